What follows belongs to an exercise in optimizing a design on an open flow for small area, a short achievable clock period and few clock cycles per item; a production flow would make more cautious choices. RTL that was checked went through simulation tests only; none was proved equivalent to the original. Runs are listed by start time; runs that overlapped did not see each other's results, and the first one shown may already differ from the original design. The series may have gaps, and a smaller design here may also do less where the tests do not look. For run 2, only the layout was checked, not whether the RTL still works. Power figures rest on the tool's default switching activity, not on a simulated workload.

### constraint.sdc
create_clock -name core_clock -period 12.5 [get_ports {clk}]
set_input_delay 2.5000 -clock core_clock [delete_from_list [all_inputs] [get_ports {clk}]]
set_output_delay 2.5000 -clock core_clock [all_outputs]
set_load 0.01 [all_outputs]
### layer_2_weights.hex
12222f21f10f1000f0fff000e0000ff0
101100010210f011010000010e000000
102cfd51f2ef2d02043ff2ee2e2d01f1
10f101001d002fee0f0003122311e00f
1f01101001000f00f0101f1111f1e110
121133f2f1e1200000d110e2f0e1200f
ec0ff2e0100f01f40e30f02c3013f114
000000f010101f0f0100ff0f00100000
32f123f00f012efe01c00ff203df111f
11f30f11101eff2d11001ff1f0eef210
0f0f00001010000f00000ff0f000f001
00f100ef1020f120100f1f000f102022
f101000210f000f01f1f10f001102f12
100e21fe0123122ff0e011fff0013f0f
00f10f0f1012f12ef201121ff2101f1f
11011010001f0000ff1f11111110f110
1f00011f0110101fff1001101001f0f1
010111022efe0fe10f0f1e0101011102
1f1e0200f1211011f01fef000e11f100
121e1f301021210e02f01201d20f1dee
10011111010ff000001000011100e110
0fff1f10f120112ff10f11f1f0012ff0
121120011ff121f000000f0010001011
2ee020fff2fe0ef1f02f110032021201
f1012012010f0001ff1f01100f110f01
e0fefd001012123202101f1c1e2e3f00
020f2f21000221ff11f00100f1010e0e
01021101010100f0010ff00101f0f000
f1211001f11001100000ff10ff010001
1110220002f11f00f1f0010100f10010
ff0ff2fff1210110fe10ff011103c2e2
e3020e141e1f012e12112102d02dfdef
1110f021f2000010010f001010ff1100
0f000f10f200ff110000ff00ff01f100
1ff01f2ff31f1000f01f0001f101f0d0
111ff220f00ff000f000e0100201c2f1
f21200110001f1f011d0100101f0001f
211f111ff101100101f0f10012f1e100
120101010101f00002ffff1001ff1200
2f0102df1f31f12e1f0ffffe10310113
e3110f241dfc2fc0fe10032f030ffef1
01111100010f0000f01f01101111f101
00011f11100f01000010101f111001f1
1f001f20010e1ff1f010011001f0f110
0f0eee1f00110121012fff1e1e3001f2
010ff0002e3112200000020f02202eff
0f01f0f01f10f000001010000f1000f2
11000101f1f00000000010ff0110f010
f22db3de2c141502020ff31d405f2010
20ff110f01010f00f110100111001110
21f0f1001020f13d010f0fe0ef1f0000
e21110233dff11e00f212212101ffd00
22200021f1002ff101e0e01ff1fff11f
00111100011f10010000101001001100
11f110f01100ff11110f0f0f10011211
e113f0f22e0f01f10f00f12e11001021
12d220f02000ff0d02e02102e1eff02f
0f1f1f2ff2001f010010f00ff00110f0
110fe20ffe30111f0f1fe1000130f1f1
0ffdd3cd3e321432101020f11f521011
ff01ef002f0f00010110122f20011100
100f001f02f00ef001ff011011e0011f
1001de2f003df12d0ff0eee0d020e0c1
d14d0f32ffe232e30010020e1f314ee1
2ee013ee01f110e10e00f00021e23322
d111ff021e12020f00f1112f1f2f1e20
32ef42f01df250dfff0122d7e1210eff
1f001f11f10f1f100f0f10001f01f0f1
c02f0d32e3e000030110013e2e2f2f00
0e10fe00010dfe020f2ffe1e1f02f103
d13df211fcb15fd20f41f42f30401ff2
1003e0ef1e51c3300ee0ed1fff110123
f0110d3310fc0fe0ff2f1110001fe0f1
d03eff41f1d020e3f12ff24c312001ff
22202011e2100fff02ef0000e0e0f010
2fbf02ed2f21002d002011f30221f00f
42ee101f03100f1f13f11fe3e0fe010e
f0010f010f01f101f00f1f010f010001
f00000f00000000f00f1f00101000ff0
0101201211f010f100101f0100111f00
0011ff11f010e11101000f01ff001f00
0cfe04dd12120003ff201f103e032001
e2000f121f01120100f0111f00001f1f
1dbdf4dd311333110f1030f122234eee
010200f110000111f00f101101000011
120310001f01f0fff0e0ff100201f120
0f0f0001f00000110f000f00000f0100
0f10000ff001000f000001010ff1ff10
11011101000f0f00001f1000101ff101
f1011f11110101110010111f10010000
00f0ff111001f11000100100f0000000
f002f1f22ef010e00f11001011111111
1001f11011000f0f000f0f00110ff211
1f000011010f0001ff0fff0f0100e1f1
00022001100f11010f00101101010f01
f1010f010100e111f1f1ff010e1f0011
02f4f00f3e21e00d0ff1002003f0f10f
00fffd1f02f0f010f12f21001f0f20ff
f0ff001100001000000010f000000000
001ef11ff10f1f01f110022022ff0200
e102000111010110000f001010000f10
fef0f1ef012212120f1fff1c2f212012
011ff0f0f00000f0010111010ff010f0
f11120010000f110000f1f01f0110e11
2000e0ff0120f03e1210f0eef01f11f2
1110111002f00f1002f0f0110f1ff121
0101f10f011ff110001ff000f1f0f101
01ff0000f0100020f110011d00102111
1f03f1e00132e23000e0ed10eef20020
22ee23e02d0242fd00e021e301111e1f
21f212f0f111e11f11df1d01e0fff12f
1101011f011ff011001001001101e011
d12fed4210fe20f1f120f24f001ee0f0
10ff002fef2f101eff1021f2f120f0d1
101cf01ff1332330f200f0fff0202eef
f102ef001d0f01e0f000000f22102011
10111011f2f100f001fff00101f1e110
00b0e1be6d32c33ef11032112110f01f
320fe20e0f31f22d0001e0d0e02ff200
222f2110e1f12ff100f001f01100111f
0f10001000ff11010f10000f0f001f00
0100ff0110f0f000f01f1f1010001110
1f111001f11f0f000f101f021f00e1f1
021100110f0010000010010f22000101
301f030fe00022ee0ef001d4e405ffb0
100f230f10f120e0101022f132001000
1f00ff2f0100f0000ff0f1100101e1ff
000ff0110010100100f00000f0f00000
### config.mk
export PLATFORM = sky130hd
export DESIGN_NAME = mnist_head
export DESIGN_NICKNAME = mnist_head
export VERILOG_FILES = /design/flow/design.v
export SDC_FILE = /design/flow/constraint.sdc
export NUM_CORES = 4
export LEC_CHECK = 0
export CAP_MARGIN = 35
export CORE_MARGIN = 2
export CORE_UTILIZATION = 40
export SLEW_MARGIN = 20
export SYNTH_MEMORY_MAX_BITS = 32768
### run.sh
#!/bin/bash
# synth_recipe.tcl (not shown) runs the flow's synth.tcl, then flattens the netlist and writes it again
# the make line also repeats each setting of config.mk as NAME=value (left out here)
make -C /OpenROAD-flow-scripts/flow DESIGN_CONFIG=/design/flow/config.mk WORK_HOME=/design/flow/orfs CLKGATE_MAP_FILE= SYNTH_SCRIPT=/design/flow/synth_recipe.tcl finish
### layer_3_weights.hex
220122e1fe
f22ebdee1f
e1d2eee01e
c0702de1fc
d1dd11d302
1c2233cf0f
f0dfff223d
d2f111fc3c
9e4c0f23ff
02ce011c11
efef303e39
d03d013eef
0ff0e2e0fe
efe111fdcc
0013fb2e12
1220f10ff1
020030cdf2
1d23d2f0e3
0b2c12c022
dc0f4d1131
ef3d0dd042
1d01d3f102
e1d2fef0c3
0f2dd32e2b
311c2f1ece
2fc12d3fe1
cf2e0fd34a
d21f1c23d1
330cc111de
31ee3be0e0
3f2afd2f0e
ee02dcf30f
### design.v
`timescale 1ns / 1ps
module neuron #(
    parameter IN_WIDTH = 4,       
    parameter NUM_INPUTS = 784,
    parameter SHIFT = 6           
)(
    input clk,
    input rst,
    input [IN_WIDTH-1:0] data_in,    
    input [IN_WIDTH-1:0] weight_in,  
    input input_valid,
    output reg [3:0] data_out,       
    output reg out_valid
);
    reg signed [19:0] accumulator;
    reg [31:0] count;
    wire signed [19:0] product = $signed({1'b0, data_in}) * $signed(weight_in);
    wire signed [19:0] normalized_sum = (accumulator + product) >>> SHIFT;
    always @(posedge clk) begin
        if (rst) begin
            accumulator <= 0;
            count <= 0;
            out_valid <= 0;
            data_out <= 0;
        end else if (input_valid) begin
            if (count < NUM_INPUTS - 1) begin
                accumulator <= accumulator + product;
                count <= count + 1;
                out_valid <= 0;
            end else begin
                if (normalized_sum < 0) 
                    data_out <= 4'd0;        
                else if (normalized_sum > 15) 
                    data_out <= 4'd15;       
                else 
                    data_out <= normalized_sum[3:0];
                out_valid <= 1;
                count <= 0;
                accumulator <= 0;
            end
        end else begin
            out_valid <= 0;
        end
    end
endmodule
`timescale 1ns / 1ps
module nn_layer #(
    parameter NUM_INPUTS = 784,
    parameter NUM_NEURONS = 128,
    parameter SHIFT = 6
)(
    input clk,
    input rst,
    input [3:0] data_in,
    input input_valid,
    input [NUM_NEURONS*4-1:0] weights_in,  
    output [NUM_NEURONS-1:0] out_valids,
    output [NUM_NEURONS*4-1:0] layer_out  
);
    genvar i;
    generate
        for (i = 0; i < NUM_NEURONS; i = i + 1) begin : neuron_block
            neuron #(
                .IN_WIDTH(4), 
                .NUM_INPUTS(NUM_INPUTS), 
                .SHIFT(SHIFT)
            ) n_inst (
                .clk(clk), 
                .rst(rst), 
                .data_in(data_in), 
                .weight_in(weights_in[i*4 +: 4]), 
                .input_valid(input_valid), 
                .data_out(layer_out[i*4 +: 4]), 
                .out_valid(out_valids[i])
            );
        end
    endgenerate
endmodule
`timescale 1ns / 1ps
module weight_rom_l2 (
    input clk,
    input [6:0] addr,
    output reg [32*4-1:0] q
);
    reg [32*4-1:0] mem [0:127];
    initial begin
        $readmemh("layer_2_weights.hex", mem);
    end
    always @(posedge clk) begin
        q <= mem[addr];
    end
endmodule
`timescale 1ns / 1ps
module weight_rom_l3 (
    input clk,
    input [4:0] addr,
    output reg [10*4-1:0] q
);
    reg [10*4-1:0] mem [0:31];
    initial begin
        $readmemh("layer_3_weights.hex", mem);
    end
    always @(posedge clk) begin
        q <= mem[addr];
    end
endmodule
`timescale 1ns / 1ps
module argmax_unit (
    input clk,
    input rst,
    input in_valid,
    input [10*4-1:0] neuron_outputs,
    output reg [3:0] prediction,
    output reg out_valid
);
    reg [3:0] max_val;
    reg [3:0] best;
    integer i;
    always @(*) begin
        max_val = 4'd0;
        best = 4'd0;
        for (i = 0; i < 10; i = i + 1) begin
            if (neuron_outputs[i*4 +: 4] > max_val) begin
                max_val = neuron_outputs[i*4 +: 4];
                best = i[3:0];
            end
        end
    end
    always @(posedge clk) begin
        if (rst) begin
            prediction <= 0;
            out_valid <= 0;
        end else if (in_valid) begin
            prediction <= best;
            out_valid <= 1;
        end else begin
            out_valid <= 0;
        end
    end
endmodule
`timescale 1ns / 1ps
module global_controller (
    input clk,
    input rst,
    input start_network,
    input l2_done,
    input l3_done,
    output reg [6:0] current_addr,
    output reg l2_run,
    output reg l3_run
);
    localparam IDLE   = 3'b000;
    localparam LAYER2 = 3'b001;
    localparam WAIT2  = 3'b010;
    localparam LAYER3 = 3'b011;
    localparam WAIT3  = 3'b100;
    reg [2:0] state;
    always @(posedge clk) begin
        if (rst) begin
            state <= IDLE; current_addr <= 0;
            l2_run <= 0; l3_run <= 0;
        end else begin
            l2_run <= (state == LAYER2);
            l3_run <= (state == LAYER3);
            case (state)
                IDLE: begin
                    if (start_network) begin
                        state <= LAYER2;
                        current_addr <= 0;
                    end
                end
                LAYER2: begin
                    current_addr <= current_addr + 1;
                    if (current_addr == 127) state <= WAIT2;
                end
                WAIT2: begin
                    if (l2_done) begin
                        state <= LAYER3; current_addr <= 0;
                    end
                end
                LAYER3: begin
                    current_addr <= current_addr + 1;
                    if (current_addr == 31) state <= WAIT3;
                end
                WAIT3: begin
                    if (l3_done) state <= IDLE;
                end
                default: state <= IDLE;
            endcase
        end
    end
endmodule
`timescale 1ns / 1ps
module mnist_head (
    input clk,
    input rst,
    input start,
    output [6:0] act_addr,
    input [3:0] act_data,
    output [3:0] predicted_class,
    output [39:0] logits,
    output [127:0] hidden,
    output done
);
    wire [6:0] internal_addr;
    wire l2_run, l3_run;
    wire [31:0] l2_valids; wire [9:0] l3_valids;
    wire [32*4-1:0] l2_bus; wire [10*4-1:0] l3_bus;
    wire [32*4-1:0] l2_w; wire [10*4-1:0] l3_w;
    reg [3:0] l3_data;
    wire am_done;
    global_controller ctrl (
        .clk(clk), .rst(rst), .start_network(start),
        .l2_done(l2_valids[0]), .l3_done(l3_valids[0]),
        .current_addr(internal_addr), .l2_run(l2_run), .l3_run(l3_run)
    );
    assign act_addr = internal_addr;
    weight_rom_l2 w2 (.clk(clk), .addr(internal_addr), .q(l2_w));
    weight_rom_l3 w3 (.clk(clk), .addr(internal_addr[4:0]), .q(l3_w));
    always @(posedge clk) l3_data <= l2_bus[internal_addr[4:0]*4 +: 4];
    nn_layer #(.NUM_INPUTS(128), .NUM_NEURONS(32), .SHIFT(6)) L2 (
        .clk(clk), .rst(rst), .data_in(act_data), .input_valid(l2_run),
        .weights_in(l2_w), .out_valids(l2_valids), .layer_out(l2_bus)
    );
    nn_layer #(.NUM_INPUTS(32), .NUM_NEURONS(10), .SHIFT(6)) L3 (
        .clk(clk), .rst(rst), .data_in(l3_data), .input_valid(l3_run),
        .weights_in(l3_w), .out_valids(l3_valids), .layer_out(l3_bus)
    );
    argmax_unit am (
        .clk(clk), .rst(rst), .in_valid(l3_valids[0]),
        .neuron_outputs(l3_bus), .prediction(predicted_class), .out_valid(am_done)
    );
    assign done = am_done;
    assign logits = l3_bus;
    assign hidden = l2_bus;
endmodule
==> results of run 1 <==
[state kept, by name (all words and copies together) (netlist names), 7 cells and up]
signal	cells
ctrl.current_addr	7
L2.neuron_block.n_inst.data_out	128
L2.neuron_block.n_inst.accumulator	640
L3.neuron_block.n_inst.count	320
L3.neuron_block.n_inst.accumulator	200
L3.neuron_block.n_inst.data_out	40
w2.q	119
w3.q	38
L2.neuron_block.n_inst.count	1024
[critical path, delay by kind of cell, from the launching register on]
kind,cells,cell delay [ps]
mux,8,2230
buf+inv,9,1110
flops,1,320
simple gates,13,1610
compound gates,25,4250
fa+ha+maj,9,2260
[area by class of cell]
type	count	share of cell area, %
Tap cell	5474	3.657
Multi-Input combinational cell	14820	57.39
Antenna cell	25	0.03340
Clock inverter	109	0.7355
Inverter	1578	3.172
Sequential cell	2532	27.08
Timing Repair Buffer	696	3.235
Clock buffer	443	4.692
[synth_stat cells, types with 413 or more instances]
library cell	n
a21oi_1	1702
a22oi_1	537
ha_1	2236
xnor2_1	740
nor2_1	2673
inv_1	1572
nand3_1	577
fa_1	462
o21bai_1	445
xor2_1	413
clkbuf_1	775
dfxtp_1	2532
a31oi_1	415
nand2_1	1209
[stage by stage]
stage | setup TNS (ps) | instances | setup WS, ps | total power [mW]
2_1_floorplan | 0 | 19790 | 553.4 | 11.89
3_3_place_gp | -68.56 | 24980 | -43.92 | 12.88
3_5_place_dp | 0 | 25060 | 30.41 | 12.96
4_1_cts | 0 | 25610 | 51.89 | 22.20
5_1_grt | -332.4 | 25660 | -110.2 | 23.14
6_report | 0 | 25680 | 591.2 | 21.93
[logic make-up after synthesis]
family / Yosys count / synth area share [%]
mux: 71 / 0.7595
compound gates: 4513 / 17.18
fa+ha+maj: 2701 / 22.37
simple gates: 6385 / 17.71
flops: 2532 / 30.43
buf+inv: 2434 / 5.492
xor+xnor: 1153 / 6.063
[power by group through the flow]
stage | sequential, mW | clock (mW) | combinational, mW
finish | 8.40 | 9.08 | 4.45
CTS | 8.41 | 9.37 | 4.42
global placement | 8.58 | 0 | 4.30
floorplan | 8.53 | 0 | 3.36
detailed placement | 8.59 | 0 | 4.37
global route | 8.43 | 9.69 | 5.02
[layer usage]
layer	track usage, %	part of all wire (%)
met1	35.12	44
met2	41.35	42
met3	7.127	7.6
met4	12.80	5.6
met5	0.04527	0.023
[layout by cell type, fill, tap and decap left out, drive strengths merged, types with 131 or more instances in the layout]
cell type,count
o21ai,410
nor3,281
and2,349
a41oi,131
o22ai,180
a22oi,537
nor2,2673
xor2,413
a21oi,1703
clkbuf,449
and3,346
nor4,266
buf,508
clkdlybuf4s50,181
nand2,1209
ha,2236
nand4,186
o21bai,445
a21o,191
a31oi,416
fa,462
dfxtp,2532
xnor2,740
inv,1592
nand3,577
nand2b,181
[how the worst max path moves through the flow]
stage	start	to	slack [ps]
2_1_floorplan	L3.neuron_block[0].n_inst.data_out[1]	am.prediction[1]	550
3_3_place_gp	L3.neuron_block[0].n_inst.data_out[3]	am.prediction[0]	-40
3_5_place_dp	L3.neuron_block[0].n_inst.data_out[3]	am.prediction[1]	30
4_1_cts	L3.neuron_block[0].n_inst.data_out[3]	am.prediction[1]	50
5_1_grt	L3.neuron_block[0].n_inst.data_out[1]	am.prediction[1]	-110
6_report	L3.neuron_block[0].n_inst.data_out[1]	am.prediction[0]	590
[what timing repair did]
action / 4_1_cts / 5_1_grt
endpoints found under the setup margin: 1 / 4
resized for setup: 1 / 40
setup buffers: 0 / 4
pin swaps: 0 / 18
==> results.sh, run 1 <==
export IMPL_outcome="timing/DRC/antenna clean"
export IMPL_cts_root_buffer="clkbuf_16"
export IMPL_setup_viol=0
export IMPL_yosysTopAreaCellShare_pct=30.43
export IMPL_grt_max_degree=141
export IMPL_drt_total_wl_um=585700
export IMPL_drc=0
export IMPL_fin_crit_ps=11910
export IMPL_start_kind="register"
export IMPL_criticalPathCategory="register to register"
export IMPL_synth_edf_count=0
export IMPL_cts_tree="yes"
export IMPL_fin_util_pct=45.24
export IMPL_slowest_delay_ps=560
export IMPL_maxCapViolCount=0
export IMPL_area_delta_synth_final_pct=12.45
export IMPL_ant_nets=0
export IMPL_crit_arrival_ps=12740
export IMPL_routabilityCongestion=1.119
export IMPL_drt_iter0_drc=10860
export IMPL_regToRegStartpoint="L3.neuron_block[0].n_inst.data_out[1]"
export IMPL_max_freq_mhz=83.97
export IMPL_power_density_mw_per_mm2=117.1
export IMPL_holdPathStages=2
export IMPL_p_comb_share_pct=20.3
export IMPL_path_common_cell="ha_1"
export IMPL_n_fill_cell=40940
export IMPL_power_switching_mw=6.556
export IMPL_leakagePower_nw=84.16
export IMPL_grt_usage_pct=26.95
export IMPL_cp_data_required_time_ps=13330
export IMPL_syn_avg_cell_area_um2=8.417
export IMPL_hold_end="L2.neuron_block[29].n_inst.accumulator[6]"
export IMPL_yosys_top_cells_area="dfxtp_1, ha_1, nor2_1"
export IMPL_cts_max_path_buffers=4
export IMPL_finalMaxSlewViolations=0
export IMPL_synthFlopType="dfxtp_1"
export IMPL_grt_pass1_wl_um=879600
export IMPL_crit_fanout=5
export IMPL_cts_sinks=2532
export IMPL_intPower_mw=15.37
export IMPL_power_share_switching_pct=29.90
export IMPL_viasPerCell=5.616
export IMPL_wl_per_cell_um=22.81
export IMPL_cpMaxStageDelayCell="a2111oi_0"
export IMPL_relSlewSlack_pct=19.53
export IMPL_die_w_um=649.3
export IMPL_cts_made_buffers=308
export IMPL_vias=144200
export IMPL_hpwl_um=425200
export IMPL_first_pass_iters=8
export IMPL_hold_start="L2.neuron_block[29].n_inst.accumulator[6]"
export IMPL_vdd_drop_max_mv=0.1065
export IMPL_hold_viol=0
export IMPL_power_frac_seq_pct=38.3
export IMPL_syn_inst=19790
export IMPL_drive_gt1_share_pct=6.204
export IMPL_grt_overflow_total=0
export IMPL_core_region_area_mm2=0.4140
export IMPL_yosys_warnings=7
export IMPL_synth_top_area_cell="dfxtp_1"
export IMPL_postCtsHoldBufs=0
export IMPL_power_frac_clock_pct=41.4
export IMPL_final_period_utilization_pct=95.27
export IMPL_r2r_end="am.prediction[0]"
export IMPL_placed_area_mm2=0.1764
export IMPL_die_h_um=649.3
export IMPL_synth_seq_cells=2532
export IMPL_multiInputGateArea_mm2=0.1075
export IMPL_end_kind="register"
export IMPL_r2r_slack_ps=590
export IMPL_reg2regPathDepth=64
export IMPL_io_buffers=186
export IMPL_synth_distinct_cells=92
export IMPL_worst_pin_slew_ps=1207
export IMPL_ys_async_sr_fraction_pct=0
export IMPL_final_area_mm2=0.1873
export IMPL_num_io_pins=187
export IMPL_fp_row_count=236
export IMPL_fin_skew_ps=46.19
export IMPL_clk_latency_ps=970
export IMPL_synth_seq_area_share_pct=30.43
export IMPL_nets=22640
export IMPL_path_clk_slew_ps=60
export IMPL_die_area_mm2=0.4216
export IMPL_antenna_found_initial=52
export IMPL_grt_pass1_vias=139600
export IMPL_hold_class="register to register"
export IMPL_htree_num_levels=5
export IMPL_initial_core_util_pct=40.23
export IMPL_fin_hold_ws_ps=460.3
export IMPL_regArea_mm2=0.05072
export IMPL_syn_area_mm2=0.1666
Testbench counts, summed over its fixed seeds: cycles 52,808, inferences 320.
==> inputs of run 2 (changes only) <==
==> design.v (replaced) <==
`timescale 1ns / 1ps
module neuron (
    input clk,
    input [3:0] a,           
    input [3:0] w,           
    input first,             
    input run,
    input fin,
    output [3:0] h,          
    output [3:0] q           
);
    reg signed [11:0] acc;
    wire signed [8:0] prod = $signed({1'b0, a}) * $signed(w);
    wire signed [11:0] base = first ? 12'sd0 : acc;
    wire signed [11:0] sum = base + prod;
    assign q = acc[9:6];
    assign h = acc[11] ? 4'd0 : (acc[10] ? 4'd15 : acc[9:6]);
    always @(posedge clk) begin
        if (run) acc <= sum;
        else if (fin) acc[9:6] <= h;
    end
endmodule
`timescale 1ns / 1ps
module nn_layer (
    input clk,
    input [3:0] x0, x1,      
    input [3:0] w0, w1,      
    input first,
    input run,
    input fin,
    output [3:0] o,
    output [3:0] q
);
    reg signed [10:0] acc;
    wire signed [8:0] p0 = $signed({1'b0, x0}) * $signed(w0);
    wire signed [8:0] p1 = $signed({1'b0, x1}) * $signed(w1);
    wire signed [10:0] base = first ? 11'sd0 : acc;
    wire signed [10:0] sum = base + p0 + p1;
    assign q = acc[9:6];
    assign o = acc[10] ? 4'd0 : acc[9:6];
    always @(posedge clk) begin
        if (run) acc <= sum;
        else if (fin) acc[9:6] <= o;
    end
endmodule
`timescale 1ns / 1ps
module weight_rom_l2 (
    input clk,
    input [6:0] addr,
    output reg [32*4-1:0] q
);
    reg [32*4-1:0] mem [0:127];
    initial begin
        $readmemh("layer_2_weights.hex", mem);
    end
    wire [6:0] ra = addr - 7'd1;
    always @(posedge clk) begin
        q <= mem[ra];
    end
endmodule
`timescale 1ns / 1ps
module weight_rom_l3 (
    input [4:0] addr,
    output [10*4-1:0] q
);
    reg [10*4-1:0] mem [0:31];
    initial begin
        $readmemh("layer_3_weights.hex", mem);
    end
    assign q = mem[addr];
endmodule
`timescale 1ns / 1ps
module argmax_unit (
    input [10*4-1:0] v,
    output [3:0] idx
);
    function [7:0] pick;   
        input [7:0] a;     
        input [7:0] b;     
        pick = (b[7:4] > a[7:4]) ? b : a;
    endfunction
    wire [7:0] l0 [0:9];
    genvar i;
    generate
        for (i = 0; i < 10; i = i + 1) begin : g
            assign l0[i] = {v[i*4 +: 4], i[3:0]};
        end
    endgenerate
    wire [7:0] a01 = pick(l0[0], l0[1]);
    wire [7:0] a23 = pick(l0[2], l0[3]);
    wire [7:0] a45 = pick(l0[4], l0[5]);
    wire [7:0] a67 = pick(l0[6], l0[7]);
    wire [7:0] a89 = pick(l0[8], l0[9]);
    wire [7:0] a03 = pick(a01, a23);
    wire [7:0] a47 = pick(a45, a67);
    wire [7:0] a07 = pick(a03, a47);
    wire [7:0] a09 = pick(a07, a89);
    assign idx = a09[3:0];
endmodule
`timescale 1ns / 1ps
module global_controller (
    input clk,
    input rst,
    input start,
    output reg [6:0] addr,
    output reg l2_first,
    output reg l2_run,
    output reg l2_fin,
    output reg [3:0] grp,      
    output reg l3_first,
    output reg l3_run,
    output reg l3_fin,
    output reg done
);
    reg rd1;       
    reg f1;        
    reg sel;       
    always @(posedge clk) begin
        if (rst) begin
            addr <= 7'd0;
            rd1 <= 1'b0; f1 <= 1'b0;
            l2_first <= 1'b0; l2_run <= 1'b0; l2_fin <= 1'b0;
            sel <= 1'b0; grp <= 4'd0;
            l3_first <= 1'b0; l3_run <= 1'b0; l3_fin <= 1'b0;
            done <= 1'b0;
        end else begin
            if (start || addr != 7'd0) addr <= addr + 7'd1;
            rd1 <= start || addr != 7'd0;
            f1 <= start;
            l2_run <= rd1;
            l2_first <= f1;
            l2_fin <= l2_run && !rd1;
            if (l2_run && !rd1) begin
                sel <= 1'b1;
                grp <= 4'd0;
            end else if (sel) begin
                grp <= grp + 4'd1;
                if (grp == 4'd15) sel <= 1'b0;
            end
            l3_run <= sel;
            l3_first <= sel && grp == 4'd0;
            l3_fin <= l3_run && !sel;
            done <= l3_fin;
        end
    end
endmodule
`timescale 1ns / 1ps
module mnist_head (
    input clk,
    input rst,
    input start,
    output [6:0] act_addr,
    input [3:0] act_data,
    output [3:0] predicted_class,
    output [39:0] logits,
    output [127:0] hidden,
    output done
);
    wire l2_first, l2_run, l2_fin, l3_first, l3_run, l3_fin;
    wire [3:0] grp;
    global_controller ctrl (
        .clk(clk), .rst(rst), .start(start), .addr(act_addr),
        .l2_first(l2_first), .l2_run(l2_run), .l2_fin(l2_fin),
        .grp(grp), .l3_first(l3_first), .l3_run(l3_run), .l3_fin(l3_fin),
        .done(done)
    );
    reg [3:0] a_q;
    always @(posedge clk) a_q <= act_data;
    wire [32*4-1:0] w2;
    weight_rom_l2 w2rom (.clk(clk), .addr(act_addr), .q(w2));
    wire [32*4-1:0] h2;
    genvar n;
    generate
        for (n = 0; n < 32; n = n + 1) begin : l2
            neuron u (
                .clk(clk), .a(a_q), .w(w2[n*4 +: 4]),
                .first(l2_first), .run(l2_run), .fin(l2_fin),
                .h(h2[n*4 +: 4]), .q(hidden[n*4 +: 4])
            );
        end
    endgenerate
    reg [3:0] x0_q, x1_q;
    reg [3:0] k_q;
    always @(posedge clk) begin
        x0_q <= h2[{grp, 1'b0}*4 +: 4];
        x1_q <= h2[{grp, 1'b1}*4 +: 4];
        k_q <= grp;
    end
    wire [10*4-1:0] w3a, w3b;
    weight_rom_l3 w3r0 (.addr({k_q, 1'b0}), .q(w3a));
    weight_rom_l3 w3r1 (.addr({k_q, 1'b1}), .q(w3b));
    wire [10*4-1:0] o3;
    genvar m;
    generate
        for (m = 0; m < 10; m = m + 1) begin : l3
            nn_layer u (
                .clk(clk), .x0(x0_q), .x1(x1_q),
                .w0(w3a[m*4 +: 4]), .w1(w3b[m*4 +: 4]),
                .first(l3_first), .run(l3_run), .fin(l3_fin),
                .o(o3[m*4 +: 4]), .q(logits[m*4 +: 4])
            );
        end
    endgenerate
    wire [3:0] best;
    argmax_unit am (.v(o3), .idx(best));
    reg [3:0] cls;
    always @(posedge clk) if (l3_fin) cls <= best;
    assign predicted_class = cls;
endmodule
==> run 2 against run 1 <==
Against the previous run:
- via count shrank 47%
- worst setup slack gained 5300 ps
- clock-buffer cell count decreased by 302
- register-to-register slack improved by 5300 ps
- highest routed layer unchanged
- fmax rose by 79%
- hold slack improved by 24 ps
- sequential share of layout area fell by 7.2 points
- sequential cell count down 1811
- critical path type unchanged
- cell count is 49% lower
==> results.sh, run 2 <==
export IMPL_grt_max_degree=138
export IMPL_num_io_pins=187
export IMPL_cts_tree="yes"
export IMPL_fp_row_count=173
export IMPL_largest_register_ffs=384
export IMPL_routabilityCongestion=1.103
export IMPL_nets=11970
export IMPL_cts_root_buffer="clkbuf_16"
export IMPL_met2_length_um=170600
export IMPL_wl_met1_um=168100
export IMPL_htree_num_levels=3
export IMPL_maxCapViolCount=0
export IMPL_antenna_found_initial=59
export IMPL_cts_resized=0
export IMPL_drc=0
export IMPL_cts_sinks=721
export IMPL_viasPerCell=5.852
export IMPL_setup_viol=0
export IMPL_layout_commonest_cell="ha_1"
export IMPL_synth_seq_cells=721
export IMPL_cts_made_buffers=102
export IMPL_hold_class="register to register"
export IMPL_crit_arrival_ps=7160
export IMPL_synth_edf_count=498
export IMPL_tns_ps=0
export IMPL_yosys_top_cells_area="ha_1, edfxtp_1, fa_1"
export IMPL_synthTopCellsByCount="ha_1, inv_1, nand2_1"
export IMPL_yosys_warnings=7
export IMPL_die_area_mm2=0.2282
export IMPL_grt_usage_pct=34.86
export IMPL_yosysMostFrequentCell="ha_1"
export IMPL_regMostFlops="l2.u.acc"
export IMPL_drive_gt1_share_pct=6.249
export IMPL_slowest_delay_ps=500
export IMPL_grt_overflow_total=0
export IMPL_start_kind="register"
export IMPL_syn_avg_cell_area_um2=8.880
export IMPL_postCtsHoldBufs=0
export IMPL_die_w_um=477.7
export IMPL_synthFlopType="edfxtp_1"
export IMPL_grt_pass1_wl_um=571800
export IMPL_grt_pass1_vias=76740
export IMPL_hold_viol=0
export IMPL_vias=76430
export IMPL_final_period_utilization_pct=53.20
export IMPL_first_pass_iters=6
export IMPL_relSlewSlack_pct=16.91
export IMPL_crit_fanout=10
export IMPL_core_region_area_mm2=0.2227
export IMPL_finalMaxSlewViolations=0
export IMPL_max_freq_mhz=150.4
export IMPL_hpwl_um=302800
export IMPL_cts_setup_buffers=0
export IMPL_syn_inst=10110
export IMPL_yosysTopAreaCellShare_pct=18.81
export IMPL_path_clk_slew_ps=60
export IMPL_worst_pin_slew_ps=1246
export IMPL_reg_largest_list="l2.u.acc x384, w2rom.q x119, l3.u.acc x110"
export IMPL_wl_per_cell_um=30.86
export IMPL_drt_total_wl_um=403000
export IMPL_cts_max_path_buffers=3
export IMPL_cp_data_required_time_ps=13010
export IMPL_path_common_cell="a21oi_1"
export IMPL_rsz0062_at_grt="no"
export IMPL_synth_distinct_cells=87
export IMPL_outcome="timing/DRC/antenna clean"
export IMPL_fin_skew_ps=53.07
export IMPL_cpMaxStageDelayCell="a31oi_1"
export IMPL_wl_met3_um=34210
export IMPL_end_kind="register"
export IMPL_criticalPathCategory="register to register"
export IMPL_fin_crit_ps=6650
export IMPL_die_h_um=477.7
export IMPL_ys_async_sr_fraction_pct=0
export IMPL_ant_nets=0
export IMPL_final_cell_mix="ha_1, inv_1, nand2_1"
export IMPL_highest_layer="met5"
export IMPL_synth_seq_area_share_pct=21.64
export IMPL_synth_top_area_cell="ha_1"
export IMPL_drt_iter0_drc=7564
export IMPL_area_delta_synth_final_pct=9.316
export IMPL_syn_area_mm2=0.08975
export IMPL_io_buffers=186
export IMPL_initial_core_util_pct=40.30
export IMPL_clk_latency_ps=790
[run 2: cell types whose count changed after synthesis, moves of 503 or more]
cell	before	now
nor2_1	2673	668
a21oi_1	1702	676
dfxtp_1	2532	223
ha_1	2236	1349
nand2_1	1209	706
a22oi_1	537	13
[run 2: path summary, 6_finish.rpt]
| kind | start | to | slack, ps | cells after the start |
|---|---|---|---|---|
| max | l3[4].u.acc[10] | cls[0] | 5850 | 33 |
| min | ctrl.rd1 | ctrl.l2_run | 480 | 1 |
| max reg2reg | l3[4].u.acc[10] | cls[0] | 5850 | 33 |
| min reg2reg | ctrl.rd1 | ctrl.l2_run | 480 | 1 |
[run 2: layout make-up]
type | instances | area (µm²)
Tap cell | 2975 | 3722
Antenna cell | 20 | 50.05
Inverter | 1162 | 4362
Multi-Input combinational cell | 7542 | 63090
Clock buffer | 141 | 2833
Clock inverter | 49 | 483.0
Fill cell | 21730 | 124600
Timing Repair Buffer | 450 | 4113
Sequential cell | 721 | 19470
[run 2: critical path: cells and delay by family, from the launching register on]
family                     cells  cell delay [ps]
muxes                          1              380
adders and majority gates      4             1100
AOI/OAI and AO/OA             16             3060
and+or+nand+nor               11             1360
buffers and inverters          1               60
DFF                            1              430
[run 2: cells by family after synthesis]
| logic type | after synthesis | synth area share, % |
|---|---|---|
| AOI/OAI and AO/OA | 2083 | 14.47 |
| xor gates and xnor gates | 516 | 5.044 |
| adders and majority gates | 1987 | 33.02 |
| buffers and inverters | 1845 | 8.513 |
| DFF | 721 | 21.64 |
| muxes | 113 | 1.507 |
| and+or+nand+nor | 2843 | 15.81 |
[run 2: through the flow]
step / setup slack, ps / utilization (%) / instances / cell area [µm²] / hold slack [ps]
floorplan: 3593 / - / 10110 / 89750 / 413.8
global placement: 5608 / 42.26 / 12790 / 94120 / 443.0
detailed placement: 5937 / 42.48 / 12840 / 94620 / 448.0
CTS: 5928 / 43.97 / 13030 / 97940 / 474.0
global route: 5297 / 44.03 / 13040 / 98070 / 483.8
finish: 5850 / 44.05 / 13060 / 98120 / 484.5
[run 2: per-layer routing]
metal	GRT usage (%)	vias up
li1	-	33760
met1	45.20	38230
met2	52.18	3348
met3	8.736	1046
met4	20.93	42
met5	0	-
Power of run 2 is left out: the tool's default activity adds up to more than one toggle a clock period on the data nets, which glitch-free logic cannot reach.
==> inputs of run 3 (changes only) <==
==> design.v (replaced) <==
`timescale 1ns / 1ps
module neuron #(
    parameter W = 12,
    parameter MB = 3,        
    parameter HAS_COMB = 0
)(
    input clk,
    input [3:0] a,
    input [MB-1:0] m,
    input s,
    input first,
    input comb,
    input [W-1:0] other,
    input wb,                
    input [3:0] wbv,
    output reg [W-1:0] acc
);
    wire [MB+3:0] p = a * m;
    wire [W-1:0] px = {{(W-MB-4){1'b0}}, p} ^ {W{s}};
    wire [W-1:0] opb = (HAS_COMB && comb) ? other : px;
    wire [W-1:0] base = first ? {W{1'b0}} : acc;
    wire [W-1:0] sum = base + opb + {{(W-1){1'b0}}, s};
    always @(posedge clk) begin
        acc <= sum;
        if (wb) acc[9:6] <= wbv;
    end
endmodule
`timescale 1ns / 1ps
`timescale 1ns / 1ps
module weight_rom_l2 (
    input clk,
    input rd,
    input [6:0] addr,
    input sel,
    input [3:0] k,
    output reg [2:0] m0,
    output reg s0,
    output reg [2:0] m1,
    output reg s1,
    output reg [2:0] m2,
    output reg s2,
    output reg [2:0] m3,
    output reg s3,
    output reg [2:0] m4,
    output reg s4,
    output reg [2:0] m5,
    output reg s5,
    output reg [2:0] m6,
    output reg s6,
    output reg [2:0] m7,
    output reg s7,
    output reg [2:0] m8,
    output reg s8,
    output reg [2:0] m9,
    output reg s9,
    output reg [2:0] m10,
    output reg s10,
    output reg [2:0] m11,
    output reg s11,
    output reg [0:0] m12,
    output reg s12,
    output reg [2:0] m13,
    output reg s13,
    output reg [2:0] m14,
    output reg s14,
    output reg [0:0] m15,
    output reg s15,
    output reg [2:0] m16,
    output reg s16,
    output reg [2:0] m17,
    output reg s17,
    output reg [2:0] m18,
    output reg s18,
    output reg [2:0] m19,
    output reg s19,
    output reg [2:0] m20,
    output reg s20,
    output reg [2:0] m21,
    output reg s21,
    output reg [2:0] m22,
    output reg s22,
    output reg [2:0] m23,
    output reg s23,
    output reg [2:0] m24,
    output reg s24,
    output reg [2:0] m25,
    output reg s25,
    output reg [2:0] m26,
    output reg s26,
    output reg [2:0] m27,
    output reg s27,
    output reg [2:0] m28,
    output reg s28,
    output reg [2:0] m29,
    output reg s29,
    output reg [2:0] m30,
    output reg s30,
    output reg [2:0] m31,
    output reg s31
);
    wire [7:0] ah = rd ? (8'd1 << addr[6:4]) : 8'd0;
    wire [15:0] al = 16'd1 << addr[3:0];
    wire [127:0] d2;    
    wire [15:0] d3 = sel ? (16'd1 << k) : 16'd0;
    genvar i;
    generate
        for (i = 0; i < 128; i = i + 1) begin : dec
            assign d2[i] = ah[i >> 4] & al[i & 15];
        end
    endgenerate
    wire m0_0 = d2[3] | d2[4] | d2[6] | d2[9] | d2[11] | d2[14] | d2[15] | d2[17] | d2[23] | d2[24] | d2[25] | d2[29] | d2[32] | d2[36] | d2[37] | d2[40] | d2[41] | d2[42] | d2[43] | d2[46] | d2[53] | d2[55] | d2[56] | d2[57] | d2[59] | d2[60] | d2[62] | d2[63] | d2[64] | d2[67] | d2[68] | d2[70] | d2[72] | d2[73] | d2[74] | d2[76] | d2[78] | d2[82] | d2[83] | d2[85] | d2[89] | d2[92] | d2[93] | d2[94] | d2[95] | d2[96] | d2[97] | d2[98] | d2[104] | d2[106] | d2[107] | d2[108] | d2[110] | d2[111] | d2[112] | d2[114] | d2[115] | d2[116] | d2[118] | d2[120] | d2[123] | d2[124] | d2[127] | d3[2] | d3[3] | d3[5] | d3[7] | d3[8] | d3[9] | d3[11] | d3[15];
    wire m0_1 = d2[12] | d2[13] | d2[18] | d2[20] | d2[27] | d2[31] | d2[40] | d2[45] | d2[47] | d2[65] | d2[70] | d2[71] | d2[72] | d2[77] | d2[84] | d2[102] | d2[105] | d3[0] | d3[1] | d3[5] | d3[6] | d3[8] | d3[12];
    wire m0_2 = d2[7] | d3[14];
    wire s0_d = d2[4] | d2[6] | d2[9] | d2[14] | d2[15] | d2[20] | d2[27] | d2[32] | d2[37] | d2[46] | d2[53] | d2[57] | d2[62] | d2[67] | d2[74] | d2[76] | d2[77] | d2[83] | d2[84] | d2[97] | d2[98] | d2[110] | d2[111] | d2[115] | d2[118] | d2[120] | d2[127] | d3[1] | d3[3] | d3[6] | d3[7] | d3[11] | d3[14] | d3[15];
    wire m1_0 = d2[1] | d2[3] | d2[5] | d2[7] | d2[9] | d2[10] | d2[13] | d2[15] | d2[16] | d2[17] | d2[21] | d2[22] | d2[23] | d2[30] | d2[35] | d2[36] | d2[37] | d2[40] | d2[41] | d2[43] | d2[44] | d2[45] | d2[46] | d2[47] | d2[48] | d2[49] | d2[50] | d2[53] | d2[55] | d2[58] | d2[59] | d2[60] | d2[62] | d2[67] | d2[68] | d2[71] | d2[73] | d2[74] | d2[75] | d2[79] | d2[83] | d2[85] | d2[88] | d2[92] | d2[93] | d2[94] | d2[96] | d2[98] | d2[101] | d2[102] | d2[103] | d2[104] | d2[105] | d2[108] | d2[110] | d2[112] | d2[113] | d2[114] | d2[116] | d2[117] | d2[118] | d2[120] | d2[122] | d2[123] | d2[125] | d2[127] | d3[0] | d3[2] | d3[3] | d3[5] | d3[7] | d3[10];
    wire m1_1 = d2[12] | d2[20] | d2[31] | d2[32] | d2[35] | d2[56] | d2[57] | d2[64] | d2[65] | d2[66] | d2[72] | d2[84] | d2[86] | d2[106] | d2[109] | d2[111] | d2[114] | d2[115] | d3[1] | d3[2] | d3[7] | d3[10] | d3[11] | d3[13] | d3[15];
    wire m1_2 = d2[63] | d2[125] | d3[4] | d3[9] | d3[12] | d3[14] | d3[15];
    wire s1_d = d2[1] | d2[3] | d2[17] | d2[20] | d2[22] | d2[31] | d2[32] | d2[35] | d2[36] | d2[41] | d2[43] | d2[45] | d2[46] | d2[47] | d2[58] | d2[59] | d2[63] | d2[64] | d2[67] | d2[68] | d2[71] | d2[73] | d2[74] | d2[79] | d2[84] | d2[94] | d2[98] | d2[103] | d2[105] | d2[113] | d2[114] | d2[115] | d2[123] | d2[125] | d2[127] | d3[2] | d3[3] | d3[4] | d3[5] | d3[9] | d3[10] | d3[12] | d3[13] | d3[14] | d3[15];
    wire m2_0 = d2[1] | d2[3] | d2[5] | d2[7] | d2[9] | d2[13] | d2[14] | d2[15] | d2[16] | d2[18] | d2[19] | d2[20] | d2[21] | d2[22] | d2[25] | d2[26] | d2[32] | d2[33] | d2[34] | d2[38] | d2[40] | d2[42] | d2[43] | d2[44] | d2[45] | d2[50] | d2[52] | d2[53] | d2[54] | d2[59] | d2[61] | d2[62] | d2[65] | d2[69] | d2[70] | d2[71] | d2[72] | d2[74] | d2[77] | d2[79] | d2[80] | d2[81] | d2[83] | d2[86] | d2[87] | d2[88] | d2[89] | d2[92] | d2[94] | d2[95] | d2[97] | d2[101] | d2[105] | d2[106] | d2[107] | d2[108] | d2[111] | d2[117] | d2[120] | d2[121] | d2[122] | d2[123] | d2[124] | d2[125] | d2[127] | d3[1] | d3[2] | d3[3] | d3[6] | d3[7] | d3[10] | d3[11] | d3[12];
    wire m2_1 = d2[10] | d2[20] | d2[24] | d2[27] | d2[31] | d2[32] | d2[36] | d2[39] | d2[41] | d2[46] | d2[52] | d2[55] | d2[64] | d2[65] | d2[66] | d2[67] | d2[84] | d2[93] | d2[100] | d2[104] | d2[110] | d2[115] | d2[119] | d3[1] | d3[2] | d3[3] | d3[5] | d3[9] | d3[10] | d3[11] | d3[13] | d3[15];
    wire m2_2 = d3[4];
    wire s2_d = d2[1] | d2[13] | d2[14] | d2[15] | d2[20] | d2[22] | d2[25] | d2[26] | d2[27] | d2[32] | d2[41] | d2[46] | d2[52] | d2[64] | d2[66] | d2[67] | d2[69] | d2[71] | d2[79] | d2[80] | d2[81] | d2[83] | d2[84] | d2[88] | d2[95] | d2[101] | d2[104] | d2[110] | d2[115] | d2[121] | d2[125] | d3[1] | d3[2] | d3[3] | d3[5] | d3[6] | d3[11];
    wire m3_0 = d2[7] | d2[9] | d2[10] | d2[11] | d2[14] | d2[15] | d2[16] | d2[17] | d2[18] | d2[19] | d2[20] | d2[23] | d2[24] | d2[26] | d2[28] | d2[32] | d2[33] | d2[34] | d2[35] | d2[39] | d2[41] | d2[42] | d2[44] | d2[48] | d2[50] | d2[52] | d2[53] | d2[54] | d2[55] | d2[56] | d2[57] | d2[58] | d2[59] | d2[60] | d2[61] | d2[65] | d2[66] | d2[68] | d2[70] | d2[71] | d2[75] | d2[76] | d2[80] | d2[81] | d2[83] | d2[86] | d2[88] | d2[89] | d2[92] | d2[93] | d2[97] | d2[103] | d2[105] | d2[106] | d2[107] | d2[110] | d2[111] | d2[114] | d2[118] | d2[119] | d2[120] | d2[121] | d2[122] | d2[125] | d2[126] | d3[3] | d3[4] | d3[5] | d3[11];
    wire m3_1 = d2[4] | d2[5] | d2[6] | d2[12] | d2[13] | d2[14] | d2[21] | d2[22] | d2[26] | d2[38] | d2[46] | d2[49] | d2[63] | d2[65] | d2[69] | d2[73] | d2[82] | d2[94] | d2[98] | d2[102] | d2[108] | d2[112] | d2[113] | d2[115] | d2[116] | d2[117] | d2[123] | d2[127] | d3[0] | d3[1] | d3[2] | d3[3] | d3[5] | d3[6] | d3[7] | d3[8] | d3[9] | d3[10] | d3[11] | d3[12] | d3[13] | d3[14] | d3[15];
    wire m3_2 = d2[31] | d2[36] | d2[64] | d2[84] | d3[5] | d3[13];
    wire s3_d = d2[4] | d2[5] | d2[7] | d2[10] | d2[11] | d2[16] | d2[17] | d2[19] | d2[21] | d2[28] | d2[31] | d2[32] | d2[34] | d2[35] | d2[36] | d2[38] | d2[41] | d2[42] | d2[44] | d2[48] | d2[52] | d2[53] | d2[57] | d2[59] | d2[63] | d2[68] | d2[70] | d2[73] | d2[75] | d2[76] | d2[86] | d2[88] | d2[89] | d2[93] | d2[94] | d2[97] | d2[106] | d2[107] | d2[111] | d2[112] | d2[113] | d2[114] | d2[117] | d2[118] | d2[119] | d2[123] | d2[125] | d2[127] | d3[0] | d3[1] | d3[3] | d3[4] | d3[5] | d3[6] | d3[12] | d3[13] | d3[14] | d3[15];
    wire m4_0 = d2[3] | d2[4] | d2[5] | d2[6] | d2[7] | d2[9] | d2[14] | d2[17] | d2[18] | d2[19] | d2[20] | d2[22] | d2[25] | d2[27] | d2[29] | d2[30] | d2[31] | d2[32] | d2[33] | d2[34] | d2[35] | d2[36] | d2[38] | d2[39] | d2[40] | d2[41] | d2[42] | d2[49] | d2[51] | d2[52] | d2[53] | d2[55] | d2[57] | d2[58] | d2[61] | d2[64] | d2[66] | d2[67] | d2[68] | d2[69] | d2[72] | d2[73] | d2[76] | d2[78] | d2[80] | d2[82] | d2[84] | d2[86] | d2[87] | d2[88] | d2[89] | d2[90] | d2[92] | d2[93] | d2[95] | d2[96] | d2[98] | d2[100] | d2[102] | d2[104] | d2[105] | d2[106] | d2[110] | d2[111] | d2[112] | d2[117] | d2[119] | d2[125] | d2[127] | d3[1] | d3[2] | d3[5] | d3[6] | d3[9] | d3[10] | d3[11] | d3[12] | d3[13] | d3[14] | d3[15];
    wire m4_1 = d2[3] | d2[7] | d2[10] | d2[24] | d2[26] | d2[31] | d2[32] | d2[60] | d2[65] | d2[70] | d2[77] | d2[82] | d2[84] | d2[109] | d2[113] | d3[0] | d3[4] | d3[8] | d3[14];
    wire m4_2 = d2[125] | d3[9];
    wire s4_d = d2[3] | d2[9] | d2[10] | d2[20] | d2[26] | d2[32] | d2[33] | d2[39] | d2[41] | d2[49] | d2[51] | d2[52] | d2[53] | d2[57] | d2[66] | d2[69] | d2[73] | d2[77] | d2[87] | d2[89] | d2[93] | d2[96] | d2[98] | d2[100] | d2[105] | d2[106] | d2[111] | d2[113] | d2[119] | d3[4] | d3[5] | d3[6] | d3[9] | d3[10] | d3[13] | d3[15];
    wire m5_0 = d2[0] | d2[4] | d2[5] | d2[7] | d2[8] | d2[9] | d2[12] | d2[13] | d2[15] | d2[16] | d2[19] | d2[25] | d2[28] | d2[30] | d2[33] | d2[37] | d2[38] | d2[39] | d2[40] | d2[42] | d2[43] | d2[44] | d2[45] | d2[47] | d2[48] | d2[49] | d2[51] | d2[52] | d2[53] | d2[59] | d2[60] | d2[64] | d2[72] | d2[73] | d2[77] | d2[80] | d2[88] | d2[89] | d2[92] | d2[96] | d2[97] | d2[100] | d2[103] | d2[104] | d2[105] | d2[106] | d2[107] | d2[108] | d2[109] | d2[110] | d2[111] | d2[113] | d2[116] | d2[117] | d2[118] | d3[2] | d3[3] | d3[4] | d3[12] | d3[14] | d3[15];
    wire m5_1 = d2[3] | d2[6] | d2[9] | d2[10] | d2[26] | d2[32] | d2[40] | d2[45] | d2[46] | d2[57] | d2[59] | d2[62] | d2[63] | d2[64] | d2[65] | d2[66] | d2[67] | d2[69] | d2[74] | d2[75] | d2[76] | d2[84] | d2[102] | d2[114] | d2[115] | d2[119] | d3[0] | d3[1] | d3[2] | d3[4] | d3[5] | d3[10] | d3[11] | d3[12] | d3[14] | d3[15];
    wire m5_2 = d2[49] | d2[60] | d2[71] | d3[4] | d3[13];
    wire s5_d = d2[0] | d2[5] | d2[6] | d2[9] | d2[10] | d2[28] | d2[30] | d2[33] | d2[37] | d2[38] | d2[39] | d2[44] | d2[53] | d2[57] | d2[62] | d2[65] | d2[75] | d2[77] | d2[88] | d2[97] | d2[100] | d2[103] | d2[107] | d2[109] | d2[111] | d2[117] | d3[1] | d3[2] | d3[3] | d3[4] | d3[5] | d3[10] | d3[11] | d3[13];
    wire m6_0 = d2[4] | d2[5] | d2[9] | d2[12] | d2[13] | d2[16] | d2[18] | d2[21] | d2[25] | d2[27] | d2[28] | d2[29] | d2[31] | d2[34] | d2[35] | d2[37] | d2[39] | d2[41] | d2[42] | d2[43] | d2[44] | d2[47] | d2[48] | d2[50] | d2[51] | d2[53] | d2[54] | d2[56] | d2[57] | d2[59] | d2[60] | d2[62] | d2[64] | d2[65] | d2[66] | d2[67] | d2[68] | d2[70] | d2[72] | d2[74] | d2[78] | d2[79] | d2[81] | d2[85] | d2[88] | d2[92] | d2[93] | d2[94] | d2[95] | d2[97] | d2[98] | d2[102] | d2[103] | d2[106] | d2[107] | d2[110] | d2[112] | d2[114] | d2[117] | d2[118] | d2[120] | d2[121] | d2[123] | d2[127] | d3[0] | d3[2] | d3[4] | d3[5] | d3[7] | d3[8] | d3[9] | d3[11] | d3[12] | d3[13] | d3[15];
    wire m6_1 = d2[2] | d2[3] | d2[4] | d2[9] | d2[15] | d2[19] | d2[20] | d2[24] | d2[26] | d2[36] | d2[38] | d2[41] | d2[45] | d2[46] | d2[69] | d2[76] | d2[82] | d2[84] | d2[86] | d2[96] | d2[97] | d2[100] | d2[109] | d2[116] | d2[124] | d2[126] | d3[8] | d3[10];
    wire m6_2 = d2[125] | d3[1] | d3[3] | d3[6] | d3[11];
    wire s6_d = d2[2] | d2[3] | d2[12] | d2[19] | d2[25] | d2[26] | d2[29] | d2[34] | d2[45] | d2[47] | d2[51] | d2[60] | d2[64] | d2[66] | d2[68] | d2[69] | d2[70] | d2[72] | d2[78] | d2[81] | d2[82] | d2[88] | d2[96] | d2[98] | d2[102] | d2[103] | d2[106] | d2[109] | d2[121] | d2[123] | d3[0] | d3[1] | d3[2] | d3[3] | d3[5] | d3[6] | d3[11] | d3[15];
    wire m7_0 = d2[0] | d2[5] | d2[6] | d2[7] | d2[10] | d2[11] | d2[14] | d2[15] | d2[16] | d2[17] | d2[20] | d2[21] | d2[22] | d2[23] | d2[24] | d2[26] | d2[27] | d2[29] | d2[31] | d2[32] | d2[33] | d2[34] | d2[35] | d2[38] | d2[40] | d2[42] | d2[43] | d2[45] | d2[50] | d2[52] | d2[53] | d2[55] | d2[56] | d2[58] | d2[60] | d2[62] | d2[63] | d2[64] | d2[66] | d2[68] | d2[70] | d2[71] | d2[72] | d2[74] | d2[81] | d2[82] | d2[89] | d2[90] | d2[91] | d2[92] | d2[93] | d2[98] | d2[101] | d2[104] | d2[105] | d2[107] | d2[112] | d2[114] | d2[115] | d2[120] | d2[122] | d2[123] | d2[126] | d3[0] | d3[1] | d3[3] | d3[4] | d3[7] | d3[9] | d3[13];
    wire m7_1 = d2[1] | d2[3] | d2[4] | d2[7] | d2[20] | d2[24] | d2[32] | d2[51] | d2[57] | d2[61] | d2[63] | d2[65] | d2[67] | d2[69] | d2[71] | d2[74] | d2[75] | d2[77] | d2[82] | d2[84] | d2[100] | d2[102] | d2[109] | d2[111] | d2[116] | d2[118] | d2[119] | d2[124] | d2[125] | d2[126] | d3[3] | d3[5] | d3[8] | d3[9] | d3[11] | d3[12] | d3[13] | d3[14];
    wire m7_2 = d2[49] | d3[6];
    wire s7_d = d2[0] | d2[1] | d2[6] | d2[10] | d2[11] | d2[14] | d2[15] | d2[20] | d2[22] | d2[27] | d2[29] | d2[32] | d2[34] | d2[35] | d2[51] | d2[53] | d2[57] | d2[58] | d2[63] | d2[67] | d2[72] | d2[75] | d2[77] | d2[81] | d2[91] | d2[104] | d2[105] | d2[107] | d2[109] | d2[111] | d2[114] | d2[115] | d2[119] | d2[125] | d3[1] | d3[5] | d3[6] | d3[7] | d3[8] | d3[12] | d3[13] | d3[14];
    wire m8_0 = d2[2] | d2[5] | d2[8] | d2[10] | d2[14] | d2[15] | d2[16] | d2[18] | d2[20] | d2[21] | d2[22] | d2[28] | d2[30] | d2[31] | d2[35] | d2[37] | d2[41] | d2[43] | d2[46] | d2[48] | d2[49] | d2[50] | d2[53] | d2[55] | d2[58] | d2[60] | d2[61] | d2[66] | d2[67] | d2[71] | d2[72] | d2[76] | d2[77] | d2[78] | d2[79] | d2[80] | d2[81] | d2[83] | d2[84] | d2[85] | d2[88] | d2[90] | d2[94] | d2[95] | d2[96] | d2[103] | d2[104] | d2[106] | d2[108] | d2[110] | d2[111] | d2[113] | d2[115] | d2[116] | d2[117] | d2[118] | d2[121] | d2[124] | d2[126] | d3[1] | d3[2] | d3[6] | d3[7] | d3[9] | d3[10] | d3[12] | d3[13] | d3[15];
    wire m8_1 = d2[3] | d2[4] | d2[6] | d2[9] | d2[32] | d2[40] | d2[45] | d2[49] | d2[52] | d2[56] | d2[57] | d2[64] | d2[67] | d2[69] | d2[70] | d2[76] | d2[77] | d2[105] | d2[108] | d2[110] | d2[114] | d2[123] | d3[0] | d3[5] | d3[6] | d3[11] | d3[13] | d3[15];
    wire m8_2 = d2[7] | d2[26] | d2[67] | d2[74] | d2[102] | d2[125] | d3[3] | d3[4];
    wire s8_d = d2[3] | d2[7] | d2[8] | d2[14] | d2[15] | d2[26] | d2[40] | d2[41] | d2[43] | d2[45] | d2[46] | d2[48] | d2[49] | d2[53] | d2[55] | d2[56] | d2[58] | d2[61] | d2[64] | d2[66] | d2[69] | d2[70] | d2[71] | d2[72] | d2[74] | d2[83] | d2[90] | d2[94] | d2[102] | d2[105] | d2[108] | d2[113] | d2[115] | d2[116] | d2[121] | d2[124] | d3[0] | d3[2] | d3[3] | d3[4] | d3[5] | d3[6] | d3[7] | d3[11] | d3[12];
    wire m9_0 = d2[4] | d2[5] | d2[9] | d2[10] | d2[11] | d2[13] | d2[14] | d2[15] | d2[16] | d2[17] | d2[22] | d2[25] | d2[26] | d2[29] | d2[33] | d2[36] | d2[39] | d2[40] | d2[42] | d2[43] | d2[44] | d2[45] | d2[48] | d2[49] | d2[52] | d2[53] | d2[54] | d2[60] | d2[62] | d2[67] | d2[69] | d2[70] | d2[72] | d2[73] | d2[76] | d2[82] | d2[83] | d2[84] | d2[85] | d2[86] | d2[90] | d2[92] | d2[95] | d2[99] | d2[101] | d2[102] | d2[106] | d2[108] | d2[109] | d2[114] | d2[115] | d2[118] | d2[119] | d2[120] | d2[122] | d2[125] | d2[126] | d2[127] | d3[3] | d3[4] | d3[5] | d3[6] | d3[8] | d3[9] | d3[10] | d3[12] | d3[15];
    wire m9_1 = d2[3] | d2[6] | d2[7] | d2[41] | d2[51] | d2[56] | d2[61] | d2[63] | d2[66] | d2[67] | d2[69] | d2[71] | d2[77] | d2[97] | d2[100] | d2[105] | d2[110] | d2[119] | d2[125] | d3[0] | d3[1] | d3[5] | d3[11] | d3[12] | d3[13] | d3[14];
    wire m9_2 = d2[74] | d2[113] | d3[2];
    wire s9_d = d2[3] | d2[6] | d2[9] | d2[10] | d2[11] | d2[13] | d2[14] | d2[22] | d2[40] | d2[48] | d2[51] | d2[60] | d2[63] | d2[67] | d2[76] | d2[77] | d2[84] | d2[99] | d2[105] | d2[110] | d2[114] | d2[115] | d2[119] | d2[120] | d2[125] | d2[126] | d3[0] | d3[1] | d3[2] | d3[3] | d3[6] | d3[8] | d3[10] | d3[14] | d3[15];
    wire m10_0 = d2[4] | d2[5] | d2[8] | d2[9] | d2[10] | d2[11] | d2[12] | d2[14] | d2[16] | d2[17] | d2[19] | d2[22] | d2[23] | d2[24] | d2[25] | d2[26] | d2[27] | d2[29] | d2[30] | d2[31] | d2[32] | d2[34] | d2[38] | d2[39] | d2[40] | d2[41] | d2[42] | d2[44] | d2[45] | d2[49] | d2[51] | d2[55] | d2[56] | d2[57] | d2[59] | d2[62] | d2[66] | d2[69] | d2[72] | d2[73] | d2[76] | d2[77] | d2[78] | d2[80] | d2[81] | d2[82] | d2[83] | d2[86] | d2[87] | d2[88] | d2[90] | d2[91] | d2[93] | d2[94] | d2[96] | d2[98] | d2[102] | d2[103] | d2[104] | d2[108] | d2[109] | d2[110] | d2[111] | d2[112] | d2[114] | d2[120] | d2[122] | d2[123] | d2[124] | d2[125] | d2[127] | d3[0] | d3[1] | d3[2] | d3[3] | d3[4] | d3[5] | d3[6] | d3[7] | d3[9] | d3[10] | d3[11] | d3[12] | d3[14];
    wire m10_1 = d2[3] | d2[4] | d2[15] | d2[18] | d2[20] | d2[41] | d2[46] | d2[49] | d2[52] | d2[61] | d2[63] | d2[64] | d2[67] | d2[70] | d2[72] | d2[74] | d2[100] | d2[109] | d2[111] | d2[113] | d2[118] | d2[126] | d3[0] | d3[1] | d3[2] | d3[8] | d3[9] | d3[10] | d3[11] | d3[12];
    wire m10_2 = d2[71] | d3[13] | d3[14] | d3[15];
    wire s10_d = d2[5] | d2[8] | d2[9] | d2[10] | d2[11] | d2[12] | d2[18] | d2[19] | d2[23] | d2[26] | d2[29] | d2[31] | d2[34] | d2[39] | d2[40] | d2[45] | d2[51] | d2[55] | d2[63] | d2[70] | d2[72] | d2[77] | d2[78] | d2[80] | d2[81] | d2[82] | d2[86] | d2[87] | d2[93] | d2[94] | d2[96] | d2[102] | d2[104] | d2[109] | d2[111] | d2[122] | d2[123] | d3[0] | d3[1] | d3[9] | d3[12] | d3[13] | d3[14] | d3[15];
    wire m11_0 = d2[1] | d2[3] | d2[5] | d2[6] | d2[7] | d2[8] | d2[10] | d2[12] | d2[13] | d2[14] | d2[15] | d2[16] | d2[18] | d2[20] | d2[22] | d2[24] | d2[26] | d2[28] | d2[29] | d2[31] | d2[34] | d2[37] | d2[38] | d2[39] | d2[40] | d2[43] | d2[45] | d2[47] | d2[48] | d2[49] | d2[50] | d2[54] | d2[56] | d2[58] | d2[61] | d2[65] | d2[66] | d2[68] | d2[70] | d2[71] | d2[73] | d2[74] | d2[76] | d2[77] | d2[78] | d2[79] | d2[80] | d2[82] | d2[83] | d2[84] | d2[85] | d2[86] | d2[89] | d2[90] | d2[94] | d2[95] | d2[96] | d2[99] | d2[102] | d2[103] | d2[104] | d2[105] | d2[106] | d2[107] | d2[111] | d2[113] | d2[115] | d2[117] | d2[118] | d2[122] | d2[123] | d2[127] | d3[0] | d3[2] | d3[3] | d3[6] | d3[7] | d3[8] | d3[10] | d3[11] | d3[13] | d3[14] | d3[15];
    wire m11_1 = d2[19] | d2[32] | d2[36] | d2[52] | d2[53] | d2[57] | d2[59] | d2[60] | d2[63] | d2[67] | d2[72] | d2[84] | d2[98] | d2[109] | d2[110] | d2[114] | d2[118] | d2[119] | d2[126] | d3[1] | d3[2] | d3[8] | d3[10] | d3[11] | d3[12] | d3[14] | d3[15];
    wire m11_2 = d3[0] | d3[9];
    wire s11_d = d2[1] | d2[3] | d2[7] | d2[8] | d2[19] | d2[28] | d2[29] | d2[31] | d2[34] | d2[36] | d2[38] | d2[39] | d2[40] | d2[45] | d2[49] | d2[53] | d2[56] | d2[58] | d2[59] | d2[63] | d2[65] | d2[70] | d2[71] | d2[72] | d2[74] | d2[79] | d2[86] | d2[94] | d2[96] | d2[102] | d2[105] | d2[106] | d2[107] | d2[109] | d2[113] | d2[115] | d2[117] | d2[119] | d2[127] | d3[0] | d3[7] | d3[8] | d3[10] | d3[11] | d3[15];
    wire m12_0 = d2[1] | d2[3] | d2[6] | d2[12] | d2[13] | d2[15] | d2[16] | d2[18] | d2[19] | d2[22] | d2[24] | d2[25] | d2[28] | d2[32] | d2[33] | d2[35] | d2[39] | d2[40] | d2[42] | d2[45] | d2[49] | d2[51] | d2[52] | d2[55] | d2[59] | d2[62] | d2[66] | d2[67] | d2[68] | d2[70] | d2[71] | d2[73] | d2[74] | d2[75] | d2[77] | d2[78] | d2[79] | d2[85] | d2[89] | d2[92] | d2[93] | d2[94] | d2[96] | d2[97] | d2[98] | d2[101] | d2[102] | d2[103] | d2[104] | d2[107] | d2[111] | d2[117] | d2[119] | d2[122];
    wire s12_d = d2[1] | d2[3] | d2[12] | d2[13] | d2[16] | d2[18] | d2[19] | d2[22] | d2[24] | d2[25] | d2[28] | d2[33] | d2[35] | d2[39] | d2[40] | d2[42] | d2[45] | d2[49] | d2[51] | d2[55] | d2[59] | d2[62] | d2[68] | d2[70] | d2[73] | d2[74] | d2[75] | d2[78] | d2[85] | d2[89] | d2[93] | d2[94] | d2[98] | d2[101] | d2[102] | d2[104] | d2[107] | d2[111] | d2[117] | d2[122];
    wire m13_0 = d2[0] | d2[1] | d2[3] | d2[5] | d2[6] | d2[7] | d2[13] | d2[16] | d2[17] | d2[19] | d2[20] | d2[21] | d2[25] | d2[26] | d2[27] | d2[30] | d2[31] | d2[32] | d2[35] | d2[37] | d2[38] | d2[39] | d2[41] | d2[42] | d2[43] | d2[44] | d2[47] | d2[50] | d2[58] | d2[59] | d2[60] | d2[61] | d2[62] | d2[63] | d2[64] | d2[66] | d2[69] | d2[77] | d2[79] | d2[80] | d2[83] | d2[84] | d2[89] | d2[90] | d2[91] | d2[92] | d2[96] | d2[97] | d2[100] | d2[102] | d2[105] | d2[106] | d2[107] | d2[108] | d2[111] | d2[112] | d2[114] | d2[117] | d2[118] | d2[120] | d2[121] | d2[122] | d2[123] | d2[124] | d2[125] | d2[126] | d2[127] | d3[3] | d3[5] | d3[6] | d3[8] | d3[9] | d3[10] | d3[11] | d3[12] | d3[13];
    wire m13_1 = d2[3] | d2[6] | d2[7] | d2[14] | d2[24] | d2[37] | d2[45] | d2[52] | d2[53] | d2[57] | d2[70] | d2[72] | d2[73] | d2[74] | d2[75] | d2[76] | d2[82] | d2[86] | d2[98] | d2[109] | d2[110] | d2[111] | d2[113] | d3[0] | d3[2] | d3[4] | d3[5] | d3[8] | d3[11] | d3[14] | d3[15];
    wire m13_2 = d2[9] | d2[71];
    wire s13_d = d2[0] | d2[1] | d2[6] | d2[9] | d2[14] | d2[20] | d2[27] | d2[30] | d2[37] | d2[38] | d2[39] | d2[53] | d2[57] | d2[62] | d2[63] | d2[66] | d2[72] | d2[75] | d2[77] | d2[79] | d2[83] | d2[86] | d2[96] | d2[97] | d2[106] | d2[109] | d2[110] | d2[111] | d2[117] | d2[120] | d2[125] | d2[127] | d3[0] | d3[4] | d3[5] | d3[9] | d3[11] | d3[13] | d3[14];
    wire m14_0 = d2[2] | d2[4] | d2[8] | d2[9] | d2[10] | d2[13] | d2[16] | d2[17] | d2[18] | d2[22] | d2[25] | d2[27] | d2[28] | d2[30] | d2[33] | d2[37] | d2[38] | d2[40] | d2[45] | d2[50] | d2[51] | d2[52] | d2[53] | d2[55] | d2[56] | d2[59] | d2[61] | d2[62] | d2[63] | d2[67] | d2[68] | d2[69] | d2[70] | d2[71] | d2[73] | d2[74] | d2[77] | d2[81] | d2[82] | d2[84] | d2[87] | d2[92] | d2[94] | d2[95] | d2[96] | d2[97] | d2[98] | d2[100] | d2[102] | d2[103] | d2[108] | d2[111] | d2[113] | d2[114] | d2[117] | d2[118] | d2[121] | d2[123] | d2[127] | d3[1] | d3[3] | d3[5] | d3[13];
    wire m14_1 = d2[7] | d2[15] | d2[20] | d2[26] | d2[31] | d2[32] | d2[39] | d2[41] | d2[49] | d2[57] | d2[65] | d2[72] | d2[75] | d2[77] | d2[105] | d2[106] | d2[115] | d2[125] | d3[0] | d3[1] | d3[2] | d3[5] | d3[6] | d3[7] | d3[8] | d3[11] | d3[14];
    wire m14_2 = d2[3] | d3[1] | d3[4] | d3[12];
    wire s14_d = d2[4] | d2[7] | d2[13] | d2[16] | d2[17] | d2[18] | d2[25] | d2[31] | d2[40] | d2[41] | d2[52] | d2[56] | d2[59] | d2[63] | d2[65] | d2[67] | d2[68] | d2[70] | d2[71] | d2[72] | d2[73] | d2[82] | d2[84] | d2[87] | d2[92] | d2[94] | d2[95] | d2[97] | d2[102] | d2[114] | d2[121] | d2[123] | d2[125] | d2[127] | d3[3] | d3[4] | d3[6] | d3[12] | d3[14];
    wire m15_0 = d2[1] | d2[5] | d2[10] | d2[12] | d2[13] | d2[14] | d2[15] | d2[16] | d2[17] | d2[19] | d2[22] | d2[24] | d2[25] | d2[27] | d2[30] | d2[31] | d2[32] | d2[35] | d2[36] | d2[37] | d2[40] | d2[41] | d2[42] | d2[44] | d2[50] | d2[55] | d2[60] | d2[67] | d2[73] | d2[74] | d2[77] | d2[78] | d2[82] | d2[85] | d2[86] | d2[94] | d2[96] | d2[98] | d2[100] | d2[105] | d2[108] | d2[111] | d2[113] | d2[114] | d2[115] | d2[116] | d2[118] | d2[122] | d2[126];
    wire s15_d = d2[1] | d2[5] | d2[14] | d2[15] | d2[16] | d2[17] | d2[19] | d2[22] | d2[24] | d2[25] | d2[30] | d2[31] | d2[35] | d2[36] | d2[41] | d2[42] | d2[44] | d2[50] | d2[67] | d2[73] | d2[74] | d2[78] | d2[82] | d2[85] | d2[86] | d2[94] | d2[96] | d2[98] | d2[100] | d2[108] | d2[113] | d2[114] | d2[115] | d2[116] | d2[118] | d2[122];
    wire m16_0 = d2[0] | d2[2] | d2[8] | d2[10] | d2[11] | d2[14] | d2[17] | d2[18] | d2[19] | d2[22] | d2[24] | d2[25] | d2[27] | d2[34] | d2[38] | d2[44] | d2[45] | d2[51] | d2[53] | d2[54] | d2[55] | d2[56] | d2[57] | d2[58] | d2[59] | d2[61] | d2[63] | d2[64] | d2[65] | d2[66] | d2[67] | d2[69] | d2[74] | d2[75] | d2[76] | d2[77] | d2[78] | d2[79] | d2[80] | d2[81] | d2[82] | d2[83] | d2[84] | d2[85] | d2[86] | d2[87] | d2[88] | d2[90] | d2[93] | d2[94] | d2[95] | d2[96] | d2[97] | d2[100] | d2[110] | d2[111] | d2[112] | d2[113] | d2[119] | d2[120] | d2[121] | d3[6] | d3[8] | d3[10] | d3[11] | d3[12] | d3[14];
    wire m16_1 = d2[3] | d2[4] | d2[9] | d2[10] | d2[15] | d2[20] | d2[26] | d2[32] | d2[40] | d2[49] | d2[51] | d2[57] | d2[60] | d2[63] | d2[64] | d2[69] | d2[70] | d2[71] | d2[74] | d2[76] | d2[82] | d2[97] | d2[102] | d2[105] | d2[110] | d2[114] | d2[118] | d2[119] | d2[125] | d3[0] | d3[3] | d3[4] | d3[7] | d3[8] | d3[10] | d3[13] | d3[15];
    wire m16_2 = d2[7] | d3[2] | d3[9];
    wire s16_d = d2[4] | d2[8] | d2[9] | d2[10] | d2[11] | d2[14] | d2[15] | d2[17] | d2[20] | d2[22] | d2[27] | d2[32] | d2[40] | d2[51] | d2[57] | d2[59] | d2[63] | d2[66] | d2[67] | d2[75] | d2[76] | d2[77] | d2[79] | d2[86] | d2[88] | d2[93] | d2[97] | d2[105] | d2[110] | d2[111] | d2[114] | d2[118] | d2[119] | d2[125] | d3[2] | d3[6] | d3[8] | d3[9] | d3[10] | d3[11] | d3[12] | d3[15];
    wire m17_0 = d2[2] | d2[7] | d2[9] | d2[13] | d2[17] | d2[19] | d2[23] | d2[24] | d2[26] | d2[27] | d2[28] | d2[29] | d2[31] | d2[33] | d2[34] | d2[37] | d2[44] | d2[51] | d2[53] | d2[55] | d2[56] | d2[59] | d2[60] | d2[62] | d2[67] | d2[68] | d2[71] | d2[72] | d2[75] | d2[77] | d2[80] | d2[81] | d2[84] | d2[85] | d2[86] | d2[87] | d2[90] | d2[91] | d2[96] | d2[98] | d2[101] | d2[102] | d2[103] | d2[104] | d2[105] | d2[106] | d2[107] | d2[109] | d2[110] | d2[111] | d2[112] | d2[113] | d2[114] | d2[115] | d2[117] | d2[118] | d2[120] | d3[0] | d3[2] | d3[3] | d3[5] | d3[7] | d3[8] | d3[9] | d3[10] | d3[13] | d3[14];
    wire m17_1 = d2[4] | d2[10] | d2[12] | d2[14] | d2[15] | d2[18] | d2[22] | d2[26] | d2[32] | d2[40] | d2[45] | d2[46] | d2[51] | d2[52] | d2[60] | d2[63] | d2[64] | d2[65] | d2[67] | d2[71] | d2[72] | d2[73] | d2[74] | d2[76] | d2[92] | d2[105] | d2[108] | d2[109] | d2[115] | d2[116] | d2[118] | d2[119] | d2[125] | d2[126] | d3[3] | d3[5] | d3[6] | d3[9] | d3[12] | d3[13] | d3[14] | d3[15];
    wire m17_2 = d2[41] | d3[1];
    wire s17_d = d2[4] | d2[7] | d2[9] | d2[13] | d2[18] | d2[23] | d2[24] | d2[27] | d2[28] | d2[37] | d2[41] | d2[44] | d2[52] | d2[53] | d2[56] | d2[62] | d2[64] | d2[65] | d2[67] | d2[71] | d2[73] | d2[74] | d2[75] | d2[80] | d2[86] | d2[92] | d2[103] | d2[110] | d2[113] | d2[116] | d2[117] | d2[120] | d2[125] | d2[126] | d3[0] | d3[1] | d3[3] | d3[5] | d3[6] | d3[9] | d3[13] | d3[15];
    wire m18_0 = d2[3] | d2[4] | d2[5] | d2[7] | d2[8] | d2[10] | d2[12] | d2[15] | d2[18] | d2[20] | d2[22] | d2[23] | d2[27] | d2[29] | d2[30] | d2[31] | d2[32] | d2[34] | d2[37] | d2[40] | d2[41] | d2[43] | d2[44] | d2[45] | d2[49] | d2[50] | d2[51] | d2[52] | d2[53] | d2[55] | d2[56] | d2[57] | d2[58] | d2[59] | d2[63] | d2[68] | d2[71] | d2[72] | d2[73] | d2[75] | d2[77] | d2[78] | d2[81] | d2[84] | d2[85] | d2[89] | d2[90] | d2[91] | d2[93] | d2[95] | d2[96] | d2[100] | d2[101] | d2[104] | d2[106] | d2[107] | d2[111] | d2[115] | d2[116] | d2[118] | d2[120] | d2[121] | d2[123];
    wire m18_1 = d2[3] | d2[9] | d2[14] | d2[24] | d2[26] | d2[46] | d2[62] | d2[64] | d2[66] | d2[70] | d2[72] | d2[83] | d2[84] | d2[102] | d2[109] | d2[110] | d2[115] | d2[118] | d2[119] | d2[125];
    wire m18_2 = d2[49] | d2[60];
    wire s18_d = d2[3] | d2[4] | d2[5] | d2[8] | d2[9] | d2[10] | d2[18] | d2[24] | d2[30] | d2[34] | d2[41] | d2[44] | d2[50] | d2[53] | d2[55] | d2[57] | d2[58] | d2[62] | d2[68] | d2[70] | d2[71] | d2[73] | d2[75] | d2[77] | d2[89] | d2[93] | d2[100] | d2[106] | d2[120] | d2[123];
    wire m19_0 = d2[0] | d2[1] | d2[2] | d2[8] | d2[10] | d2[12] | d2[14] | d2[15] | d2[17] | d2[19] | d2[21] | d2[22] | d2[26] | d2[30] | d2[34] | d2[35] | d2[36] | d2[37] | d2[38] | d2[39] | d2[40] | d2[44] | d2[46] | d2[47] | d2[49] | d2[51] | d2[52] | d2[54] | d2[55] | d2[57] | d2[58] | d2[59] | d2[60] | d2[63] | d2[64] | d2[65] | d2[67] | d2[68] | d2[70] | d2[71] | d2[78] | d2[80] | d2[83] | d2[84] | d2[86] | d2[91] | d2[92] | d2[95] | d2[98] | d2[99] | d2[100] | d2[102] | d2[104] | d2[105] | d2[107] | d2[112] | d2[114] | d2[119] | d2[121] | d2[122] | d2[124] | d2[127];
    wire m19_1 = d2[3] | d2[4] | d2[6] | d2[9] | d2[20] | d2[23] | d2[27] | d2[41] | d2[53] | d2[64] | d2[74] | d2[81] | d2[84] | d2[96] | d2[97] | d2[109] | d2[111] | d2[113] | d2[115] | d2[120] | d2[125] | d2[126];
    wire m19_2 = d2[67] | d2[71] | d2[72] | d2[110] | d2[118];
    wire s19_d = d2[2] | d2[10] | d2[12] | d2[15] | d2[21] | d2[34] | d2[36] | d2[37] | d2[39] | d2[40] | d2[47] | d2[51] | d2[55] | d2[57] | d2[63] | d2[70] | d2[72] | d2[78] | d2[81] | d2[86] | d2[91] | d2[96] | d2[97] | d2[98] | d2[104] | d2[105] | d2[107] | d2[109] | d2[111] | d2[112] | d2[118] | d2[119] | d2[122] | d2[127];
    wire m20_0 = d2[1] | d2[3] | d2[6] | d2[7] | d2[9] | d2[14] | d2[16] | d2[19] | d2[20] | d2[21] | d2[23] | d2[25] | d2[28] | d2[30] | d2[31] | d2[32] | d2[35] | d2[36] | d2[37] | d2[38] | d2[39] | d2[40] | d2[42] | d2[43] | d2[45] | d2[46] | d2[50] | d2[52] | d2[54] | d2[56] | d2[61] | d2[63] | d2[65] | d2[68] | d2[70] | d2[71] | d2[72] | d2[76] | d2[78] | d2[83] | d2[84] | d2[86] | d2[88] | d2[89] | d2[90] | d2[91] | d2[94] | d2[95] | d2[97] | d2[100] | d2[101] | d2[107] | d2[111] | d2[112] | d2[114] | d2[115] | d2[116] | d2[117] | d2[119] | d2[120] | d2[121] | d2[123] | d2[126];
    wire m20_1 = d2[10] | d2[14] | d2[15] | d2[18] | d2[24] | d2[26] | d2[27] | d2[44] | d2[60] | d2[63] | d2[64] | d2[66] | d2[67] | d2[70] | d2[82] | d2[84] | d2[102] | d2[109] | d2[110] | d2[113] | d2[115] | d2[118];
    wire m20_2 = d2[41] | d2[49] | d2[73];
    wire s20_d = d2[1] | d2[3] | d2[7] | d2[10] | d2[16] | d2[18] | d2[21] | d2[24] | d2[25] | d2[32] | d2[35] | d2[36] | d2[41] | d2[42] | d2[43] | d2[44] | d2[52] | d2[54] | d2[56] | d2[61] | d2[63] | d2[68] | d2[70] | d2[73] | d2[89] | d2[94] | d2[95] | d2[100] | d2[107] | d2[112] | d2[113] | d2[114] | d2[116] | d2[121] | d2[123];
    wire m21_0 = d2[0] | d2[2] | d2[8] | d2[10] | d2[11] | d2[13] | d2[15] | d2[16] | d2[17] | d2[18] | d2[23] | d2[24] | d2[26] | d2[29] | d2[30] | d2[32] | d2[35] | d2[40] | d2[41] | d2[45] | d2[46] | d2[47] | d2[48] | d2[49] | d2[52] | d2[54] | d2[59] | d2[60] | d2[62] | d2[63] | d2[65] | d2[66] | d2[67] | d2[71] | d2[72] | d2[73] | d2[74] | d2[75] | d2[77] | d2[80] | d2[81] | d2[82] | d2[84] | d2[92] | d2[98] | d2[106] | d2[107] | d2[108] | d2[109] | d2[111] | d2[112] | d2[113] | d2[115] | d2[117] | d2[118] | d2[119] | d2[120] | d2[121] | d2[122] | d2[123] | d2[126];
    wire m21_1 = d2[3] | d2[6] | d2[12] | d2[14] | d2[19] | d2[20] | d2[22] | d2[31] | d2[40] | d2[46] | d2[51] | d2[59] | d2[60] | d2[63] | d2[64] | d2[69] | d2[74] | d2[76] | d2[97] | d2[102] | d2[105] | d2[109] | d2[114] | d2[115] | d2[118] | d2[119];
    wire m21_2 = d2[71] | d2[72];
    wire s21_d = d2[3] | d2[6] | d2[13] | d2[18] | d2[23] | d2[24] | d2[30] | d2[41] | d2[48] | d2[52] | d2[62] | d2[64] | d2[65] | d2[67] | d2[69] | d2[71] | d2[73] | d2[74] | d2[80] | d2[92] | d2[98] | d2[106] | d2[113] | d2[117] | d2[120] | d2[121] | d2[122] | d2[126];
    wire m22_0 = d2[1] | d2[4] | d2[5] | d2[6] | d2[9] | d2[14] | d2[17] | d2[19] | d2[21] | d2[22] | d2[23] | d2[25] | d2[28] | d2[29] | d2[31] | d2[35] | d2[38] | d2[39] | d2[40] | d2[41] | d2[42] | d2[44] | d2[47] | d2[48] | d2[50] | d2[52] | d2[53] | d2[54] | d2[55] | d2[61] | d2[64] | d2[65] | d2[67] | d2[68] | d2[69] | d2[70] | d2[74] | d2[76] | d2[77] | d2[78] | d2[80] | d2[83] | d2[84] | d2[86] | d2[90] | d2[93] | d2[94] | d2[96] | d2[100] | d2[101] | d2[102] | d2[105] | d2[107] | d2[109] | d2[110] | d2[111] | d2[112] | d2[114] | d2[115] | d2[116] | d2[118] | d2[119] | d2[120] | d2[123] | d2[124] | d2[127] | d3[0] | d3[1] | d3[3] | d3[4] | d3[5] | d3[6] | d3[7] | d3[8] | d3[14];
    wire m22_1 = d2[2] | d2[3] | d2[4] | d2[18] | d2[24] | d2[30] | d2[32] | d2[33] | d2[34] | d2[35] | d2[41] | d2[46] | d2[52] | d2[56] | d2[58] | d2[59] | d2[60] | d2[62] | d2[66] | d2[67] | d2[69] | d2[72] | d2[75] | d2[77] | d2[82] | d2[92] | d2[97] | d2[98] | d2[106] | d2[110] | d2[116] | d2[117] | d2[118] | d3[3] | d3[5] | d3[9] | d3[14];
    wire m22_2 = d2[49] | d2[71] | d3[10] | d3[11] | d3[12] | d3[13];
    wire s22_d = d2[4] | d2[9] | d2[18] | d2[23] | d2[32] | d2[40] | d2[41] | d2[46] | d2[47] | d2[49] | d2[52] | d2[56] | d2[59] | d2[60] | d2[61] | d2[64] | d2[66] | d2[67] | d2[71] | d2[72] | d2[76] | d2[78] | d2[83] | d2[86] | d2[92] | d2[97] | d2[110] | d2[114] | d2[116] | d2[118] | d2[119] | d2[124] | d3[0] | d3[4] | d3[6] | d3[8] | d3[11] | d3[12] | d3[14];
    wire m23_0 = d2[1] | d2[3] | d2[4] | d2[6] | d2[7] | d2[8] | d2[10] | d2[11] | d2[12] | d2[13] | d2[15] | d2[19] | d2[20] | d2[22] | d2[23] | d2[24] | d2[26] | d2[29] | d2[31] | d2[32] | d2[33] | d2[34] | d2[35] | d2[36] | d2[38] | d2[40] | d2[41] | d2[43] | d2[47] | d2[48] | d2[51] | d2[52] | d2[53] | d2[55] | d2[58] | d2[59] | d2[60] | d2[64] | d2[66] | d2[67] | d2[68] | d2[71] | d2[72] | d2[73] | d2[74] | d2[80] | d2[81] | d2[82] | d2[83] | d2[84] | d2[85] | d2[86] | d2[87] | d2[88] | d2[90] | d2[91] | d2[93] | d2[95] | d2[97] | d2[100] | d2[101] | d2[103] | d2[108] | d2[111] | d2[113] | d2[115] | d2[116] | d2[117] | d2[122] | d2[123] | d2[126];
    wire m23_1 = d2[18] | d2[46] | d2[49] | d2[52] | d2[56] | d2[57] | d2[60] | d2[61] | d2[69] | d2[75] | d2[76] | d2[84] | d2[92] | d2[97] | d2[110] | d2[114] | d2[118] | d2[120] | d2[125];
    wire m23_2 = d2[118];
    wire s23_d = d2[1] | d2[3] | d2[6] | d2[19] | d2[22] | d2[24] | d2[29] | d2[31] | d2[33] | d2[34] | d2[35] | d2[36] | d2[38] | d2[48] | d2[53] | d2[58] | d2[59] | d2[64] | d2[68] | d2[69] | d2[71] | d2[74] | d2[75] | d2[81] | d2[87] | d2[88] | d2[100] | d2[103] | d2[108] | d2[111] | d2[114] | d2[115] | d2[117] | d2[120] | d2[123] | d2[125];
    wire m24_0 = d2[0] | d2[1] | d2[2] | d2[3] | d2[10] | d2[12] | d2[15] | d2[17] | d2[21] | d2[23] | d2[24] | d2[27] | d2[28] | d2[29] | d2[31] | d2[33] | d2[35] | d2[37] | d2[38] | d2[39] | d2[40] | d2[43] | d2[45] | d2[48] | d2[50] | d2[52] | d2[53] | d2[58] | d2[59] | d2[60] | d2[62] | d2[63] | d2[68] | d2[71] | d2[72] | d2[73] | d2[74] | d2[75] | d2[76] | d2[77] | d2[78] | d2[81] | d2[82] | d2[84] | d2[85] | d2[87] | d2[88] | d2[89] | d2[90] | d2[91] | d2[94] | d2[95] | d2[96] | d2[97] | d2[98] | d2[99] | d2[100] | d2[101] | d2[102] | d2[104] | d2[105] | d2[107] | d2[112] | d2[114] | d2[115] | d2[117] | d2[122] | d2[123] | d2[124] | d2[125] | d2[126] | d2[127];
    wire m24_1 = d2[6] | d2[13] | d2[14] | d2[18] | d2[25] | d2[49] | d2[52] | d2[56] | d2[60] | d2[64] | d2[65] | d2[66] | d2[69] | d2[73] | d2[76] | d2[80] | d2[82] | d2[83] | d2[84] | d2[92] | d2[113] | d2[118] | d2[119];
    wire m24_2 = d2[32] | d2[41];
    wire s24_d = d2[12] | d2[14] | d2[15] | d2[17] | d2[24] | d2[31] | d2[35] | d2[38] | d2[40] | d2[45] | d2[49] | d2[50] | d2[58] | d2[59] | d2[60] | d2[62] | d2[63] | d2[65] | d2[72] | d2[76] | d2[77] | d2[82] | d2[84] | d2[88] | d2[97] | d2[98] | d2[100] | d2[102] | d2[105] | d2[107] | d2[112] | d2[114] | d2[115] | d2[118] | d2[119] | d2[125] | d2[126] | d2[127];
    wire m25_0 = d2[0] | d2[3] | d2[5] | d2[6] | d2[8] | d2[9] | d2[10] | d2[14] | d2[16] | d2[17] | d2[20] | d2[21] | d2[22] | d2[24] | d2[25] | d2[31] | d2[32] | d2[34] | d2[37] | d2[38] | d2[40] | d2[43] | d2[45] | d2[47] | d2[49] | d2[55] | d2[56] | d2[57] | d2[62] | d2[64] | d2[67] | d2[68] | d2[69] | d2[71] | d2[73] | d2[75] | d2[77] | d2[79] | d2[80] | d2[81] | d2[82] | d2[83] | d2[84] | d2[85] | d2[90] | d2[91] | d2[92] | d2[93] | d2[94] | d2[98] | d2[99] | d2[100] | d2[103] | d2[105] | d2[106] | d2[111] | d2[112] | d2[115] | d2[117] | d2[118] | d2[120] | d2[121] | d2[124] | d3[0] | d3[2] | d3[4] | d3[8] | d3[13] | d3[14] | d3[15];
    wire m25_1 = d2[1] | d2[7] | d2[12] | d2[20] | d2[27] | d2[33] | d2[35] | d2[36] | d2[40] | d2[41] | d2[44] | d2[49] | d2[52] | d2[53] | d2[58] | d2[63] | d2[64] | d2[65] | d2[69] | d2[72] | d2[73] | d2[76] | d2[82] | d2[84] | d2[102] | d2[109] | d2[110] | d2[114] | d2[127] | d3[2] | d3[3] | d3[4] | d3[5] | d3[7] | d3[8] | d3[12] | d3[13];
    wire m25_2 = d2[3] | d2[60] | d2[74] | d2[113] | d2[118];
    wire s25_d = d2[6] | d2[7] | d2[8] | d2[9] | d2[12] | d2[14] | d2[24] | d2[31] | d2[40] | d2[47] | d2[49] | d2[55] | d2[56] | d2[57] | d2[60] | d2[65] | d2[67] | d2[72] | d2[76] | d2[79] | d2[82] | d2[84] | d2[85] | d2[92] | d2[102] | d2[103] | d2[105] | d2[109] | d2[110] | d2[111] | d2[118] | d3[5] | d3[7] | d3[8] | d3[12] | d3[15];
    wire m26_0 = d2[1] | d2[3] | d2[4] | d2[6] | d2[9] | d2[10] | d2[14] | d2[15] | d2[17] | d2[18] | d2[20] | d2[21] | d2[22] | d2[26] | d2[27] | d2[28] | d2[34] | d2[35] | d2[38] | d2[39] | d2[41] | d2[42] | d2[43] | d2[44] | d2[48] | d2[49] | d2[50] | d2[51] | d2[54] | d2[58] | d2[60] | d2[61] | d2[64] | d2[65] | d2[66] | d2[68] | d2[69] | d2[73] | d2[74] | d2[78] | d2[81] | d2[83] | d2[89] | d2[90] | d2[91] | d2[92] | d2[93] | d2[96] | d2[98] | d2[100] | d2[102] | d2[106] | d2[107] | d2[109] | d2[110] | d2[112] | d2[113] | d2[116] | d2[118] | d2[120] | d2[122] | d2[125] | d2[126] | d2[127];
    wire m26_1 = d2[3] | d2[6] | d2[7] | d2[9] | d2[19] | d2[26] | d2[30] | d2[31] | d2[32] | d2[36] | d2[40] | d2[45] | d2[49] | d2[59] | d2[60] | d2[63] | d2[65] | d2[67] | d2[69] | d2[70] | d2[71] | d2[73] | d2[76] | d2[98] | d2[110] | d2[111] | d2[113] | d2[119] | d2[125] | d2[126];
    wire m26_2 = d2[82] | d2[84];
    wire s26_d = d2[1] | d2[3] | d2[10] | d2[15] | d2[20] | d2[22] | d2[26] | d2[27] | d2[32] | d2[34] | d2[35] | d2[41] | d2[43] | d2[44] | d2[45] | d2[58] | d2[61] | d2[63] | d2[64] | d2[66] | d2[68] | d2[69] | d2[70] | d2[73] | d2[74] | d2[78] | d2[81] | d2[83] | d2[90] | d2[91] | d2[96] | d2[98] | d2[113] | d2[116] | d2[122] | d2[127];
    wire m27_0 = d2[0] | d2[3] | d2[5] | d2[6] | d2[7] | d2[16] | d2[18] | d2[20] | d2[21] | d2[22] | d2[26] | d2[28] | d2[29] | d2[31] | d2[33] | d2[35] | d2[36] | d2[38] | d2[42] | d2[43] | d2[44] | d2[46] | d2[47] | d2[49] | d2[50] | d2[51] | d2[52] | d2[54] | d2[55] | d2[56] | d2[58] | d2[60] | d2[63] | d2[65] | d2[66] | d2[68] | d2[70] | d2[71] | d2[74] | d2[77] | d2[81] | d2[84] | d2[86] | d2[89] | d2[90] | d2[91] | d2[92] | d2[93] | d2[97] | d2[98] | d2[100] | d2[102] | d2[103] | d2[106] | d2[107] | d2[109] | d2[111] | d2[115] | d2[117] | d2[122] | d2[123] | d2[127];
    wire m27_1 = d2[1] | d2[6] | d2[9] | d2[14] | d2[23] | d2[24] | d2[25] | d2[27] | d2[30] | d2[45] | d2[57] | d2[59] | d2[60] | d2[61] | d2[63] | d2[72] | d2[75] | d2[80] | d2[95] | d2[104] | d2[105] | d2[110] | d2[113] | d2[116] | d2[118] | d2[119] | d2[120] | d2[126];
    wire m27_2 = d2[49] | d2[67];
    wire s27_d = d2[0] | d2[3] | d2[7] | d2[26] | d2[31] | d2[33] | d2[36] | d2[45] | d2[46] | d2[47] | d2[49] | d2[51] | d2[56] | d2[59] | d2[60] | d2[61] | d2[63] | d2[66] | d2[70] | d2[71] | d2[72] | d2[74] | d2[81] | d2[84] | d2[91] | d2[92] | d2[93] | d2[97] | d2[98] | d2[100] | d2[102] | d2[103] | d2[105] | d2[107] | d2[109] | d2[113] | d2[115] | d2[116] | d2[118] | d2[119] | d2[122] | d2[127];
    wire m28_0 = d2[0] | d2[2] | d2[4] | d2[5] | d2[6] | d2[7] | d2[9] | d2[10] | d2[11] | d2[12] | d2[13] | d2[15] | d2[16] | d2[18] | d2[21] | d2[22] | d2[23] | d2[25] | d2[27] | d2[29] | d2[31] | d2[36] | d2[38] | d2[39] | d2[40] | d2[41] | d2[42] | d2[43] | d2[46] | d2[47] | d2[49] | d2[50] | d2[52] | d2[54] | d2[55] | d2[56] | d2[58] | d2[59] | d2[60] | d2[61] | d2[62] | d2[63] | d2[64] | d2[66] | d2[67] | d2[69] | d2[71] | d2[72] | d2[73] | d2[76] | d2[78] | d2[80] | d2[81] | d2[84] | d2[86] | d2[87] | d2[89] | d2[90] | d2[93] | d2[96] | d2[98] | d2[99] | d2[103] | d2[104] | d2[107] | d2[108] | d2[109] | d2[112] | d2[113] | d2[114] | d2[117] | d2[119] | d2[120] | d2[123] | d2[124] | d2[125] | d2[126] | d3[2] | d3[5] | d3[10] | d3[11] | d3[12] | d3[13] | d3[14];
    wire m28_1 = d2[1] | d2[10] | d2[14] | d2[19] | d2[20] | d2[26] | d2[28] | d2[32] | d2[37] | d2[45] | d2[49] | d2[56] | d2[57] | d2[60] | d2[64] | d2[71] | d2[72] | d2[74] | d2[77] | d2[82] | d2[84] | d2[85] | d2[86] | d2[92] | d2[95] | d2[100] | d2[101] | d2[109] | d2[110] | d2[111] | d2[116] | d3[0] | d3[1] | d3[2] | d3[3] | d3[4] | d3[5] | d3[6] | d3[7] | d3[10] | d3[13] | d3[15];
    wire m28_2 = d2[3] | d2[97] | d2[115] | d3[8] | d3[9];
    wire s28_d = d2[0] | d2[3] | d2[7] | d2[11] | d2[14] | d2[19] | d2[20] | d2[22] | d2[26] | d2[27] | d2[31] | d2[36] | d2[38] | d2[45] | d2[46] | d2[49] | d2[50] | d2[58] | d2[59] | d2[60] | d2[62] | d2[64] | d2[67] | d2[69] | d2[71] | d2[74] | d2[76] | d2[77] | d2[82] | d2[84] | d2[87] | d2[98] | d2[99] | d2[100] | d2[103] | d2[108] | d2[110] | d2[113] | d2[114] | d2[115] | d2[119] | d2[120] | d2[125] | d2[126] | d3[0] | d3[1] | d3[2] | d3[6] | d3[8] | d3[9] | d3[10] | d3[11] | d3[13];
    wire m29_0 = d2[2] | d2[4] | d2[6] | d2[9] | d2[10] | d2[12] | d2[15] | d2[19] | d2[20] | d2[22] | d2[23] | d2[26] | d2[30] | d2[33] | d2[35] | d2[36] | d2[37] | d2[38] | d2[41] | d2[42] | d2[50] | d2[51] | d2[52] | d2[54] | d2[55] | d2[56] | d2[57] | d2[58] | d2[60] | d2[66] | d2[70] | d2[71] | d2[73] | d2[74] | d2[76] | d2[81] | d2[82] | d2[84] | d2[88] | d2[91] | d2[97] | d2[98] | d2[99] | d2[100] | d2[102] | d2[103] | d2[104] | d2[106] | d2[108] | d2[111] | d2[114] | d2[115] | d2[117] | d2[118] | d2[121] | d2[123] | d2[124] | d2[125];
    wire m29_1 = d2[1] | d2[3] | d2[24] | d2[29] | d2[49] | d2[53] | d2[57] | d2[65] | d2[67] | d2[69] | d2[71] | d2[74] | d2[75] | d2[77] | d2[110] | d2[113] | d2[120];
    wire m29_2 = d2[64] | d2[76] | d2[84] | d2[118];
    wire s29_d = d2[4] | d2[9] | d2[10] | d2[12] | d2[15] | d2[22] | d2[24] | d2[26] | d2[35] | d2[50] | d2[51] | d2[55] | d2[57] | d2[60] | d2[65] | d2[67] | d2[76] | d2[77] | d2[82] | d2[84] | d2[91] | d2[97] | d2[98] | d2[99] | d2[102] | d2[108] | d2[110] | d2[111] | d2[114] | d2[118];
    wire m30_0 = d2[5] | d2[10] | d2[11] | d2[13] | d2[16] | d2[17] | d2[18] | d2[19] | d2[22] | d2[25] | d2[28] | d2[29] | d2[30] | d2[31] | d2[32] | d2[33] | d2[34] | d2[35] | d2[36] | d2[38] | d2[40] | d2[41] | d2[42] | d2[44] | d2[45] | d2[46] | d2[47] | d2[48] | d2[51] | d2[55] | d2[56] | d2[58] | d2[59] | d2[60] | d2[61] | d2[64] | d2[66] | d2[68] | d2[71] | d2[76] | d2[80] | d2[84] | d2[85] | d2[87] | d2[88] | d2[89] | d2[90] | d2[94] | d2[96] | d2[101] | d2[103] | d2[104] | d2[106] | d2[107] | d2[108] | d2[109] | d2[111] | d2[112] | d2[113] | d2[116] | d2[121] | d2[122] | d2[123] | d2[127];
    wire m30_1 = d2[1] | d2[6] | d2[9] | d2[20] | d2[23] | d2[24] | d2[27] | d2[32] | d2[37] | d2[39] | d2[41] | d2[49] | d2[52] | d2[53] | d2[57] | d2[65] | d2[67] | d2[70] | d2[75] | d2[77] | d2[83] | d2[84] | d2[86] | d2[97] | d2[102] | d2[110] | d2[119] | d2[120] | d2[124];
    wire m30_2 = d2[7] | d2[82];
    wire s30_d = d2[5] | d2[7] | d2[11] | d2[17] | d2[19] | d2[22] | d2[24] | d2[31] | d2[34] | d2[35] | d2[40] | d2[44] | d2[45] | d2[47] | d2[58] | d2[60] | d2[61] | d2[65] | d2[68] | d2[70] | d2[76] | d2[82] | d2[84] | d2[87] | d2[88] | d2[94] | d2[102] | d2[109] | d2[121] | d2[123] | d2[127];
    wire m31_0 = d2[1] | d2[2] | d2[3] | d2[4] | d2[5] | d2[6] | d2[9] | d2[10] | d2[13] | d2[14] | d2[16] | d2[17] | d2[19] | d2[20] | d2[21] | d2[23] | d2[25] | d2[29] | d2[30] | d2[31] | d2[33] | d2[35] | d2[36] | d2[37] | d2[39] | d2[44] | d2[48] | d2[49] | d2[55] | d2[57] | d2[59] | d2[61] | d2[62] | d2[63] | d2[64] | d2[66] | d2[67] | d2[68] | d2[71] | d2[72] | d2[73] | d2[74] | d2[78] | d2[79] | d2[84] | d2[86] | d2[89] | d2[90] | d2[92] | d2[93] | d2[94] | d2[96] | d2[99] | d2[102] | d2[104] | d2[106] | d2[109] | d2[112] | d2[113] | d2[114] | d2[115] | d2[116] | d2[117] | d2[119] | d2[123] | d2[125] | d2[126] | d2[127] | d3[2] | d3[3] | d3[4] | d3[7] | d3[10] | d3[12] | d3[13] | d3[14] | d3[15];
    wire m31_1 = d2[7] | d2[9] | d2[24] | d2[26] | d2[32] | d2[38] | d2[40] | d2[41] | d2[50] | d2[51] | d2[52] | d2[53] | d2[56] | d2[64] | d2[65] | d2[66] | d2[67] | d2[71] | d2[74] | d2[75] | d2[76] | d2[83] | d2[101] | d2[105] | d2[110] | d2[111] | d2[113] | d2[119] | d2[120] | d2[125] | d3[0] | d3[1] | d3[6] | d3[9] | d3[10] | d3[11] | d3[15];
    wire m31_2 = d2[69] | d2[77] | d3[7];
    wire s31_d = d2[7] | d2[13] | d2[25] | d2[26] | d2[29] | d2[31] | d2[32] | d2[37] | d2[41] | d2[49] | d2[52] | d2[56] | d2[61] | d2[64] | d2[66] | d2[69] | d2[71] | d2[73] | d2[74] | d2[78] | d2[79] | d2[83] | d2[90] | d2[92] | d2[96] | d2[99] | d2[101] | d2[102] | d2[104] | d2[113] | d2[116] | d3[1] | d3[3] | d3[4] | d3[7] | d3[10] | d3[11] | d3[12] | d3[13] | d3[15];
    always @(posedge clk) begin
        m0 <= {m0_2, m0_1, m0_0};
        s0 <= s0_d;
        m1 <= {m1_2, m1_1, m1_0};
        s1 <= s1_d;
        m2 <= {m2_2, m2_1, m2_0};
        s2 <= s2_d;
        m3 <= {m3_2, m3_1, m3_0};
        s3 <= s3_d;
        m4 <= {m4_2, m4_1, m4_0};
        s4 <= s4_d;
        m5 <= {m5_2, m5_1, m5_0};
        s5 <= s5_d;
        m6 <= {m6_2, m6_1, m6_0};
        s6 <= s6_d;
        m7 <= {m7_2, m7_1, m7_0};
        s7 <= s7_d;
        m8 <= {m8_2, m8_1, m8_0};
        s8 <= s8_d;
        m9 <= {m9_2, m9_1, m9_0};
        s9 <= s9_d;
        m10 <= {m10_2, m10_1, m10_0};
        s10 <= s10_d;
        m11 <= {m11_2, m11_1, m11_0};
        s11 <= s11_d;
        m12 <= {m12_0};
        s12 <= s12_d;
        m13 <= {m13_2, m13_1, m13_0};
        s13 <= s13_d;
        m14 <= {m14_2, m14_1, m14_0};
        s14 <= s14_d;
        m15 <= {m15_0};
        s15 <= s15_d;
        m16 <= {m16_2, m16_1, m16_0};
        s16 <= s16_d;
        m17 <= {m17_2, m17_1, m17_0};
        s17 <= s17_d;
        m18 <= {m18_2, m18_1, m18_0};
        s18 <= s18_d;
        m19 <= {m19_2, m19_1, m19_0};
        s19 <= s19_d;
        m20 <= {m20_2, m20_1, m20_0};
        s20 <= s20_d;
        m21 <= {m21_2, m21_1, m21_0};
        s21 <= s21_d;
        m22 <= {m22_2, m22_1, m22_0};
        s22 <= s22_d;
        m23 <= {m23_2, m23_1, m23_0};
        s23 <= s23_d;
        m24 <= {m24_2, m24_1, m24_0};
        s24 <= s24_d;
        m25 <= {m25_2, m25_1, m25_0};
        s25 <= s25_d;
        m26 <= {m26_2, m26_1, m26_0};
        s26 <= s26_d;
        m27 <= {m27_2, m27_1, m27_0};
        s27 <= s27_d;
        m28 <= {m28_2, m28_1, m28_0};
        s28 <= s28_d;
        m29 <= {m29_2, m29_1, m29_0};
        s29 <= s29_d;
        m30 <= {m30_2, m30_1, m30_0};
        s30 <= s30_d;
        m31 <= {m31_2, m31_1, m31_0};
        s31 <= s31_d;
    end
endmodule
`timescale 1ns / 1ps
`timescale 1ns / 1ps
module argmax_unit (
    input [10*4-1:0] v,
    output reg [3:0] idx
);
    reg [9:0] c;
    reg any;
    integer b, i;
    always @(*) begin
        c = 10'h3ff;
        for (b = 3; b >= 0; b = b - 1) begin
            any = 1'b0;
            for (i = 0; i < 10; i = i + 1)
                any = any | (c[i] & v[i*4 + b]);
            for (i = 0; i < 10; i = i + 1)
                c[i] = c[i] & (v[i*4 + b] | ~any);
        end
        idx = 4'd0;
        for (i = 9; i >= 0; i = i - 1)
            if (c[i]) idx = i[3:0];
    end
endmodule
`timescale 1ns / 1ps
module global_controller (
    input clk,
    input rst,
    input start,
    output reg [6:0] addr,
    output reg rd,           
    output reg first,
    output reg l2fin,
    output reg sel,
    output reg [3:0] k,
    output reg comb,
    output reg fin,
    output reg done
);
    reg f1, v2, seld;
    always @(posedge clk) begin
        if (rst) begin
            addr <= 7'd0;
            rd <= 1'b0; f1 <= 1'b0; v2 <= 1'b0; first <= 1'b0; l2fin <= 1'b0;
            sel <= 1'b0; k <= 4'd0; seld <= 1'b0;
            comb <= 1'b0; fin <= 1'b0; done <= 1'b0;
        end else begin
            if (start || addr != 7'd0) addr <= addr + 7'd1;
            rd <= start || addr != 7'd0;
            f1 <= start;
            v2 <= rd;
            l2fin <= v2 && !rd;
            first <= f1 || (sel && k == 4'd0);
            if (v2 && !rd) begin
                sel <= 1'b1;
                k <= 4'd0;
            end else if (sel) begin
                k <= k + 4'd1;
                if (k == 4'd15) sel <= 1'b0;
            end
            seld <= sel;
            comb <= seld && !sel;
            fin <= comb;
            done <= fin;
        end
    end
endmodule
`timescale 1ns / 1ps
module mnist_head (
    input clk,
    input rst,
    input start,
    output [6:0] act_addr,
    input [3:0] act_data,
    output [3:0] predicted_class,
    output [39:0] logits,
    output [127:0] hidden,
    output done
);
    wire rd, first, l2fin, sel, comb, fin;
    wire [3:0] k;
    global_controller ctrl (
        .clk(clk), .rst(rst), .start(start), .addr(act_addr), .rd(rd),
        .first(first), .l2fin(l2fin), .sel(sel), .k(k), .comb(comb),
        .fin(fin), .done(done)
    );
    wire [2:0] m0;
    wire s0;
    wire [2:0] m1;
    wire s1;
    wire [2:0] m2;
    wire s2;
    wire [2:0] m3;
    wire s3;
    wire [2:0] m4;
    wire s4;
    wire [2:0] m5;
    wire s5;
    wire [2:0] m6;
    wire s6;
    wire [2:0] m7;
    wire s7;
    wire [2:0] m8;
    wire s8;
    wire [2:0] m9;
    wire s9;
    wire [2:0] m10;
    wire s10;
    wire [2:0] m11;
    wire s11;
    wire [0:0] m12;
    wire s12;
    wire [2:0] m13;
    wire s13;
    wire [2:0] m14;
    wire s14;
    wire [0:0] m15;
    wire s15;
    wire [2:0] m16;
    wire s16;
    wire [2:0] m17;
    wire s17;
    wire [2:0] m18;
    wire s18;
    wire [2:0] m19;
    wire s19;
    wire [2:0] m20;
    wire s20;
    wire [2:0] m21;
    wire s21;
    wire [2:0] m22;
    wire s22;
    wire [2:0] m23;
    wire s23;
    wire [2:0] m24;
    wire s24;
    wire [2:0] m25;
    wire s25;
    wire [2:0] m26;
    wire s26;
    wire [2:0] m27;
    wire s27;
    wire [2:0] m28;
    wire s28;
    wire [2:0] m29;
    wire s29;
    wire [2:0] m30;
    wire s30;
    wire [2:0] m31;
    wire s31;
    weight_rom_l2 rom (.clk(clk), .rd(rd), .addr(act_addr), .sel(sel), .k(k),
        .m0(m0), .s0(s0), .m1(m1), .s1(s1), .m2(m2), .s2(s2), .m3(m3), .s3(s3), .m4(m4), .s4(s4), .m5(m5), .s5(s5), .m6(m6), .s6(s6), .m7(m7), .s7(s7), .m8(m8), .s8(s8), .m9(m9), .s9(s9), .m10(m10), .s10(s10), .m11(m11), .s11(s11), .m12(m12), .s12(s12), .m13(m13), .s13(s13), .m14(m14), .s14(s14), .m15(m15), .s15(s15), .m16(m16), .s16(s16), .m17(m17), .s17(s17), .m18(m18), .s18(s18), .m19(m19), .s19(s19), .m20(m20), .s20(s20), .m21(m21), .s21(s21), .m22(m22), .s22(s22), .m23(m23), .s23(s23), .m24(m24), .s24(s24), .m25(m25), .s25(s25), .m26(m26), .s26(s26), .m27(m27), .s27(s27), .m28(m28), .s28(s28), .m29(m29), .s29(s29), .m30(m30), .s30(s30), .m31(m31), .s31(s31));
    wire [127:0] hd;
    reg [127:0] hq;
    always @(posedge clk) if (l2fin) hq <= hd;
    assign hidden = hq;
    reg [3:0] a0, a1;
    reg [3:0] x0, x1;
    always @(*) begin
        case (k)
            4'd0: begin x0 = hd[0 +: 4]; x1 = hd[4 +: 4]; end
            4'd1: begin x0 = hq[8 +: 4]; x1 = hq[12 +: 4]; end
            4'd2: begin x0 = hq[16 +: 4]; x1 = hq[20 +: 4]; end
            4'd3: begin x0 = hq[24 +: 4]; x1 = hq[28 +: 4]; end
            4'd4: begin x0 = hq[32 +: 4]; x1 = hq[36 +: 4]; end
            4'd5: begin x0 = hq[40 +: 4]; x1 = hq[44 +: 4]; end
            4'd6: begin x0 = hq[48 +: 4]; x1 = hq[52 +: 4]; end
            4'd7: begin x0 = hq[56 +: 4]; x1 = hq[60 +: 4]; end
            4'd8: begin x0 = hq[64 +: 4]; x1 = hq[68 +: 4]; end
            4'd9: begin x0 = hq[72 +: 4]; x1 = hq[76 +: 4]; end
            4'd10: begin x0 = hq[80 +: 4]; x1 = hq[84 +: 4]; end
            4'd11: begin x0 = hq[88 +: 4]; x1 = hq[92 +: 4]; end
            4'd12: begin x0 = hq[96 +: 4]; x1 = hq[100 +: 4]; end
            4'd13: begin x0 = hq[104 +: 4]; x1 = hq[108 +: 4]; end
            4'd14: begin x0 = hq[112 +: 4]; x1 = hq[116 +: 4]; end
            4'd15: begin x0 = hq[120 +: 4]; x1 = hq[124 +: 4]; end
            default: begin x0 = 4'd0; x1 = 4'd0; end
        endcase
    end
    always @(posedge clk) begin
        a0 <= sel ? x0 : act_data;
        a1 <= sel ? x1 : act_data;
    end
    wire [3:0] o [0:9];    
    wire [10:0] acc0;
    wire [10:0] acc1;
    wire [10:0] acc2;
    wire [11:0] acc3;
    wire [10:0] acc4;
    wire [10:0] acc5;
    wire [10:0] acc6;
    wire [10:0] acc7;
    wire [10:0] acc8;
    wire [10:0] acc9;
    wire [10:0] acc10;
    wire [10:0] acc11;
    wire [9:0] acc12;
    wire [10:0] acc13;
    wire [10:0] acc14;
    wire [9:0] acc15;
    wire [10:0] acc16;
    wire [10:0] acc17;
    wire [10:0] acc18;
    wire [10:0] acc19;
    wire [10:0] acc20;
    wire [10:0] acc21;
    wire [11:0] acc22;
    wire [10:0] acc23;
    wire [10:0] acc24;
    wire [11:0] acc25;
    wire [10:0] acc26;
    wire [10:0] acc27;
    wire [11:0] acc28;
    wire [10:0] acc29;
    wire [10:0] acc30;
    wire [11:0] acc31;
    neuron #(.W(11), .MB(3), .HAS_COMB(1)) u0 (.clk(clk), .a(a0), .m(m0), .s(s0),
        .first(first), .comb(comb), .other(acc11[10:0]), .wb(fin), .wbv(o[5]), .acc(acc0));
    wire [4:0] t0 = acc0[10:6];
    assign hd[0 +: 4] = (t0 >= 5'd24) ? 4'd0 : (t0 >= 5'd16) ? 4'd15 : t0[3:0];
    assign o[5] = acc0[10] ? 4'd0 : acc0[9:6];
    assign logits[20 +: 4] = acc0[9:6];
    neuron #(.W(11), .MB(3), .HAS_COMB(1)) u1 (.clk(clk), .a(a0), .m(m1), .s(s1),
        .first(first), .comb(comb), .other(acc13[10:0]), .wb(fin), .wbv(o[6]), .acc(acc1));
    wire [4:0] t1 = acc1[10:6];
    assign hd[4 +: 4] = (t1 >= 5'd16) ? 4'd0 : t1[3:0];
    assign o[6] = acc1[10] ? 4'd0 : acc1[9:6];
    assign logits[24 +: 4] = acc1[9:6];
    neuron #(.W(11), .MB(3), .HAS_COMB(1)) u2 (.clk(clk), .a(a0), .m(m2), .s(s2),
        .first(first), .comb(comb), .other(acc14[10:0]), .wb(fin), .wbv(o[7]), .acc(acc2));
    wire [4:0] t2 = acc2[10:6];
    assign hd[8 +: 4] = (t2 >= 5'd16) ? 4'd0 : t2[3:0];
    assign o[7] = acc2[10] ? 4'd0 : acc2[9:6];
    assign logits[28 +: 4] = acc2[9:6];
    neuron #(.W(12), .MB(3), .HAS_COMB(1)) u3 (.clk(clk), .a(a0), .m(m3), .s(s3),
        .first(first), .comb(comb), .other({{1{acc6[10]}}, acc6}), .wb(fin), .wbv(o[0]), .acc(acc3));
    wire [5:0] t3 = acc3[11:6];
    assign hd[12 +: 4] = (t3 >= 6'd32) ? 4'd0 : (t3 >= 6'd16) ? 4'd15 : t3[3:0];
    assign o[0] = acc3[11] ? 4'd0 : acc3[9:6];
    assign logits[0 +: 4] = acc3[9:6];
    neuron #(.W(11), .MB(3), .HAS_COMB(1)) u4 (.clk(clk), .a(a0), .m(m4), .s(s4),
        .first(first), .comb(comb), .other(acc16[10:0]), .wb(fin), .wbv(o[8]), .acc(acc4));
    wire [4:0] t4 = acc4[10:6];
    assign hd[16 +: 4] = (t4 >= 5'd16) ? 4'd0 : t4[3:0];
    assign o[8] = acc4[10] ? 4'd0 : acc4[9:6];
    assign logits[32 +: 4] = acc4[9:6];
    neuron #(.W(11), .MB(3), .HAS_COMB(1)) u5 (.clk(clk), .a(a0), .m(m5), .s(s5),
        .first(first), .comb(comb), .other(acc17[10:0]), .wb(fin), .wbv(o[9]), .acc(acc5));
    wire [4:0] t5 = acc5[10:6];
    assign hd[20 +: 4] = (t5 >= 5'd24) ? 4'd0 : (t5 >= 5'd16) ? 4'd15 : t5[3:0];
    assign o[9] = acc5[10] ? 4'd0 : acc5[9:6];
    assign logits[36 +: 4] = acc5[9:6];
    neuron #(.W(11), .MB(3), .HAS_COMB(0)) u6 (.clk(clk), .a(a1), .m(m6), .s(s6),
        .first(first), .comb(1'b0), .other({11{1'b0}}), .wb(1'b0), .wbv(4'd0), .acc(acc6));
    wire [4:0] t6 = acc6[10:6];
    assign hd[24 +: 4] = (t6 >= 5'd20) ? 4'd0 : (t6 >= 5'd16) ? 4'd15 : t6[3:0];
    neuron #(.W(11), .MB(3), .HAS_COMB(0)) u7 (.clk(clk), .a(a1), .m(m7), .s(s7),
        .first(first), .comb(1'b0), .other({11{1'b0}}), .wb(1'b0), .wbv(4'd0), .acc(acc7));
    wire [4:0] t7 = acc7[10:6];
    assign hd[28 +: 4] = (t7 >= 5'd20) ? 4'd0 : (t7 >= 5'd16) ? 4'd15 : t7[3:0];
    neuron #(.W(11), .MB(3), .HAS_COMB(0)) u8 (.clk(clk), .a(a1), .m(m8), .s(s8),
        .first(first), .comb(1'b0), .other({11{1'b0}}), .wb(1'b0), .wbv(4'd0), .acc(acc8));
    wire [4:0] t8 = acc8[10:6];
    assign hd[32 +: 4] = (t8 >= 5'd16) ? 4'd0 : t8[3:0];
    neuron #(.W(11), .MB(3), .HAS_COMB(0)) u9 (.clk(clk), .a(a1), .m(m9), .s(s9),
        .first(first), .comb(1'b0), .other({11{1'b0}}), .wb(1'b0), .wbv(4'd0), .acc(acc9));
    wire [4:0] t9 = acc9[10:6];
    assign hd[36 +: 4] = (t9 >= 5'd16) ? 4'd0 : t9[3:0];
    neuron #(.W(11), .MB(3), .HAS_COMB(0)) u10 (.clk(clk), .a(a1), .m(m10), .s(s10),
        .first(first), .comb(1'b0), .other({11{1'b0}}), .wb(1'b0), .wbv(4'd0), .acc(acc10));
    wire [4:0] t10 = acc10[10:6];
    assign hd[40 +: 4] = (t10 >= 5'd20) ? 4'd0 : (t10 >= 5'd16) ? 4'd15 : t10[3:0];
    neuron #(.W(11), .MB(3), .HAS_COMB(0)) u11 (.clk(clk), .a(a1), .m(m11), .s(s11),
        .first(first), .comb(1'b0), .other({11{1'b0}}), .wb(1'b0), .wbv(4'd0), .acc(acc11));
    wire [4:0] t11 = acc11[10:6];
    assign hd[44 +: 4] = (t11 >= 5'd16) ? 4'd0 : t11[3:0];
    neuron #(.W(10), .MB(1), .HAS_COMB(0)) u12 (.clk(clk), .a(a0), .m(m12), .s(s12),
        .first(first), .comb(1'b0), .other({10{1'b0}}), .wb(1'b0), .wbv(4'd0), .acc(acc12));
    wire [3:0] t12 = acc12[9:6];
    assign hd[48 +: 4] = (t12 >= 4'd4) ? 4'd0 : t12[3:0];
    neuron #(.W(11), .MB(3), .HAS_COMB(0)) u13 (.clk(clk), .a(a1), .m(m13), .s(s13),
        .first(first), .comb(1'b0), .other({11{1'b0}}), .wb(1'b0), .wbv(4'd0), .acc(acc13));
    wire [4:0] t13 = acc13[10:6];
    assign hd[52 +: 4] = (t13 >= 5'd20) ? 4'd0 : (t13 >= 5'd16) ? 4'd15 : t13[3:0];
    neuron #(.W(11), .MB(3), .HAS_COMB(0)) u14 (.clk(clk), .a(a1), .m(m14), .s(s14),
        .first(first), .comb(1'b0), .other({11{1'b0}}), .wb(1'b0), .wbv(4'd0), .acc(acc14));
    wire [4:0] t14 = acc14[10:6];
    assign hd[56 +: 4] = (t14 >= 5'd16) ? 4'd0 : t14[3:0];
    neuron #(.W(10), .MB(1), .HAS_COMB(0)) u15 (.clk(clk), .a(a0), .m(m15), .s(s15),
        .first(first), .comb(1'b0), .other({10{1'b0}}), .wb(1'b0), .wbv(4'd0), .acc(acc15));
    wire [3:0] t15 = acc15[9:6];
    assign hd[60 +: 4] = (t15 >= 4'd4) ? 4'd0 : t15[3:0];
    neuron #(.W(11), .MB(3), .HAS_COMB(0)) u16 (.clk(clk), .a(a1), .m(m16), .s(s16),
        .first(first), .comb(1'b0), .other({11{1'b0}}), .wb(1'b0), .wbv(4'd0), .acc(acc16));
    wire [4:0] t16 = acc16[10:6];
    assign hd[64 +: 4] = (t16 >= 5'd16) ? 4'd0 : t16[3:0];
    neuron #(.W(11), .MB(3), .HAS_COMB(0)) u17 (.clk(clk), .a(a1), .m(m17), .s(s17),
        .first(first), .comb(1'b0), .other({11{1'b0}}), .wb(1'b0), .wbv(4'd0), .acc(acc17));
    wire [4:0] t17 = acc17[10:6];
    assign hd[68 +: 4] = (t17 >= 5'd19) ? 4'd0 : (t17 >= 5'd16) ? 4'd15 : t17[3:0];
    neuron #(.W(11), .MB(3), .HAS_COMB(0)) u18 (.clk(clk), .a(a0), .m(m18), .s(s18),
        .first(first), .comb(1'b0), .other({11{1'b0}}), .wb(1'b0), .wbv(4'd0), .acc(acc18));
    wire [4:0] t18 = acc18[10:6];
    assign hd[72 +: 4] = (t18 >= 5'd20) ? 4'd0 : (t18 >= 5'd16) ? 4'd15 : t18[3:0];
    neuron #(.W(11), .MB(3), .HAS_COMB(0)) u19 (.clk(clk), .a(a0), .m(m19), .s(s19),
        .first(first), .comb(1'b0), .other({11{1'b0}}), .wb(1'b0), .wbv(4'd0), .acc(acc19));
    wire [4:0] t19 = acc19[10:6];
    assign hd[76 +: 4] = (t19 >= 5'd20) ? 4'd0 : (t19 >= 5'd16) ? 4'd15 : t19[3:0];
    neuron #(.W(11), .MB(3), .HAS_COMB(0)) u20 (.clk(clk), .a(a0), .m(m20), .s(s20),
        .first(first), .comb(1'b0), .other({11{1'b0}}), .wb(1'b0), .wbv(4'd0), .acc(acc20));
    wire [4:0] t20 = acc20[10:6];
    assign hd[80 +: 4] = (t20 >= 5'd20) ? 4'd0 : (t20 >= 5'd16) ? 4'd15 : t20[3:0];
    neuron #(.W(11), .MB(3), .HAS_COMB(0)) u21 (.clk(clk), .a(a0), .m(m21), .s(s21),
        .first(first), .comb(1'b0), .other({11{1'b0}}), .wb(1'b0), .wbv(4'd0), .acc(acc21));
    wire [4:0] t21 = acc21[10:6];
    assign hd[84 +: 4] = (t21 >= 5'd20) ? 4'd0 : (t21 >= 5'd16) ? 4'd15 : t21[3:0];
    neuron #(.W(12), .MB(3), .HAS_COMB(1)) u22 (.clk(clk), .a(a0), .m(m22), .s(s22),
        .first(first), .comb(comb), .other({{1{acc7[10]}}, acc7}), .wb(fin), .wbv(o[1]), .acc(acc22));
    wire [5:0] t22 = acc22[11:6];
    assign hd[88 +: 4] = (t22 >= 6'd32) ? 4'd0 : (t22 >= 6'd16) ? 4'd15 : t22[3:0];
    assign o[1] = acc22[11] ? 4'd0 : acc22[9:6];
    assign logits[4 +: 4] = acc22[9:6];
    neuron #(.W(11), .MB(3), .HAS_COMB(0)) u23 (.clk(clk), .a(a0), .m(m23), .s(s23),
        .first(first), .comb(1'b0), .other({11{1'b0}}), .wb(1'b0), .wbv(4'd0), .acc(acc23));
    wire [4:0] t23 = acc23[10:6];
    assign hd[92 +: 4] = (t23 >= 5'd20) ? 4'd0 : (t23 >= 5'd16) ? 4'd15 : t23[3:0];
    neuron #(.W(11), .MB(3), .HAS_COMB(0)) u24 (.clk(clk), .a(a0), .m(m24), .s(s24),
        .first(first), .comb(1'b0), .other({11{1'b0}}), .wb(1'b0), .wbv(4'd0), .acc(acc24));
    wire [4:0] t24 = acc24[10:6];
    assign hd[96 +: 4] = (t24 >= 5'd20) ? 4'd0 : (t24 >= 5'd16) ? 4'd15 : t24[3:0];
    neuron #(.W(12), .MB(3), .HAS_COMB(1)) u25 (.clk(clk), .a(a0), .m(m25), .s(s25),
        .first(first), .comb(comb), .other({{1{acc8[10]}}, acc8}), .wb(fin), .wbv(o[2]), .acc(acc25));
    wire [5:0] t25 = acc25[11:6];
    assign hd[100 +: 4] = (t25 >= 6'd32) ? 4'd0 : (t25 >= 6'd16) ? 4'd15 : t25[3:0];
    assign o[2] = acc25[11] ? 4'd0 : acc25[9:6];
    assign logits[8 +: 4] = acc25[9:6];
    neuron #(.W(11), .MB(3), .HAS_COMB(0)) u26 (.clk(clk), .a(a0), .m(m26), .s(s26),
        .first(first), .comb(1'b0), .other({11{1'b0}}), .wb(1'b0), .wbv(4'd0), .acc(acc26));
    wire [4:0] t26 = acc26[10:6];
    assign hd[104 +: 4] = (t26 >= 5'd19) ? 4'd0 : (t26 >= 5'd16) ? 4'd15 : t26[3:0];
    neuron #(.W(11), .MB(3), .HAS_COMB(0)) u27 (.clk(clk), .a(a0), .m(m27), .s(s27),
        .first(first), .comb(1'b0), .other({11{1'b0}}), .wb(1'b0), .wbv(4'd0), .acc(acc27));
    wire [4:0] t27 = acc27[10:6];
    assign hd[108 +: 4] = (t27 >= 5'd16) ? 4'd0 : t27[3:0];
    neuron #(.W(12), .MB(3), .HAS_COMB(1)) u28 (.clk(clk), .a(a0), .m(m28), .s(s28),
        .first(first), .comb(comb), .other({{1{acc9[10]}}, acc9}), .wb(fin), .wbv(o[3]), .acc(acc28));
    wire [5:0] t28 = acc28[11:6];
    assign hd[112 +: 4] = (t28 >= 6'd32) ? 4'd0 : (t28 >= 6'd16) ? 4'd15 : t28[3:0];
    assign o[3] = acc28[11] ? 4'd0 : acc28[9:6];
    assign logits[12 +: 4] = acc28[9:6];
    neuron #(.W(11), .MB(3), .HAS_COMB(0)) u29 (.clk(clk), .a(a0), .m(m29), .s(s29),
        .first(first), .comb(1'b0), .other({11{1'b0}}), .wb(1'b0), .wbv(4'd0), .acc(acc29));
    wire [4:0] t29 = acc29[10:6];
    assign hd[116 +: 4] = (t29 >= 5'd16) ? 4'd0 : t29[3:0];
    neuron #(.W(11), .MB(3), .HAS_COMB(0)) u30 (.clk(clk), .a(a0), .m(m30), .s(s30),
        .first(first), .comb(1'b0), .other({11{1'b0}}), .wb(1'b0), .wbv(4'd0), .acc(acc30));
    wire [4:0] t30 = acc30[10:6];
    assign hd[120 +: 4] = (t30 >= 5'd21) ? 4'd0 : (t30 >= 5'd16) ? 4'd15 : t30[3:0];
    neuron #(.W(12), .MB(3), .HAS_COMB(1)) u31 (.clk(clk), .a(a0), .m(m31), .s(s31),
        .first(first), .comb(comb), .other({{1{acc10[10]}}, acc10}), .wb(fin), .wbv(o[4]), .acc(acc31));
    wire [5:0] t31 = acc31[11:6];
    assign hd[124 +: 4] = (t31 >= 6'd32) ? 4'd0 : (t31 >= 6'd16) ? 4'd15 : t31[3:0];
    assign o[4] = acc31[11] ? 4'd0 : acc31[9:6];
    assign logits[16 +: 4] = acc31[9:6];
    wire [39:0] ov = {o[9], o[8], o[7], o[6], o[5], o[4], o[3], o[2], o[1], o[0]};
    wire [3:0] best;
    argmax_unit am (.v(ov), .idx(best));
    reg [3:0] cls;
    always @(posedge clk) if (fin) cls <= best;
    assign predicted_class = cls;
endmodule
removed: layer_2_weights.hex
removed: layer_3_weights.hex
==> run 3 against run 2 <==
Against the previous run:
- sequential cell count decreased by 81
- via count decreased by 26%
- synthesized area decreased by 43%
- die area decreased by 43%
- non-clock buffer count increased by 67
- fmax increased by 20%
- clock skew increased by 11 ps
- core utilization increased by 3.4 points
- sequential share of layout area increased by 3.8 points
==> results.sh, run 3 <==
export IMPL_initial_core_util_pct=40.45
export IMPL_grt_overflow_total=0
export IMPL_synth_seq_area_share_pct=27.72
export IMPL_p_comb_share_pct=51.7
export IMPL_fp_row_count=130
export IMPL_intPower_mw=7.003
export IMPL_cts_resized=0
export IMPL_leakagePower_nw=30.16
export IMPL_die_area_mm2=0.1303
export IMPL_htree_num_levels=3
export IMPL_power_density_mw_per_mm2=211.8
export IMPL_num_io_pins=187
export IMPL_die_w_um=361.0
export IMPL_fin_crit_ps=5522
export IMPL_synth_edf_count=132
export IMPL_synthTopCellsByCount="nand2_1, nor2_1, dfxtp_1"
export IMPL_multiInputGateArea_mm2=0.03463
export IMPL_routabilityCongestion=1.308
export IMPL_ant_nets=0
export IMPL_syn_avg_cell_area_um2=8.095
export IMPL_antenna_found_initial=83
export IMPL_synth_distinct_cells=81
export IMPL_power_frac_clock_pct=19.3
export IMPL_worst_pin_slew_ps=1176
export IMPL_cts_made_buffers=79
export IMPL_yosysTopAreaCellShare_pct=19.94
export IMPL_drive_gt1_share_pct=9.065
export IMPL_nets=7243
export IMPL_hold_class="register to register"
export IMPL_area_delta_synth_final_pct=17.21
export IMPL_yosys_warnings=8
export IMPL_cts_root_buffer="clkbuf_16"
export IMPL_wl_per_cell_um=42.71
export IMPL_max_freq_mhz=181.1
export IMPL_yosys_top_cells_area="dfxtp_1, ha_1, edfxtp_1"
export IMPL_tns_ps=0
export IMPL_hpwl_um=271500
export IMPL_regArea_mm2=0.01415
export IMPL_cts_max_path_buffers=3
export IMPL_hold_viol=0
export IMPL_dp_cells=8140
export IMPL_largest_register_ffs=128
export IMPL_clk_latency_ps=740
export IMPL_synth_top_area_cell="dfxtp_1"
export IMPL_cts_setup_buffers=0
export IMPL_regMostFlops="hq"
export IMPL_n_fill_cell=11700
export IMPL_io_buffers=186
export IMPL_maxCapViolCount=0
export IMPL_grt_max_degree=93
export IMPL_synth_seq_cells=640
export IMPL_vdd_drop_max_mv=0.1330
export IMPL_grt_pass1_vias=54220
export IMPL_vias=56660
export IMPL_drt_iter0_drc=8599
export IMPL_final_cell_mix="nand2_1, dfxtp_1, nor2_1"
export IMPL_drc=0
export IMPL_fin_skew_ps=63.62
export IMPL_relSlewSlack_pct=20.85
export IMPL_criticalPathCategory="register to register"
export IMPL_grt_pass1_wl_um=484600
export IMPL_ys_async_sr_fraction_pct=0
export IMPL_first_pass_iters=8
export IMPL_power_switching_mw=5.653
export IMPL_finalMaxSlewViolations=0
export IMPL_synthFlopType="dfxtp_1"
export IMPL_cts_tree="yes"
export IMPL_grt_usage_pct=54.98
export IMPL_postCtsHoldBufs=0
export IMPL_die_h_um=361.0
export IMPL_setup_viol=0
export IMPL_drt_total_wl_um=358300
export IMPL_fin_cells=8389
export IMPL_syn_area_mm2=0.05099
export IMPL_outcome="timing/DRC/antenna clean"
export IMPL_yosysMostFrequentCell="nand2_1"
export IMPL_end_kind="register"
export IMPL_layout_commonest_cell="nand2_1"
export IMPL_crit_fanout=16
export IMPL_cp_data_required_time_ps=13040
export IMPL_syn_inst=6299
export IMPL_start_kind="register"
export IMPL_final_period_utilization_pct=44.18
export IMPL_cts_sinks=640
export IMPL_viasPerCell=6.754
export IMPL_power_frac_seq_pct=29.0
export IMPL_core_region_area_mm2=0.1261
export IMPL_power_share_switching_pct=44.67
export IMPL_crit_arrival_ps=6060
export IMPL_rsz0062_at_grt="no"
export IMPL_path_clk_slew_ps=70
## run 3: cell types whose count changed in the layout (fill, tap and decap cells not counted), moves of 182 or more
cell / previous run / this run
ha_1: 1343 / 482
a21oi_1: 666 / 330
inv_1: 1159 / 379
edfxtp_1: 498 / 132
dfxtp_1: 207 / 498
and2_1: 417 / 185
o21ai_0: 424 / 242
fa_1: 637 / 132
## run 3: path summary, 6_finish.rpt
path	startpoint	endpoint	slack [ps]	depth (start not counted)
max reg2reg	ctrl.addr[2]	rom.m9[0]	6980	9
max	ctrl.addr[2]	rom.m9[0]	6980	9
min reg2reg	ctrl.seld	ctrl.comb	450	1
min	ctrl.seld	ctrl.comb	450	1
## run 3: final cells by class
cell class                 count  area share (%)
multi-input combinational   4999           57.94
sequential                   640           23.68
timing repair buffer         517           7.844
clock buffer                 107           3.636
tap                         1650           3.454
inverter                     381           2.393
clock inverter                41          0.8248
antenna                       54          0.2261
## run 3: layer usage
| layer | GRT usage (%) | share of wire (%) | vias up |
|---|---|---|---|
| met3 | 31.04 | 13 | 1916 |
| met5 | 6.548 | 0.34 | - |
| met4 | 50.99 | 12 | 72 |
| li1 | - | - | 22330 |
| met2 | 75.30 | 40 | 4750 |
| met1 | 58.85 | 35 | 27590 |
## run 3: power by group through the flow
stage | Clock [mW] | Combinational (mW) | Sequential [mW]
2_1_floorplan | 0 | 4.61 | 3.27
3_3_place_gp | 0 | 5.82 | 3.66
3_5_place_dp | 0 | 6.16 | 3.66
4_1_cts | 2.42 | 6.26 | 3.64
5_1_grt | 2.50 | 7.05 | 3.71
6_report | 2.44 | 6.54 | 3.67
## run 3: cell families (layout without fill, tap and decap cells)
kind of cell / count (synthesis) / in the layout / synth area share [%]
mux: 40 / 40 / 0.9374
buf+inv: 663 / 1046 / 5.205
other cells: 1 / 58 / 0.007354
simple gates: 2765 / 2765 / 27.10
compound gates: 978 / 978 / 11.72
xor+xnor: 594 / 594 / 10.20
fa+ha+maj: 618 / 618 / 17.11
flops: 640 / 640 / 27.72
## run 3: critical path, cell delays in order (launching register included)
cell,delay (ps)
dfxtp_1,610
clkinv_1,350
nand2_1,400
nor2_1,310
nand2_1,370
nand2_1,610
nor4_1,820
nand3_1,820
nor4_1,750
nand4_1,260
## run 3: per-stage QoR
step	utilization, %	instance area [µm²]	power, mW	hold slack (ps)	worst slack (ps)
2_1_floorplan	-	51000	7.881	416.1	7821
3_3_place_gp	44.26	55790	9.473	434.0	7382
3_5_place_dp	44.64	56280	9.830	444.1	7474
4_1_cts	46.76	58940	12.32	453.4	7463
5_1_grt	47.33	59660	13.27	467.3	6961
6_report	47.41	59770	12.66	451.8	6978
Testbench counts for the RTL of run 3, summed over its fixed seeds: cycles 47,688, inferences 320.
--- run 4: outline of the changes from run 3 ---
design.v: 671 -> 1164 lines; modules unchanged: 0
  neuron: edited, 26 -> 33 lines
  weight_rom_l2: edited, 272 -> 509 lines, shown in part
  argmax_unit: edited, 21 -> 24 lines
  global_controller: edited, 42 -> 41 lines
  mnist_head: edited, 303 -> 550 lines
==> module neuron as of run 4 <==
module neuron #(
    parameter W = 12,
    parameter HAS_COMB = 0
)(
    input clk,
    input [3:0] m1,
    input [5:0] m3,
    input [6:0] m5,
    input [6:0] m7,
    input [7:1] e,
    input s,
    input clr,
    input comb,
    input [W-1:0] other,
    input wb,                
    input [3:0] wbv,
    output reg [W-1:0] acc
);
    wire [6:0] p = ({7{e[1]}} & {3'd0, m1})
                 | ({7{e[2]}} & {2'd0, m1, 1'b0})
                 | ({7{e[3]}} & {1'd0, m3})
                 | ({7{e[4]}} & {1'd0, m1, 2'b0})
                 | ({7{e[5]}} & m5)
                 | ({7{e[6]}} & {m3, 1'b0})
                 | ({7{e[7]}} & m7);
    wire [W-1:0] px = {{(W-7){s}}, p ^ {7{s}}};
    wire [W-1:0] opb = HAS_COMB ? (px | (other & {W{comb}})) : px;
    wire [W-1:0] sum = acc + opb + {{(W-1){1'b0}}, s};
    always @(posedge clk) begin
        acc <= clr ? {W{1'b0}} : sum;
        if (wb) acc[9:6] <= wbv;
    end
endmodule
==> module weight_rom_l2, changes in run 4, first 80 of 681 lines <==
@@ -4,69 +4,168 @@
     input [6:0] addr,
     input sel,
     input [3:0] k,
-    output reg [2:0] m0,
+    output reg e0_1,
+    output reg e0_2,
+    output reg e0_3,
+    output reg e0_4,
     output reg s0,
-    output reg [2:0] m1,
+    output reg e1_1,
+    output reg e1_2,
+    output reg e1_3,
+    output reg e1_4,
+    output reg e1_5,
     output reg s1,
-    output reg [2:0] m2,
+    output reg e2_1,
+    output reg e2_2,
+    output reg e2_3,
     output reg s2,
-    output reg [2:0] m3,
+    output reg e3_1,
+    output reg e3_2,
+    output reg e3_3,
+    output reg e3_4,
     output reg s3,
-    output reg [2:0] m4,
+    output reg e4_1,
+    output reg e4_2,
+    output reg e4_3,
+    output reg e4_5,
     output reg s4,
-    output reg [2:0] m5,
+    output reg e5_1,
+    output reg e5_2,
+    output reg e5_3,
+    output reg e5_4,
+    output reg e5_5,
     output reg s5,
-    output reg [2:0] m6,
+    output reg e6_1,
+    output reg e6_2,
+    output reg e6_3,
+    output reg e6_4,
     output reg s6,
-    output reg [2:0] m7,
+    output reg e7_1,
+    output reg e7_2,
+    output reg e7_3,
+    output reg e7_4,
     output reg s7,
-    output reg [2:0] m8,
+    output reg e8_1,
+    output reg e8_2,
+    output reg e8_3,
+    output reg e8_4,
+    output reg e8_7,
     output reg s8,
-    output reg [2:0] m9,
+    output reg e9_1,
+    output reg e9_2,
+    output reg e9_3,
+    output reg e9_4,
     output reg s9,
-    output reg [2:0] m10,
+    output reg e10_1,
+    output reg e10_2,
+    output reg e10_3,
+    output reg e10_4,
+    output reg e10_6,
     output reg s10,
-    output reg [2:0] m11,
+    output reg e11_1,
+    output reg e11_2,
+    output reg e11_3,
     output reg s11,
-    output reg [0:0] m12,
+    output reg e12_1,
==> module argmax_unit as of run 4 <==
module argmax_unit #(
    parameter OMAX = 15
)(
    input [10*4-1:0] v,
    output reg [3:0] idx
);
    reg [OMAX:1] t [0:9];
    reg [OMAX:1] mx;
    reg [9:0] c;
    integer i, k;
    always @(*) begin
        mx = {OMAX{1'b0}};
        for (i = 0; i < 10; i = i + 1) begin
            for (k = 1; k <= OMAX; k = k + 1)
                t[i][k] = (v[i*4 +: 4] >= k);
            mx = mx | t[i];
        end
        for (i = 0; i < 10; i = i + 1)
            c[i] = &(t[i] | ~mx);
        idx = 4'd0;
        for (i = 9; i >= 0; i = i - 1)
            if (c[i]) idx = i[3:0];
    end
endmodule
==> module global_controller as of run 4 <==
module global_controller (
    input clk,
    input rst,
    input start,
    output reg [6:0] addr,
    output reg rd,           
    output reg clr,
    output reg l2fin,
    output reg sel,
    output reg [3:0] k,
    output reg comb,
    output reg fin,
    output reg done
);
    reg v2, seld;
    always @(posedge clk) begin
        if (rst) begin
            addr <= 7'd0;
            rd <= 1'b0; v2 <= 1'b0; clr <= 1'b0; l2fin <= 1'b0;
            sel <= 1'b0; k <= 4'd0; seld <= 1'b0;
            comb <= 1'b0; fin <= 1'b0; done <= 1'b0;
        end else begin
            if (start || addr != 7'd0) addr <= addr + 7'd1;
            rd <= start || addr != 7'd0;
            v2 <= rd;
            l2fin <= v2 && !rd;
            clr <= start || (v2 && !rd);
            if (v2 && !rd) begin
                sel <= 1'b1;
                k <= 4'd0;
            end else if (sel) begin
                k <= k + 4'd1;
                if (k == 4'd15) sel <= 1'b0;
            end
            seld <= sel;
            comb <= seld && !sel;
            fin <= comb;
            done <= fin;
        end
    end
endmodule
==> module mnist_head as of run 4 <==
module mnist_head (
    input clk,
    input rst,
    input start,
    output [6:0] act_addr,
    input [3:0] act_data,
    output [3:0] predicted_class,
    output [39:0] logits,
    output [127:0] hidden,
    output done
);
    wire rd, clr, l2fin, sel, comb, fin;
    wire [3:0] k;
    global_controller ctrl (
        .clk(clk), .rst(rst), .start(start), .addr(act_addr), .rd(rd),
        .clr(clr), .l2fin(l2fin), .sel(sel), .k(k), .comb(comb),
        .fin(fin), .done(done)
    );
    wire e0_1;
    wire e0_2;
    wire e0_3;
    wire e0_4;
    wire s0;
    wire e1_1;
    wire e1_2;
    wire e1_3;
    wire e1_4;
    wire e1_5;
    wire s1;
    wire e2_1;
    wire e2_2;
    wire e2_3;
    wire s2;
    wire e3_1;
    wire e3_2;
    wire e3_3;
    wire e3_4;
    wire s3;
    wire e4_1;
    wire e4_2;
    wire e4_3;
    wire e4_5;
    wire s4;
    wire e5_1;
    wire e5_2;
    wire e5_3;
    wire e5_4;
    wire e5_5;
    wire s5;
    wire e6_1;
    wire e6_2;
    wire e6_3;
    wire e6_4;
    wire s6;
    wire e7_1;
    wire e7_2;
    wire e7_3;
    wire e7_4;
    wire s7;
    wire e8_1;
    wire e8_2;
    wire e8_3;
    wire e8_4;
    wire e8_7;
    wire s8;
    wire e9_1;
    wire e9_2;
    wire e9_3;
    wire e9_4;
    wire s9;
    wire e10_1;
    wire e10_2;
    wire e10_3;
    wire e10_4;
    wire e10_6;
    wire s10;
    wire e11_1;
    wire e11_2;
    wire e11_3;
    wire s11;
    wire e12_1;
    wire s12;
    wire e13_1;
    wire e13_2;
    wire e13_3;
    wire e13_4;
    wire s13;
    wire e14_1;
    wire e14_2;
    wire e14_3;
    wire e14_4;
    wire s14;
    wire e15_1;
    wire s15;
    wire e16_1;
    wire e16_2;
    wire e16_3;
    wire e16_4;
    wire e16_7;
    wire s16;
    wire e17_1;
    wire e17_2;
    wire e17_3;
    wire e17_4;
    wire s17;
    wire e18_1;
    wire e18_2;
    wire e18_3;
    wire e18_4;
    wire e18_5;
    wire s18;
    wire e19_1;
    wire e19_2;
    wire e19_3;
    wire e19_4;
    wire e19_5;
    wire s19;
    wire e20_1;
    wire e20_2;
    wire e20_3;
    wire e20_4;
    wire s20;
    wire e21_1;
    wire e21_2;
    wire e21_3;
    wire e21_5;
    wire s21;
    wire e22_1;
    wire e22_2;
    wire e22_3;
    wire e22_4;
    wire s22;
    wire e23_1;
    wire e23_2;
    wire e23_3;
    wire e23_6;
    wire e23_7;
    wire s23;
    wire e24_1;
    wire e24_2;
    wire e24_3;
    wire e24_4;
    wire s24;
    wire e25_1;
    wire e25_2;
    wire e25_3;
    wire e25_4;
    wire e25_5;
    wire s25;
    wire e26_1;
    wire e26_2;
    wire e26_3;
    wire e26_4;
    wire s26;
    wire e27_1;
    wire e27_2;
    wire e27_3;
    wire e27_4;
    wire e27_5;
    wire s27;
    wire e28_1;
    wire e28_2;
    wire e28_3;
    wire e28_4;
    wire s28;
    wire e29_1;
    wire e29_2;
    wire e29_3;
    wire e29_4;
    wire e29_5;
    wire s29;
    wire e30_1;
    wire e30_2;
    wire e30_3;
    wire e30_4;
    wire s30;
    wire e31_1;
    wire e31_2;
    wire e31_3;
    wire e31_4;
    wire s31;
    weight_rom_l2 rom (.clk(clk), .rd(rd), .addr(act_addr), .sel(sel), .k(k),
        .e0_1(e0_1), .e0_2(e0_2), .e0_3(e0_3), .e0_4(e0_4), .s0(s0), .e1_1(e1_1), .e1_2(e1_2), .e1_3(e1_3), .e1_4(e1_4), .e1_5(e1_5), .s1(s1), .e2_1(e2_1), .e2_2(e2_2), .e2_3(e2_3), .s2(s2), .e3_1(e3_1), .e3_2(e3_2), .e3_3(e3_3), .e3_4(e3_4), .s3(s3), .e4_1(e4_1), .e4_2(e4_2), .e4_3(e4_3), .e4_5(e4_5), .s4(s4), .e5_1(e5_1), .e5_2(e5_2), .e5_3(e5_3), .e5_4(e5_4), .e5_5(e5_5), .s5(s5), .e6_1(e6_1), .e6_2(e6_2), .e6_3(e6_3), .e6_4(e6_4), .s6(s6), .e7_1(e7_1), .e7_2(e7_2), .e7_3(e7_3), .e7_4(e7_4), .s7(s7), .e8_1(e8_1), .e8_2(e8_2), .e8_3(e8_3), .e8_4(e8_4), .e8_7(e8_7), .s8(s8), .e9_1(e9_1), .e9_2(e9_2), .e9_3(e9_3), .e9_4(e9_4), .s9(s9), .e10_1(e10_1), .e10_2(e10_2), .e10_3(e10_3), .e10_4(e10_4), .e10_6(e10_6), .s10(s10), .e11_1(e11_1), .e11_2(e11_2), .e11_3(e11_3), .s11(s11), .e12_1(e12_1), .s12(s12), .e13_1(e13_1), .e13_2(e13_2), .e13_3(e13_3), .e13_4(e13_4), .s13(s13), .e14_1(e14_1), .e14_2(e14_2), .e14_3(e14_3), .e14_4(e14_4), .s14(s14), .e15_1(e15_1), .s15(s15), .e16_1(e16_1), .e16_2(e16_2), .e16_3(e16_3), .e16_4(e16_4), .e16_7(e16_7), .s16(s16), .e17_1(e17_1), .e17_2(e17_2), .e17_3(e17_3), .e17_4(e17_4), .s17(s17), .e18_1(e18_1), .e18_2(e18_2), .e18_3(e18_3), .e18_4(e18_4), .e18_5(e18_5), .s18(s18), .e19_1(e19_1), .e19_2(e19_2), .e19_3(e19_3), .e19_4(e19_4), .e19_5(e19_5), .s19(s19), .e20_1(e20_1), .e20_2(e20_2), .e20_3(e20_3), .e20_4(e20_4), .s20(s20), .e21_1(e21_1), .e21_2(e21_2), .e21_3(e21_3), .e21_5(e21_5), .s21(s21), .e22_1(e22_1), .e22_2(e22_2), .e22_3(e22_3), .e22_4(e22_4), .s22(s22), .e23_1(e23_1), .e23_2(e23_2), .e23_3(e23_3), .e23_6(e23_6), .e23_7(e23_7), .s23(s23), .e24_1(e24_1), .e24_2(e24_2), .e24_3(e24_3), .e24_4(e24_4), .s24(s24), .e25_1(e25_1), .e25_2(e25_2), .e25_3(e25_3), .e25_4(e25_4), .e25_5(e25_5), .s25(s25), .e26_1(e26_1), .e26_2(e26_2), .e26_3(e26_3), .e26_4(e26_4), .s26(s26), .e27_1(e27_1), .e27_2(e27_2), .e27_3(e27_3), .e27_4(e27_4), .e27_5(e27_5), .s27(s27), .e28_1(e28_1), .e28_2(e28_2), .e28_3(e28_3), .e28_4(e28_4), .s28(s28), .e29_1(e29_1), .e29_2(e29_2), .e29_3(e29_3), .e29_4(e29_4), .e29_5(e29_5), .s29(s29), .e30_1(e30_1), .e30_2(e30_2), .e30_3(e30_3), .e30_4(e30_4), .s30(s30), .e31_1(e31_1), .e31_2(e31_2), .e31_3(e31_3), .e31_4(e31_4), .s31(s31));
    wire [127:0] hd;
    wire [127:0] hq;
    reg [3:0] x0, x1;
    always @(*) begin
        case (k)
            4'd0: begin x0 = hd[0 +: 4]; x1 = hd[4 +: 4]; end
            4'd1: begin x0 = hq[8 +: 4]; x1 = hq[12 +: 4]; end
            4'd2: begin x0 = hq[16 +: 4]; x1 = hq[20 +: 4]; end
            4'd3: begin x0 = hq[24 +: 4]; x1 = hq[28 +: 4]; end
            4'd4: begin x0 = hq[32 +: 4]; x1 = hq[36 +: 4]; end
            4'd5: begin x0 = hq[40 +: 4]; x1 = hq[44 +: 4]; end
            4'd6: begin x0 = hq[48 +: 4]; x1 = hq[52 +: 4]; end
            4'd7: begin x0 = hq[56 +: 4]; x1 = hq[60 +: 4]; end
            4'd8: begin x0 = hq[64 +: 4]; x1 = hq[68 +: 4]; end
            4'd9: begin x0 = hq[72 +: 4]; x1 = hq[76 +: 4]; end
            4'd10: begin x0 = hq[80 +: 4]; x1 = hq[84 +: 4]; end
            4'd11: begin x0 = hq[88 +: 4]; x1 = hq[92 +: 4]; end
            4'd12: begin x0 = hq[96 +: 4]; x1 = hq[100 +: 4]; end
            4'd13: begin x0 = hq[104 +: 4]; x1 = hq[108 +: 4]; end
            4'd14: begin x0 = hq[112 +: 4]; x1 = hq[116 +: 4]; end
            4'd15: begin x0 = hq[120 +: 4]; x1 = hq[124 +: 4]; end
            default: begin x0 = 4'd0; x1 = 4'd0; end
        endcase
    end
    wire [3:0] v0 = sel ? x0 : act_data;
    wire [3:0] v1 = sel ? x1 : act_data;
    reg [3:0] b0_m1;
    reg [5:0] b0_m3;
    reg [6:0] b0_m5, b0_m7;
    reg [3:0] b1_m1;
    reg [5:0] b1_m3;
    reg [6:0] b1_m5, b1_m7;
    always @(posedge clk) begin
        b0_m1 <= v0;
        b0_m3 <= {2'd0, v0} + {1'd0, v0, 1'b0};
        b0_m5 <= {3'd0, v0} + {1'd0, v0, 2'b0};
        b0_m7 <= {v0, 3'b0} - {3'd0, v0};
        b1_m1 <= v1;
        b1_m3 <= {2'd0, v1} + {1'd0, v1, 1'b0};
        b1_m5 <= {3'd0, v1} + {1'd0, v1, 2'b0};
        b1_m7 <= {v1, 3'b0} - {3'd0, v1};
    end
    wire [3:0] o [0:9];    
    wire [10:0] acc0;
    wire [10:0] acc1;
    wire [10:0] acc2;
    wire [11:0] acc3;
    wire [10:0] acc4;
    wire [10:0] acc5;
    wire [10:0] acc6;
    wire [10:0] acc7;
    wire [10:0] acc8;
    wire [10:0] acc9;
    wire [10:0] acc10;
    wire [10:0] acc11;
    wire [9:0] acc12;
    wire [10:0] acc13;
    wire [10:0] acc14;
    wire [9:0] acc15;
    wire [10:0] acc16;
    wire [10:0] acc17;
    wire [10:0] acc18;
    wire [10:0] acc19;
    wire [10:0] acc20;
    wire [10:0] acc21;
    wire [11:0] acc22;
    wire [10:0] acc23;
    wire [10:0] acc24;
    wire [11:0] acc25;
    wire [10:0] acc26;
    wire [10:0] acc27;
    wire [11:0] acc28;
    wire [10:0] acc29;
    wire [10:0] acc30;
    wire [11:0] acc31;
    neuron #(.W(11), .HAS_COMB(0)) u0 (.clk(clk),
        .m1(b0_m1), .m3(b0_m3), .m5(b0_m5), .m7(b0_m7),
        .e({1'b0, 1'b0, 1'b0, e0_4, e0_3, e0_2, e0_1}), .s(s0), .clr(clr),
        .comb(1'b0), .other({11{1'b0}}), .wb(1'b0), .wbv(4'd0), .acc(acc0));
    reg [3:0] hq0;
    always @(posedge clk) hq0 <= (hd[0 +: 4] & {4{l2fin}}) | (hq0 & {4{~l2fin}});
    assign hq[0 +: 4] = hq0;
    wire [4:0] t0 = acc0[10:6];
    assign hd[0 +: 4] = (t0[3:0] | {4{t0 >= 5'd16}}) & {4{t0 < 5'd24}};
    neuron #(.W(11), .HAS_COMB(0)) u1 (.clk(clk),
        .m1(b1_m1), .m3(b1_m3), .m5(b1_m5), .m7(b1_m7),
        .e({1'b0, 1'b0, e1_5, e1_4, e1_3, e1_2, e1_1}), .s(s1), .clr(clr),
        .comb(1'b0), .other({11{1'b0}}), .wb(1'b0), .wbv(4'd0), .acc(acc1));
    reg [3:0] hq1;
    always @(posedge clk) hq1 <= (hd[4 +: 4] & {4{l2fin}}) | (hq1 & {4{~l2fin}});
    assign hq[4 +: 4] = hq1;
    wire [4:0] t1 = acc1[10:6];
    assign hd[4 +: 4] = t1[3:0] & {4{t1 < 5'd16}};
    neuron #(.W(11), .HAS_COMB(1)) u2 (.clk(clk),
        .m1(b0_m1), .m3(b0_m3), .m5(b0_m5), .m7(b0_m7),
        .e({1'b0, 1'b0, 1'b0, 1'b0, e2_3, e2_2, e2_1}), .s(s2), .clr(clr),
        .comb(comb), .other(acc5), .wb(fin), .wbv(o[2]), .acc(acc2));
    reg [3:0] hq2;
    always @(posedge clk) hq2 <= (hd[8 +: 4] & {4{l2fin}}) | (hq2 & {4{~l2fin}});
    assign hq[8 +: 4] = hq2;
    wire [4:0] t2 = acc2[10:6];
    assign hd[8 +: 4] = t2[3:0] & {4{t2 < 5'd16}};
    assign o[2] = acc2[9:6] & {4{~acc2[10]}};
    assign logits[8 +: 4] = acc2[9:6];
    neuron #(.W(12), .HAS_COMB(1)) u3 (.clk(clk),
        .m1(b1_m1), .m3(b1_m3), .m5(b1_m5), .m7(b1_m7),
        .e({1'b0, 1'b0, 1'b0, e3_4, e3_3, e3_2, e3_1}), .s(s3), .clr(clr),
        .comb(comb), .other({{1{acc0[10]}}, acc0}), .wb(fin), .wbv(o[1]), .acc(acc3));
    reg [3:0] hq3;
    always @(posedge clk) hq3 <= (hd[12 +: 4] & {4{l2fin}}) | (hq3 & {4{~l2fin}});
    assign hq[12 +: 4] = hq3;
    wire [5:0] t3 = acc3[11:6];
    assign hd[12 +: 4] = (t3[3:0] | {4{t3 >= 6'd16}}) & {4{t3 < 6'd32}};
    assign o[1] = acc3[9:6] & {4{~acc3[11]}};
    assign logits[4 +: 4] = acc3[9:6];
    neuron #(.W(11), .HAS_COMB(1)) u4 (.clk(clk),
        .m1(b0_m1), .m3(b0_m3), .m5(b0_m5), .m7(b0_m7),
        .e({1'b0, 1'b0, e4_5, 1'b0, e4_3, e4_2, e4_1}), .s(s4), .clr(clr),
        .comb(comb), .other(acc18), .wb(fin), .wbv(o[4]), .acc(acc4));
    reg [3:0] hq4;
    always @(posedge clk) hq4 <= (hd[16 +: 4] & {4{l2fin}}) | (hq4 & {4{~l2fin}});
    assign hq[16 +: 4] = hq4;
    wire [4:0] t4 = acc4[10:6];
    assign hd[16 +: 4] = t4[3:0] & {4{t4 < 5'd16}};
    assign o[4] = acc4[9:6] & {4{~acc4[10]}};
    assign logits[16 +: 4] = acc4[9:6];
    neuron #(.W(11), .HAS_COMB(0)) u5 (.clk(clk),
        .m1(b1_m1), .m3(b1_m3), .m5(b1_m5), .m7(b1_m7),
        .e({1'b0, 1'b0, e5_5, e5_4, e5_3, e5_2, e5_1}), .s(s5), .clr(clr),
        .comb(1'b0), .other({11{1'b0}}), .wb(1'b0), .wbv(4'd0), .acc(acc5));
    reg [3:0] hq5;
    always @(posedge clk) hq5 <= (hd[20 +: 4] & {4{l2fin}}) | (hq5 & {4{~l2fin}});
    assign hq[20 +: 4] = hq5;
    wire [4:0] t5 = acc5[10:6];
    assign hd[20 +: 4] = (t5[3:0] | {4{t5 >= 5'd16}}) & {4{t5 < 5'd24}};
    neuron #(.W(11), .HAS_COMB(1)) u6 (.clk(clk),
        .m1(b0_m1), .m3(b0_m3), .m5(b0_m5), .m7(b0_m7),
        .e({1'b0, 1'b0, 1'b0, e6_4, e6_3, e6_2, e6_1}), .s(s6), .clr(clr),
        .comb(comb), .other(acc7), .wb(fin), .wbv(o[3]), .acc(acc6));
    reg [3:0] hq6;
    always @(posedge clk) hq6 <= (hd[24 +: 4] & {4{l2fin}}) | (hq6 & {4{~l2fin}});
    assign hq[24 +: 4] = hq6;
    wire [4:0] t6 = acc6[10:6];
    assign hd[24 +: 4] = (t6[3:0] | {4{t6 >= 5'd16}}) & {4{t6 < 5'd20}};
    assign o[3] = acc6[9:6] & {4{~acc6[10]}};
    assign logits[12 +: 4] = acc6[9:6];
    neuron #(.W(11), .HAS_COMB(0)) u7 (.clk(clk),
        .m1(b1_m1), .m3(b1_m3), .m5(b1_m5), .m7(b1_m7),
        .e({1'b0, 1'b0, 1'b0, e7_4, e7_3, e7_2, e7_1}), .s(s7), .clr(clr),
        .comb(1'b0), .other({11{1'b0}}), .wb(1'b0), .wbv(4'd0), .acc(acc7));
    reg [3:0] hq7;
    always @(posedge clk) hq7 <= (hd[28 +: 4] & {4{l2fin}}) | (hq7 & {4{~l2fin}});
    assign hq[28 +: 4] = hq7;
    wire [4:0] t7 = acc7[10:6];
    assign hd[28 +: 4] = (t7[3:0] | {4{t7 >= 5'd16}}) & {4{t7 < 5'd20}};
    neuron #(.W(11), .HAS_COMB(0)) u8 (.clk(clk),
        .m1(b1_m1), .m3(b1_m3), .m5(b1_m5), .m7(b1_m7),
        .e({e8_7, 1'b0, 1'b0, e8_4, e8_3, e8_2, e8_1}), .s(s8), .clr(clr),
        .comb(1'b0), .other({11{1'b0}}), .wb(1'b0), .wbv(4'd0), .acc(acc8));
    reg [3:0] hq8;
    always @(posedge clk) hq8 <= (hd[32 +: 4] & {4{l2fin}}) | (hq8 & {4{~l2fin}});
    assign hq[32 +: 4] = hq8;
    wire [4:0] t8 = acc8[10:6];
    assign hd[32 +: 4] = t8[3:0] & {4{t8 < 5'd16}};
    neuron #(.W(11), .HAS_COMB(1)) u9 (.clk(clk),
        .m1(b0_m1), .m3(b0_m3), .m5(b0_m5), .m7(b0_m7),
        .e({1'b0, 1'b0, 1'b0, e9_4, e9_3, e9_2, e9_1}), .s(s9), .clr(clr),
        .comb(comb), .other(acc19), .wb(fin), .wbv(o[5]), .acc(acc9));
    reg [3:0] hq9;
    always @(posedge clk) hq9 <= (hd[36 +: 4] & {4{l2fin}}) | (hq9 & {4{~l2fin}});
    assign hq[36 +: 4] = hq9;
    wire [4:0] t9 = acc9[10:6];
    assign hd[36 +: 4] = t9[3:0] & {4{t9 < 5'd16}};
    assign o[5] = acc9[9:6] & {4{~acc9[10]}};
    assign logits[20 +: 4] = acc9[9:6];
    neuron #(.W(11), .HAS_COMB(1)) u10 (.clk(clk),
        .m1(b0_m1), .m3(b0_m3), .m5(b0_m5), .m7(b0_m7),
        .e({1'b0, e10_6, 1'b0, e10_4, e10_3, e10_2, e10_1}), .s(s10), .clr(clr),
        .comb(comb), .other(acc11), .wb(fin), .wbv(o[6]), .acc(acc10));
    reg [3:0] hq10;
    always @(posedge clk) hq10 <= (hd[40 +: 4] & {4{l2fin}}) | (hq10 & {4{~l2fin}});
    assign hq[40 +: 4] = hq10;
    wire [4:0] t10 = acc10[10:6];
    assign hd[40 +: 4] = (t10[3:0] | {4{t10 >= 5'd16}}) & {4{t10 < 5'd20}};
    assign o[6] = acc10[9:6] & {4{~acc10[10]}};
    assign logits[24 +: 4] = acc10[9:6];
    neuron #(.W(11), .HAS_COMB(0)) u11 (.clk(clk),
        .m1(b1_m1), .m3(b1_m3), .m5(b1_m5), .m7(b1_m7),
        .e({1'b0, 1'b0, 1'b0, 1'b0, e11_3, e11_2, e11_1}), .s(s11), .clr(clr),
        .comb(1'b0), .other({11{1'b0}}), .wb(1'b0), .wbv(4'd0), .acc(acc11));
    reg [3:0] hq11;
    always @(posedge clk) hq11 <= (hd[44 +: 4] & {4{l2fin}}) | (hq11 & {4{~l2fin}});
    assign hq[44 +: 4] = hq11;
    wire [4:0] t11 = acc11[10:6];
    assign hd[44 +: 4] = t11[3:0] & {4{t11 < 5'd16}};
    neuron #(.W(10), .HAS_COMB(0)) u12 (.clk(clk),
        .m1(b0_m1), .m3(b0_m3), .m5(b0_m5), .m7(b0_m7),
        .e({1'b0, 1'b0, 1'b0, 1'b0, 1'b0, 1'b0, e12_1}), .s(s12), .clr(clr),
        .comb(1'b0), .other({10{1'b0}}), .wb(l2fin), .wbv(hd[48 +: 4]), .acc(acc12));
    assign hq[48 +: 4] = acc12[9:6];
    wire [3:0] t12 = acc12[9:6];
    assign hd[48 +: 4] = t12[3:0] & {4{t12 < 4'd4}};
    neuron #(.W(11), .HAS_COMB(1)) u13 (.clk(clk),
        .m1(b0_m1), .m3(b0_m3), .m5(b0_m5), .m7(b0_m7),
        .e({1'b0, 1'b0, 1'b0, e13_4, e13_3, e13_2, e13_1}), .s(s13), .clr(clr),
        .comb(comb), .other(acc8), .wb(fin), .wbv(o[7]), .acc(acc13));
    reg [3:0] hq13;
    always @(posedge clk) hq13 <= (hd[52 +: 4] & {4{l2fin}}) | (hq13 & {4{~l2fin}});
    assign hq[52 +: 4] = hq13;
    wire [4:0] t13 = acc13[10:6];
    assign hd[52 +: 4] = (t13[3:0] | {4{t13 >= 5'd16}}) & {4{t13 < 5'd20}};
    assign o[7] = acc13[9:6] & {4{~acc13[10]}};
    assign logits[28 +: 4] = acc13[9:6];
    neuron #(.W(11), .HAS_COMB(0)) u14 (.clk(clk),
        .m1(b1_m1), .m3(b1_m3), .m5(b1_m5), .m7(b1_m7),
        .e({1'b0, 1'b0, 1'b0, e14_4, e14_3, e14_2, e14_1}), .s(s14), .clr(clr),
        .comb(1'b0), .other({11{1'b0}}), .wb(1'b0), .wbv(4'd0), .acc(acc14));
    reg [3:0] hq14;
    always @(posedge clk) hq14 <= (hd[56 +: 4] & {4{l2fin}}) | (hq14 & {4{~l2fin}});
    assign hq[56 +: 4] = hq14;
    wire [4:0] t14 = acc14[10:6];
    assign hd[56 +: 4] = t14[3:0] & {4{t14 < 5'd16}};
    neuron #(.W(10), .HAS_COMB(0)) u15 (.clk(clk),
        .m1(b0_m1), .m3(b0_m3), .m5(b0_m5), .m7(b0_m7),
        .e({1'b0, 1'b0, 1'b0, 1'b0, 1'b0, 1'b0, e15_1}), .s(s15), .clr(clr),
        .comb(1'b0), .other({10{1'b0}}), .wb(l2fin), .wbv(hd[60 +: 4]), .acc(acc15));
    assign hq[60 +: 4] = acc15[9:6];
    wire [3:0] t15 = acc15[9:6];
    assign hd[60 +: 4] = t15[3:0] & {4{t15 < 4'd4}};
    neuron #(.W(11), .HAS_COMB(1)) u16 (.clk(clk),
        .m1(b0_m1), .m3(b0_m3), .m5(b0_m5), .m7(b0_m7),
        .e({e16_7, 1'b0, 1'b0, e16_4, e16_3, e16_2, e16_1}), .s(s16), .clr(clr),
        .comb(comb), .other(acc17), .wb(fin), .wbv(o[9]), .acc(acc16));
    reg [3:0] hq16;
    always @(posedge clk) hq16 <= (hd[64 +: 4] & {4{l2fin}}) | (hq16 & {4{~l2fin}});
    assign hq[64 +: 4] = hq16;
    wire [4:0] t16 = acc16[10:6];
    assign hd[64 +: 4] = t16[3:0] & {4{t16 < 5'd16}};
    assign o[9] = acc16[9:6] & {4{~acc16[10]}};
    assign logits[36 +: 4] = acc16[9:6];
    neuron #(.W(11), .HAS_COMB(0)) u17 (.clk(clk),
        .m1(b1_m1), .m3(b1_m3), .m5(b1_m5), .m7(b1_m7),
        .e({1'b0, 1'b0, 1'b0, e17_4, e17_3, e17_2, e17_1}), .s(s17), .clr(clr),
        .comb(1'b0), .other({11{1'b0}}), .wb(1'b0), .wbv(4'd0), .acc(acc17));
    reg [3:0] hq17;
    always @(posedge clk) hq17 <= (hd[68 +: 4] & {4{l2fin}}) | (hq17 & {4{~l2fin}});
    assign hq[68 +: 4] = hq17;
    wire [4:0] t17 = acc17[10:6];
    assign hd[68 +: 4] = (t17[3:0] | {4{t17 >= 5'd16}}) & {4{t17 < 5'd19}};
    neuron #(.W(11), .HAS_COMB(0)) u18 (.clk(clk),
        .m1(b1_m1), .m3(b1_m3), .m5(b1_m5), .m7(b1_m7),
        .e({1'b0, 1'b0, e18_5, e18_4, e18_3, e18_2, e18_1}), .s(s18), .clr(clr),
        .comb(1'b0), .other({11{1'b0}}), .wb(1'b0), .wbv(4'd0), .acc(acc18));
    reg [3:0] hq18;
    always @(posedge clk) hq18 <= (hd[72 +: 4] & {4{l2fin}}) | (hq18 & {4{~l2fin}});
    assign hq[72 +: 4] = hq18;
    wire [4:0] t18 = acc18[10:6];
    assign hd[72 +: 4] = (t18[3:0] | {4{t18 >= 5'd16}}) & {4{t18 < 5'd20}};
    neuron #(.W(11), .HAS_COMB(0)) u19 (.clk(clk),
        .m1(b1_m1), .m3(b1_m3), .m5(b1_m5), .m7(b1_m7),
        .e({1'b0, 1'b0, e19_5, e19_4, e19_3, e19_2, e19_1}), .s(s19), .clr(clr),
        .comb(1'b0), .other({11{1'b0}}), .wb(1'b0), .wbv(4'd0), .acc(acc19));
    reg [3:0] hq19;
    always @(posedge clk) hq19 <= (hd[76 +: 4] & {4{l2fin}}) | (hq19 & {4{~l2fin}});
    assign hq[76 +: 4] = hq19;
    wire [4:0] t19 = acc19[10:6];
    assign hd[76 +: 4] = (t19[3:0] | {4{t19 >= 5'd16}}) & {4{t19 < 5'd20}};
    neuron #(.W(11), .HAS_COMB(0)) u20 (.clk(clk),
        .m1(b0_m1), .m3(b0_m3), .m5(b0_m5), .m7(b0_m7),
        .e({1'b0, 1'b0, 1'b0, e20_4, e20_3, e20_2, e20_1}), .s(s20), .clr(clr),
        .comb(1'b0), .other({11{1'b0}}), .wb(l2fin), .wbv(hd[80 +: 4]), .acc(acc20));
    assign hq[80 +: 4] = acc20[9:6];
    wire [4:0] t20 = acc20[10:6];
    assign hd[80 +: 4] = (t20[3:0] | {4{t20 >= 5'd16}}) & {4{t20 < 5'd20}};
    neuron #(.W(11), .HAS_COMB(1)) u21 (.clk(clk),
        .m1(b0_m1), .m3(b0_m3), .m5(b0_m5), .m7(b0_m7),
        .e({1'b0, 1'b0, e21_5, 1'b0, e21_3, e21_2, e21_1}), .s(s21), .clr(clr),
        .comb(comb), .other(acc14), .wb(fin), .wbv(o[8]), .acc(acc21));
    reg [3:0] hq21;
    always @(posedge clk) hq21 <= (hd[84 +: 4] & {4{l2fin}}) | (hq21 & {4{~l2fin}});
    assign hq[84 +: 4] = hq21;
    wire [4:0] t21 = acc21[10:6];
    assign hd[84 +: 4] = (t21[3:0] | {4{t21 >= 5'd16}}) & {4{t21 < 5'd20}};
    assign o[8] = acc21[9:6] & {4{~acc21[10]}};
    assign logits[32 +: 4] = acc21[9:6];
    neuron #(.W(12), .HAS_COMB(0)) u22 (.clk(clk),
        .m1(b0_m1), .m3(b0_m3), .m5(b0_m5), .m7(b0_m7),
        .e({1'b0, 1'b0, 1'b0, e22_4, e22_3, e22_2, e22_1}), .s(s22), .clr(clr),
        .comb(1'b0), .other({12{1'b0}}), .wb(l2fin), .wbv(hd[88 +: 4]), .acc(acc22));
    assign hq[88 +: 4] = acc22[9:6];
    wire [5:0] t22 = acc22[11:6];
    assign hd[88 +: 4] = (t22[3:0] | {4{t22 >= 6'd16}}) & {4{t22 < 6'd32}};
    neuron #(.W(11), .HAS_COMB(1)) u23 (.clk(clk),
        .m1(b0_m1), .m3(b0_m3), .m5(b0_m5), .m7(b0_m7),
        .e({e23_7, e23_6, 1'b0, 1'b0, e23_3, e23_2, e23_1}), .s(s23), .clr(clr),
        .comb(comb), .other(acc1), .wb(fin), .wbv(o[0]), .acc(acc23));
    reg [3:0] hq23;
    always @(posedge clk) hq23 <= (hd[92 +: 4] & {4{l2fin}}) | (hq23 & {4{~l2fin}});
    assign hq[92 +: 4] = hq23;
    wire [4:0] t23 = acc23[10:6];
    assign hd[92 +: 4] = (t23[3:0] | {4{t23 >= 5'd16}}) & {4{t23 < 5'd20}};
    assign o[0] = acc23[9:6] & {4{~acc23[10]}};
    assign logits[0 +: 4] = acc23[9:6];
    neuron #(.W(11), .HAS_COMB(0)) u24 (.clk(clk),
        .m1(b0_m1), .m3(b0_m3), .m5(b0_m5), .m7(b0_m7),
        .e({1'b0, 1'b0, 1'b0, e24_4, e24_3, e24_2, e24_1}), .s(s24), .clr(clr),
        .comb(1'b0), .other({11{1'b0}}), .wb(l2fin), .wbv(hd[96 +: 4]), .acc(acc24));
    assign hq[96 +: 4] = acc24[9:6];
    wire [4:0] t24 = acc24[10:6];
    assign hd[96 +: 4] = (t24[3:0] | {4{t24 >= 5'd16}}) & {4{t24 < 5'd20}};
    neuron #(.W(12), .HAS_COMB(0)) u25 (.clk(clk),
        .m1(b0_m1), .m3(b0_m3), .m5(b0_m5), .m7(b0_m7),
        .e({1'b0, 1'b0, e25_5, e25_4, e25_3, e25_2, e25_1}), .s(s25), .clr(clr),
        .comb(1'b0), .other({12{1'b0}}), .wb(l2fin), .wbv(hd[100 +: 4]), .acc(acc25));
    assign hq[100 +: 4] = acc25[9:6];
    wire [5:0] t25 = acc25[11:6];
    assign hd[100 +: 4] = (t25[3:0] | {4{t25 >= 6'd16}}) & {4{t25 < 6'd32}};
    neuron #(.W(11), .HAS_COMB(0)) u26 (.clk(clk),
        .m1(b0_m1), .m3(b0_m3), .m5(b0_m5), .m7(b0_m7),
        .e({1'b0, 1'b0, 1'b0, e26_4, e26_3, e26_2, e26_1}), .s(s26), .clr(clr),
        .comb(1'b0), .other({11{1'b0}}), .wb(l2fin), .wbv(hd[104 +: 4]), .acc(acc26));
    assign hq[104 +: 4] = acc26[9:6];
    wire [4:0] t26 = acc26[10:6];
    assign hd[104 +: 4] = (t26[3:0] | {4{t26 >= 5'd16}}) & {4{t26 < 5'd19}};
    neuron #(.W(11), .HAS_COMB(0)) u27 (.clk(clk),
        .m1(b0_m1), .m3(b0_m3), .m5(b0_m5), .m7(b0_m7),
        .e({1'b0, 1'b0, e27_5, e27_4, e27_3, e27_2, e27_1}), .s(s27), .clr(clr),
        .comb(1'b0), .other({11{1'b0}}), .wb(l2fin), .wbv(hd[108 +: 4]), .acc(acc27));
    assign hq[108 +: 4] = acc27[9:6];
    wire [4:0] t27 = acc27[10:6];
    assign hd[108 +: 4] = t27[3:0] & {4{t27 < 5'd16}};
    neuron #(.W(12), .HAS_COMB(0)) u28 (.clk(clk),
        .m1(b0_m1), .m3(b0_m3), .m5(b0_m5), .m7(b0_m7),
        .e({1'b0, 1'b0, 1'b0, e28_4, e28_3, e28_2, e28_1}), .s(s28), .clr(clr),
        .comb(1'b0), .other({12{1'b0}}), .wb(l2fin), .wbv(hd[112 +: 4]), .acc(acc28));
    assign hq[112 +: 4] = acc28[9:6];
    wire [5:0] t28 = acc28[11:6];
    assign hd[112 +: 4] = (t28[3:0] | {4{t28 >= 6'd16}}) & {4{t28 < 6'd32}};
    neuron #(.W(11), .HAS_COMB(0)) u29 (.clk(clk),
        .m1(b0_m1), .m3(b0_m3), .m5(b0_m5), .m7(b0_m7),
        .e({1'b0, 1'b0, e29_5, e29_4, e29_3, e29_2, e29_1}), .s(s29), .clr(clr),
        .comb(1'b0), .other({11{1'b0}}), .wb(l2fin), .wbv(hd[116 +: 4]), .acc(acc29));
    assign hq[116 +: 4] = acc29[9:6];
    wire [4:0] t29 = acc29[10:6];
    assign hd[116 +: 4] = t29[3:0] & {4{t29 < 5'd16}};
    neuron #(.W(11), .HAS_COMB(0)) u30 (.clk(clk),
        .m1(b0_m1), .m3(b0_m3), .m5(b0_m5), .m7(b0_m7),
        .e({1'b0, 1'b0, 1'b0, e30_4, e30_3, e30_2, e30_1}), .s(s30), .clr(clr),
        .comb(1'b0), .other({11{1'b0}}), .wb(l2fin), .wbv(hd[120 +: 4]), .acc(acc30));
    assign hq[120 +: 4] = acc30[9:6];
    wire [4:0] t30 = acc30[10:6];
    assign hd[120 +: 4] = (t30[3:0] | {4{t30 >= 5'd16}}) & {4{t30 < 5'd21}};
    neuron #(.W(12), .HAS_COMB(0)) u31 (.clk(clk),
        .m1(b0_m1), .m3(b0_m3), .m5(b0_m5), .m7(b0_m7),
        .e({1'b0, 1'b0, 1'b0, e31_4, e31_3, e31_2, e31_1}), .s(s31), .clr(clr),
        .comb(1'b0), .other({12{1'b0}}), .wb(l2fin), .wbv(hd[124 +: 4]), .acc(acc31));
    assign hq[124 +: 4] = acc31[9:6];
    wire [5:0] t31 = acc31[11:6];
    assign hd[124 +: 4] = (t31[3:0] | {4{t31 >= 6'd16}}) & {4{t31 < 6'd32}};
    wire [39:0] ov = {o[9], o[8], o[7], o[6], o[5], o[4], o[3], o[2], o[1], o[0]};
    wire [3:0] best;
    argmax_unit #(.OMAX(8)) am (.v(ov), .idx(best));
    assign hidden = hq;
    reg [3:0] cls;           
    always @(posedge clk) cls <= best;
    assign predicted_class = cls;
endmodule
removed: run.sh
==> flow/run.sh (new file) <==
#!/bin/bash
set -euo pipefail
echo "export SETUP_SLACK_MARGIN = 8.9" >> config.mk
bash standard.sh > standard.log 2>&1
==> standard.sh (new file) <==
#!/bin/bash
# synth_recipe.tcl (not shown) runs the flow's synth.tcl, then flattens the netlist and writes it again
# the make line also repeats each setting of config.mk as NAME=value (left out here)
make -C /OpenROAD-flow-scripts/flow DESIGN_CONFIG=/design/flow/config.mk WORK_HOME=/design/flow/orfs CLKGATE_MAP_FILE= SYNTH_SCRIPT=/design/flow/synth_recipe.tcl "${@:-finish}"
--- a/config.mk
+++ b/config.mk
@@ -7,6 +7,7 @@
 export LEC_CHECK = 0
 export CAP_MARGIN = 35
 export CORE_MARGIN = 2
-export CORE_UTILIZATION = 40
+export CORE_UTILIZATION = 55
 export SLEW_MARGIN = 20
 export SYNTH_MEMORY_MAX_BITS = 32768
+export SETUP_SLACK_MARGIN = 8.9
==> run 4 against run 3 <==
Against the previous run:
- the run now fails in global routing (5_1_grt)
- synthesized cell count is 6.3% lower
- synthesized area is 8.3% lower
==> results.sh, run 4 <==
export IMPL_outcome="aborted with a tool error"
export IMPL_stop_stage="global routing (5_1_grt)"
export IMPL_stop_error="[ERROR GRT-0116] Global routing finished with congestion. Check the congestion regions in the DRC Viewer."
export IMPL_synth_distinct_cells=88
export IMPL_cts_sinks=660
export IMPL_num_io_pins=187
export IMPL_cts_root_buffer="clkbuf_16"
export IMPL_htree_num_levels=3
export IMPL_grt_overflow_total=1253
export IMPL_grt_usage_pct=82.70
export IMPL_hpwl_um=212900
export IMPL_synth_top_area_cell="dfxtp_1"
export IMPL_grt_pass1_wl_um=530300
export IMPL_cts_made_buffers=74
export IMPL_die_h_um=295.6
export IMPL_syn_avg_cell_area_um2=7.923
export IMPL_initial_core_util_pct=55.69
export IMPL_yosys_top_cells_area="dfxtp_1, ha_1, nand2_1"
export IMPL_synthFlopType="dfxtp_1"
export IMPL_yosysTopAreaCellShare_pct=24.84
export IMPL_synth_edf_count=80
export IMPL_postCtsHoldBufs=0
export IMPL_cts_max_path_buffers=3
export IMPL_synthTopCellsByCount="nand2_1, nor2_1, dfxtp_1"
export IMPL_grt_max_degree=80
export IMPL_syn_inst=5901
export IMPL_yosys_warnings=10
export IMPL_die_w_um=295.6
export IMPL_grt_pass1_vias=65450
export IMPL_fp_row_count=106
export IMPL_ys_async_sr_fraction_pct=0
export IMPL_synth_seq_area_share_pct=29.97
export IMPL_syn_area_mm2=0.04675
export IMPL_yosysMostFrequentCell="nand2_1"
export IMPL_io_buffers=186
export IMPL_synth_seq_cells=660
export IMPL_routabilityCongestion=1.612
## run 4: timing repair
action	in CTS
setup endpoints to repair	298
setup buffers	163
pin swaps	19
hold endpoints to repair	0
resized for setup	1137
cloned	1
## run 4: how the worst min path moves through the flow
stage	slack [ps]	from	endpoint
global placement	450	ctrl.seld	ctrl.comb
floorplan	440	ctrl.seld	ctrl.comb
CTS	470	ctrl.seld	ctrl.comb
detailed placement	460	ctrl.seld	ctrl.comb
## run 4: kinds of logic after synthesis
logic type	Yosys count	share of synthesized area (%)
simple gates	2540	26.18
compound gates	1247	18.04
fa+ha+maj	369	10.61
flops	660	29.97
mux	42	1.044
xor+xnor	464	8.693
buf+inv	579	5.454
## run 4: through the flow
| step | hold slack (ps) | cells | setup slack, ps | cell area [µm²] |
|---|---|---|---|---|
| 2_1_floorplan | 442.1 | 5901 | 8798 | 46930 |
| 3_5_place_dp | 458.3 | 7039 | 7790 | 49920 |
| 3_3_place_gp | 454.9 | 7007 | 8021 | 49650 |
| 4_1_cts | 473.2 | 7335 | 8622 | 54220 |
## run 4: layer usage
layer	track usage (%)	GRT overflow
met4	78.88	435
met1	83.16	61
met2	95.59	697
met3	73.03	56
met5	40.91	4
Testbench counts for the RTL of run 4, summed over its fixed seeds: cycles 47,688, inferences 320.
==> inputs of run 5 (changes only) <==
==> run.sh (new file) <==
#!/bin/bash
# synth_recipe.tcl (not shown) runs the flow's synth.tcl, then flattens the netlist and writes it again
# the make line also repeats each setting of config.mk as NAME=value (left out here)
make -C /OpenROAD-flow-scripts/flow DESIGN_CONFIG=/design/flow/config.mk WORK_HOME=/design/flow/orfs CLKGATE_MAP_FILE= SYNTH_SCRIPT=/design/flow/synth_recipe.tcl finish
--- a/config.mk
+++ b/config.mk
@@ -8,6 +8,6 @@
 export CAP_MARGIN = 35
 export CORE_MARGIN = 2
 export CORE_UTILIZATION = 55
+export SETUP_SLACK_MARGIN = 5
 export SLEW_MARGIN = 20
 export SYNTH_MEMORY_MAX_BITS = 32768
-export SETUP_SLACK_MARGIN = 8.9
removed: flow/run.sh
removed: standard.sh
==> run 5 against run 4 <==
Against the previous run:
- the run again fails in global routing (5_1_grt)
- synthesized area unchanged
- synthesized cell count unchanged
==> results.sh, run 5 <==
export IMPL_stop_error="[ERROR GRT-0116] Global routing finished with congestion. Check the congestion regions in the DRC Viewer."
export IMPL_grt_pass1_wl_um=444200
export IMPL_cts_setup_buffers=0
export IMPL_dp_cells=7039
export IMPL_synth_top_area_cell="dfxtp_1"
export IMPL_outcome="aborted with a tool error"
export IMPL_grt_overflow_total=80
export IMPL_initial_core_util_pct=55.69
export IMPL_io_buffers=186
export IMPL_yosys_top_cells_area="dfxtp_1, ha_1, nand2_1"
export IMPL_yosys_warnings=10
export IMPL_yosysMostFrequentCell="nand2_1"
export IMPL_cts_resized=0
export IMPL_htree_num_levels=3
export IMPL_postCtsHoldBufs=0
export IMPL_synth_distinct_cells=88
export IMPL_synth_edf_count=80
export IMPL_grt_max_degree=188
export IMPL_die_h_um=295.6
export IMPL_cts_made_buffers=74
export IMPL_grt_usage_pct=71.42
export IMPL_die_w_um=295.6
export IMPL_cts_root_buffer="clkbuf_16"
export IMPL_syn_avg_cell_area_um2=7.923
export IMPL_num_io_pins=187
export IMPL_syn_inst=5901
export IMPL_synth_seq_area_share_pct=29.97
export IMPL_cts_max_path_buffers=3
export IMPL_ys_async_sr_fraction_pct=0
export IMPL_stop_stage="global routing (5_1_grt)"
export IMPL_fp_row_count=106
export IMPL_yosysTopAreaCellShare_pct=24.84
export IMPL_cts_sinks=660
export IMPL_syn_area_mm2=0.04675
export IMPL_routabilityCongestion=1.573
export IMPL_synthTopCellsByCount="nand2_1, nor2_1, dfxtp_1"
export IMPL_synth_seq_cells=660
export IMPL_grt_pass1_vias=56520
export IMPL_hpwl_um=212200
export IMPL_synthFlopType="dfxtp_1"
[run 5: cell counts after synthesis]
Identical to the previous run, type by type.
[run 5: worst max-delay path by stage]
stage | start | slack, ps | end | cells past startpoint
2_1_floorplan | act_data[2] | 8460 | b1_m5[4] | 6
3_5_place_dp | act_data[3] | 7560 | b1_m7[6] | 8
4_1_cts | b0_m5[1] | 7850 | u6.acc[10] | 15
3_3_place_gp | act_data[2] | 7480 | b1_m7[5] | 7
[run 5: cell families after synthesis]
kind of cell	after synthesis	synth area share, %
and+or+nand+nor	2540	26.18
buffers and inverters	579	5.454
adders and majority gates	369	10.61
muxes	42	1.044
xor gates and xnor gates	464	8.693
DFF	660	29.97
AOI/OAI and AO/OA	1247	18.04
[run 5: layer usage]
metal,track usage (%),GRT overflow
met1,74.40,0
met2,87.68,38
met3,56.51,2
met4,63.51,40
met5,24.56,0
[run 5: through the flow]
| stage | hold WS, ps | util, % | area (µm²) | worst slack [ps] |
|---|---|---|---|---|
| after detailed placement | 438.4 | 59.25 | 49750 | 7557 |
| after floorplan | 442.1 | - | 46750 | 8462 |
| after CTS | 448.1 | 62.34 | 52340 | 7852 |
| after global placement | 434.7 | 58.87 | 49420 | 7477 |
==> inputs of run 6 (changes only) <==
--- a/design.v
+++ b/design.v
@@ -11,6 +11,7 @@
     input [7:1] e,
     input s,
     input clr,
+    input [W-1:0] ldv,
     input comb,
     input [W-1:0] other,
     input wb,                
@@ -28,7 +29,7 @@
     wire [W-1:0] opb = HAS_COMB ? (px | (other & {W{comb}})) : px;
     wire [W-1:0] sum = acc + opb + {{(W-1){1'b0}}, s};
     always @(posedge clk) begin
-        acc <= clr ? {W{1'b0}} : sum;
+        acc <= clr ? ldv : sum;
         if (wb) acc[9:6] <= wbv;
     end
 endmodule
@@ -872,288 +873,292 @@
     wire [11:0] acc31;
     neuron #(.W(11), .HAS_COMB(0)) u0 (.clk(clk),
         .m1(b0_m1), .m3(b0_m3), .m5(b0_m5), .m7(b0_m7),
-        .e({1'b0, 1'b0, 1'b0, e0_4, e0_3, e0_2, e0_1}), .s(s0), .clr(clr),
+        .e({1'b0, 1'b0, 1'b0, e0_4, e0_3, e0_2, e0_1}), .s(s0),
+        .clr(clr), .ldv({11{1'b0}}),
         .comb(1'b0), .other({11{1'b0}}), .wb(1'b0), .wbv(4'd0), .acc(acc0));
-    reg [3:0] hq0;
-    always @(posedge clk) hq0 <= (hd[0 +: 4] & {4{l2fin}}) | (hq0 & {4{~l2fin}});
-    assign hq[0 +: 4] = hq0;
     wire [4:0] t0 = acc0[10:6];
     assign hd[0 +: 4] = (t0[3:0] | {4{t0 >= 5'd16}}) & {4{t0 < 5'd24}};
     neuron #(.W(11), .HAS_COMB(0)) u1 (.clk(clk),
         .m1(b1_m1), .m3(b1_m3), .m5(b1_m5), .m7(b1_m7),
-        .e({1'b0, 1'b0, e1_5, e1_4, e1_3, e1_2, e1_1}), .s(s1), .clr(clr),
+        .e({1'b0, 1'b0, e1_5, e1_4, e1_3, e1_2, e1_1}), .s(s1),
+        .clr(clr), .ldv({11{1'b0}}),
         .comb(1'b0), .other({11{1'b0}}), .wb(1'b0), .wbv(4'd0), .acc(acc1));
-    reg [3:0] hq1;
-    always @(posedge clk) hq1 <= (hd[4 +: 4] & {4{l2fin}}) | (hq1 & {4{~l2fin}});
-    assign hq[4 +: 4] = hq1;
     wire [4:0] t1 = acc1[10:6];
     assign hd[4 +: 4] = t1[3:0] & {4{t1 < 5'd16}};
     neuron #(.W(11), .HAS_COMB(1)) u2 (.clk(clk),
         .m1(b0_m1), .m3(b0_m3), .m5(b0_m5), .m7(b0_m7),
-        .e({1'b0, 1'b0, 1'b0, 1'b0, e2_3, e2_2, e2_1}), .s(s2), .clr(clr),
+        .e({1'b0, 1'b0, 1'b0, 1'b0, e2_3, e2_2, e2_1}), .s(s2),
+        .clr(clr), .ldv({11{1'b0}}),
         .comb(comb), .other(acc5), .wb(fin), .wbv(o[2]), .acc(acc2));
-    reg [3:0] hq2;
-    always @(posedge clk) hq2 <= (hd[8 +: 4] & {4{l2fin}}) | (hq2 & {4{~l2fin}});
-    assign hq[8 +: 4] = hq2;
     wire [4:0] t2 = acc2[10:6];
     assign hd[8 +: 4] = t2[3:0] & {4{t2 < 5'd16}};
     assign o[2] = acc2[9:6] & {4{~acc2[10]}};
     assign logits[8 +: 4] = acc2[9:6];
     neuron #(.W(12), .HAS_COMB(1)) u3 (.clk(clk),
         .m1(b1_m1), .m3(b1_m3), .m5(b1_m5), .m7(b1_m7),
-        .e({1'b0, 1'b0, 1'b0, e3_4, e3_3, e3_2, e3_1}), .s(s3), .clr(clr),
+        .e({1'b0, 1'b0, 1'b0, e3_4, e3_3, e3_2, e3_1}), .s(s3),
+        .clr(clr), .ldv({12{1'b0}}),
         .comb(comb), .other({{1{acc0[10]}}, acc0}), .wb(fin), .wbv(o[1]), .acc(acc3));
-    reg [3:0] hq3;
-    always @(posedge clk) hq3 <= (hd[12 +: 4] & {4{l2fin}}) | (hq3 & {4{~l2fin}});
-    assign hq[12 +: 4] = hq3;
     wire [5:0] t3 = acc3[11:6];
     assign hd[12 +: 4] = (t3[3:0] | {4{t3 >= 6'd16}}) & {4{t3 < 6'd32}};
     assign o[1] = acc3[9:6] & {4{~acc3[11]}};
     assign logits[4 +: 4] = acc3[9:6];
     neuron #(.W(11), .HAS_COMB(1)) u4 (.clk(clk),
         .m1(b0_m1), .m3(b0_m3), .m5(b0_m5), .m7(b0_m7),
-        .e({1'b0, 1'b0, e4_5, 1'b0, e4_3, e4_2, e4_1}), .s(s4), .clr(clr),
+        .e({1'b0, 1'b0, e4_5, 1'b0, e4_3, e4_2, e4_1}), .s(s4),
+        .clr(clr), .ldv({11{1'b0}}),
         .comb(comb), .other(acc18), .wb(fin), .wbv(o[4]), .acc(acc4));
-    reg [3:0] hq4;
-    always @(posedge clk) hq4 <= (hd[16 +: 4] & {4{l2fin}}) | (hq4 & {4{~l2fin}});
-    assign hq[16 +: 4] = hq4;
     wire [4:0] t4 = acc4[10:6];
     assign hd[16 +: 4] = t4[3:0] & {4{t4 < 5'd16}};
     assign o[4] = acc4[9:6] & {4{~acc4[10]}};
     assign logits[16 +: 4] = acc4[9:6];
     neuron #(.W(11), .HAS_COMB(0)) u5 (.clk(clk),
         .m1(b1_m1), .m3(b1_m3), .m5(b1_m5), .m7(b1_m7),
-        .e({1'b0, 1'b0, e5_5, e5_4, e5_3, e5_2, e5_1}), .s(s5), .clr(clr),
+        .e({1'b0, 1'b0, e5_5, e5_4, e5_3, e5_2, e5_1}), .s(s5),
+        .clr(clr), .ldv({11{1'b0}}),
         .comb(1'b0), .other({11{1'b0}}), .wb(1'b0), .wbv(4'd0), .acc(acc5));
-    reg [3:0] hq5;
-    always @(posedge clk) hq5 <= (hd[20 +: 4] & {4{l2fin}}) | (hq5 & {4{~l2fin}});
-    assign hq[20 +: 4] = hq5;
     wire [4:0] t5 = acc5[10:6];
     assign hd[20 +: 4] = (t5[3:0] | {4{t5 >= 5'd16}}) & {4{t5 < 5'd24}};
     neuron #(.W(11), .HAS_COMB(1)) u6 (.clk(clk),
         .m1(b0_m1), .m3(b0_m3), .m5(b0_m5), .m7(b0_m7),
-        .e({1'b0, 1'b0, 1'b0, e6_4, e6_3, e6_2, e6_1}), .s(s6), .clr(clr),
+        .e({1'b0, 1'b0, 1'b0, e6_4, e6_3, e6_2, e6_1}), .s(s6),
+        .clr(clr), .ldv({11{1'b0}}),
         .comb(comb), .other(acc7), .wb(fin), .wbv(o[3]), .acc(acc6));
-    reg [3:0] hq6;
-    always @(posedge clk) hq6 <= (hd[24 +: 4] & {4{l2fin}}) | (hq6 & {4{~l2fin}});
-    assign hq[24 +: 4] = hq6;
     wire [4:0] t6 = acc6[10:6];
     assign hd[24 +: 4] = (t6[3:0] | {4{t6 >= 5'd16}}) & {4{t6 < 5'd20}};
     assign o[3] = acc6[9:6] & {4{~acc6[10]}};
     assign logits[12 +: 4] = acc6[9:6];
     neuron #(.W(11), .HAS_COMB(0)) u7 (.clk(clk),
         .m1(b1_m1), .m3(b1_m3), .m5(b1_m5), .m7(b1_m7),
-        .e({1'b0, 1'b0, 1'b0, e7_4, e7_3, e7_2, e7_1}), .s(s7), .clr(clr),
+        .e({1'b0, 1'b0, 1'b0, e7_4, e7_3, e7_2, e7_1}), .s(s7),
+        .clr(clr), .ldv({11{1'b0}}),
         .comb(1'b0), .other({11{1'b0}}), .wb(1'b0), .wbv(4'd0), .acc(acc7));
-    reg [3:0] hq7;
-    always @(posedge clk) hq7 <= (hd[28 +: 4] & {4{l2fin}}) | (hq7 & {4{~l2fin}});
-    assign hq[28 +: 4] = hq7;
     wire [4:0] t7 = acc7[10:6];
     assign hd[28 +: 4] = (t7[3:0] | {4{t7 >= 5'd16}}) & {4{t7 < 5'd20}};
     neuron #(.W(11), .HAS_COMB(0)) u8 (.clk(clk),
         .m1(b1_m1), .m3(b1_m3), .m5(b1_m5), .m7(b1_m7),
-        .e({e8_7, 1'b0, 1'b0, e8_4, e8_3, e8_2, e8_1}), .s(s8), .clr(clr),
+        .e({e8_7, 1'b0, 1'b0, e8_4, e8_3, e8_2, e8_1}), .s(s8),
+        .clr(clr), .ldv({11{1'b0}}),
         .comb(1'b0), .other({11{1'b0}}), .wb(1'b0), .wbv(4'd0), .acc(acc8));
-    reg [3:0] hq8;
-    always @(posedge clk) hq8 <= (hd[32 +: 4] & {4{l2fin}}) | (hq8 & {4{~l2fin}});
-    assign hq[32 +: 4] = hq8;
     wire [4:0] t8 = acc8[10:6];
     assign hd[32 +: 4] = t8[3:0] & {4{t8 < 5'd16}};
     neuron #(.W(11), .HAS_COMB(1)) u9 (.clk(clk),
         .m1(b0_m1), .m3(b0_m3), .m5(b0_m5), .m7(b0_m7),
-        .e({1'b0, 1'b0, 1'b0, e9_4, e9_3, e9_2, e9_1}), .s(s9), .clr(clr),
+        .e({1'b0, 1'b0, 1'b0, e9_4, e9_3, e9_2, e9_1}), .s(s9),
+        .clr(clr), .ldv({11{1'b0}}),
         .comb(comb), .other(acc19), .wb(fin), .wbv(o[5]), .acc(acc9));
-    reg [3:0] hq9;
-    always @(posedge clk) hq9 <= (hd[36 +: 4] & {4{l2fin}}) | (hq9 & {4{~l2fin}});
-    assign hq[36 +: 4] = hq9;
     wire [4:0] t9 = acc9[10:6];
     assign hd[36 +: 4] = t9[3:0] & {4{t9 < 5'd16}};
     assign o[5] = acc9[9:6] & {4{~acc9[10]}};
     assign logits[20 +: 4] = acc9[9:6];
     neuron #(.W(11), .HAS_COMB(1)) u10 (.clk(clk),
         .m1(b0_m1), .m3(b0_m3), .m5(b0_m5), .m7(b0_m7),
-        .e({1'b0, e10_6, 1'b0, e10_4, e10_3, e10_2, e10_1}), .s(s10), .clr(clr),
+        .e({1'b0, e10_6, 1'b0, e10_4, e10_3, e10_2, e10_1}), .s(s10),
+        .clr(clr), .ldv({11{1'b0}}),
         .comb(comb), .other(acc11), .wb(fin), .wbv(o[6]), .acc(acc10));
-    reg [3:0] hq10;
-    always @(posedge clk) hq10 <= (hd[40 +: 4] & {4{l2fin}}) | (hq10 & {4{~l2fin}});
-    assign hq[40 +: 4] = hq10;
     wire [4:0] t10 = acc10[10:6];
     assign hd[40 +: 4] = (t10[3:0] | {4{t10 >= 5'd16}}) & {4{t10 < 5'd20}};
     assign o[6] = acc10[9:6] & {4{~acc10[10]}};
     assign logits[24 +: 4] = acc10[9:6];
     neuron #(.W(11), .HAS_COMB(0)) u11 (.clk(clk),
         .m1(b1_m1), .m3(b1_m3), .m5(b1_m5), .m7(b1_m7),
-        .e({1'b0, 1'b0, 1'b0, 1'b0, e11_3, e11_2, e11_1}), .s(s11), .clr(clr),
+        .e({1'b0, 1'b0, 1'b0, 1'b0, e11_3, e11_2, e11_1}), .s(s11),
+        .clr(clr), .ldv({11{1'b0}}),
         .comb(1'b0), .other({11{1'b0}}), .wb(1'b0), .wbv(4'd0), .acc(acc11));
-    reg [3:0] hq11;
-    always @(posedge clk) hq11 <= (hd[44 +: 4] & {4{l2fin}}) | (hq11 & {4{~l2fin}});
-    assign hq[44 +: 4] = hq11;
     wire [4:0] t11 = acc11[10:6];
     assign hd[44 +: 4] = t11[3:0] & {4{t11 < 5'd16}};
+    wire [9:0] ld12 = {hd[51], hd[50], hd[49], hd[48], hd[5], hd[4], hd[3], hd[2], hd[1], hd[0]} & {10{l2fin}};
     neuron #(.W(10), .HAS_COMB(0)) u12 (.clk(clk),
         .m1(b0_m1), .m3(b0_m3), .m5(b0_m5), .m7(b0_m7),
-        .e({1'b0, 1'b0, 1'b0, 1'b0, 1'b0, 1'b0, e12_1}), .s(s12), .clr(clr),
-        .comb(1'b0), .other({10{1'b0}}), .wb(l2fin), .wbv(hd[48 +: 4]), .acc(acc12));
-    assign hq[48 +: 4] = acc12[9:6];
+        .e({1'b0, 1'b0, 1'b0, 1'b0, 1'b0, 1'b0, e12_1}), .s(s12),
+        .clr(clr), .ldv(ld12),
+        .comb(1'b0), .other({10{1'b0}}), .wb(1'b0), .wbv(4'd0), .acc(acc12));
     wire [3:0] t12 = acc12[9:6];
     assign hd[48 +: 4] = t12[3:0] & {4{t12 < 4'd4}};
     neuron #(.W(11), .HAS_COMB(1)) u13 (.clk(clk),
         .m1(b0_m1), .m3(b0_m3), .m5(b0_m5), .m7(b0_m7),
-        .e({1'b0, 1'b0, 1'b0, e13_4, e13_3, e13_2, e13_1}), .s(s13), .clr(clr),
+        .e({1'b0, 1'b0, 1'b0, e13_4, e13_3, e13_2, e13_1}), .s(s13),
+        .clr(clr), .ldv({11{1'b0}}),
         .comb(comb), .other(acc8), .wb(fin), .wbv(o[7]), .acc(acc13));
-    reg [3:0] hq13;
-    always @(posedge clk) hq13 <= (hd[52 +: 4] & {4{l2fin}}) | (hq13 & {4{~l2fin}});
-    assign hq[52 +: 4] = hq13;
     wire [4:0] t13 = acc13[10:6];
     assign hd[52 +: 4] = (t13[3:0] | {4{t13 >= 5'd16}}) & {4{t13 < 5'd20}};
     assign o[7] = acc13[9:6] & {4{~acc13[10]}};
     assign logits[28 +: 4] = acc13[9:6];
     neuron #(.W(11), .HAS_COMB(0)) u14 (.clk(clk),
         .m1(b1_m1), .m3(b1_m3), .m5(b1_m5), .m7(b1_m7),
-        .e({1'b0, 1'b0, 1'b0, e14_4, e14_3, e14_2, e14_1}), .s(s14), .clr(clr),
+        .e({1'b0, 1'b0, 1'b0, e14_4, e14_3, e14_2, e14_1}), .s(s14),
+        .clr(clr), .ldv({11{1'b0}}),
         .comb(1'b0), .other({11{1'b0}}), .wb(1'b0), .wbv(4'd0), .acc(acc14));
-    reg [3:0] hq14;
-    always @(posedge clk) hq14 <= (hd[56 +: 4] & {4{l2fin}}) | (hq14 & {4{~l2fin}});
-    assign hq[56 +: 4] = hq14;
     wire [4:0] t14 = acc14[10:6];
     assign hd[56 +: 4] = t14[3:0] & {4{t14 < 5'd16}};
+    wire [9:0] ld15 = {hd[63], hd[62], hd[61], hd[60], hd[11], hd[10], hd[9], hd[8], hd[7], hd[6]} & {10{l2fin}};
     neuron #(.W(10), .HAS_COMB(0)) u15 (.clk(clk),
         .m1(b0_m1), .m3(b0_m3), .m5(b0_m5), .m7(b0_m7),
-        .e({1'b0, 1'b0, 1'b0, 1'b0, 1'b0, 1'b0, e15_1}), .s(s15), .clr(clr),
-        .comb(1'b0), .other({10{1'b0}}), .wb(l2fin), .wbv(hd[60 +: 4]), .acc(acc15));
-    assign hq[60 +: 4] = acc15[9:6];
+        .e({1'b0, 1'b0, 1'b0, 1'b0, 1'b0, 1'b0, e15_1}), .s(s15),
+        .clr(clr), .ldv(ld15),
+        .comb(1'b0), .other({10{1'b0}}), .wb(1'b0), .wbv(4'd0), .acc(acc15));
     wire [3:0] t15 = acc15[9:6];
     assign hd[60 +: 4] = t15[3:0] & {4{t15 < 4'd4}};
     neuron #(.W(11), .HAS_COMB(1)) u16 (.clk(clk),
         .m1(b0_m1), .m3(b0_m3), .m5(b0_m5), .m7(b0_m7),
-        .e({e16_7, 1'b0, 1'b0, e16_4, e16_3, e16_2, e16_1}), .s(s16), .clr(clr),
+        .e({e16_7, 1'b0, 1'b0, e16_4, e16_3, e16_2, e16_1}), .s(s16),
+        .clr(clr), .ldv({11{1'b0}}),
         .comb(comb), .other(acc17), .wb(fin), .wbv(o[9]), .acc(acc16));
-    reg [3:0] hq16;
-    always @(posedge clk) hq16 <= (hd[64 +: 4] & {4{l2fin}}) | (hq16 & {4{~l2fin}});
-    assign hq[64 +: 4] = hq16;
     wire [4:0] t16 = acc16[10:6];
     assign hd[64 +: 4] = t16[3:0] & {4{t16 < 5'd16}};
     assign o[9] = acc16[9:6] & {4{~acc16[10]}};
     assign logits[36 +: 4] = acc16[9:6];
     neuron #(.W(11), .HAS_COMB(0)) u17 (.clk(clk),
         .m1(b1_m1), .m3(b1_m3), .m5(b1_m5), .m7(b1_m7),
-        .e({1'b0, 1'b0, 1'b0, e17_4, e17_3, e17_2, e17_1}), .s(s17), .clr(clr),
+        .e({1'b0, 1'b0, 1'b0, e17_4, e17_3, e17_2, e17_1}), .s(s17),
+        .clr(clr), .ldv({11{1'b0}}),
         .comb(1'b0), .other({11{1'b0}}), .wb(1'b0), .wbv(4'd0), .acc(acc17));
-    reg [3:0] hq17;
-    always @(posedge clk) hq17 <= (hd[68 +: 4] & {4{l2fin}}) | (hq17 & {4{~l2fin}});
-    assign hq[68 +: 4] = hq17;
     wire [4:0] t17 = acc17[10:6];
     assign hd[68 +: 4] = (t17[3:0] | {4{t17 >= 5'd16}}) & {4{t17 < 5'd19}};
     neuron #(.W(11), .HAS_COMB(0)) u18 (.clk(clk),
         .m1(b1_m1), .m3(b1_m3), .m5(b1_m5), .m7(b1_m7),
-        .e({1'b0, 1'b0, e18_5, e18_4, e18_3, e18_2, e18_1}), .s(s18), .clr(clr),
+        .e({1'b0, 1'b0, e18_5, e18_4, e18_3, e18_2, e18_1}), .s(s18),
+        .clr(clr), .ldv({11{1'b0}}),
         .comb(1'b0), .other({11{1'b0}}), .wb(1'b0), .wbv(4'd0), .acc(acc18));
-    reg [3:0] hq18;
-    always @(posedge clk) hq18 <= (hd[72 +: 4] & {4{l2fin}}) | (hq18 & {4{~l2fin}});
-    assign hq[72 +: 4] = hq18;
     wire [4:0] t18 = acc18[10:6];
     assign hd[72 +: 4] = (t18[3:0] | {4{t18 >= 5'd16}}) & {4{t18 < 5'd20}};
     neuron #(.W(11), .HAS_COMB(0)) u19 (.clk(clk),
         .m1(b1_m1), .m3(b1_m3), .m5(b1_m5), .m7(b1_m7),
-        .e({1'b0, 1'b0, e19_5, e19_4, e19_3, e19_2, e19_1}), .s(s19), .clr(clr),
+        .e({1'b0, 1'b0, e19_5, e19_4, e19_3, e19_2, e19_1}), .s(s19),
+        .clr(clr), .ldv({11{1'b0}}),
         .comb(1'b0), .other({11{1'b0}}), .wb(1'b0), .wbv(4'd0), .acc(acc19));
-    reg [3:0] hq19;
-    always @(posedge clk) hq19 <= (hd[76 +: 4] & {4{l2fin}}) | (hq19 & {4{~l2fin}});
-    assign hq[76 +: 4] = hq19;
     wire [4:0] t19 = acc19[10:6];
     assign hd[76 +: 4] = (t19[3:0] | {4{t19 >= 5'd16}}) & {4{t19 < 5'd20}};
+    wire [10:0] ld20 = {hd[18], hd[83], hd[82], hd[81], hd[80], hd[17], hd[16], hd[15], hd[14], hd[13], hd[12]} & {11{l2fin}};
     neuron #(.W(11), .HAS_COMB(0)) u20 (.clk(clk),
         .m1(b0_m1), .m3(b0_m3), .m5(b0_m5), .m7(b0_m7),
-        .e({1'b0, 1'b0, 1'b0, e20_4, e20_3, e20_2, e20_1}), .s(s20), .clr(clr),
-        .comb(1'b0), .other({11{1'b0}}), .wb(l2fin), .wbv(hd[80 +: 4]), .acc(acc20));
-    assign hq[80 +: 4] = acc20[9:6];
+        .e({1'b0, 1'b0, 1'b0, e20_4, e20_3, e20_2, e20_1}), .s(s20),
+        .clr(clr), .ldv(ld20),
+        .comb(1'b0), .other({11{1'b0}}), .wb(1'b0), .wbv(4'd0), .acc(acc20));
     wire [4:0] t20 = acc20[10:6];
     assign hd[80 +: 4] = (t20[3:0] | {4{t20 >= 5'd16}}) & {4{t20 < 5'd20}};
     neuron #(.W(11), .HAS_COMB(1)) u21 (.clk(clk),
         .m1(b0_m1), .m3(b0_m3), .m5(b0_m5), .m7(b0_m7),
-        .e({1'b0, 1'b0, e21_5, 1'b0, e21_3, e21_2, e21_1}), .s(s21), .clr(clr),
+        .e({1'b0, 1'b0, e21_5, 1'b0, e21_3, e21_2, e21_1}), .s(s21),
+        .clr(clr), .ldv({11{1'b0}}),
         .comb(comb), .other(acc14), .wb(fin), .wbv(o[8]), .acc(acc21));
-    reg [3:0] hq21;
-    always @(posedge clk) hq21 <= (hd[84 +: 4] & {4{l2fin}}) | (hq21 & {4{~l2fin}});
-    assign hq[84 +: 4] = hq21;
     wire [4:0] t21 = acc21[10:6];
     assign hd[84 +: 4] = (t21[3:0] | {4{t21 >= 5'd16}}) & {4{t21 < 5'd20}};
     assign o[8] = acc21[9:6] & {4{~acc21[10]}};
     assign logits[32 +: 4] = acc21[9:6];
+    wire [11:0] ld22 = {hd[26], hd[25], hd[91], hd[90], hd[89], hd[88], hd[24], hd[23], hd[22], hd[21], hd[20], hd[19]} & {12{l2fin}};
     neuron #(.W(12), .HAS_COMB(0)) u22 (.clk(clk),
         .m1(b0_m1), .m3(b0_m3), .m5(b0_m5), .m7(b0_m7),
-        .e({1'b0, 1'b0, 1'b0, e22_4, e22_3, e22_2, e22_1}), .s(s22), .clr(clr),
-        .comb(1'b0), .other({12{1'b0}}), .wb(l2fin), .wbv(hd[88 +: 4]), .acc(acc22));
-    assign hq[88 +: 4] = acc22[9:6];
+        .e({1'b0, 1'b0, 1'b0, e22_4, e22_3, e22_2, e22_1}), .s(s22),
+        .clr(clr), .ldv(ld22),
+        .comb(1'b0), .other({12{1'b0}}), .wb(1'b0), .wbv(4'd0), .acc(acc22));
     wire [5:0] t22 = acc22[11:6];
     assign hd[88 +: 4] = (t22[3:0] | {4{t22 >= 6'd16}}) & {4{t22 < 6'd32}};
     neuron #(.W(11), .HAS_COMB(1)) u23 (.clk(clk),
         .m1(b0_m1), .m3(b0_m3), .m5(b0_m5), .m7(b0_m7),
-        .e({e23_7, e23_6, 1'b0, 1'b0, e23_3, e23_2, e23_1}), .s(s23), .clr(clr),
+        .e({e23_7, e23_6, 1'b0, 1'b0, e23_3, e23_2, e23_1}), .s(s23),
+        .clr(clr), .ldv({11{1'b0}}),
         .comb(comb), .other(acc1), .wb(fin), .wbv(o[0]), .acc(acc23));
-    reg [3:0] hq23;
-    always @(posedge clk) hq23 <= (hd[92 +: 4] & {4{l2fin}}) | (hq23 & {4{~l2fin}});
-    assign hq[92 +: 4] = hq23;
     wire [4:0] t23 = acc23[10:6];
     assign hd[92 +: 4] = (t23[3:0] | {4{t23 >= 5'd16}}) & {4{t23 < 5'd20}};
     assign o[0] = acc23[9:6] & {4{~acc23[10]}};
     assign logits[0 +: 4] = acc23[9:6];
+    wire [10:0] ld24 = {hd[33], hd[99], hd[98], hd[97], hd[96], hd[32], hd[31], hd[30], hd[29], hd[28], hd[27]} & {11{l2fin}};
     neuron #(.W(11), .HAS_COMB(0)) u24 (.clk(clk),
         .m1(b0_m1), .m3(b0_m3), .m5(b0_m5), .m7(b0_m7),
-        .e({1'b0, 1'b0, 1'b0, e24_4, e24_3, e24_2, e24_1}), .s(s24), .clr(clr),
-        .comb(1'b0), .other({11{1'b0}}), .wb(l2fin), .wbv(hd[96 +: 4]), .acc(acc24));
-    assign hq[96 +: 4] = acc24[9:6];
+        .e({1'b0, 1'b0, 1'b0, e24_4, e24_3, e24_2, e24_1}), .s(s24),
+        .clr(clr), .ldv(ld24),
+        .comb(1'b0), .other({11{1'b0}}), .wb(1'b0), .wbv(4'd0), .acc(acc24));
     wire [4:0] t24 = acc24[10:6];
     assign hd[96 +: 4] = (t24[3:0] | {4{t24 >= 5'd16}}) & {4{t24 < 5'd20}};
+    wire [11:0] ld25 = {hd[41], hd[40], hd[103], hd[102], hd[101], hd[100], hd[39], hd[38], hd[37], hd[36], hd[35], hd[34]} & {12{l2fin}};
     neuron #(.W(12), .HAS_COMB(0)) u25 (.clk(clk),
         .m1(b0_m1), .m3(b0_m3), .m5(b0_m5), .m7(b0_m7),
-        .e({1'b0, 1'b0, e25_5, e25_4, e25_3, e25_2, e25_1}), .s(s25), .clr(clr),
-        .comb(1'b0), .other({12{1'b0}}), .wb(l2fin), .wbv(hd[100 +: 4]), .acc(acc25));
-    assign hq[100 +: 4] = acc25[9:6];
+        .e({1'b0, 1'b0, e25_5, e25_4, e25_3, e25_2, e25_1}), .s(s25),
+        .clr(clr), .ldv(ld25),
+        .comb(1'b0), .other({12{1'b0}}), .wb(1'b0), .wbv(4'd0), .acc(acc25));
     wire [5:0] t25 = acc25[11:6];
     assign hd[100 +: 4] = (t25[3:0] | {4{t25 >= 6'd16}}) & {4{t25 < 6'd32}};
+    wire [10:0] ld26 = {hd[52], hd[107], hd[106], hd[105], hd[104], hd[47], hd[46], hd[45], hd[44], hd[43], hd[42]} & {11{l2fin}};
     neuron #(.W(11), .HAS_COMB(0)) u26 (.clk(clk),
         .m1(b0_m1), .m3(b0_m3), .m5(b0_m5), .m7(b0_m7),
-        .e({1'b0, 1'b0, 1'b0, e26_4, e26_3, e26_2, e26_1}), .s(s26), .clr(clr),
-        .comb(1'b0), .other({11{1'b0}}), .wb(l2fin), .wbv(hd[104 +: 4]), .acc(acc26));
-    assign hq[104 +: 4] = acc26[9:6];
+        .e({1'b0, 1'b0, 1'b0, e26_4, e26_3, e26_2, e26_1}), .s(s26),
+        .clr(clr), .ldv(ld26),
+        .comb(1'b0), .other({11{1'b0}}), .wb(1'b0), .wbv(4'd0), .acc(acc26));
     wire [4:0] t26 = acc26[10:6];
     assign hd[104 +: 4] = (t26[3:0] | {4{t26 >= 5'd16}}) & {4{t26 < 5'd19}};
+    wire [10:0] ld27 = {hd[59], hd[111], hd[110], hd[109], hd[108], hd[58], hd[57], hd[56], hd[55], hd[54], hd[53]} & {11{l2fin}};
     neuron #(.W(11), .HAS_COMB(0)) u27 (.clk(clk),
         .m1(b0_m1), .m3(b0_m3), .m5(b0_m5), .m7(b0_m7),
-        .e({1'b0, 1'b0, e27_5, e27_4, e27_3, e27_2, e27_1}), .s(s27), .clr(clr),
-        .comb(1'b0), .other({11{1'b0}}), .wb(l2fin), .wbv(hd[108 +: 4]), .acc(acc27));
-    assign hq[108 +: 4] = acc27[9:6];
+        .e({1'b0, 1'b0, e27_5, e27_4, e27_3, e27_2, e27_1}), .s(s27),
+        .clr(clr), .ldv(ld27),
+        .comb(1'b0), .other({11{1'b0}}), .wb(1'b0), .wbv(4'd0), .acc(acc27));
     wire [4:0] t27 = acc27[10:6];
     assign hd[108 +: 4] = t27[3:0] & {4{t27 < 5'd16}};
+    wire [11:0] ld28 = {hd[71], hd[70], hd[115], hd[114], hd[113], hd[112], hd[69], hd[68], hd[67], hd[66], hd[65], hd[64]} & {12{l2fin}};
     neuron #(.W(12), .HAS_COMB(0)) u28 (.clk(clk),
         .m1(b0_m1), .m3(b0_m3), .m5(b0_m5), .m7(b0_m7),
-        .e({1'b0, 1'b0, 1'b0, e28_4, e28_3, e28_2, e28_1}), .s(s28), .clr(clr),
-        .comb(1'b0), .other({12{1'b0}}), .wb(l2fin), .wbv(hd[112 +: 4]), .acc(acc28));
-    assign hq[112 +: 4] = acc28[9:6];
+        .e({1'b0, 1'b0, 1'b0, e28_4, e28_3, e28_2, e28_1}), .s(s28),
+        .clr(clr), .ldv(ld28),
+        .comb(1'b0), .other({12{1'b0}}), .wb(1'b0), .wbv(4'd0), .acc(acc28));
     wire [5:0] t28 = acc28[11:6];
     assign hd[112 +: 4] = (t28[3:0] | {4{t28 >= 6'd16}}) & {4{t28 < 6'd32}};
+    wire [10:0] ld29 = {hd[78], hd[119], hd[118], hd[117], hd[116], hd[77], hd[76], hd[75], hd[74], hd[73], hd[72]} & {11{l2fin}};
     neuron #(.W(11), .HAS_COMB(0)) u29 (.clk(clk),
         .m1(b0_m1), .m3(b0_m3), .m5(b0_m5), .m7(b0_m7),
-        .e({1'b0, 1'b0, e29_5, e29_4, e29_3, e29_2, e29_1}), .s(s29), .clr(clr),
-        .comb(1'b0), .other({11{1'b0}}), .wb(l2fin), .wbv(hd[116 +: 4]), .acc(acc29));
-    assign hq[116 +: 4] = acc29[9:6];
+        .e({1'b0, 1'b0, e29_5, e29_4, e29_3, e29_2, e29_1}), .s(s29),
+        .clr(clr), .ldv(ld29),
+        .comb(1'b0), .other({11{1'b0}}), .wb(1'b0), .wbv(4'd0), .acc(acc29));
     wire [4:0] t29 = acc29[10:6];
     assign hd[116 +: 4] = t29[3:0] & {4{t29 < 5'd16}};
+    wire [10:0] ld30 = {hd[93], hd[123], hd[122], hd[121], hd[120], hd[92], hd[87], hd[86], hd[85], hd[84], hd[79]} & {11{l2fin}};
     neuron #(.W(11), .HAS_COMB(0)) u30 (.clk(clk),
         .m1(b0_m1), .m3(b0_m3), .m5(b0_m5), .m7(b0_m7),
-        .e({1'b0, 1'b0, 1'b0, e30_4, e30_3, e30_2, e30_1}), .s(s30), .clr(clr),
-        .comb(1'b0), .other({11{1'b0}}), .wb(l2fin), .wbv(hd[120 +: 4]), .acc(acc30));
-    assign hq[120 +: 4] = acc30[9:6];
+        .e({1'b0, 1'b0, 1'b0, e30_4, e30_3, e30_2, e30_1}), .s(s30),
+        .clr(clr), .ldv(ld30),
+        .comb(1'b0), .other({11{1'b0}}), .wb(1'b0), .wbv(4'd0), .acc(acc30));
     wire [4:0] t30 = acc30[10:6];
     assign hd[120 +: 4] = (t30[3:0] | {4{t30 >= 5'd16}}) & {4{t30 < 5'd21}};
+    wire [11:0] ld31 = {1'b0, 1'b0, hd[127], hd[126], hd[125], hd[124], 1'b0, 1'b0, 1'b0, 1'b0, hd[95], hd[94]} & {12{l2fin}};
     neuron #(.W(12), .HAS_COMB(0)) u31 (.clk(clk),
         .m1(b0_m1), .m3(b0_m3), .m5(b0_m5), .m7(b0_m7),
-        .e({1'b0, 1'b0, 1'b0, e31_4, e31_3, e31_2, e31_1}), .s(s31), .clr(clr),
-        .comb(1'b0), .other({12{1'b0}}), .wb(l2fin), .wbv(hd[124 +: 4]), .acc(acc31));
-    assign hq[124 +: 4] = acc31[9:6];
+        .e({1'b0, 1'b0, 1'b0, e31_4, e31_3, e31_2, e31_1}), .s(s31),
+        .clr(clr), .ldv(ld31),
+        .comb(1'b0), .other({12{1'b0}}), .wb(1'b0), .wbv(4'd0), .acc(acc31));
     wire [5:0] t31 = acc31[11:6];
     assign hd[124 +: 4] = (t31[3:0] | {4{t31 >= 6'd16}}) & {4{t31 < 6'd32}};
+    assign hq[0 +: 4] = {acc12[3], acc12[2], acc12[1], acc12[0]};
+    assign hq[4 +: 4] = {acc15[1], acc15[0], acc12[5], acc12[4]};
+    assign hq[8 +: 4] = {acc15[5], acc15[4], acc15[3], acc15[2]};
+    assign hq[12 +: 4] = {acc20[3], acc20[2], acc20[1], acc20[0]};
+    assign hq[16 +: 4] = {acc22[0], acc20[10], acc20[5], acc20[4]};
+    assign hq[20 +: 4] = {acc22[4], acc22[3], acc22[2], acc22[1]};
+    assign hq[24 +: 4] = {acc24[0], acc22[11], acc22[10], acc22[5]};
+    assign hq[28 +: 4] = {acc24[4], acc24[3], acc24[2], acc24[1]};
+    assign hq[32 +: 4] = {acc25[1], acc25[0], acc24[10], acc24[5]};
+    assign hq[36 +: 4] = {acc25[5], acc25[4], acc25[3], acc25[2]};
+    assign hq[40 +: 4] = {acc26[1], acc26[0], acc25[11], acc25[10]};
+    assign hq[44 +: 4] = {acc26[5], acc26[4], acc26[3], acc26[2]};
+    assign hq[48 +: 4] = acc12[9:6];
+    assign hq[52 +: 4] = {acc27[2], acc27[1], acc27[0], acc26[10]};
+    assign hq[56 +: 4] = {acc27[10], acc27[5], acc27[4], acc27[3]};
+    assign hq[60 +: 4] = acc15[9:6];
+    assign hq[64 +: 4] = {acc28[3], acc28[2], acc28[1], acc28[0]};
+    assign hq[68 +: 4] = {acc28[11], acc28[10], acc28[5], acc28[4]};
+    assign hq[72 +: 4] = {acc29[3], acc29[2], acc29[1], acc29[0]};
+    assign hq[76 +: 4] = {acc30[0], acc29[10], acc29[5], acc29[4]};
+    assign hq[80 +: 4] = acc20[9:6];
+    assign hq[84 +: 4] = {acc30[4], acc30[3], acc30[2], acc30[1]};
+    assign hq[88 +: 4] = acc22[9:6];
+    assign hq[92 +: 4] = {acc31[1], acc31[0], acc30[10], acc30[5]};
+    assign hq[96 +: 4] = acc24[9:6];
+    assign hq[100 +: 4] = acc25[9:6];
+    assign hq[104 +: 4] = acc26[9:6];
+    assign hq[108 +: 4] = acc27[9:6];
+    assign hq[112 +: 4] = acc28[9:6];
+    assign hq[116 +: 4] = acc29[9:6];
+    assign hq[120 +: 4] = acc30[9:6];
+    assign hq[124 +: 4] = acc31[9:6];
     wire [39:0] ov = {o[9], o[8], o[7], o[6], o[5], o[4], o[3], o[2], o[1], o[0]};
     wire [3:0] best;
     argmax_unit #(.OMAX(8)) am (.v(ov), .idx(best));
==> flow/run.sh (new file) <==
#!/bin/bash
set -euo pipefail
echo "export SETUP_SLACK_MARGIN = 8.9" >> config.mk
bash standard.sh > standard.log 2>&1
==> standard.sh (new file) <==
#!/bin/bash
# synth_recipe.tcl (not shown) runs the flow's synth.tcl, then flattens the netlist and writes it again
# the make line also repeats each setting of config.mk as NAME=value (left out here)
make -C /OpenROAD-flow-scripts/flow DESIGN_CONFIG=/design/flow/config.mk WORK_HOME=/design/flow/orfs CLKGATE_MAP_FILE= SYNTH_SCRIPT=/design/flow/synth_recipe.tcl "${@:-finish}"
--- a/config.mk
+++ b/config.mk
@@ -7,7 +7,7 @@
 export LEC_CHECK = 0
 export CAP_MARGIN = 35
 export CORE_MARGIN = 2
-export CORE_UTILIZATION = 55
-export SETUP_SLACK_MARGIN = 5
+export CORE_UTILIZATION = 47
 export SLEW_MARGIN = 20
 export SYNTH_MEMORY_MAX_BITS = 32768
+export SETUP_SLACK_MARGIN = 8.9
removed: run.sh
==> run 6 against run 5 <==
Against the previous run:
- the run again fails in global routing (5_1_grt)
- synthesized cell count down 1.0%
- synthesized area shrank 5.2%
==> results.sh, run 6 <==
export IMPL_outcome="aborted with a tool error"
export IMPL_stop_stage="global routing (5_1_grt)"
export IMPL_stop_error="[ERROR GRT-0116] Global routing finished with congestion. Check the congestion regions in the DRC Viewer."
export IMPL_synthFlopType="dfxtp_1"
export IMPL_synth_edf_count=0
export IMPL_cts_root_buffer="clkbuf_16"
export IMPL_grt_pass1_vias=62920
export IMPL_die_w_um=311.0
export IMPL_die_h_um=311.0
export IMPL_yosysTopAreaCellShare_pct=26.20
export IMPL_synth_adder_area_share_pct=11.17
export IMPL_synth_seq_area_share_pct=26.20
export IMPL_grt_max_degree=79
export IMPL_synth_distinct_cells=93
export IMPL_yosys_warnings=10
export IMPL_io_buffers=186
export IMPL_synth_seq_cells=580
export IMPL_synth_top_family_by_area="simple AND/OR/NAND/NOR gates"
export IMPL_initial_core_util_pct=47.48
export IMPL_synth_mux_area_share_pct=1.045
export IMPL_dpl_worst_slack_ps=7891
export IMPL_cts_made_buffers=68
export IMPL_syn_area_mm2=0.04431
export IMPL_num_io_pins=187
export IMPL_fp_row_count=112
export IMPL_grt_usage_pct=77.75
export IMPL_grt_overflow_total=1035
export IMPL_hpwl_um=240700
export IMPL_cts_max_path_buffers=3
export IMPL_yosysMostFrequentCell="nand2_1"
export IMPL_yosys_top_cells_area="dfxtp_1, ha_1, nand2_1"
export IMPL_syn_inst=5841
export IMPL_htree_num_levels=3
export IMPL_grt_pass1_wl_um=556500
export IMPL_postCtsHoldBufs=0
export IMPL_cts_sinks=580
export IMPL_syn_avg_cell_area_um2=7.586
export IMPL_synth_compound_area_share_pct=20.48
export IMPL_synthTopCellsByCount="nand2_1, nor2_1, dfxtp_1"
export IMPL_synth_xor_area_share_pct=9.172
export IMPL_synth_simple_area_share_pct=26.66
export IMPL_synth_top_area_cell="dfxtp_1"
export IMPL_routabilityCongestion=1.464
export IMPL_ys_async_sr_fraction_pct=0
[run 6: cell count changes after synthesis, moves of 12 or more]
cell | before | now
nand2_1 | 703 | 770
nor2b_1 | 124 | 106
o21a_1 | 29 | 9
nor3b_1 | 9 | 22
nand3_1 | 178 | 152
edfxtp_1 | 80 | 0
o211ai_1 | 8 | 29
mux2_2 | 34 | 22
buf_4 | 88 | 50
o21bai_1 | 70 | 58
a21oi_1 | 252 | 277
nor2_1 | 654 | 597
o21ai_0 | 254 | 342
[run 6: worst max path at each step]
| stage | end | startpoint | cells past startpoint | slack [ps] |
|---|---|---|---|---|
| after detailed placement | u2.acc[10] | b0_m7[0] | 16 | 7890 |
| after global placement | u2.acc[10] | b0_m7[0] | 16 | 7960 |
| after CTS | rom.e0_1 | ctrl.addr[0] | 9 | 8790 |
| after floorplan | b1_m5[3] | act_data[2] | 6 | 8840 |
[run 6: per-layer routing]
layer | overflow | GRT usage [%]
met5 | 2 | 33.00
met1 | 25 | 79.18
met2 | 597 | 92.35
met3 | 28 | 64.17
met4 | 383 | 74.71
[run 6: cell families after synthesis]
family | after synthesis
and+or+nand+nor | 2476
AOI/OAI and AO/OA | 1356
DFF | 580
buffers and inverters | 556
xor gates and xnor gates | 464
adders and majority gates | 368
muxes | 41
[run 6: metrics by stage]
| stage | area [µm²] | std cells |
|---|---|---|
| 4_1_cts | 53610 | 7500 |
| 3_5_place_dp | 48560 | 7184 |
| 2_1_floorplan | 44500 | 5841 |
| 3_3_place_gp | 48040 | 7133 |
[run 6: what timing repair did]
| item | CTS |
|---|---|
| gates resized for setup | 1371 |
| setup endpoints to repair | 315 |
| pin swaps | 14 |
| buffers inserted | 190 |
Testbench counts for the RTL of run 6, summed over its fixed seeds: cycles 47,688, inferences 320.
==> inputs of run 7 (changes only) <==
--- a/config.mk
+++ b/config.mk
@@ -7,7 +7,7 @@
 export LEC_CHECK = 0
 export CAP_MARGIN = 35
 export CORE_MARGIN = 2
-export CORE_UTILIZATION = 47
+export CORE_UTILIZATION = 40
 export SLEW_MARGIN = 20
 export SYNTH_MEMORY_MAX_BITS = 32768
 export SETUP_SLACK_MARGIN = 8.9
==> run 7 against run 6 <==
Against the previous run:
- the run again fails in global routing (5_1_grt)
- synthesized cell count did not move
- synthesized area did not move
==> results.sh, run 7 <==
export IMPL_syn_inst=5841
export IMPL_grt_overflow_total=443
export IMPL_ys_async_sr_fraction_pct=0
export IMPL_postCtsHoldBufs=0
export IMPL_stop_stage="global routing (5_1_grt)"
export IMPL_cts_root_buffer="clkbuf_16"
export IMPL_cts_sinks=580
export IMPL_htree_num_levels=3
export IMPL_syn_avg_cell_area_um2=7.586
export IMPL_grt_pass1_vias=64370
export IMPL_outcome="aborted with a tool error"
export IMPL_yosys_warnings=10
export IMPL_grt_pass1_wl_um=598900
export IMPL_cts_made_buffers=74
export IMPL_io_buffers=186
export IMPL_die_w_um=336.8
export IMPL_grt_usage_pct=74.08
export IMPL_synthTopCellsByCount="nand2_1, nor2_1, dfxtp_1"
export IMPL_hpwl_um=274800
export IMPL_syn_area_mm2=0.04431
export IMPL_num_io_pins=187
export IMPL_die_h_um=336.8
export IMPL_synth_seq_area_share_pct=26.20
export IMPL_initial_core_util_pct=40.20
export IMPL_synth_top_area_cell="dfxtp_1"
export IMPL_routabilityCongestion=1.270
export IMPL_synthFlopType="dfxtp_1"
export IMPL_synth_seq_cells=580
export IMPL_grt_max_degree=153
export IMPL_stop_error="[ERROR GRT-0116] Global routing finished with congestion. Check the congestion regions in the DRC Viewer."
export IMPL_fp_row_count=122
export IMPL_yosysTopAreaCellShare_pct=26.20
export IMPL_synth_distinct_cells=93
export IMPL_cts_max_path_buffers=3
export IMPL_yosys_top_cells_area="dfxtp_1, ha_1, nand2_1"
export IMPL_yosysMostFrequentCell="nand2_1"
export IMPL_synth_edf_count=0
## run 7: stage by stage
stage / hold slack (ps) / area, µm² / worst slack, ps / std cells
3_5_place_dp: 450.0 / 49370 / 7980 / 7467
2_1_floorplan: 442.1 / 44500 / 8839 / 5841
3_3_place_gp: 433.6 / 48680 / 7869 / 7408
4_1_cts: 458.4 / 54600 / 8646 / 7790
## run 7: logic make-up after synthesis
logic type	count (synthesis)	synth area share [%]
AND/OR/NAND/NOR	2476	26.66
AO/OA/AOI/OAI	1356	20.48
flip-flops	580	26.20
buffers and inverters	556	5.266
XOR/XNOR	464	9.172
adder cells (fa/ha/maj)	368	11.17
multiplexers	41	1.045
## run 7: how the worst max path moves through the flow
stage	startpoint	depth (start not counted)	slack, ps	to
2_1_floorplan	act_data[2]	6	8840	b1_m5[3]
3_3_place_gp	ctrl.addr[1]	11	7870	rom.s29
3_5_place_dp	act_data[2]	7	7980	b0_m3[4]
4_1_cts	u21.acc[9]	1	8650	logits[35]
## run 7: metal layers
metal	overflow	global-route usage, %
met1	2	75.18
met2	238	89.49
met3	2	60.51
met4	201	71.64
met5	0	22.51
## run 7: timing repair
action,CTS
cloned,1
gates resized for setup,1429
buffers inserted,189
setup endpoints to repair,327
hold endpoints to repair,0
pin swaps,17
==> inputs of run 8 (changes only) <==
==> flow/run.sh (replaced) <==
#!/bin/bash
set -euo pipefail
echo "export SETUP_SLACK_MARGIN = 8.9" >> config.mk

bash standard.sh > standard.log 2>&1
--- a/config.mk
+++ b/config.mk
@@ -7,7 +7,7 @@
 export LEC_CHECK = 0
 export CAP_MARGIN = 35
 export CORE_MARGIN = 2
-export CORE_UTILIZATION = 40
+export CORE_UTILIZATION = 30
 export SLEW_MARGIN = 20
 export SYNTH_MEMORY_MAX_BITS = 32768
 export SETUP_SLACK_MARGIN = 8.9
==> run 8 against run 7 <==
Against the previous run:
- now clean on timing, DRC and antenna
- synthesized cell count unchanged
- synthesized area did not move
==> results.sh, run 8 <==
export IMPL_outcome="timing/DRC/antenna clean"
export IMPL_drt_total_wl_um=396200
export IMPL_setup_viol=0
export IMPL_die_w_um=388.3
export IMPL_clk_latency_ps=750
export IMPL_cts_root_buffer="clkbuf_16"
export IMPL_die_h_um=388.3
export IMPL_vdd_drop_max_mv=0.1243
export IMPL_yosys_warnings=10
export IMPL_finalMaxSlewViolations=0
export IMPL_layout_commonest_cell="nand2_1"
export IMPL_synth_edf_count=0
export IMPL_p_comb_share_pct=53.4
export IMPL_drive_gt1_share_pct=24.62
export IMPL_synth_top_family_by_area="simple AND/OR/NAND/NOR gates"
export IMPL_yosysMostFrequentCell="nand2_1"
export IMPL_cts_tree="yes"
export IMPL_grt_pass1_vias=51420
export IMPL_power_frac_seq_pct=27.7
export IMPL_area_delta_synth_final_pct=30.80
export IMPL_synth_simple_area_share_pct=26.66
export IMPL_wl_per_cell_um=46.97
export IMPL_leakagePower_nw=26.95
export IMPL_cp_startpoint="ctrl.addr[1]"
export IMPL_final_period_utilization_pct=31.88
export IMPL_power_frac_clock_pct=18.8
export IMPL_path_clk_slew_ps=60
export IMPL_fin_skew_ps=73.21
export IMPL_first_pass_iters=9
export IMPL_initial_core_util_pct=30.12
export IMPL_grt_overflow_total=0
export IMPL_tns_ps=0
export IMPL_viasPerCell=6.617
export IMPL_maxCapViolCount=0
export IMPL_synth_adder_area_share_pct=11.17
export IMPL_relSlewSlack_pct=24.49
export IMPL_synth_compound_area_share_pct=20.48
export IMPL_rsz0062_at_grt="yes"
export IMPL_vias=55810
export IMPL_postCtsHoldBufs=0
export IMPL_fp_row_count=141
export IMPL_cp_data_required_time_ps=12900
export IMPL_hold_start="ctrl.fin"
export IMPL_crit_arrival_ps=4390
export IMPL_power_share_switching_pct=46.94
export IMPL_io_buffers=186
export IMPL_drc=0
export IMPL_ys_async_sr_fraction_pct=0
export IMPL_grt_usage_pct=51.59
export IMPL_synthFlopType="dfxtp_1"
export IMPL_core_region_area_mm2=0.1471
export IMPL_die_area_mm2=0.1508
export IMPL_grt_max_degree=111
export IMPL_synth_top_area_cell="dfxtp_1"
export IMPL_fin_crit_ps=3985
export IMPL_hold_viol=0
export IMPL_synth_seq_area_share_pct=26.20
export IMPL_syn_inst=5841
export IMPL_grt_pass1_wl_um=516300
export IMPL_cts_sinks=580
export IMPL_routabilityCongestion=1.182
export IMPL_antenna_found_initial=68
export IMPL_cts_made_buffers=76
export IMPL_cts_max_path_buffers=3
export IMPL_end_kind="register"
export IMPL_final_cell_mix="nand2_1, nor2_1, buf_4"
export IMPL_num_io_pins=187
export IMPL_synth_mux_area_share_pct=1.045
export IMPL_max_freq_mhz=250.9
export IMPL_power_density_mw_per_mm2=223.2
export IMPL_synth_seq_cells=580
export IMPL_htree_num_levels=3
export IMPL_drt_iter0_drc=8262
export IMPL_start_kind="register"
export IMPL_ant_nets=0
export IMPL_power_total_mw=12.93
export IMPL_n_fill_cell=15060
export IMPL_syn_avg_cell_area_um2=7.586
export IMPL_nets=6743
export IMPL_yosys_top_cells_area="dfxtp_1, ha_1, nand2_1"
export IMPL_crit_fanout=8
export IMPL_power_switching_mw=6.070
export IMPL_synthTopCellsByCount="nand2_1, nor2_1, dfxtp_1"
export IMPL_synth_xor_area_share_pct=9.172
export IMPL_hpwl_um=304500
export IMPL_intPower_mw=6.863
export IMPL_hold_class="register to register"
export IMPL_worst_pin_slew_ps=1133
export IMPL_yosysTopAreaCellShare_pct=26.20
export IMPL_syn_area_mm2=0.04431
export IMPL_regToRegStartpoint="ctrl.addr[1]"
export IMPL_synth_distinct_cells=93
export IMPL_criticalPathCategory="register to register"
==> run 8: cell counts after synthesis <==
No cell type changed its count.
==> run 8: repair_timing <==
item,CTS,global route
endpoints found under the setup margin,331,310
pin swaps,22,45
cloned,2,0
resized for setup,1509,248
setup buffers,194,34
==> run 8: path summary, 6_finish.rpt <==
check / cells after the start / to / slack, ps
min: 1 / ctrl.done / 460
max reg2reg: 9 / rom.s0 / 8510
max: 9 / rom.s0 / 8510
min reg2reg: 1 / ctrl.done / 460
==> run 8: area by class of cell <==
cell class | count | area (µm²) | area share [%]
Multi-Input combinational cell | 4705 | 32450 | 55.99
Sequential cell | 580 | 12310 | 21.25
Timing Repair Buffer | 771 | 6984 | 12.05
Tap cell | 1930 | 2415 | 4.167
Clock buffer | 105 | 2232 | 3.851
Inverter | 234 | 895.9 | 1.546
Clock inverter | 34 | 474.2 | 0.8182
Antenna cell | 76 | 190.2 | 0.3282
==> run 8: routing by layer <==
layer | vias up | GRT usage (%) | share of wire, %
met1 | 26960 | 55.56 | 35
met5 | - | 1.627 | 0.080
met4 | 30 | 56.87 | 13
met2 | 4683 | 72.13 | 40
met3 | 1796 | 21.70 | 11
li1 | 22350 | - | -
==> run 8: cell families after synthesis <==
group	count (synthesis)
adder cells (fa/ha/maj)	368
AND/OR/NAND/NOR	2476
XOR/XNOR	464
flip-flops	580
buffers and inverters	556
AO/OA/AOI/OAI	1356
multiplexers	41
==> run 8: stage by stage <==
stage                     worst slack [ps]  instances  area [µm²]  util (%)  hold slack [ps]
after floorplan                       8839       5841       44500         -            442.1
after global placement                7202       7891       49700     33.78            465.4
after detailed placement              7361       7961       50400     34.25            461.5
after CTS                             8713       8296       56340     38.29            463.5
after global routing                  8632       8383       57830     39.30            490.6
final                                 8515       8435       57960     39.39            462.9
==> run 8: critical path, cell delays in order (launching register included) <==
cell,delay [ps]
dfxtp_4,390
buf_4,120
inv_1,50
ha_2,220
and2_1,250
buf_4,220
nand2_1,550
nand3_2,280
nor4_4,960
nand4_1,550
==> run 8: power groups by stage <==
stage	sequential, mW	combinational (mW)	clock [mW]
floorplan	2.97	4.09	0
global placement	3.69	5.63	0
detailed placement	3.69	5.77	0
CTS	3.52	6.52	2.44
global route	3.60	7.35	2.51
finish	3.59	6.91	2.44
==> inputs of run 9 (changes only) <==
--- a/design.v
+++ b/design.v
@@ -38,9 +38,9 @@
 module weight_rom_l2 (
     input clk,
     input rd,
-    input [6:0] addr,
-    input sel,
-    input [3:0] k,
+    input [7:0] ahr,
+    input [15:0] alr,
+    input [15:0] kr,
     output reg e0_1,
     output reg e0_2,
     output reg e0_3,
@@ -205,10 +205,10 @@
     output reg e31_4,
     output reg s31
 );
-    wire [7:0] ah = rd ? (8'd1 << addr[6:4]) : 8'd0;
-    wire [15:0] al = 16'd1 << addr[3:0];
+    wire [7:0] ah = ahr & {8{rd}};
+    wire [15:0] al = alr;
     wire [127:0] d2;    
-    wire [15:0] d3 = sel ? (16'd1 << k) : 16'd0;
+    wire [15:0] d3 = kr;
     genvar i;
     generate
         for (i = 0; i < 128; i = i + 1) begin : dec
@@ -576,35 +576,36 @@
     input rst,
     input start,
     output reg [6:0] addr,
+    output reg [7:0] ahr,    
+    output reg [15:0] alr,   
     output reg rd,           
     output reg clr,
     output reg l2fin,
-    output reg sel,
-    output reg [3:0] k,
+    output reg [15:0] kr,    
     output reg comb,
     output reg fin,
     output reg done
 );
     reg v2, seld;
+    wire run = start || addr != 7'd0;
+    wire sel = |kr;
     always @(posedge clk) begin
         if (rst) begin
-            addr <= 7'd0;
+            addr <= 7'd0; ahr <= 8'd1; alr <= 16'd1;
             rd <= 1'b0; v2 <= 1'b0; clr <= 1'b0; l2fin <= 1'b0;
-            sel <= 1'b0; k <= 4'd0; seld <= 1'b0;
+            kr <= 16'd0; seld <= 1'b0;
             comb <= 1'b0; fin <= 1'b0; done <= 1'b0;
         end else begin
-            if (start || addr != 7'd0) addr <= addr + 7'd1;
-            rd <= start || addr != 7'd0;
+            if (run) begin
+                addr <= addr + 7'd1;
+                alr <= {alr[14:0], alr[15]};
+                if (alr[15]) ahr <= {ahr[6:0], ahr[7]};
+            end
+            rd <= run;
             v2 <= rd;
             l2fin <= v2 && !rd;
             clr <= start || (v2 && !rd);
-            if (v2 && !rd) begin
-                sel <= 1'b1;
-                k <= 4'd0;
-            end else if (sel) begin
-                k <= k + 4'd1;
-                if (k == 4'd15) sel <= 1'b0;
-            end
+            kr <= (v2 && !rd) ? 16'd1 : {kr[14:0], 1'b0};
             seld <= sel;
             comb <= seld && !sel;
             fin <= comb;
@@ -624,11 +625,13 @@
     output [127:0] hidden,
     output done
 );
-    wire rd, clr, l2fin, sel, comb, fin;
-    wire [3:0] k;
+    wire rd, clr, l2fin, comb, fin;
+    wire [7:0] ahr;
+    wire [15:0] alr, kr;
+    wire sel = |kr;
     global_controller ctrl (
-        .clk(clk), .rst(rst), .start(start), .addr(act_addr), .rd(rd),
-        .clr(clr), .l2fin(l2fin), .sel(sel), .k(k), .comb(comb),
+        .clk(clk), .rst(rst), .start(start), .addr(act_addr), .ahr(ahr),
+        .alr(alr), .rd(rd), .clr(clr), .l2fin(l2fin), .kr(kr), .comb(comb),
         .fin(fin), .done(done)
     );
     wire e0_1;
@@ -794,32 +797,43 @@
     wire e31_3;
     wire e31_4;
     wire s31;
-    weight_rom_l2 rom (.clk(clk), .rd(rd), .addr(act_addr), .sel(sel), .k(k),
+    weight_rom_l2 rom (.clk(clk), .rd(rd), .ahr(ahr), .alr(alr), .kr(kr),
         .e0_1(e0_1), .e0_2(e0_2), .e0_3(e0_3), .e0_4(e0_4), .s0(s0), .e1_1(e1_1), .e1_2(e1_2), .e1_3(e1_3), .e1_4(e1_4), .e1_5(e1_5), .s1(s1), .e2_1(e2_1), .e2_2(e2_2), .e2_3(e2_3), .s2(s2), .e3_1(e3_1), .e3_2(e3_2), .e3_3(e3_3), .e3_4(e3_4), .s3(s3), .e4_1(e4_1), .e4_2(e4_2), .e4_3(e4_3), .e4_5(e4_5), .s4(s4), .e5_1(e5_1), .e5_2(e5_2), .e5_3(e5_3), .e5_4(e5_4), .e5_5(e5_5), .s5(s5), .e6_1(e6_1), .e6_2(e6_2), .e6_3(e6_3), .e6_4(e6_4), .s6(s6), .e7_1(e7_1), .e7_2(e7_2), .e7_3(e7_3), .e7_4(e7_4), .s7(s7), .e8_1(e8_1), .e8_2(e8_2), .e8_3(e8_3), .e8_4(e8_4), .e8_7(e8_7), .s8(s8), .e9_1(e9_1), .e9_2(e9_2), .e9_3(e9_3), .e9_4(e9_4), .s9(s9), .e10_1(e10_1), .e10_2(e10_2), .e10_3(e10_3), .e10_4(e10_4), .e10_6(e10_6), .s10(s10), .e11_1(e11_1), .e11_2(e11_2), .e11_3(e11_3), .s11(s11), .e12_1(e12_1), .s12(s12), .e13_1(e13_1), .e13_2(e13_2), .e13_3(e13_3), .e13_4(e13_4), .s13(s13), .e14_1(e14_1), .e14_2(e14_2), .e14_3(e14_3), .e14_4(e14_4), .s14(s14), .e15_1(e15_1), .s15(s15), .e16_1(e16_1), .e16_2(e16_2), .e16_3(e16_3), .e16_4(e16_4), .e16_7(e16_7), .s16(s16), .e17_1(e17_1), .e17_2(e17_2), .e17_3(e17_3), .e17_4(e17_4), .s17(s17), .e18_1(e18_1), .e18_2(e18_2), .e18_3(e18_3), .e18_4(e18_4), .e18_5(e18_5), .s18(s18), .e19_1(e19_1), .e19_2(e19_2), .e19_3(e19_3), .e19_4(e19_4), .e19_5(e19_5), .s19(s19), .e20_1(e20_1), .e20_2(e20_2), .e20_3(e20_3), .e20_4(e20_4), .s20(s20), .e21_1(e21_1), .e21_2(e21_2), .e21_3(e21_3), .e21_5(e21_5), .s21(s21), .e22_1(e22_1), .e22_2(e22_2), .e22_3(e22_3), .e22_4(e22_4), .s22(s22), .e23_1(e23_1), .e23_2(e23_2), .e23_3(e23_3), .e23_6(e23_6), .e23_7(e23_7), .s23(s23), .e24_1(e24_1), .e24_2(e24_2), .e24_3(e24_3), .e24_4(e24_4), .s24(s24), .e25_1(e25_1), .e25_2(e25_2), .e25_3(e25_3), .e25_4(e25_4), .e25_5(e25_5), .s25(s25), .e26_1(e26_1), .e26_2(e26_2), .e26_3(e26_3), .e26_4(e26_4), .s26(s26), .e27_1(e27_1), .e27_2(e27_2), .e27_3(e27_3), .e27_4(e27_4), .e27_5(e27_5), .s27(s27), .e28_1(e28_1), .e28_2(e28_2), .e28_3(e28_3), .e28_4(e28_4), .s28(s28), .e29_1(e29_1), .e29_2(e29_2), .e29_3(e29_3), .e29_4(e29_4), .e29_5(e29_5), .s29(s29), .e30_1(e30_1), .e30_2(e30_2), .e30_3(e30_3), .e30_4(e30_4), .s30(s30), .e31_1(e31_1), .e31_2(e31_2), .e31_3(e31_3), .e31_4(e31_4), .s31(s31));
     wire [127:0] hd;
     wire [127:0] hq;
-    reg [3:0] x0, x1;
-    always @(*) begin
-        case (k)
-            4'd0: begin x0 = hd[0 +: 4]; x1 = hd[4 +: 4]; end
-            4'd1: begin x0 = hq[8 +: 4]; x1 = hq[12 +: 4]; end
-            4'd2: begin x0 = hq[16 +: 4]; x1 = hq[20 +: 4]; end
-            4'd3: begin x0 = hq[24 +: 4]; x1 = hq[28 +: 4]; end
-            4'd4: begin x0 = hq[32 +: 4]; x1 = hq[36 +: 4]; end
-            4'd5: begin x0 = hq[40 +: 4]; x1 = hq[44 +: 4]; end
-            4'd6: begin x0 = hq[48 +: 4]; x1 = hq[52 +: 4]; end
-            4'd7: begin x0 = hq[56 +: 4]; x1 = hq[60 +: 4]; end
-            4'd8: begin x0 = hq[64 +: 4]; x1 = hq[68 +: 4]; end
-            4'd9: begin x0 = hq[72 +: 4]; x1 = hq[76 +: 4]; end
-            4'd10: begin x0 = hq[80 +: 4]; x1 = hq[84 +: 4]; end
-            4'd11: begin x0 = hq[88 +: 4]; x1 = hq[92 +: 4]; end
-            4'd12: begin x0 = hq[96 +: 4]; x1 = hq[100 +: 4]; end
-            4'd13: begin x0 = hq[104 +: 4]; x1 = hq[108 +: 4]; end
-            4'd14: begin x0 = hq[112 +: 4]; x1 = hq[116 +: 4]; end
-            4'd15: begin x0 = hq[120 +: 4]; x1 = hq[124 +: 4]; end
-            default: begin x0 = 4'd0; x1 = 4'd0; end
-        endcase
-    end
+    wire [3:0] x0, x1;
+    assign x0 = ({4{kr[0]}} & hd[0 +: 4])
+        | ({4{kr[1]}} & hq[8 +: 4])
+        | ({4{kr[2]}} & hq[16 +: 4])
+        | ({4{kr[3]}} & hq[24 +: 4])
+        | ({4{kr[4]}} & hq[32 +: 4])
+        | ({4{kr[5]}} & hq[40 +: 4])
+        | ({4{kr[6]}} & hq[48 +: 4])
+        | ({4{kr[7]}} & hq[56 +: 4])
+        | ({4{kr[8]}} & hq[64 +: 4])
+        | ({4{kr[9]}} & hq[72 +: 4])
+        | ({4{kr[10]}} & hq[80 +: 4])
+        | ({4{kr[11]}} & hq[88 +: 4])
+        | ({4{kr[12]}} & hq[96 +: 4])
+        | ({4{kr[13]}} & hq[104 +: 4])
+        | ({4{kr[14]}} & hq[112 +: 4])
+        | ({4{kr[15]}} & hq[120 +: 4]);
+    assign x1 = ({4{kr[0]}} & hd[4 +: 4])
+        | ({4{kr[1]}} & hq[12 +: 4])
+        | ({4{kr[2]}} & hq[20 +: 4])
+        | ({4{kr[3]}} & hq[28 +: 4])
+        | ({4{kr[4]}} & hq[36 +: 4])
+        | ({4{kr[5]}} & hq[44 +: 4])
+        | ({4{kr[6]}} & hq[52 +: 4])
+        | ({4{kr[7]}} & hq[60 +: 4])
+        | ({4{kr[8]}} & hq[68 +: 4])
+        | ({4{kr[9]}} & hq[76 +: 4])
+        | ({4{kr[10]}} & hq[84 +: 4])
+        | ({4{kr[11]}} & hq[92 +: 4])
+        | ({4{kr[12]}} & hq[100 +: 4])
+        | ({4{kr[13]}} & hq[108 +: 4])
+        | ({4{kr[14]}} & hq[116 +: 4])
+        | ({4{kr[15]}} & hq[124 +: 4]);
     wire [3:0] v0 = sel ? x0 : act_data;
     wire [3:0] v1 = sel ? x1 : act_data;
     reg [3:0] b0_m1;
==> run 9 against run 8 <==
Against the previous run:
- worst setup slack improved by 58 ps
- hold slack improved by 30 ps
- synthesized area increased by 1.7%
- critical path type unchanged
- largest cell class unchanged
- highest routed layer unchanged
==> results.sh, run 9 <==
export IMPL_grt_overflow_total=0
export IMPL_viasPerCell=6.651
export IMPL_grt_pass1_vias=51430
export IMPL_drt_total_wl_um=400100
export IMPL_slowest_delay_ps=530
export IMPL_grt_usage_pct=50.94
export IMPL_end_kind="register"
export IMPL_htree_num_levels=3
export IMPL_ys_async_sr_fraction_pct=0
export IMPL_regArea_mm2=0.01301
export IMPL_cts_made_buffers=80
export IMPL_synthTopCellsByCount="nand2_1, dfxtp_1, nor2_1"
export IMPL_highest_layer="met5"
export IMPL_hold_viol=0
export IMPL_criticalPathCategory="register to register"
export IMPL_leakagePower_nw=27.32
export IMPL_yosysMostFrequentCell="nand2_1"
export IMPL_grt_max_degree=160
export IMPL_fin_cells=8399
export IMPL_routabilityCongestion=1.139
export IMPL_path_cells="buf_12 -> and2_2 -> buf_4 -> nand2_1 -> buf_4 -> nand2_1 -> nor2_1 -> nand3_1 -> nor4_1 -> nand4_1"
export IMPL_max_freq_mhz=254.6
export IMPL_n_fill_cell=15480
export IMPL_antenna_found_initial=66
export IMPL_crit_arrival_ps=4360
export IMPL_synthFlopType="dfxtp_1"
export IMPL_final_cell_mix="nand2_1, nor2_1, buf_4"
export IMPL_syn_inst=5884
export IMPL_hold_class="register to register"
export IMPL_clk_latency_ps=740
export IMPL_vias=55870
export IMPL_tns_ps=0
export IMPL_io_buffers=186
export IMPL_cts_root_buffer="clkbuf_16"
export IMPL_synth_top_area_cell="dfxtp_1"
export IMPL_fp_row_count=142
export IMPL_yosys_top_cells_area="dfxtp_1, ha_1, nand2_1"
export IMPL_syn_area_mm2=0.04507
export IMPL_drt_iter0_drc=8354
export IMPL_wl_met3_um=48610
export IMPL_area_delta_synth_final_pct=27.09
export IMPL_fin_crit_ps=3927
export IMPL_critPathTopFamily="simple AND/OR/NAND/NOR gates"
export IMPL_crit_fanout=71
export IMPL_finalMaxSlewViolations=0
export IMPL_die_h_um=391.6
export IMPL_drive_gt1_share_pct=21.83
export IMPL_dp_cells=7951
export IMPL_first_pass_iters=9
export IMPL_worst_pin_slew_ps=1138
export IMPL_start_kind="register"
export IMPL_synth_seq_cells=614
export IMPL_cts_max_path_buffers=3
export IMPL_synth_distinct_cells=85
export IMPL_power_density_mw_per_mm2=210.5
export IMPL_grt_pass1_wl_um=515000
export IMPL_met2_length_um=162000
export IMPL_path_clk_slew_ps=60
export IMPL_wl_per_cell_um=47.64
export IMPL_cts_sinks=614
export IMPL_nets=6632
export IMPL_reg_largest_list="ctrl.alr x16, ctrl.kr x16"
export IMPL_relSlewSlack_pct=23.85
export IMPL_setup_viol=0
export IMPL_wl_met1_um=141100
export IMPL_hpwl_um=294600
export IMPL_crit_buf_inv=3
export IMPL_synth_edf_count=0
export IMPL_initial_core_util_pct=30.17
export IMPL_num_io_pins=187
export IMPL_ant_nets=0
export IMPL_yosys_warnings=10
export IMPL_die_w_um=391.6
export IMPL_core_region_area_mm2=0.1494
export IMPL_vdd_drop_max_mv=0.1262
export IMPL_syn_avg_cell_area_um2=7.660
export IMPL_cp_data_required_time_ps=12930
export IMPL_die_area_mm2=0.1534
export IMPL_yosysTopAreaCellShare_pct=27.27
export IMPL_layout_commonest_cell="nand2_1"
export IMPL_maxCapViolCount=0
export IMPL_fin_skew_ps=50.69
export IMPL_cpMaxStageDelayCell="nor4_1"
export IMPL_synth_seq_area_share_pct=27.27
export IMPL_cts_tree="yes"
export IMPL_outcome="timing/DRC/antenna clean"
export IMPL_drc=0
export IMPL_final_period_utilization_pct=31.42
export IMPL_rsz0062_at_grt="yes"
export IMPL_multiInputGateArea_mm2=0.03154
## run 9: path summary, 6_finish.rpt
check                               start   endpoint  slack (ps)  cells past startpoint
worst max-delay path              ctrl.rd   rom.e4_1        8570                     10
worst min-delay path            ctrl.seld  ctrl.comb         490                      1
worst max register to register    ctrl.rd   rom.e4_1        8570                     10
worst min register to register  ctrl.seld  ctrl.comb         490                      1
## run 9: final cells by class
type,count,share of cell area (%)
diodes,53,0.2315
clock buffers,105,3.921
clock inverters,42,1.064
inverters,203,1.332
multi-input cells,4666,55.06
flip-flops and latches,614,22.70
well taps,2016,4.403
repair buffers,700,11.29
## run 9: metrics by stage
stage	area, µm²	utilization, %	power (mW)	setup WS, ps	hold WS [ps]
after floorplan	45260	-	6.243	8834	329.0
after global placement	49890	33.39	8.325	7260	484.1
after detailed placement	50270	33.64	8.420	7310	486.6
after CTS	56100	37.55	11.68	8656	484.7
after global routing	57180	38.27	12.47	8665	508.4
final	57280	38.34	12.06	8573	492.9
## run 9: power breakdown
group	total, mW	switching (mW)	internal (mW)
sequential	3.66	1.03	2.63
combinational	5.82	3.41	2.42
clock	2.57	1.09	1.48
total	12.1	5.53	6.53
## run 9: repair_timing
item,CTS,global route
gates resized for setup,1413,188
endpoints found under the setup margin,352,287
setup buffers,197,30
gates cloned,4,0
hold buffers,0,0
pin swaps,27,67
## run 9: logic make-up after synthesis
logic type | after synthesis | synth area share, %
buffers and inverters | 605 | 5.496
adders and majority gates | 360 | 10.76
AOI/OAI and AO/OA | 1463 | 21.33
DFF | 614 | 27.27
muxes | 28 | 0.6857
and+or+nand+nor | 2342 | 25.29
xor gates and xnor gates | 472 | 9.172
## run 9: per-layer routing
metal  up-vias  track usage [%]
met5         -           0.8293
met4        28            49.83
met3      1679            23.59
met2      4480            72.53
met1     27440            54.82
li1      22240                -
Testbench counts for the RTL of run 9, summed over its fixed seeds: cycles 47,688, inferences 320.
==> inputs of run 10 (changes only) <==
--- a/config.mk
+++ b/config.mk
@@ -8,6 +8,7 @@
 export CAP_MARGIN = 35
 export CORE_MARGIN = 2
 export CORE_UTILIZATION = 30
+export PLACE_DENSITY = 0.5
 export SLEW_MARGIN = 20
 export SYNTH_MEMORY_MAX_BITS = 32768
 export SETUP_SLACK_MARGIN = 8.9
==> run 10 against run 9 <==
Against the previous run:
- hold slack worse by 1.2 ps
- first-iteration DRC count decreased by 1.3%
- largest cell class unchanged
- register-to-register slack worse by 130 ps
- die area did not move
==> results.sh, run 10 <==
export IMPL_hpwl_um=293600
export IMPL_regArea_mm2=0.01299
export IMPL_yosys_top_cells_area="dfxtp_1, ha_1, nand2_1"
export IMPL_final_cell_mix="nand2_1, nor2_1, buf_4"
export IMPL_synthTopCellsByCount="nand2_1, dfxtp_1, nor2_1"
export IMPL_die_area_mm2=0.1534
export IMPL_crit_buf_inv=1
export IMPL_ys_async_sr_fraction_pct=0
export IMPL_synth_seq_area_share_pct=27.27
export IMPL_cts_max_path_buffers=3
export IMPL_drive_gt1_share_pct=21.88
export IMPL_synth_distinct_cells=85
export IMPL_max_freq_mhz=246.5
export IMPL_final_area_mm2=0.05745
export IMPL_drt_iter0_drc=8248
export IMPL_grt_pass1_vias=51050
export IMPL_drc=0
export IMPL_n_fill_cell=15590
export IMPL_core_region_area_mm2=0.1494
export IMPL_routabilityCongestion=1.189
export IMPL_syn_area_mm2=0.04507
export IMPL_finalMaxSlewViolations=0
export IMPL_area_delta_synth_final_pct=27.45
export IMPL_power_frac_clock_pct=20.8
export IMPL_die_w_um=391.6
export IMPL_io_buffers=186
export IMPL_cts_tree="yes"
export IMPL_r2r_slack_ps=8440
export IMPL_p_comb_share_pct=48.9
export IMPL_maxCapViolCount=0
export IMPL_criticalPathCategory="register to register"
export IMPL_fp_row_count=142
export IMPL_dp_cells=7972
export IMPL_viasPerCell=6.664
export IMPL_crit_fanout=20
export IMPL_vias=56110
export IMPL_leakagePower_nw=27.53
export IMPL_yosys_warnings=10
export IMPL_hold_class="register to register"
export IMPL_synth_edf_count=0
export IMPL_fin_crit_ps=4057
export IMPL_power_switching_mw=5.502
export IMPL_num_io_pins=187
export IMPL_power_density_mw_per_mm2=208.2
export IMPL_wl_per_cell_um=47.69
export IMPL_cts_root_buffer="clkbuf_16"
export IMPL_rsz0062_at_grt="yes"
export IMPL_fin_cells=8420
export IMPL_synth_top_area_cell="dfxtp_1"
export IMPL_htree_num_levels=3
export IMPL_start_kind="register"
export IMPL_placed_area_mm2=0.05043
export IMPL_final_period_utilization_pct=32.46
export IMPL_crit_arrival_ps=4440
export IMPL_vdd_drop_max_mv=0.1249
export IMPL_worst_pin_slew_ps=1190
export IMPL_cp_data_required_time_ps=12880
export IMPL_antenna_found_initial=77
export IMPL_die_h_um=391.6
export IMPL_hold_start="ctrl.ahr[1]"
export IMPL_drt_total_wl_um=401500
export IMPL_holdPathStages=2
export IMPL_yosysMostFrequentCell="nand2_1"
export IMPL_hold_end="ctrl.ahr[1]"
export IMPL_outcome="timing/DRC/antenna clean"
export IMPL_cts_made_buffers=81
export IMPL_syn_avg_cell_area_um2=7.660
export IMPL_path_cells="buf_4 -> o21ai_0 -> nand3_1 -> nor2_1 -> nand4_1"
export IMPL_relSlewSlack_pct=20.47
export IMPL_grt_pass1_wl_um=514100
export IMPL_initial_core_util_pct=30.17
export IMPL_yosysTopAreaCellShare_pct=27.27
export IMPL_intPower_mw=6.460
export IMPL_slowest_delay_ps=930
export IMPL_nets=6659
export IMPL_tns_ps=0
export IMPL_critPathTopFamily="simple AND/OR/NAND/NOR gates"
export IMPL_ant_nets=0
export IMPL_multiInputGateArea_mm2=0.03155
export IMPL_power_frac_seq_pct=30.3
export IMPL_grt_max_degree=147
export IMPL_grt_usage_pct=50.89
export IMPL_fin_hold_ws_ps=491.7
export IMPL_cpMaxStageDelayCell="o21ai_0"
export IMPL_grt_overflow_total=0
export IMPL_clk_latency_ps=740
export IMPL_reg2regPathDepth=5
export IMPL_cts_sinks=614
export IMPL_reg_largest_list="ctrl.alr x16, ctrl.kr x16"
export IMPL_power_share_switching_pct=46.00
export IMPL_r2r_end="rom.e26_1"
export IMPL_postCtsHoldBufs=0
export IMPL_path_clk_slew_ps=60
export IMPL_setup_viol=0
export IMPL_end_kind="register"
export IMPL_hold_viol=0
export IMPL_syn_inst=5884
export IMPL_regToRegStartpoint="ctrl.alr[10]"
export IMPL_layout_commonest_cell="nand2_1"
export IMPL_synthFlopType="dfxtp_1"
export IMPL_first_pass_iters=10
export IMPL_fin_skew_ps=57.37
export IMPL_synth_seq_cells=614
## run 10: cell counts after synthesis
No cell type changed its count.
## run 10: how the worst max path moves through the flow
stage	from	depth (start not counted)	slack (ps)	end
floorplan	act_data[2]	7	8830	b0_m3[4]
global placement	start	6	7710	ctrl.alr[0]
detailed placement	start	6	7750	ctrl.alr[0]
CTS	u2.acc[6]	2	8660	logits[8]
global route	u2.acc[6]	2	8650	logits[8]
finish	ctrl.alr[10]	5	8440	rom.e26_1
## run 10: final cells by class
type,instances,area share [%]
multi-input combinational,4666,54.92
sequential,614,22.61
timing repair buffer,726,11.76
tap,2016,4.391
clock buffer,104,3.905
inverter,203,1.335
clock inverter,44,0.8734
antenna,47,0.2047
## run 10: tightest hold or removal path: cells and delay by family, from the launching register on
| family | cells | cell delay (ps) |
|---|---|---|
| DFF | 1 | 330 |
| and+or+nand+nor | 1 | 60 |
| AOI/OAI and AO/OA | 1 | 50 |
## run 10: routing by layer
layer | track usage (%) | vias up | wire length (µm)
li1 | - | 22240 | -
met1 | 55.68 | 27610 | 142300
met2 | 71.51 | 4436 | 161700
met3 | 24.52 | 1773 | 50160
met4 | 47.70 | 48 | 46900
met5 | 1.467 | - | 448
## run 10: power by group through the flow
| stage | registers (mW) | logic (mW) | clock network, mW |
|---|---|---|---|
| floorplan | 2.99 | 3.26 | 0 |
| CTS | 3.56 | 5.46 | 2.50 |
| global route | 3.63 | 6.19 | 2.58 |
| global placement | 3.71 | 4.61 | 0 |
| finish | 3.62 | 5.85 | 2.49 |
| detailed placement | 3.67 | 4.74 | 0 |
## run 10: kinds of logic (layout without fill, tap and decap cells)
logic type	after synthesis	count (layout)	synth area share, %
AND/OR/NAND/NOR	2342	2343	25.29
AO/OA/AOI/OAI	1463	1463	21.33
flip-flops	614	614	27.27
buffers and inverters	605	1077	5.496
XOR/XNOR	472	472	9.172
adder cells (fa/ha/maj)	360	360	10.76
multiplexers	28	28	0.6857
other	0	47	0
## run 10: repair_timing
item,CTS,global route
gates cloned,2,7
gates resized for setup,1379,220
buffers inserted,189,27
pin swaps,13,47
endpoints found under the setup margin,342,323
## run 10: per-stage QoR
stage                     total power, mW  utilization (%)  worst slack, ps
after floorplan                     6.243                -             8834
after global placement              8.317            33.45             7712
after detailed placement            8.403            33.75             7753
after CTS                           11.52            37.43             8657
after global routing                12.40            38.38             8649
final                               11.96            38.45             8443
==> inputs of run 11 (changes only) <==
--- a/design.v
+++ b/design.v
@@ -205,7 +205,7 @@
     output reg e31_4,
     output reg s31
 );
-    wire [7:0] ah = ahr & {8{rd}};
+    wire [7:0] ah = ahr;
     wire [15:0] al = alr;
     wire [127:0] d2;    
     wire [15:0] d3 = kr;
@@ -587,11 +587,13 @@
     output reg done
 );
     reg v2, seld;
+    reg [7:0] ahp;           
     wire run = start || addr != 7'd0;
+    wire [7:0] ahn = (run && alr[15]) ? {ahp[6:0], ahp[7]} : ahp;
     wire sel = |kr;
     always @(posedge clk) begin
         if (rst) begin
-            addr <= 7'd0; ahr <= 8'd1; alr <= 16'd1;
+            addr <= 7'd0; ahp <= 8'd1; ahr <= 8'd0; alr <= 16'd1;
             rd <= 1'b0; v2 <= 1'b0; clr <= 1'b0; l2fin <= 1'b0;
             kr <= 16'd0; seld <= 1'b0;
             comb <= 1'b0; fin <= 1'b0; done <= 1'b0;
@@ -599,8 +601,9 @@
             if (run) begin
                 addr <= addr + 7'd1;
                 alr <= {alr[14:0], alr[15]};
-                if (alr[15]) ahr <= {ahr[6:0], ahr[7]};
             end
+            ahp <= ahn;
+            ahr <= ahn & {8{run}};
             rd <= run;
             v2 <= rd;
             l2fin <= v2 && !rd;
--- a/config.mk
+++ b/config.mk
@@ -8,7 +8,6 @@
 export CAP_MARGIN = 35
 export CORE_MARGIN = 2
 export CORE_UTILIZATION = 30
-export PLACE_DENSITY = 0.5
 export SLEW_MARGIN = 20
 export SYNTH_MEMORY_MAX_BITS = 32768
 export SETUP_SLACK_MARGIN = 8.9
==> run 11 against run 10 <==
Against the previous run:
- register-to-register slack better by 80 ps
- clock skew is 19 ps lower
- critical endpoint is now rom.s6
- synthesized area is 0.66% higher
- clock-buffer cell count rose by 5
- worst setup slack gained 76 ps
==> results.sh, run 11 <==
export IMPL_nets=6610
export IMPL_drt_iter0_drc=8016
export IMPL_finalMaxSlewViolations=0
export IMPL_cp_data_required_time_ps=13010
export IMPL_power_frac_clock_pct=19.8
export IMPL_synthTopCellsByCount="nand2_1, dfxtp_1, nor2_1"
export IMPL_routabilityCongestion=1.170
export IMPL_drt_total_wl_um=388500
export IMPL_fin_hold_ws_ps=459.3
export IMPL_drc=0
export IMPL_wl_per_cell_um=46.54
export IMPL_tns_ps=0
export IMPL_holdPathStages=1
export IMPL_ant_nets=0
export IMPL_drive_gt1_share_pct=20.05
export IMPL_intPower_mw=6.539
export IMPL_crit_fanout=19
export IMPL_end_kind="register"
export IMPL_synth_top_area_cell="dfxtp_1"
export IMPL_syn_inst=5879
export IMPL_yosysTopAreaCellShare_pct=27.44
export IMPL_io_buffers=186
export IMPL_die_area_mm2=0.1544
export IMPL_reg2regPathDepth=6
export IMPL_r2r_end="rom.s6"
export IMPL_grt_overflow_total=0
export IMPL_area_delta_synth_final_pct=25.27
export IMPL_hold_start="ctrl.seld"
export IMPL_crit_arrival_ps=4500
export IMPL_multiInputGateArea_mm2=0.03122
export IMPL_htree_num_levels=3
export IMPL_vdd_drop_max_mv=0.1325
export IMPL_power_frac_seq_pct=29.9
export IMPL_setup_viol=0
export IMPL_syn_avg_cell_area_um2=7.717
export IMPL_max_freq_mhz=251.2
export IMPL_p_comb_share_pct=50.3
export IMPL_syn_area_mm2=0.04537
export IMPL_yosys_warnings=10
export IMPL_n_fill_cell=15730
export IMPL_core_region_area_mm2=0.1500
export IMPL_clk_latency_ps=740
export IMPL_power_switching_mw=5.732
export IMPL_synth_seq_area_share_pct=27.44
export IMPL_fp_row_count=142
export IMPL_synth_edf_count=0
export IMPL_grt_pass1_vias=50600
export IMPL_ys_async_sr_fraction_pct=0
export IMPL_grt_usage_pct=48.78
export IMPL_power_density_mw_per_mm2=215.9
export IMPL_synthFlopType="dfxtp_1"
export IMPL_viasPerCell=6.597
export IMPL_hold_class="register to register"
export IMPL_first_pass_iters=11
export IMPL_initial_core_util_pct=30.26
export IMPL_start_kind="register"
export IMPL_final_period_utilization_pct=31.85
export IMPL_synth_distinct_cells=87
export IMPL_criticalPathCategory="register to register"
export IMPL_cts_made_buffers=78
export IMPL_yosys_top_cells_area="dfxtp_1, ha_1, nand2_1"
export IMPL_worst_pin_slew_ps=1293
export IMPL_r2r_slack_ps=8520
export IMPL_antenna_found_initial=59
export IMPL_power_share_switching_pct=46.71
export IMPL_cts_tree="yes"
export IMPL_grt_max_degree=122
export IMPL_cts_max_path_buffers=3
export IMPL_layout_commonest_cell="nand2_1"
export IMPL_vias=55080
export IMPL_die_h_um=392.9
export IMPL_postCtsHoldBufs=0
export IMPL_cts_root_buffer="clkbuf_16"
export IMPL_yosysMostFrequentCell="nand2_1"
export IMPL_fin_crit_ps=3982
export IMPL_cts_sinks=622
export IMPL_maxCapViolCount=0
export IMPL_hpwl_um=287900
export IMPL_leakagePower_nw=26.53
export IMPL_hold_viol=0
export IMPL_rsz0062_at_grt="yes"
export IMPL_regArea_mm2=0.01315
export IMPL_die_w_um=392.9
export IMPL_fin_skew_ps=37.98
export IMPL_outcome="timing/DRC/antenna clean"
export IMPL_relSlewSlack_pct=13.81
export IMPL_path_clk_slew_ps=60
export IMPL_grt_pass1_wl_um=497000
export IMPL_synth_seq_cells=622
export IMPL_final_cell_mix="nand2_1, nor2_1, buf_4"
export IMPL_reg_largest_list="ctrl.alr x16, ctrl.kr x16"
export IMPL_num_io_pins=187
export IMPL_regToRegStartpoint="ctrl.alr[11]"
export IMPL_hold_end="ctrl.comb"
run 11: logic make-up (layout without fill, tap and decap cells):
logic type / after synthesis / count (layout) / synth area share (%)
AOI/OAI and AO/OA: 1504 / 1504 / 21.73
xor gates and xnor gates: 470 / 470 / 9.073
adders and majority gates: 357 / 357 / 10.61
buffers and inverters: 616 / 1040 / 5.587
DFF: 622 / 622 / 27.44
muxes: 29 / 29 / 0.7032
other: 0 / 30 / 0
and+or+nand+nor: 2281 / 2281 / 24.86
run 11: per-stage QoR:
step                      power (mW)  cell area (µm²)  util [%]  setup slack, ps  cells
after floorplan                6.484            45580         -             8763   5879
after global placement         8.664            50210     33.48             7905   7915
after detailed placement       8.768            50670     33.79             7923   7961
after CTS                      11.84            55860     37.25             8676   8280
after global routing           12.72            56770     37.86             8671   8321
final                          12.27            56840     37.90             8518   8349
run 11: metal layers:
metal	GRT usage (%)	wire (µm)	up-vias
li1	-	-	22120
met1	55.18	140200	27220
met2	69.34	156500	4201
met3	20.64	48160	1511
met4	44.06	43380	34
met5	0	230	-
run 11: what timing repair did:
| item | 4_1_cts | 5_1_grt |
|---|---|---|
| pin swaps | 7 | 60 |
| setup buffers | 182 | 20 |
| gates cloned | 0 | 5 |
| endpoints found under the setup margin | 327 | 269 |
| gates resized for setup | 1326 | 162 |
run 11: worst max path at each step:
stage          cells after the start         end         start
2_1_floorplan                      7    b0_m3[2]   act_data[0]
3_3_place_gp                       8    b1_m7[6]   act_data[3]
3_5_place_dp                       8    b1_m7[6]   act_data[3]
4_1_cts                            2  hidden[12]    u20.acc[0]
5_1_grt                            2  hidden[12]    u20.acc[0]
6_report                           6      rom.s6  ctrl.alr[11]
run 11: worst max-delay path: stages (launching register included):
cell and delay (ps):
dfxtp_2 450, buf_4 310, and2_1 390, a21oi_1 650, nand4_1 770, nor4b_1 860, nand4_1 320
run 11: layout make-up:
type / instances / share of cell area, %
well taps: 2016 / 4.438
inverters: 212 / 1.400
clock buffers: 109 / 3.868
diodes: 30 / 0.1321
repair buffers: 691 / 11.30
flip-flops and latches: 622 / 23.13
multi-input cells: 4641 / 54.94
clock inverters: 28 / 0.7969
run 11: power groups by stage:
stage | combinational, mW | clock (mW) | sequential (mW)
after floorplan | 3.45 | 0 | 3.04
after global placement | 4.99 | 0 | 3.68
after detailed placement | 5.09 | 0 | 3.68
after CTS | 5.82 | 2.43 | 3.59
after global routing | 6.54 | 2.52 | 3.66
final | 6.18 | 2.43 | 3.67
Testbench counts for the RTL of run 11, summed over its fixed seeds: cycles 47,688, inferences 320.
==> inputs of run 12 (changes only) <==
==> run.sh (new file) <==
#!/bin/bash
# synth_recipe.tcl (not shown) runs the flow's synth.tcl, then flattens the netlist and writes it again
# the make line also repeats each setting of config.mk as NAME=value (left out here)
make -C /OpenROAD-flow-scripts/flow DESIGN_CONFIG=/design/flow/config.mk WORK_HOME=/design/flow/orfs CLKGATE_MAP_FILE= SYNTH_SCRIPT=/design/flow/synth_recipe.tcl finish
--- a/config.mk
+++ b/config.mk
@@ -7,7 +7,7 @@
 export LEC_CHECK = 0
 export CAP_MARGIN = 35
 export CORE_MARGIN = 2
-export CORE_UTILIZATION = 30
+export CORE_UTILIZATION = 35
+export SETUP_SLACK_MARGIN = 5
 export SLEW_MARGIN = 20
 export SYNTH_MEMORY_MAX_BITS = 32768
-export SETUP_SLACK_MARGIN = 8.9
removed: flow/run.sh
removed: standard.sh
==> run 12 against run 11 <==
Against the previous run:
- still clean on timing, DRC and antenna
- non-clock buffer count decreased by 248
- cell count fell by 5.9%
- first-iteration DRC count is 5.8% higher
- clock skew grew 7.4 ps
- routed wire length is 13% lower
- clock power fell by 4%
- synthesized area unchanged
- sequential power rose by 2%
- final area decreased by 7.5%
- hold slack got worse by 0.82 ps
- critical path type unchanged
- critical endpoint is now u13.acc[10]
==> results.sh, run 12 <==
export IMPL_outcome="timing/DRC/antenna clean"
export IMPL_yosysTopAreaCellShare_pct=27.44
export IMPL_wl_per_cell_um=43.20
export IMPL_dp_cells=7645
export IMPL_die_h_um=364.0
export IMPL_crit_fanout=32
export IMPL_cts_root_buffer="clkbuf_16"
export IMPL_relSlewSlack_pct=20.62
export IMPL_synth_simple_area_share_pct=24.86
export IMPL_tns_ps=0
export IMPL_setup_viol=0
export IMPL_grt_overflow_total=0
export IMPL_syn_area_mm2=0.04537
export IMPL_drive_gt1_share_pct=8.238
export IMPL_ys_async_sr_fraction_pct=0
export IMPL_power_total_mw=11.21
export IMPL_synth_top_area_cell="dfxtp_1"
export IMPL_core_region_area_mm2=0.1292
export IMPL_routabilityCongestion=1.186
export IMPL_reg_largest_list="ctrl.alr x16, ctrl.kr x16"
export IMPL_clk_latency_ps=730
export IMPL_syn_avg_cell_area_um2=7.717
export IMPL_fin_cells=7859
export IMPL_critPathTopFamily="compound AO/OA/AOI/OAI gates"
export IMPL_fin_hold_ws_ps=458.5
export IMPL_hold_viol=0
export IMPL_path_cells="buf_4 -> o21ai_0 -> xor2_1 -> nand2_1 -> fa_1 -> inv_1 -> fa_1 -> nor2b_1 -> o21ai_0 -> a21boi_0 -> o21ai_0 -> a21boi_0 -> o21ai_0 -> a21oi_1 -> or3_1 -> a21oi_1"
export IMPL_die_w_um=364.0
export IMPL_io_buffers=186
export IMPL_power_density_mw_per_mm2=213.3
export IMPL_yosys_top_cells_area="dfxtp_1, ha_1, nand2_1"
export IMPL_htree_num_levels=3
export IMPL_vias=53780
export IMPL_criticalPathCategory="register to register"
export IMPL_cp_data_required_time_ps=13120
export IMPL_synth_top_family_by_area="simple AND/OR/NAND/NOR gates"
export IMPL_hpwl_um=259300
export IMPL_area_delta_synth_final_pct=15.85
export IMPL_nets=6361
export IMPL_synth_compound_area_share_pct=21.73
export IMPL_initial_core_util_pct=35.13
export IMPL_fin_util_pct=40.70
export IMPL_synth_seq_area_share_pct=27.44
export IMPL_cts_made_buffers=77
export IMPL_grt_pass1_vias=49300
export IMPL_antenna_found_initial=80
export IMPL_max_freq_mhz=200.5
export IMPL_syn_inst=5879
export IMPL_crit_arrival_ps=5610
export IMPL_final_cell_mix="nand2_1, dfxtp_1, nor2_1"
export IMPL_hold_class="register to register"
export IMPL_synth_mux_area_share_pct=0.7032
export IMPL_drc=0
export IMPL_leakagePower_nw=24.27
export IMPL_crit_buf_inv=2
export IMPL_worst_pin_slew_ps=1182
export IMPL_end_kind="register"
export IMPL_rsz0062_at_grt="no"
export IMPL_yosys_warnings=10
export IMPL_grt_usage_pct=50.06
export IMPL_vdd_drop_max_mv=0.1304
export IMPL_viasPerCell=6.843
export IMPL_synth_seq_cells=622
export IMPL_final_area_mm2=0.05256
export IMPL_ant_nets=0
export IMPL_synth_xor_area_share_pct=9.073
export IMPL_start_kind="register"
export IMPL_synthTopCellsByCount="nand2_1, dfxtp_1, nor2_1"
export IMPL_synth_distinct_cells=87
export IMPL_setup_ws_ps=7511
export IMPL_path_clk_slew_ps=70
export IMPL_finalMaxSlewViolations=0
export IMPL_fp_row_count=132
export IMPL_cts_setup_buffers=0
export IMPL_synthFlopType="dfxtp_1"
export IMPL_num_io_pins=187
export IMPL_drt_total_wl_um=339500
export IMPL_fin_skew_ps=45.42
export IMPL_grt_max_degree=123
export IMPL_yosysMostFrequentCell="nand2_1"
export IMPL_layout_commonest_cell="nand2_1"
export IMPL_synth_adder_area_share_pct=10.61
export IMPL_cts_sinks=622
export IMPL_postCtsHoldBufs=0
export IMPL_cts_max_path_buffers=3
export IMPL_fin_crit_ps=4989
export IMPL_slowest_delay_ps=830
export IMPL_path_common_cell="o21ai_0"
export IMPL_cts_tree="yes"
export IMPL_grt_pass1_wl_um=448200
export IMPL_drt_iter0_drc=8482
export IMPL_placed_area_mm2=0.04963
export IMPL_cts_resized=0
export IMPL_die_area_mm2=0.1325
export IMPL_synth_edf_count=0
export IMPL_final_period_utilization_pct=39.91
export IMPL_dpl_worst_slack_ps=7558
export IMPL_cpMaxStageDelayCell="dfxtp_2"
export IMPL_maxCapViolCount=0
export IMPL_first_pass_iters=12
[run 12: cell families after synthesis]
group	Yosys count
muxes	29
AOI/OAI and AO/OA	1504
buffers and inverters	616
adders and majority gates	357
and+or+nand+nor	2281
DFF	622
xor gates and xnor gates	470
[run 12: final timing paths]
check | slack (ps) | cells after the start | startpoint | endpoint
max | 7510 | 16 | b0_m7[0] | u13.acc[10]
min | 460 | 2 | ctrl.alr[8] | ctrl.alr[9]
max reg2reg | 7510 | 16 | b0_m7[0] | u13.acc[10]
min reg2reg | 460 | 2 | ctrl.alr[8] | ctrl.alr[9]
[run 12: layer usage]
metal / up-vias / track usage [%] / part of all wire, %
met5: - / 0.4357 / 0.17
met4: 38 / 41.27 / 10
met3: 1499 / 24.09 / 13
met2: 4350 / 69.61 / 40
met1: 26230 / 57.65 / 37
li1: 21670 / - / -
[run 12: worst min-delay path, stage by stage, from the launching register on]
cell and delay (ps):
dfxtp_1 310, nand2_1 50, a21oi_1 60
[run 12: cell type report]
cell class              count  area [µm²]
fillers                 13380       76590
multi-input cells        4641       30500
flip-flops and latches    622       12490
repair buffers            443        3861
clock buffers             114        2268
well taps                1742        2180
inverters                 212       795.8
clock inverters            25       312.8
diodes                     60       150.1
[run 12: power by group]
part	leakage, nW	switching (mW)	internal [mW]	total, mW
Sequential	5.12	1.18	2.56	3.74
Combinational	17.9	3.04	2.10	5.14
Clock	1.26	0.990	1.35	2.34
==> inputs of run 13 (changes only) <==
==> flow/run.sh (new file) <==
#!/bin/bash
set -euo pipefail
echo "export SETUP_SLACK_MARGIN = 9.2" >> config.mk

bash standard.sh > standard.log 2>&1
==> standard.sh (new file) <==
#!/bin/bash
# synth_recipe.tcl (not shown) runs the flow's synth.tcl, then flattens the netlist and writes it again
# the make line also repeats each setting of config.mk as NAME=value (left out here)
make -C /OpenROAD-flow-scripts/flow DESIGN_CONFIG=/design/flow/config.mk WORK_HOME=/design/flow/orfs CLKGATE_MAP_FILE= SYNTH_SCRIPT=/design/flow/synth_recipe.tcl "${@:-finish}"
--- a/config.mk
+++ b/config.mk
@@ -7,7 +7,7 @@
 export LEC_CHECK = 0
 export CAP_MARGIN = 35
 export CORE_MARGIN = 2
-export CORE_UTILIZATION = 35
-export SETUP_SLACK_MARGIN = 5
+export CORE_UTILIZATION = 30
 export SLEW_MARGIN = 20
 export SYNTH_MEMORY_MAX_BITS = 32768
+export SETUP_SLACK_MARGIN = 9.2
removed: run.sh
==> run 13 against run 12 <==
Against the previous run:
- power up 17%
- worst setup slack better by 1100 ps
- clock power up 7%
- global-route usage down 1.5 points
- fmax up 29%
- combinational power up 35%
- final area up 15%
- first-iteration DRC count down 1.3%
- synthesized cell count unchanged
- highest routed layer unchanged
==> results.sh, run 13 <==
export IMPL_hold_class="register to register"
export IMPL_wl_per_cell_um=45.35
export IMPL_n_fill_cell=15330
export IMPL_hold_start="ctrl.rd"
export IMPL_rsz0062_at_grt="yes"
export IMPL_grt_pass1_wl_um=497100
export IMPL_yosys_warnings=10
export IMPL_cp_data_required_time_ps=10000
export IMPL_reg2regPathDepth=7
export IMPL_setup_viol=0
export IMPL_grt_usage_pct=48.57
export IMPL_r2r_slack_ps=8870
export IMPL_finalMaxSlewViolations=0
export IMPL_synth_edf_count=0
export IMPL_end_kind="output port"
export IMPL_cts_sinks=622
export IMPL_grt_overflow_total=0
export IMPL_fin_skew_ps=82.60
export IMPL_vdd_drop_max_mv=0.1189
export IMPL_hold_end="ctrl.v2"
export IMPL_io_buffers=186
export IMPL_worst_pin_slew_ps=1330
export IMPL_final_period_utilization_pct=30.92
export IMPL_htree_num_levels=3
export IMPL_syn_area_mm2=0.04537
export IMPL_fin_crit_ps=3865
export IMPL_final_cell_mix="nand2_1, buf_4, nor2_1"
export IMPL_cts_tree="yes"
export IMPL_criticalPathCategory="register to output port"
export IMPL_routabilityCongestion=1.165
export IMPL_drc=0
export IMPL_start_kind="register"
export IMPL_power_total_mw=13.13
export IMPL_drt_iter0_drc=8371
export IMPL_r2r_end="rom.s10"
export IMPL_cts_root_buffer="clkbuf_16"
export IMPL_num_io_pins=187
export IMPL_initial_core_util_pct=30.26
export IMPL_yosysMostFrequentCell="nand2_1"
export IMPL_synthFlopType="dfxtp_1"
export IMPL_yosysTopAreaCellShare_pct=27.44
export IMPL_power_density_mw_per_mm2=216.6
export IMPL_holdPathStages=1
export IMPL_syn_inst=5879
export IMPL_die_w_um=392.9
export IMPL_synthTopCellsByCount="nand2_1, dfxtp_1, nor2_1"
export IMPL_maxCapViolCount=0
export IMPL_drive_gt1_share_pct=27.43
export IMPL_synth_top_area_cell="dfxtp_1"
export IMPL_crit_arrival_ps=1370
export IMPL_antenna_found_initial=69
export IMPL_ys_async_sr_fraction_pct=0
export IMPL_path_clk_slew_ps=60
export IMPL_synth_seq_cells=622
export IMPL_area_delta_synth_final_pct=33.60
export IMPL_drt_total_wl_um=388400
export IMPL_hold_viol=0
export IMPL_viasPerCell=6.613
export IMPL_leakagePower_nw=28.04
export IMPL_hpwl_um=280700
export IMPL_max_freq_mhz=258.7
export IMPL_synth_seq_area_share_pct=27.44
export IMPL_cts_max_path_buffers=3
export IMPL_crit_fanout=2
export IMPL_layout_commonest_cell="nand2_1"
export IMPL_grt_max_degree=112
export IMPL_core_region_area_mm2=0.1500
export IMPL_synth_distinct_cells=87
export IMPL_ant_nets=0
export IMPL_clk_latency_ps=780
export IMPL_first_pass_iters=10
export IMPL_tns_ps=0
export IMPL_die_area_mm2=0.1544
export IMPL_regToRegStartpoint="ctrl.ahr[3]"
export IMPL_grt_pass1_vias=51860
export IMPL_die_h_um=392.9
export IMPL_cts_made_buffers=81
export IMPL_vias=56630
export IMPL_syn_avg_cell_area_um2=7.717
export IMPL_fp_row_count=142
export IMPL_yosys_top_cells_area="dfxtp_1, ha_1, nand2_1"
export IMPL_nets=6804
export IMPL_reg_largest_list="ctrl.alr x16, ctrl.kr x16"
export IMPL_relSlewSlack_pct=10.54
export IMPL_outcome="timing/DRC/antenna clean"
## run 13: cell counts after synthesis
Identical to the previous run, type by type.
## run 13: metrics by stage
| step | worst slack (ps) | hold WS, ps | cells | util, % | instance area [µm²] |
|---|---|---|---|---|---|
| after global routing | 8621 | 471.5 | 8527 | 40.36 | 60520 |
| final | 8635 | 465.4 | 8564 | 40.42 | 60610 |
| after global placement | 7803 | 455.5 | 7920 | 33.52 | 50270 |
| after CTS | 8617 | 468.5 | 8394 | 38.43 | 57620 |
| after floorplan | 8761 | 329.0 | 5879 | - | 45700 |
| after detailed placement | 7816 | 459.5 | 7965 | 33.79 | 50670 |
## run 13: worst max path at each step
stage	slack [ps]	end	from	depth (start not counted)
5_1_grt	8620	logits[29]	u13.acc[7]	2
3_5_place_dp	7820	ctrl.ahr[3]	start	7
3_3_place_gp	7800	ctrl.ahr[5]	start	7
2_1_floorplan	8760	b0_m3[2]	act_data[0]	7
6_report	8630	logits[29]	u13.acc[7]	2
4_1_cts	8620	logits[29]	u13.acc[7]	2
## run 13: layer usage
layer / wire, µm / track usage (%) / share of wire (%)
met3: 52200 / 24.67 / 13
met4: 41460 / 40.47 / 11
met2: 153300 / 67.54 / 39
met1: 140900 / 54.84 / 36
met5: 573 / 0.9250 / 0.15
## run 13: power by group
group          switching (mW)  internal [mW]  total (mW)  leakage [nW]
clock                    1.09           1.42        2.51          1.38
combinational            4.06           2.89        6.95          21.4
sequential              0.993           2.67        3.66          5.24
total                    6.15           6.98        13.1          28.0
## run 13: cell type report
class	instances	area [µm²]	share of cell area, %
clock buffer	114	2341	3.862
sequential	622	13150	21.70
multi-input combinational	4642	32960	54.38
inverter	212	819.5	1.352
tap	2016	2522	4.161
clock inverter	36	490.5	0.8092
antenna	41	102.6	0.1693
timing repair buffer	881	8224	13.57
## run 13: critical path, stage by stage, from the launching register on
cell	delay, ps
dfxtp_2	320
buf_6	150
buf_6	120
## run 13: repair_timing
action	CTS	global route
gates cloned	6	5
endpoints found under the hold margin	0	0
resized for setup	1564	412
pin swaps	114	314
setup endpoints to repair	391	357
hold buffers	0	0
buffers inserted	273	110
## run 13: logic make-up after synthesis
family | share of synthesized area, %
adder cells (fa/ha/maj) | 10.61
multiplexers | 0.7032
AO/OA/AOI/OAI | 21.73
buffers and inverters | 5.587
AND/OR/NAND/NOR | 24.86
flip-flops | 27.44
XOR/XNOR | 9.073

-- static timing again, ports no longer ideal --
The results above use ideal ports. As a check the final layouts listed here were re-extracted and re-timed, cells and wires unchanged.
Step 1 assumes that a clkbuf_16 drives the clock port and a buf_2 every other input.
Step 2 moves the port delays by t, midway between the first and last clock arrival at a register: inputs arrive t later, outputs are due t later. That takes back most of the time a late clock gives input paths.
Slacks: no drivers / after step 1 / after step 2; pairs: no drivers / after step 1.
| run | t, ns | setup WS [ns] | latest minus earliest clock arrival (ns) | slew at the worst register clock pin (ns) |
|---|---|---|---|---|
| run 1 | 1.059 | 0.591 / 0.591 / 0.591 | 0.056 / 0.056 | 0.07 / 0.07 |
| run 2 | 0.873 | 5.850 / 5.850 / 5.850 | 0.054 / 0.054 | 0.07 / 0.07 |
| run 3 | 0.794 | 6.978 / 6.978 / 6.978 | 0.063 / 0.063 | 0.07 / 0.07 |
| run 8 | 0.814 | 8.515 / 8.515 / 8.187 | 0.074 / 0.074 | 0.08 / 0.08 |
| run 9 | 0.807 | 8.573 / 8.573 / 8.167 | 0.051 / 0.051 | 0.07 / 0.07 |
| run 10 | 0.812 | 8.443 / 8.443 / 8.157 | 0.062 / 0.062 | 0.08 / 0.08 |
| run 11 | 0.810 | 8.518 / 8.518 / 8.269 | 0.038 / 0.038 | 0.07 / 0.07 |
| run 12 | 0.789 | 7.511 / 7.511 / 7.501 | 0.046 / 0.046 | 0.09 / 0.09 |
| run 13 | 0.823 | 8.635 / 8.551 / 8.424 | 0.084 / 0.083 | 0.07 / 0.07 |
After both steps every run listed still meets setup and hold. For run 9, which loses most, drivers alone change the setup slack by 0.000 ns; drivers and shift together by -0.406 ns.
